What follows belongs to an exercise in optimizing a design on an open flow for small area; a production flow would make more cautious choices.
Where RTL was checked, it was by simulation tests only, not by an equivalence proof against the original.
Runs are listed by start time; runs that overlapped did not see each other's results, and the first one shown may already differ from the original design.
Some runs may be left out. An edit can pass the tests and still lose a function that they never use.
The RTL of runs 6, 7 and 10 was laid out without a check of its function.
Power is estimated from default activity; no workload was simulated.

<file path="design/flow/config.mk">
export PLATFORM = sky130hd
export DESIGN_NAME = PharmacyMem
export DESIGN_NICKNAME = PharmacyMem
export VERILOG_FILES = /design/flow/design.v
export SDC_FILE = /design/flow/constraint.sdc
export NUM_CORES = 4
export LEC_CHECK = 0
export CAP_MARGIN = 20
export CORE_MARGIN = 2
export CORE_UTILIZATION = 40
export SETUP_SLACK_MARGIN = 0.2
export SLEW_MARGIN = 20
</file>
<file path="design/flow/constraint.sdc">
create_clock -name core_clock -period 11.0 [get_ports {clk}]
set_input_delay 2.2000 -clock core_clock [delete_from_list [all_inputs] [get_ports {clk}]]
set_output_delay 2.2000 -clock core_clock [all_outputs]
set_load 0.01 [all_outputs]
</file>
<file path="design/flow/design.v">
`timescale 1ns / 1ps
module PharmacyMem(
    input [4:0] studentID ,
    input clk,
    input [1:0] mode ,  
    input [7:0] checkInTime,
    output reg [4:0] listOutput,
    output reg listBusy ,
    output reg ready,
    input rst  
	);
reg[3:0] last;
reg[3:0] i;
reg[4:0]stdid[10:1];
reg[7:0]chkin[10:1];
reg[7:0] tempt;
reg[4:0] tempid;
always@(posedge clk)
begin
	if(rst)begin
		i=0;
		last = 0;
		listBusy = 0;
		ready = 0;
		listOutput = 0;
		stdid[1] = 0;stdid[2] = 0;stdid[3] = 0;stdid[4] = 0;stdid[5] = 0;stdid[6] = 0;stdid[7] = 0;stdid[8] = 0;stdid[9] = 0;stdid[10] = 0;
		chkin[1] = 0;chkin[2] = 0;chkin[3] = 0;chkin[4] = 0;chkin[5] = 0;chkin[6] = 0;chkin[7] = 0;chkin[8] = 0;chkin[9] = 0;chkin[10] = 0;
	end
	else if(mode == 2  && last!=10)begin
		listBusy = 0;
		last = last+1;
		stdid[last] = studentID;
		chkin[last] = checkInTime;
		if((stdid[10] != 0) && chkin[10] < chkin[5])begin
			tempt = chkin[5];
			chkin[5] = chkin[10];
			chkin[10] = tempt;
			tempid = stdid[5];
			stdid[5] = stdid[10];
			stdid[10] = tempid;
		end
		if((stdid[9] != 0) && chkin[9] < chkin[4])begin
			tempt = chkin[4];
			chkin[4] = chkin[9];
			chkin[9] = tempt;
			tempid = stdid[4];
			stdid[4] = stdid[9];
			stdid[9] = tempid;
		end
		if((stdid[8] != 0) && chkin[8] < chkin[4])begin
			tempt = chkin[4];
			chkin[4] = chkin[8];
			chkin[8] = tempt;
			tempid = stdid[4];
			stdid[4] = stdid[8];
			stdid[8] = tempid;
		end
		if((stdid[7] != 0) && chkin[7] < chkin[3])begin
			tempt = chkin[3];
			chkin[3] = chkin[7];
			chkin[7] = tempt;
			tempid = stdid[3];
			stdid[3] = stdid[7];
			stdid[7] = tempid;
		end
		if((stdid[6] != 0) && chkin[6] < chkin[3])begin
			tempt = chkin[3];
			chkin[3] = chkin[6];
			chkin[6] = tempt;
			tempid = stdid[3];
			stdid[3] = stdid[6];
			stdid[6] = tempid;
		end
		if((stdid[5] != 0) && chkin[5] < chkin[2])begin
			tempt = chkin[2];
			chkin[2] = chkin[5];
			chkin[5] = tempt;
			tempid = stdid[2];
			stdid[2] = stdid[5];
			stdid[5] = tempid;
		end
		if((stdid[4] != 0) && chkin[4] < chkin[2])begin
			tempt = chkin[2];
			chkin[2] = chkin[4];
			chkin[4] = tempt;
			tempid = stdid[2];
			stdid[2] = stdid[4];
			stdid[4] = tempid;
		end
		if((stdid[3] != 0) && chkin[3] < chkin[1])begin
			tempt = chkin[1];
			chkin[1] = chkin[3];
			chkin[3] = tempt;
			tempid = stdid[1];
			stdid[1] = stdid[3];
			stdid[3] = tempid;
		end
		if((stdid[2] != 0) && chkin[2] < chkin[1])begin
			tempt = chkin[1];
			chkin[1] = chkin[2];
			chkin[2] = tempt;
			tempid = stdid[1];
			stdid[1] = stdid[2];
			stdid[2] = tempid;
		end
		i=0;
	end
	else if(mode==3 && last!=0)begin
		listBusy = 0;
		stdid[1] = stdid[last];
		chkin[1] = chkin[last];
		stdid[last] = 0;
		chkin[last] = 0;
		last = last-1;
		if(((chkin[1] > chkin[2]) && (chkin[3] > chkin[2]) && (stdid[2] != 0)))begin
			tempt = chkin[1];
			chkin[1] = chkin[2];
			chkin[2] = tempt;
			tempid = stdid[1];
			stdid[1] = stdid[2];
			stdid[2] = tempid;
		end
		else if(((chkin[1] > chkin[2]) && (stdid[3]==0) && (stdid[2] != 0)))begin
			tempt = chkin[1];
			chkin[1] = chkin[2];
			chkin[2] = tempt;
			tempid = stdid[1];
			stdid[1] = stdid[2];
			stdid[2] = tempid;
		end
		else if((chkin[1] > chkin[3]) && (chkin[2] > chkin[3]) && (stdid[3] != 0))begin
			tempt = chkin[1];
			chkin[1] = chkin[3];
			chkin[3] = tempt;
			tempid = stdid[1];
			stdid[1] = stdid[3];
			stdid[3] = tempid;
		end
		if((chkin[2] > chkin[4]) && (chkin[5] > chkin[4]) && (stdid[4] != 0))begin
			tempt = chkin[2];
			chkin[2] = chkin[4];
			chkin[4] = tempt;
			tempid = stdid[2];
			stdid[2] = stdid[4];
			stdid[4] = tempid;
		end
		else if(((chkin[2] > chkin[4]) && (stdid[5]==0) && (stdid[4] != 0)))begin
			tempt = chkin[2];
			chkin[2] = chkin[4];
			chkin[4] = tempt;
			tempid = stdid[2];
			stdid[2] = stdid[4];
			stdid[4] = tempid;
		end
		else if((chkin[2] > chkin[5]) && (chkin[4] > chkin[5]) && (stdid[5] != 0))begin
			tempt = chkin[2];
			chkin[2] = chkin[5];
			chkin[5] = tempt;
			tempid = stdid[2];
			stdid[2] = stdid[5];
			stdid[5] = tempid;
		end
		if((chkin[3] > chkin[6]) && (chkin[7] > chkin[6]) && (stdid[6] != 0))begin
			tempt = chkin[3];
			chkin[3] = chkin[6];
			chkin[6] = tempt;
			tempid = stdid[3];
			stdid[3] = stdid[6];
			stdid[6] = tempid;
		end
		else if(((chkin[3] > chkin[6]) && (stdid[7]==0) && (stdid[6] != 0)))begin
			tempt = chkin[3];
			chkin[3] = chkin[6];
			chkin[6] = tempt;
			tempid = stdid[3];
			stdid[3] = stdid[6];
			stdid[6] = tempid;
		end
		else if((chkin[3] > chkin[7]) && (chkin[6] > chkin[7]) && (stdid[7] != 0))begin
			tempt = chkin[3];
			chkin[3] = chkin[7];
			chkin[7] = tempt;
			tempid = stdid[3];
			stdid[3] = stdid[7];
			stdid[7] = tempid;
		end
		if((chkin[4] > chkin[8]) && (chkin[9] > chkin[8]) && (stdid[8] != 0))begin
			tempt = chkin[4];
			chkin[4] = chkin[8];
			chkin[8] = tempt;
			tempid = stdid[4];
			stdid[4] = stdid[8];
			stdid[8] = tempid;
		end
		else if(((chkin[4] > chkin[8]) && (stdid[9]==0) && (stdid[8] != 0)))begin
			tempt = chkin[4];
			chkin[4] = chkin[8];
			chkin[8] = tempt;
			tempid = stdid[4];
			stdid[4] = stdid[8];
			stdid[8] = tempid;
		end
		else if((chkin[4] > chkin[9]) && (chkin[8] > chkin[9]) && (stdid[9] != 0))begin
			tempt = chkin[4];
			chkin[4] = chkin[9];
			chkin[9] = tempt;
			tempid = stdid[4];
			stdid[4] = stdid[9];
			stdid[9] = tempid;
		end
		i=0;
	end
	else if(mode == 0)begin
		if(i==0)begin
			ready=1;
			listBusy = 0;
			i=i+1;
		end
		if(i>0 && i<=last)begin
			listBusy=1;
			ready=0;
			listOutput = stdid[i];
			i=i+1;
		end
		else if(i>last)begin
			ready = 1;
			listBusy = 0;
			i = 1;
		end
	end
end
endmodule
</file>
<file path="design/flow/run.sh">
#!/bin/bash
# synth_recipe.tcl (not shown) runs the flow's synth.tcl, then flattens the netlist and writes it again
# the make line also repeats each setting of config.mk as NAME=value (left out here)
make -C /OpenROAD-flow-scripts/flow DESIGN_CONFIG=/design/flow/config.mk WORK_HOME=/design/flow/orfs CLKGATE_MAP_FILE= SYNTH_SCRIPT=/design/flow/synth_recipe.tcl finish
</file>
==> results of run 1 <==
metrics by stage:
stage / setup TNS, ns / setup slack [ns]
5_1_grt: 0 / 0.177
3_5_place_dp: -3.98 / -0.264
2_1_floorplan: 0 / 0.317
6_report: 0 / 0.552
4_1_cts: 0 / 0.261
3_3_place_gp: -2.48 / -0.197
cell usage after synthesis, drive strengths merged, types with 7 or more instances:
cell	n
nand2	297
nor2	239
mux2i	206
a21oi	176
ha	164
o21ai	159
dfxtp	145
clkbuf	141
inv	132
a221oi	81
a211oi	71
a22oi	55
nand3	53
buf	51
nor3	49
and2	45
a21o	43
mux2	36
nand4	32
o211ai	30
nor2b	29
o221ai	28
nand2b	24
a2111oi	21
o21a	19
or3	17
a311oi	14
a31oi	13
edfxtp	13
a222oi	12
o22ai	12
o31ai	12
nor4	10
xnor2	10
a211o	9
and3	8
or2	7
worst paths after layout:
kind	cells past startpoint	startpoint	endpoint
setup / recovery	35	checkInTime[2]	chkin[2][0]
setup reg to reg	44	last[1]	chkin[2][0]
hold reg to reg	2	ready	ready
hold / removal	2	ready	ready
worst max-delay path, delay by kind of cell:
family	cells	cell delay, ns
simple gates	8	2.01
buf+inv	6	1.44
mux	4	0.94
fa+ha+maj	4	1.20
compound gates	13	3.01
placed cells by master, fill, tap and decap left out, types with 30 or more instances in the layout:
| master | Yosys | final |
|---|---|---|
| nor2_1 | 237 | 237 |
| nor3_1 | 48 | 46 |
| a21oi_1 | 176 | 170 |
| buf_4 | 6 | 139 |
| o21ai_0 | 152 | 149 |
| a211oi_1 | 70 | 70 |
| mux2_2 | 33 | 33 |
| mux2i_1 | 206 | 197 |
| nand3_1 | 53 | 50 |
| ha_1 | 164 | 163 |
| nand4_1 | 32 | 32 |
| a221oi_1 | 81 | 81 |
| dfxtp_1 | 145 | 145 |
| a22oi_1 | 55 | 55 |
| inv_1 | 132 | 132 |
| o211ai_1 | 30 | 30 |
| nand2_1 | 297 | 297 |
| and2_1 | 45 | 45 |
| a21o_1 | 43 | 41 |
layout make-up:
type	instances	area [µm²]	area share
tap	607	759	0.0365
inverter	133	499	0.0240
timing repair buffer	163	1310	0.0631
sequential	158	3290	0.158
antenna	1	2.50	0.000120
multi-input combinational	2066	14400	0.690
clock buffer	19	453	0.0218
clock inverter	13	140	0.00673
logic make-up after synthesis:
group | Yosys count | share of synthesized area
AO/OA/AOI/OAI | 812 | 0.302
AND/OR/NAND/NOR | 834 | 0.205
XOR/XNOR | 10 | 0.00468
flip-flops | 158 | 0.176
buffers and inverters | 325 | 0.0688
multiplexers | 242 | 0.132
adder cells (fa/ha/maj) | 166 | 0.111
state kept, by name, summed over array words and instances, names as in the netlist:
register,cells
listBusy,1
i,4
last,4
listOutput,5
stdid,55
ready,1
chkin,88
routing by layer:
layer,up-vias,part of all wire
met5,-,0
met1,10100,0.41
met3,225,0.097
met2,1151,0.44
met4,0,0.047
li1,9493,-
what timing repair did:
item	CTS	global route
setup buffers	0	5
endpoints found under the setup margin	0	26
gates resized for setup	0	33
hold buffers	0	0
endpoints found under the hold margin	0	0
==> flow_summary.toml, run 1 <==
[status]
outcome = "no timing/DRC/antenna violations"

[yosys]
synth_top_area_frac = 0.155
ys_types = 89
yosysSeqAreaShare = 0.176
dominantRegCellSynth = "dfxtp_1"
syn_nets = 2728
ys_ff_latch = 158
synth_top_area_cell = "dfxtp_1"
synth.area.top_cells = "dfxtp_1 (16%), mux2i_1 (11%), ha_1 (11%), nand2_1 (6.0%), nor2_1 (4.8%)"
synth-warning-count = 3
synthArstFlopShare = 0
avgSynthCellArea_um2 = 7.34
synth-edff-count = 13
synthCells = 2547
syn-cell-area_um2 = 18700

[floorplanning]
fp.dieH_um = 220
die_area_um2 = 48500
io-pin-count = 24
fp.coreArea_um2 = 46400
rows = 79
initial_utilization = 0.403
die_w_um = 220

[min_path]
min_path_type = "reg2reg"

[placement]
dp_cells = 3120
portBuffers = 23
post-dp-hpwl_mm = 66.5
place_congestion = 1.02
placed_area_um2 = 20000

[timing]
skew_ns = 0.0191
worst_pin_slew_ns = 1.16
finalCriticalPeriod_ns = 10.45
fmax_ghz = 0.0957
slew_headroom = 0.206
timing.hold.ws_ns = 0.459
post-route-period-util = 0.950
slew_violations = 0
rsz0062_at_grt = "false"
setup_viol = 0
hold_viol = 0

[global_route]
busiest_layer = "met2"
grt_pass1_vias = 19700
overflow = 0
grt_first_pass_wirelength_mm = 127
grtUsageMet3 = 0.0685
grtUsageMet1 = 0.464
grtUsageTotal = 0.352
antenna_found_initial = 1
grt_max_degree = 65
grtUsageMet2 = 0.553

[clocking]
cts_buffers = 17
h-tree-depth = 4
cts_root_buffer = "clkbuf_16"
clkTransAtPathRegs_ns = 0.07
tritoncts = "done"
clock_latency_ns = 0.52
clk_path_buf_depth = 2
cts_sinks = 158

[critical_path]
crit_slowest_cell = "clkdlybuf4s50_1"
max_stage_delay_ns = 0.61
critPathArrivalTime_ns = 10.85
crit_fanout = 22
critical_path_class = "in2reg"
required_ns = 11.40
crit_top_cell = "ha_1"
rrSetupSlack_ns = 0.73
cp-end-kind = "flop"
startpoint_type = "input port"

[final_layout]
layout.nets = 2720
drive_gt1_frac = 0.109
area_growth_pct = 11.3
stdcell_count = 3160
post-route-util = 0.449
finalInstanceArea_um2 = 20800
fillCellCount = 4738

[drt]
drt_iter0_markers = 2875
vias_per_cell = 6.63
vias = 20900
dr.pass1.iters = 7
ant_nets = 0
routed_wirelength_mm = 86.1
wl_per_cell_um = 27.3
drc = 0

[flow_run]
cap_violations = 0
Power of run 1 is not shown: default switching activity piles up to over one toggle a cycle in this logic, so the estimate is an artifact.
==> run 2, diff against run 1 <==
==> design/flow/design.v (replaced) <==
`timescale 1ns / 1ps
module PharmacyMem(
    input [4:0] studentID ,
    input clk,
    input [1:0] mode ,  
    input [7:0] checkInTime,
    output reg [4:0] listOutput,
    output reg listBusy ,
    output reg ready,
    input rst  
	);
reg [3:0] last;           
reg [3:0] ptr;            
reg [12:0] slot [1:10];   
wire ins = (mode == 2'd2) && (last != 4'd10);
wire del = (mode == 2'd3) && (last != 4'd0);
function lt8(input [7:0] a, input [7:0] b);
	integer j;
	begin
		lt8 = 1'b0;
		for (j = 0; j < 8; j = j + 1)
			lt8 = (~a[j] & b[j]) | ((~a[j] | b[j]) & lt8);
	end
endfunction
wire [3:0] sel = mode[1] ? last : ptr;
reg  [12:0] rdata;
integer r;
always @* begin
	rdata = slot[1];
	for (r = 2; r <= 10; r = r + 1)
		if (sel == r) rdata = slot[r];
end
wire [12:0] newe = {studentID, checkInTime};
reg [12:0] a [1:10];
reg nza [1:10];
reg sw;
reg [12:0] tq;
integer c, q;
always @* begin
	for (q = 1; q <= 10; q = q + 1) begin
		a[q] = (q == last + 1) ? newe : slot[q];
		nza[q] = ins && (q <= last + 1) && (|a[q][12:8]);
	end
	for (c = 10; c >= 2; c = c - 1) begin
		sw = nza[c] && lt8(a[c][7:0], a[c/2][7:0]);
		tq = a[c/2];
		if (sw) begin a[c/2] = a[c]; a[c] = tq; nza[c/2] = 1'b1; end
	end
end
reg [7:0] st [1:10];
reg nzd [1:10];
reg sl [1:4];
reg sr [1:4];
reg [7:0] tp;
integer p, k;
always @* begin
	for (k = 1; k <= 10; k = k + 1) begin
		st[k] = slot[k][7:0];
		nzd[k] = del && (k < last) && (|slot[k][12:8]);
	end
	st[1] = rdata[7:0];
	for (p = 1; p <= 4; p = p + 1) begin
		sl[p] = nzd[2*p] && lt8(st[2*p], st[p]) &&
		        (lt8(st[2*p], st[2*p+1]) || !nzd[2*p+1]);
		sr[p] = nzd[2*p+1] && lt8(st[2*p+1], st[p]) &&
		        lt8(st[2*p+1], st[2*p]);
		tp = st[p];
		if (sl[p]) begin st[p] = st[2*p]; st[2*p] = tp; end
		if (sr[p]) begin st[p] = st[2*p+1]; st[2*p+1] = tp; end
	end
end
reg [12:0] d [1:10];
reg [12:0] tz;
integer m;
always @* begin
	for (m = 1; m <= 10; m = m + 1) d[m] = a[m];
	if (mode == 2'd3) d[1] = rdata;
	for (m = 1; m <= 4; m = m + 1) begin
		tz = d[m];
		if (sl[m]) begin d[m] = d[2*m]; d[2*m] = tz; end
		if (sr[m]) begin d[m] = d[2*m+1]; d[2*m+1] = tz; end
	end
end
integer w;
always @(posedge clk) begin
	for (w = 1; w <= 10; w = w + 1) slot[w] <= d[w];
	if (rst) begin
		last <= 4'd0;
		ptr <= 4'd1;
		listBusy <= 1'b0;
		ready <= 1'b0;
		listOutput <= 5'd0;
	end else if (ins) begin
		last <= last + 4'd1;
		ptr <= 4'd1;
		listBusy <= 1'b0;
	end else if (del) begin
		last <= last - 4'd1;
		ptr <= 4'd1;
		listBusy <= 1'b0;
	end else if (mode == 2'd0) begin
		if (ptr <= last) begin
			listBusy <= 1'b1;
			ready <= 1'b0;
			listOutput <= rdata[12:8];
			ptr <= ptr + 4'd1;
		end else begin
			listBusy <= 1'b0;
			ready <= 1'b1;
			ptr <= 4'd1;
		end
	end
end
endmodule
==> design/flow/flow/run.sh (new file) <==
#!/bin/bash
# Standard ORFS layout (standard.sh), with one change: Yosys's ABC step maps
# the logic with the area-oriented script in flow/abc_area.script.
set -euo pipefail
work=$(pwd)
rm -rf "$work/scripts_abc"
cp -r "$FLOW_HOME/scripts" "$work/scripts_abc"
cp "$work/flow/abc_area.script" "$work/scripts_abc/abc_area.script"
cp "$work/flow/abc_area.script" "$work/scripts_abc/abc_speed.script"
sed "s#^make -C #make SCRIPTS_DIR=$work/scripts_abc -C #" standard.sh > standard_abc.sh
grep -q "SCRIPTS_DIR=" standard_abc.sh
bash standard_abc.sh > "$work/flow_make.log" 2>&1
==> design/flow/flow/abc_area.script (new file) <==
strash
dch
amap -m
topo
==> design/flow/standard.sh (new file) <==
#!/bin/bash
# synth_recipe.tcl (not shown) runs the flow's synth.tcl, then flattens the netlist and writes it again
# the make line also repeats each setting of config.mk as NAME=value (left out here)
make -C /OpenROAD-flow-scripts/flow DESIGN_CONFIG=/design/flow/config.mk WORK_HOME=/design/flow/orfs CLKGATE_MAP_FILE= SYNTH_SCRIPT=/design/flow/synth_recipe.tcl "${@:-finish}"
--- a/design/flow/config.mk
+++ b/design/flow/config.mk
@@ -5,6 +5,7 @@
 export SDC_FILE = /design/flow/constraint.sdc
 export NUM_CORES = 4
 export LEC_CHECK = 0
+export ABC_AREA = 1
 export CAP_MARGIN = 20
 export CORE_MARGIN = 2
 export CORE_UTILIZATION = 40
removed: design/flow/run.sh
==> run 2 against run 1 <==
Still clean. Worst hold slack got worse by 0.0075 ns. Clock skew decreased by 0.0030 ns. Via count decreased by 15%. Non-clock buffer count increased by 307. Synthesized cell count decreased by 28%. Sequential cell count decreased by 13. Register-to-register slack got worse by 0.27 ns. Sequential share of layout area about the same. Setup slack got worse by 0.18 ns. Critical path depth increased by 19. Critical endpoint is now slot[3][10].
==> flow_summary.toml, run 2 <==
[yosys]
syn_nets = 1855
synthArstFlopShare = 0
synth.area.top_cells = "o22ai_1 (25%), dfxtp_1 (24%), nor2_1 (8.6%), clkinv_1 (8.4%), a21oi_1 (6.8%)"
synth.most_common_cell = "o22ai_1"
syn-cell-area_um2 = 11900
synth_top_area_frac = 0.250
ys_types = 44
synthCells = 1824
synth-warning-count = 9
dominantRegCellSynth = "dfxtp_1"
avgSynthCellArea_um2 = 6.54
ys_ff_latch = 145
synth_top_area_cell = "o22ai_1"
synth-edff-count = 0
synthTopCellsByCount = "o22ai_1 (477), nor2_1 (273), clkinv_1 (266), a21oi_1 (161), dfxtp_1 (145)"
yosysSeqAreaShare = 0.243

[final_layout]
layout.nets = 2348
area_growth_pct = 54.1
layout_commonest_cell = "buf_4"
drive_gt1_frac = 0.300
diodes = 0
largest_register_ffs = 130
final_cell_mix = "buf_4 (396), o22ai_1 (383), nor2_1 (257)"
regArea_um2 = 2900
fillCellCount = 2718
multi_input_area_um2 = 9350

[global_route]
grt_max_degree = 34
overflow = 0
grt_first_pass_wirelength_mm = 96.5
grtUsageMet3 = 0.0689
grtUsageTotal = 0.411
grt_pass1_vias = 16300
grtUsageMet1 = 0.530
grtUsageMet2 = 0.633
antenna_found_initial = 0
busiest_layer = "met2"

[clocking]
cts_root_buffer = "clkbuf_16"
clk_path_buf_depth = 2
cts_sinks = 145
clkTransAtPathRegs_ns = 0.07
h-tree-depth = 4
clock_latency_ns = 0.47
tritoncts = "done"
cts_hold_buffers = 0
cts_buffers = 17

[min_path]
worstHoldStart = "listOutput[1]"
min_path_type = "reg2reg"
worstHoldPathCells = 2
hold-path-endpoint = "listOutput[1]"

[critical_path]
critPathArrivalTime_ns = 10.98
crit_slowest_cell = "a221oi_1"
rrSetupSlack_ns = 0.46
critical_path_class = "in2reg"
cp-end-kind = "flop"
crit_fanout = 6
max_stage_delay_ns = 0.34
reg2reg_depth = 67
r2r_start = "last[0]"
startpoint_type = "input port"
required_ns = 11.35
timing.rr.end = "slot[3][10]"

[placement]
place_congestion = 1.06
post-dp-hpwl_mm = 51.6
portBuffers = 23

[drt]
dr.pass1.iters = 6
routed_wirelength_mm = 67.1
ant_nets = 0
wl_per_cell_um = 24.7
drt_iter0_markers = 2132
vias_per_cell = 6.57
vias = 17900
drc = 0

[floorplanning]
die_w_um = 177
fp.coreArea_um2 = 29500
rows = 63
io-pin-count = 24
fp.dieH_um = 177
die_area_um2 = 31200
initial_utilization = 0.405

[timing]
fin_tns_setup_ns = 0
finalCriticalPeriod_ns = 10.63
fmax_ghz = 0.0941
post-route-period-util = 0.966
slew_violations = 0
hold_viol = 0
setup_viol = 0
worst_pin_slew_ns = 0.986
slew_headroom = 0.339
skew_ns = 0.0161
rsz0062_at_grt = "true"

[flow_run]
cap_violations = 0

[status]
outcome = "no timing/DRC/antenna violations"
==> run 2: routing by layer <==
layer	wire length, µm	part of all wire	up-vias
met5	0	0	-
met4	4930	0.073	0
met3	6530	0.097	247
met2	29200	0.44	1129
met1	26400	0.39	8374
li1	-	-	8127
==> run 2: logic make-up after synthesis <==
kind of cell    synth area share
compound gates             0.501
flops                      0.243
fa+ha+maj                 0.0153
buf+inv                   0.0837
simple gates               0.157
==> run 2: layout make-up <==
| type | count | share of cell area |
|---|---|---|
| multi-input cells | 1413 | 0.508 |
| repair buffers | 470 | 0.212 |
| flip-flops and latches | 145 | 0.158 |
| inverters | 266 | 0.0601 |
| well taps | 390 | 0.0265 |
| clock buffers | 19 | 0.0246 |
| clock inverters | 12 | 0.00850 |
| repair inverters | 4 | 0.00218 |
==> run 2: how the worst max path moves through the flow <==
| stage | startpoint | endpoint | cells after the start |
|---|---|---|---|
| after floorplan | mode[1] | slot[4][0] | 56 |
| after global placement | checkInTime[1] | slot[4][12] | 61 |
| after detailed placement | checkInTime[1] | slot[4][12] | 61 |
| after CTS | checkInTime[1] | slot[4][10] | 63 |
| after global routing | last[0] | slot[4][10] | 67 |
| final | checkInTime[0] | slot[3][10] | 54 |
==> run 2: timing repair <==
action | 4_1_cts | 5_1_grt
hold endpoints to repair | 0 | 0
buffers inserted | 16 | 17
cloned | 5 | 3
pin swaps | 23 | 78
resized for setup | 59 | 216
setup endpoints to repair | 93 | 93
==> run 2: stage by stage <==
stage               worst slack (ns)  instance area [µm²]  std cells  hold slack (ns)  utilization
floorplan                     -0.233                12400       1824            0.484            -
global placement               -1.10                16200       2647            0.434        0.551
detailed placement             -1.05                16200       2647            0.442        0.551
CTS                            0.215                17300       2699            0.457        0.586
global route                  -0.238                18400       2719            0.496        0.624
finish                         0.373                18400       2719            0.451        0.624
==> run 2: worst max-delay path: cells and delay by family <==
kind / cells / cell delay (ns)
compound gates: 37 / 6.57
buf+inv: 11 / 1.59
simple gates: 6 / 0.63
Power of run 2 is not shown: the default activity estimate is doubtful for this run.
==> run 3, diff against run 2 <==
--- a/design/flow/config.mk
+++ b/design/flow/config.mk
@@ -9,5 +9,6 @@
 export CAP_MARGIN = 20
 export CORE_MARGIN = 2
 export CORE_UTILIZATION = 40
-export SETUP_SLACK_MARGIN = 0.2
+export GPL_TIMING_DRIVEN = 0
+export SETUP_SLACK_MARGIN = 0
 export SLEW_MARGIN = 20
==> run 3 against run 2 <==
Now fails the layout checks on setup timing. Setup slack worse by 0.66 ns. Clock-buffer cell count is 1 lower. Routed wire length is 8.8% lower. Die area stayed put. Critical path depth is 7 higher. Via count is 5.7% lower. Sequential cell count stayed put. First-iteration DRC count is 20% higher. Cell area is 10% lower. Synthesized area stayed put. Synthesized cell count stayed put. Worst hold slack worse by 0.0013 ns.
==> flow_summary.toml, run 3 <==
[global_route]
overflow = 0
grt_pass1_vias = 14700
grt_max_degree = 49
antenna_found_initial = 0
grtUsageTotal = 0.373
grt_first_pass_wirelength_mm = 88.4

[placement]
placed_area_um2 = 13200
portBuffers = 23
dp_cells = 2243
post-dp-hpwl_mm = 41.0
pre_cts_ws_ns = -4.43
place_congestion = 0.998

[critical_path]
crit_fanout = 12
cp-end-kind = "flop"
required_ns = 11.34
startpoint_type = "input port"
crit_slowest_cell = "a222oi_1"
crit_top_cell = "o21ai_1"
critPathArrivalTime_ns = 11.62
critical_path_class = "in2reg"
max_stage_delay_ns = 0.44

[yosys]
yosysSeqAreaShare = 0.243
ys_ff_latch = 145
dominantRegCellSynth = "dfxtp_1"
synth-edff-count = 0
avgSynthCellArea_um2 = 6.54
synthArstFlopShare = 0
synthTopCellsByCount = "o22ai_1 (477), nor2_1 (273), clkinv_1 (266), a21oi_1 (161), dfxtp_1 (145)"
synthCells = 1824
syn_nets = 1855
ys_types = 44
synth.most_common_cell = "o22ai_1"
syn-cell-area_um2 = 11900
synth.area.top_cells = "o22ai_1 (25%), dfxtp_1 (24%), nor2_1 (8.6%), clkinv_1 (8.4%), a21oi_1 (6.8%)"
synth-warning-count = 9
synth_top_area_cell = "o22ai_1"
synth_top_area_frac = 0.250

[clocking]
cts_buffers = 17
cts_sinks = 145
h-tree-depth = 4
cts_hold_buffers = 0
clk_path_buf_depth = 2
cts_root_buffer = "clkbuf_16"
tritoncts = "done"
clkTransAtPathRegs_ns = 0.06
clock_latency_ns = 0.47

[drt]
routed_wirelength_mm = 61.2
vias_per_cell = 6.97
dr.pass1.iters = 6
drt_iter0_markers = 2564
drc = 0
vias = 16900
ant_nets = 0
wl_per_cell_um = 25.3

[floorplanning]
die_w_um = 177
fp.dieH_um = 177
die_area_um2 = 31200
rows = 63
io-pin-count = 24
fp.coreArea_um2 = 29500
initial_utilization = 0.405

[timing]
slew_violations = 0
hold_viol = 0
slew_headroom = 0.142
setup_viol = 59
worst_pin_slew_ns = 1.29
setup_slack_ns = -0.286
rsz0062_at_grt = "true"
post-route-period-util = 1.03
fmax_ghz = 0.0886
skew_ns = 0.0147
finalCriticalPeriod_ns = 11.29

[final_layout]
multi_input_area_um2 = 9810
drive_gt1_frac = 0.220
layout.nets = 2045
area_growth_pct = 38.4
final_cell_mix = "o22ai_1 (389), nor2_1 (254), clkinv_1 (211)"
regArea_um2 = 2910
diodes = 0
fillCellCount = 2835
stdcell_count = 2417
largest_register_ffs = 130
layout_commonest_cell = "o22ai_1"
finalInstanceArea_um2 = 16500

[status]
outcome = "finished with violations"
violatedChecks = "setup timing"

[min_path]
min_path_type = "reg2reg"

[flow_run]
cap_violations = 0
-- run 3: cell count changes in the layout (fill, tap and decap cells not counted), sizes merged, moves of 3 or more --
cell / delta
o221ai: +3
clkinv: -5
clkdlybuf4s50: -4
clkbuf: -3
inv: +11
buf: -315
dlygate4sd2: +4
-- run 3: repair_timing --
item,in CTS,in global routing
setup buffers,57,63
pin swaps,30,72
setup endpoints to repair,117,113
resized for setup,186,207
cloned,18,4
-- run 3: per-stage QoR --
stage	hold WS [ns]	setup TNS [ns]	util
CTS	0.455	0	0.507
global route	0.471	-37.97	0.560
detailed placement	0.441	-408.23	0.447
floorplan	0.484	-3.16	-
global placement	0.433	-513.79	0.444
finish	0.450	-7.20	0.560
-- run 3: area by class of cell --
cell class / count / share of cell area
multi-input combinational: 1425 / 0.594
sequential: 145 / 0.176
timing repair buffer: 150 / 0.0841
inverter: 266 / 0.0766
tap: 390 / 0.0295
clock buffer: 18 / 0.0266
clock inverter: 14 / 0.00833
timing repair inverter: 9 / 0.00454
-- run 3: per-layer routing --
layer,vias up,share of wire,GRT usage
met2,1155,0.42,0.549
li1,7545,-,-
met4,0,0.069,0.221
met1,7882,0.41,0.506
met3,268,0.11,0.0672
met5,-,0,0
-- run 3: cells by family (layout without fill, tap and decap cells) --
kind of cell / count (synthesis) / count (layout) / share of synthesized area
adders and majority gates: 14 / 14 / 0.0153
AOI/OAI and AO/OA: 937 / 945 / 0.501
DFF: 145 / 145 / 0.243
and+or+nand+nor: 462 / 466 / 0.157
buffers and inverters: 266 / 457 / 0.0837
-- run 3: worst paths after layout --
kind	from	to	slack [ns]	cells after the start
max	checkInTime[0]	slot[4][5]	-0.29	61
min	listOutput[3]	listOutput[3]	0.45	2
max reg2reg	last[0]	slot[4][9]	-0.22	57
min reg2reg	listOutput[3]	listOutput[3]	0.45	2
-- run 3: worst max-delay path: cells and delay by family --
kind,cells,cell delay (ns)
AO/OA/AOI/OAI,44,7.09
AND/OR/NAND/NOR,5,0.50
buffers and inverters,12,1.79
Power of run 3 is not shown: the default activity estimate is doubtful for this run.
==> run 4, diff against run 3 <==
==> design/flow/run.sh (new file) <==
#!/bin/bash
# synth_recipe.tcl (not shown) runs the flow's synth.tcl, then flattens the netlist and writes it again
# the make line also repeats each setting of config.mk as NAME=value (left out here)
make -C /OpenROAD-flow-scripts/flow DESIGN_CONFIG=/design/flow/config.mk WORK_HOME=/design/flow/orfs CLKGATE_MAP_FILE= SYNTH_SCRIPT=/design/flow/synth_recipe.tcl finish
removed: design/flow/flow/run.sh
removed: design/flow/flow/abc_area.script
removed: design/flow/standard.sh
==> run 4 against run 3 <==
The run now finishes clean. Critical path depth fell by 18. Non-clock buffer count shrank 9. Register-to-register slack gained 3.0 ns. Critical endpoint is now slot[8][0].
==> flow_summary.toml, run 4 <==
[status]
outcome = "no timing/DRC/antenna violations"

[global_route]
grt_max_degree = 17
grt_pass1_vias = 18200
overflow = 0
antenna_found_initial = 1
grtUsageTotal = 0.397
grt_first_pass_wirelength_mm = 117

[timing]
post-route-period-util = 0.871
timing.hold.ws_ns = 0.487
setup_viol = 0
rsz0062_at_grt = "false"
worst_pin_slew_ns = 1.14
finalCriticalPeriod_ns = 9.58
slew_violations = 0
fmax_ghz = 0.104
hold_viol = 0
skew_ns = 0.0127
slew_headroom = 0.229
fin_tns_setup_ns = 0

[floorplanning]
rows = 72
die_w_um = 202
io-pin-count = 24
initial_utilization = 0.405
die_area_um2 = 40700
fp.dieH_um = 202
fp.coreArea_um2 = 38600

[power]
comb_power_share = 0.687
total_power_mw = 5.88
p_seq_frac = 0.199
leakage_nw = 9.06
p_switching_mw = 3.51
power_density_nw_per_um2 = 342
p_clk_frac = 0.113
p_int_mw = 2.36
p_sw_frac = 0.598
ir_drop_v = 0.000148

[clocking]
cts_sinks = 145
cts_root_buffer = "clkbuf_16"
cts_hold_buffers = 0
clock_latency_ns = 0.47
post-cts-setup-buffers = 0
tritoncts = "done"
clk_path_buf_depth = 2
cts_buffers = 17
clkTransAtPathRegs_ns = 0.06
h-tree-depth = 4
ctsResizeCount = 0

[yosys]
ys_ff_latch = 145
avgSynthCellArea_um2 = 5.48
synth_top_area_frac = 0.239
synth-edff-count = 0
synth.most_common_cell = "nand2_1"
synth.area.top_cells = "nand2_1 (24%), dfxtp_1 (19%), o21ai_0 (13%), inv_1 (9.1%), nand3_1 (6.7%)"
dominantRegCellSynth = "dfxtp_1"
synth_top_area_cell = "nand2_1"
synthArstFlopShare = 0
syn-cell-area_um2 = 15600
syn_nets = 2886
yosysSeqAreaShare = 0.186
synthCells = 2855
synth-warning-count = 9
synthTopCellsByCount = "nand2_1 (995), o21ai_0 (392), inv_1 (380), nand3_1 (209), dfxtp_1 (145)"
ys_types = 59

[final_layout]
layout.nets = 2928
layout_commonest_cell = "nand2_1"
stdcell_count = 3427
area_growth_pct = 9.70
drive_gt1_frac = 0.0791
final_cell_mix = "nand2_1 (995), o21ai_0 (392), inv_1 (380)"
largest_register_ffs = 130
post-route-util = 0.444

[drt]
drc = 0
routed_wirelength_mm = 82.0
vias = 19700
dr.pass1.iters = 8
ant_nets = 0
vias_per_cell = 5.74
drt_iter0_markers = 2132
wl_per_cell_um = 23.9

[critical_path]
crit_top_cell = "nand2_1"
crit_slowest_cell = "o21ai_0"
critical_path_class = "in2reg"
required_ns = 11.32
max_stage_delay_ns = 0.72
critPathArrivalTime_ns = 9.90
startpoint_type = "input port"
cp-end-kind = "flop"
crit_fanout = 10

[placement]
portBuffers = 23
dp_cells = 3396
post-dp-hpwl_mm = 67.5
place_congestion = 1.04

[min_path]
min_path_type = "reg2reg"

[flow_run]
cap_violations = 0
-- run 4: cell types whose count changed after synthesis, sizes merged, moves of 65 or more --
cell,change
a21oi,-83
clkbuf,+65
clkinv,-261
inv,+405
nand2,+923
nand3,+216
nor2,-165
o21ai,+417
o22ai,-434
-- run 4: kinds of logic after synthesis --
logic type | after synthesis | synth area share
adder cells (fa/ha/maj) | 14 | 0.0117
AND/OR/NAND/NOR | 1415 | 0.387
XOR/XNOR | 2 | 0.00112
flip-flops | 145 | 0.186
AO/OA/AOI/OAI | 737 | 0.266
multiplexers | 14 | 0.00896
buffers and inverters | 528 | 0.140
-- run 4: area by class of cell --
cell class | count | area (µm²)
fillers | 4314 | 21500
multi-input cells | 2182 | 10600
flip-flops and latches | 145 | 2900
inverters | 410 | 1540
plain buffers | 118 | 648
well taps | 518 | 648
clock buffers | 22 | 484
repair buffers | 23 | 230
clock inverters | 8 | 153
diodes | 1 | 2.50
-- run 4: final timing paths --
path / from / end / slack, ns / cells after the start
worst max-delay path: mode[1] / slot[8][0] / 1.42 / 43
worst min-delay path: listBusy / listBusy / 0.49 / 2
worst max register to register: last[0] / slot[9][2] / 2.75 / 56
worst min register to register: listBusy / listBusy / 0.49 / 2
-- run 4: routing by layer --
layer | vias to the layer above | part of all wire | global-route usage
met4 | 2 | 0.075 | 0.258
met5 | - | 0.00017 | 0
met1 | 9041 | 0.40 | 0.489
li1 | 9380 | - | -
met2 | 989 | 0.44 | 0.638
met3 | 244 | 0.086 | 0.0724
-- run 4: stage by stage --
step           area, µm²  setup WS, ns
2_1_floorplan      15600          4.25
3_3_place_gp       16500          1.25
3_5_place_dp       16500          1.24
4_1_cts            17200          1.69
5_1_grt            17200         0.811
6_report           17200          1.42
-- run 4: critical path, delay by kind of cell --
family | cells | cell delay, ns
buffers and inverters | 9 | 2.12
and+or+nand+nor | 20 | 2.59
AOI/OAI and AO/OA | 14 | 2.94
-- run 4: power by group through the flow --
stage / Sequential [mW] / Combinational (mW) / Clock [mW]
CTS: 1.14 / 3.93 / 0.665
global placement: 1.15 / 3.89 / 0
floorplan: 0.952 / 2.68 / 0
global route: 1.17 / 4.44 / 0.683
finish: 1.17 / 4.04 / 0.666
detailed placement: 1.15 / 3.90 / 0
==> run 5, diff against run 4 <==
==> design/flow/flow/run.sh (new file) <==
#!/bin/bash
# Standard ORFS layout (standard.sh), with one change: Yosys's ABC step maps
# the logic with the area-oriented script in flow/abc_area.script.
set -euo pipefail
work=$(pwd)
rm -rf "$work/scripts_abc"
cp -r "$FLOW_HOME/scripts" "$work/scripts_abc"
cp "$work/flow/abc_area.script" "$work/scripts_abc/abc_area.script"
cp "$work/flow/abc_area.script" "$work/scripts_abc/abc_speed.script"
sed "s#^make -C #make SCRIPTS_DIR=$work/scripts_abc -C #" standard.sh > standard_abc.sh
grep -q "SCRIPTS_DIR=" standard_abc.sh
bash standard_abc.sh > "$work/flow_make.log" 2>&1
==> design/flow/flow/abc_area.script (new file) <==
strash
dch
amap -m
topo
stime -c
buffer -c
upsize -c
dnsize -c
==> design/flow/standard.sh (new file) <==
#!/bin/bash
# synth_recipe.tcl (not shown) runs the flow's synth.tcl, then flattens the netlist and writes it again
# the make line also repeats each setting of config.mk as NAME=value (left out here)
make -C /OpenROAD-flow-scripts/flow DESIGN_CONFIG=/design/flow/config.mk WORK_HOME=/design/flow/orfs CLKGATE_MAP_FILE= SYNTH_SCRIPT=/design/flow/synth_recipe.tcl "${@:-finish}"
removed: design/flow/run.sh
==> run 5 against run 4 <==
Cell area down 8.4%. Final cell count fell by 28%. Fmax is 11% lower. Die area fell by 19%. Critical path type unchanged. Global-route usage up 0.73 points. Non-clock buffer count is 59 higher. Synthesized area down 20%. Critical endpoint is now slot[4][12]. Register-to-register slack got worse by 2.4 ns. Worst hold slack worse by 0.035 ns. Clock-buffer cell count fell by 3. First-iteration DRC count grew 45%. Via count is 12% lower.
==> flow_summary.toml, run 5 <==
[status]
outcome = "no timing/DRC/antenna violations"

[floorplanning]
initial_utilization = 0.409
io-pin-count = 24
rows = 64
fp.dieH_um = 181
fp.coreArea_um2 = 30700
die_area_um2 = 32900
die_w_um = 181

[yosys]
ys_types = 68
synthArstFlopShare = 0
synth.mux.area_fraction = 0
syn-cell-area_um2 = 12600
synthAdderAreaFrac = 0.0145
synthCells = 1948
synthTopCellsByCount = "o22ai_1 (469), nor2_1 (270), inv_1 (241), a21oi_1 (159), dfxtp_1 (145)"
synth_top_area_frac = 0.233
synth-simple-area-share = 0.151
dominantRegCellSynth = "dfxtp_1"
synth_top_area_cell = "o22ai_1"
avgSynthCellArea_um2 = 6.46
synth-edff-count = 0
synth-compound-area-share = 0.485
synth_top_family_by_area = "compound AO/OA/AOI/OAI gates"
yosysSeqAreaShare = 0.231
syn_nets = 1979
synth-warning-count = 9
ys_ff_latch = 145
synth.area.top_cells = "o22ai_1 (23%), dfxtp_1 (23%), nor2_1 (8.1%), inv_1 (7.2%), a21oi_1 (6.3%)"
synth.most_common_cell = "o22ai_1"
yosys.area_share.xor_xnor = 0

[critical_path]
crit_fanout = 10
critical_path_class = "in2reg"
max_stage_delay_ns = 0.79
crit_slowest_cell = "clkbuf_1"
critPathArrivalTime_ns = 11.14
cp-end-kind = "flop"
required_ns = 11.35
critPathLaunch = "checkInTime[5]"
startpoint_type = "input port"
r2r_start = "last[0]"

[placement]
placed_area_um2 = 13200
portBuffers = 15
dp_cells = 2360
place_congestion = 1.10
post-dp-hpwl_mm = 54.6

[min_path]
worstHoldStart = "listOutput[3]"
min_path_type = "reg2reg"

[timing]
fmax_ghz = 0.0927
worst_pin_slew_ns = 1.10
setup_viol = 0
slew_violations = 0
slew_headroom = 0.270
fin_tns_setup_ns = 0
hold_viol = 0
post-route-period-util = 0.981
skew_ns = 0.0171
timing.hold.ws_ns = 0.451
finalCriticalPeriod_ns = 10.79

[drt]
dr.pass1.iters = 8
ant_nets = 0
vias_per_cell = 7.03
routed_wirelength_mm = 70.5
drc = 0
wl_per_cell_um = 28.7
drt_iter0_markers = 3089
vias = 17300

[global_route]
overflow = 0
antenna_found_initial = 3
grt_first_pass_wirelength_mm = 98.1
grtUsageTotal = 0.405
grt_max_degree = 17
grt_pass1_vias = 14700

[final_layout]
stdcell_count = 2453
drive_gt1_frac = 0.163
finalInstanceArea_um2 = 15700
largest_register_ffs = 130
layout.nets = 2075
diodes = 0
layout_commonest_cell = "o22ai_1"
area_growth_pct = 25.0
final_cell_mix = "o22ai_1 (382), nor2_1 (258), inv_1 (227)"

[flow_run]
cap_violations = 0

[clocking]
clkTransAtPathRegs_ns = 0.07
cts_buffers = 17
cts_root_buffer = "clkbuf_16"
tritoncts = "done"
cts_hold_buffers = 0
h-tree-depth = 4
cts_sinks = 145
clk_path_buf_depth = 2
clock_latency_ns = 0.47
-- run 5: cell count changes in the layout (fill, tap and decap cells not counted), sizes merged, moves of 30 or more --
cell    change
buf        +35
nor3       +31
nor2      +165
o22ai     +434
clkbuf     +32
o21ai     -417
nand2     -922
a21oi      +83
a221oi     +30
o22a       +42
inv       -143
o211ai     -43
nand3     -216
-- run 5: through the flow --
stage	util	setup WS (ns)
after CTS	0.471	0.00127
final	0.511	0.209
after global placement	0.430	-2.81
after floorplan	-	0.994
after global routing	0.511	-0.0835
after detailed placement	0.431	-2.82
-- run 5: final cells by class --
type                    instances  area (µm²)
multi-input cells            1414        9370
clock buffers                  19         453
inverters                     266        1030
flip-flops and latches        145        2910
plain buffers                 122         594
repair buffers                 78         667
clock inverters                13         199
well taps                     396         495
fillers                      3209       15000
-- run 5: path summary, 6_finish.rpt --
kind                                 endpoint  slack [ns]  cells past startpoint
worst max-delay path              slot[4][12]        0.21                     46
worst min-delay path            listOutput[3]        0.45                      2
worst max register to register    slot[4][12]        0.32                     55
worst min register to register  listOutput[3]        0.45                      2
-- run 5: cell families (layout without fill, tap and decap cells) --
| group | count (synthesis) | after routing |
|---|---|---|
| AOI/OAI and AO/OA | 937 | 937 |
| and+or+nand+nor | 462 | 463 |
| buffers and inverters | 390 | 498 |
| DFF | 145 | 145 |
| adders and majority gates | 14 | 14 |
-- run 5: repair_timing --
item,in CTS,in global routing
gates cloned,0,3
setup endpoints to repair,117,117
setup buffers,14,46
pin swaps,9,43
gates resized for setup,118,186
-- run 5: critical path: cells and delay by family --
family                 cells  cell delay (ns)
AOI/OAI and AO/OA         34             6.44
buffers and inverters      9             2.06
and+or+nand+nor            3             0.39
-- run 5: routing by layer --
metal  GRT usage  wire (µm)
met1       0.552      27900
met2       0.564      27800
met3       0.127      10200
met4       0.215       4580
met5           0         13
Power of run 5 is not shown: the default activity estimate is doubtful for this run.
==> run 6, diff against run 5 <==
--- a/design/flow/design.v
+++ b/design/flow/design.v
@@ -23,13 +23,18 @@
 	end
 endfunction
 wire [3:0] sel = mode[1] ? last : ptr;
-reg  [12:0] rdata;
+reg  [7:0] rtime;
+reg  [4:0] rid;
 integer r;
 always @* begin
-	rdata = slot[1];
-	for (r = 2; r <= 10; r = r + 1)
-		if (sel == r) rdata = slot[r];
+	rtime = 8'd0;
+	rid = 5'd0;
+	for (r = 1; r <= 10; r = r + 1) begin
+		rtime = rtime | ({8{last == r}} & slot[r][7:0]);
+		rid = rid | ({5{sel == r}} & slot[r][12:8]);
+	end
 end
+wire [12:0] rdata = {rid, rtime};
 wire [12:0] newe = {studentID, checkInTime};
 reg [12:0] a [1:10];
 reg nza [1:10];
@@ -38,8 +43,8 @@
 integer c, q;
 always @* begin
 	for (q = 1; q <= 10; q = q + 1) begin
-		a[q] = (q == last + 1) ? newe : slot[q];
-		nza[q] = ins && (q <= last + 1) && (|a[q][12:8]);
+		a[q] = (last == q - 1) ? newe : slot[q];
+		nza[q] = ins && (last >= q - 1) && (|a[q][12:8]);
 	end
 	for (c = 10; c >= 2; c = c - 1) begin
 		sw = nza[c] && lt8(a[c][7:0], a[c/2][7:0]);
==> run 6 against run 5 <==
Still clean on timing, DRC and antenna. Non-clock buffer count is 24 lower. Core utilization decreased by 2.7 points. Global-route usage shrank 3.2 points. Critical path type unchanged.
==> flow_summary.toml, run 6 <==
[drt]
wl_per_cell_um = 26.1
drt_iter0_markers = 2354
drc = 0
vias = 16000
ant_nets = 0
dr.pass1.iters = 9
routed_wirelength_mm = 61.2
vias_per_cell = 6.84

[final_layout]
largest_register_ffs = 130
diodes = 0
drive_gt1_frac = 0.124
final_cell_mix = "o22ai_1 (399), inv_1 (251), nor2_1 (249)"
layout.nets = 1966
fillCellCount = 3111
post-route-util = 0.484
layout_commonest_cell = "o22ai_1"
area_growth_pct = 18.5

[yosys]
synth-edff-count = 0
ys_types = 61
dominantRegCellSynth = "dfxtp_1"
synth.most_common_cell = "o22ai_1"
yosysSeqAreaShare = 0.239
synthArstFlopShare = 0
syn_nets = 1888
synthTopCellsByCount = "o22ai_1 (439), inv_1 (257), nor2_1 (254), dfxtp_1 (145), a21oi_1 (133)"
synth_top_area_cell = "dfxtp_1"
synth-warning-count = 9
ys_ff_latch = 145
avgSynthCellArea_um2 = 6.55
syn-cell-area_um2 = 12200
synthCells = 1859
synth_top_area_frac = 0.239
synth.area.top_cells = "dfxtp_1 (24%), o22ai_1 (23%), inv_1 (7.9%), nor2_1 (7.8%), a21oi_1 (5.5%)"

[power]
p_seq_frac = 0.229
p_clk_frac = 0.124
p_switching_mw = 2.60
comb_power_share = 0.647
total_power_mw = 4.86
power_density_nw_per_um2 = 337
p_int_mw = 2.26
p_sw_frac = 0.535
leakage_nw = 5.77
ir_drop_v = 0.000149

[clocking]
clkTransAtPathRegs_ns = 0.06
cts_buffers = 17
tritoncts = "done"
cts_hold_buffers = 0
cts_root_buffer = "clkbuf_16"
cts_sinks = 145
h-tree-depth = 4
clk_path_buf_depth = 2
clock_latency_ns = 0.48

[timing]
finalCriticalPeriod_ns = 10.73
fmax_ghz = 0.0932
skew_ns = 0.0171
slew_headroom = 0.232
hold_viol = 0
setup_viol = 0
worst_pin_slew_ns = 1.15
post-route-period-util = 0.975
slew_violations = 0

[floorplanning]
initial_utilization = 0.408
rows = 63
fp.coreArea_um2 = 29800
fp.dieH_um = 178
die_w_um = 178
die_area_um2 = 31800
io-pin-count = 24

[global_route]
grt_pass1_vias = 14400
grtUsageTotal = 0.373
grt_max_degree = 17
overflow = 0
grt_first_pass_wirelength_mm = 87.5
antenna_found_initial = 1

[placement]
place_congestion = 1.03
post-dp-hpwl_mm = 47.9
portBuffers = 16

[critical_path]
cp-end-kind = "flop"
crit_fanout = 10
critical_path_class = "in2reg"
crit_slowest_cell = "clkdlybuf4s50_1"
critPathArrivalTime_ns = 11.10
required_ns = 11.37
max_stage_delay_ns = 0.65
crit_top_cell = "o22ai_1"
startpoint_type = "input port"

[status]
outcome = "no timing/DRC/antenna violations"

[flow_run]
cap_violations = 0

[min_path]
min_path_type = "reg2reg"
run 6: cell count changes after synthesis, sizes merged, moves of 7 or more:
cell    change
a211oi      +7
a21oi      -27
a221oi      +8
a222oi     +16
buf        +12
clkbuf     -17
inv        +19
nand2      -16
nor2       -17
nor3        +9
o21ai      -31
o22a       -14
o22ai      -36
or3         +8
run 6: final timing paths:
kind / from / cells past startpoint / slack (ns) / end
max: studentID[4] / 44 / 0.27 / slot[2][0]
min: listBusy / 2 / 0.51 / listBusy
max reg2reg: last[0] / 56 / 0.50 / slot[2][0]
min reg2reg: listBusy / 2 / 0.51 / listBusy
run 6: cell families after synthesis:
| family | count (synthesis) | synth area share |
|---|---|---|
| AO/OA/AOI/OAI | 853 | 0.469 |
| AND/OR/NAND/NOR | 446 | 0.153 |
| buffers and inverters | 403 | 0.127 |
| flip-flops | 145 | 0.239 |
| adder cells (fa/ha/maj) | 12 | 0.0123 |
run 6: final cells by class:
type,count,area (µm²),area share
Multi-Input combinational cell,1313,8360,0.579
Sequential cell,145,2900,0.201
Inverter,284,1100,0.0762
Buffer,118,524,0.0363
Tap cell,390,488,0.0338
Timing Repair Buffer,58,478,0.0331
Clock buffer,18,439,0.0304
Clock inverter,13,138,0.00954
run 6: timing repair:
item                       4_1_cts  5_1_grt
pin swaps                        2       45
resized for setup               44      119
setup buffers                    9       32
gates cloned                     0        2
setup endpoints to repair       95       94
run 6: worst max-delay path, delay by kind of cell:
family | cells | cell delay, ns
AND/OR/NAND/NOR | 7 | 1.02
buffers and inverters | 10 | 2.66
AO/OA/AOI/OAI | 27 | 5.18
run 6: metal layers:
layer,up-vias,global-route usage,share of wire
li1,7163,-,-
met1,7582,0.480,0.40
met2,1045,0.597,0.44
met3,198,0.0797,0.11
met4,2,0.168,0.046
met5,-,0,0.00015
run 6: stage by stage:
stage	worst slack [ns]	TNS [ns]	cells	hold slack [ns]	area, µm²
6_report	0.272	0	2339	0.506	14400
5_1_grt	-0.0608	-0.137	2339	0.531	14400
4_1_cts	0.00697	0	2306	0.508	13600
3_5_place_dp	-1.70	-125.49	2266	0.497	12800
3_3_place_gp	-1.63	-118.45	2265	0.482	12800
2_1_floorplan	1.15	0	1859	0.475	12200
run 6: power groups by stage:
stage | Combinational [mW] | Sequential, mW | Clock [mW]
CTS | 2.83 | 1.08 | 0.602
floorplan | 2.06 | 0.952 | 0
global route | 3.38 | 1.12 | 0.625
global placement | 2.75 | 1.09 | 0
detailed placement | 2.76 | 1.08 | 0
finish | 3.15 | 1.11 | 0.604
==> run 7, diff against run 6 <==
--- a/design/flow/design.v
+++ b/design/flow/design.v
@@ -38,7 +38,7 @@
 wire [12:0] newe = {studentID, checkInTime};
 reg [12:0] a [1:10];
 reg nza [1:10];
-reg sw;
+reg sw1, sw2;
 reg [12:0] tq;
 integer c, q;
 always @* begin
@@ -46,33 +46,55 @@
 		a[q] = (last == q - 1) ? newe : slot[q];
 		nza[q] = ins && (last >= q - 1) && (|a[q][12:8]);
 	end
-	for (c = 10; c >= 2; c = c - 1) begin
-		sw = nza[c] && lt8(a[c][7:0], a[c/2][7:0]);
-		tq = a[c/2];
-		if (sw) begin a[c/2] = a[c]; a[c] = tq; nza[c/2] = 1'b1; end
+	sw1 = nza[10] && lt8(a[10][7:0], a[5][7:0]);
+	tq = a[5];
+	if (sw1) begin a[5] = a[10]; a[10] = tq; nza[5] = 1'b1; end
+	for (c = 4; c >= 1; c = c - 1) begin
+		sw1 = nza[2*c+1] && lt8(a[2*c+1][7:0], a[c][7:0]);
+		sw2 = nza[2*c] && (sw1 ? lt8(a[2*c][7:0], a[2*c+1][7:0])
+		                       : lt8(a[2*c][7:0], a[c][7:0]));
+		tq = a[c];
+		if (sw1) begin a[c] = a[2*c+1]; a[2*c+1] = tq; end
+		tq = a[c];
+		if (sw2) begin a[c] = a[2*c]; a[2*c] = tq; end
+		if (sw1 || sw2) nza[c] = 1'b1;
 	end
 end
-reg [7:0] st [1:10];
+wire [7:0] x = rtime;
+reg [7:0] tt [1:10];
 reg nzd [1:10];
+integer k;
+always @* begin
+	for (k = 1; k <= 10; k = k + 1) begin
+		tt[k] = slot[k][7:0];
+		nzd[k] = del && (k < last) && (|slot[k][12:8]);
+	end
+end
+wire c23 = lt8(tt[2], tt[3]), c32 = lt8(tt[3], tt[2]);
+wire c45 = lt8(tt[4], tt[5]), c54 = lt8(tt[5], tt[4]);
+wire c67 = lt8(tt[6], tt[7]), c76 = lt8(tt[7], tt[6]);
+wire c89 = lt8(tt[8], tt[9]), c98 = lt8(tt[9], tt[8]);
+wire s1l = nzd[2] && lt8(tt[2], x) && (c23 || !nzd[3]);
+wire s1r = nzd[3] && lt8(tt[3], x) && c32;
+wire l4p = s1l ? lt8(tt[4], x) : lt8(tt[4], tt[2]);
+wire l5p = s1l ? lt8(tt[5], x) : lt8(tt[5], tt[2]);
+wire s2l = nzd[4] && l4p && (c45 || !nzd[5]);
+wire s2r = nzd[5] && l5p && c54;
+wire l6p = s1r ? lt8(tt[6], x) : lt8(tt[6], tt[3]);
+wire l7p = s1r ? lt8(tt[7], x) : lt8(tt[7], tt[3]);
+wire s3l = nzd[6] && l6p && (c67 || !nzd[7]);
+wire s3r = nzd[7] && l7p && c76;
+wire l8p = s2l ? (s1l ? lt8(tt[8], x) : lt8(tt[8], tt[2])) : lt8(tt[8], tt[4]);
+wire l9p = s2l ? (s1l ? lt8(tt[9], x) : lt8(tt[9], tt[2])) : lt8(tt[9], tt[4]);
+wire s4l = nzd[8] && l8p && (c89 || !nzd[9]);
+wire s4r = nzd[9] && l9p && c98;
 reg sl [1:4];
 reg sr [1:4];
-reg [7:0] tp;
-integer p, k;
 always @* begin
-	for (k = 1; k <= 10; k = k + 1) begin
-		st[k] = slot[k][7:0];
-		nzd[k] = del && (k < last) && (|slot[k][12:8]);
-	end
-	st[1] = rdata[7:0];
-	for (p = 1; p <= 4; p = p + 1) begin
-		sl[p] = nzd[2*p] && lt8(st[2*p], st[p]) &&
-		        (lt8(st[2*p], st[2*p+1]) || !nzd[2*p+1]);
-		sr[p] = nzd[2*p+1] && lt8(st[2*p+1], st[p]) &&
-		        lt8(st[2*p+1], st[2*p]);
-		tp = st[p];
-		if (sl[p]) begin st[p] = st[2*p]; st[2*p] = tp; end
-		if (sr[p]) begin st[p] = st[2*p+1]; st[2*p+1] = tp; end
-	end
+	sl[1] = s1l; sr[1] = s1r;
+	sl[2] = s2l; sr[2] = s2r;
+	sl[3] = s3l; sr[3] = s3r;
+	sl[4] = s4l; sr[4] = s4r;
 end
 reg [12:0] d [1:10];
 reg [12:0] tz;
==> run 7 against run 6 <==
Sequential share of layout area decreased by 0.23 points. Worst hold slack worse by 0.045 ns. Largest power group unchanged. Highest routed layer unchanged. Core utilization down 3.2 points. First-iteration DRC count grew 63%. Cell area is 1.2% higher. Critical endpoint is now slot[4][11]. Critical path type unchanged. Sequential power about the same. Clock skew is 0.0065 ns lower. Final cell count grew 7.2%. Global-route usage increased by 1.9 points. Die area is 7.0% higher. Combinational power up 13%.
==> flow_summary.toml, run 7 <==
[final_layout]
layout.nets = 2080
area_growth_pct = 11.9
drive_gt1_frac = 0.0683
stdcell_count = 2508
layout_commonest_cell = "o22ai_1"
final_cell_mix = "o22ai_1 (408), nor2_1 (292), inv_1 (234)"
finalInstanceArea_um2 = 14600
fillCellCount = 3471
post-route-util = 0.452
largest_register_ffs = 130

[power]
p_seq_frac = 0.205
ir_drop_v = 0.000136
leakage_nw = 5.70
p_clk_frac = 0.119
power_density_nw_per_um2 = 361
p_sw_frac = 0.553
comb_power_share = 0.677
total_power_mw = 5.27
p_switching_mw = 2.92
p_int_mw = 2.36

[critical_path]
crit_fanout = 10
cp.buffers_inverters = 13
startpoint_type = "input port"
required_ns = 11.30
crit_slowest_cell = "o22ai_2"
critPathArrivalTime_ns = 10.91
reg2reg_depth = 47
critPathTopFamily = "compound AO/OA/AOI/OAI gates"
cp-end-kind = "flop"
crit_cells = 47
critical_path_class = "in2reg"
max_stage_delay_ns = 0.42

[timing]
post-route-period-util = 0.964
setup_viol = 0
slew_headroom = 0.234
worst_pin_slew_ns = 1.12
fmax_ghz = 0.0943
slew_violations = 0
hold_viol = 0
finalCriticalPeriod_ns = 10.61
skew_ns = 0.0106
fin_tns_setup_ns = 0

[drt]
routed_wirelength_mm = 68.4
drt_iter0_markers = 3845
vias_per_cell = 7.01
drc = 0
dr.pass1.iters = 11
ant_nets = 0
wl_per_cell_um = 27.3
vias = 17600

[yosys]
synthCells = 2010
synth_top_area_frac = 0.223
syn-cell-area_um2 = 13000
synth.most_common_cell = "o22ai_1"
synth.area.top_cells = "dfxtp_1 (22%), o22ai_1 (20%), nor2_1 (8.4%), inv_1 (6.8%), a21oi_1 (5.5%)"
synth-simple-area-share = 0.166
syn_nets = 2038
synth.mux.area_fraction = 0
yosysSeqAreaShare = 0.223
dominantRegCellSynth = "dfxtp_1"
synth_top_area_cell = "dfxtp_1"
synth-compound-area-share = 0.479
avgSynthCellArea_um2 = 6.49
synth_top_family_by_area = "compound AO/OA/AOI/OAI gates"
synthAdderAreaFrac = 0.0106
synthTopCellsByCount = "o22ai_1 (421), nor2_1 (292), inv_1 (235), dfxtp_1 (145), a21oi_1 (143)"
synth-warning-count = 9
synth-edff-count = 0
ys_types = 64
yosys.area_share.xor_xnor = 0
synthArstFlopShare = 0
ys_ff_latch = 145

[floorplanning]
fp.coreArea_um2 = 32300
io-pin-count = 24
rows = 66
die_w_um = 185
fp.dieH_um = 185
initial_utilization = 0.404
die_area_um2 = 34100

[global_route]
grt_max_degree = 17
antenna_found_initial = 3
grtUsageTotal = 0.392
grt_first_pass_wirelength_mm = 98.5
overflow = 0
grt_pass1_vias = 15400

[placement]
place_congestion = 1.02
portBuffers = 16
placed_area_um2 = 13800
dp_cells = 2469
post-dp-hpwl_mm = 54.5

[clocking]
cts_root_buffer = "clkbuf_16"
tritoncts = "done"
h-tree-depth = 4
clk_path_buf_depth = 2
clock_latency_ns = 0.46
clkTransAtPathRegs_ns = 0.06
cts_buffers = 17
cts_sinks = 145
cts_hold_buffers = 0

[min_path]
worstHoldPathCells = 2
min_path_type = "reg2reg"

[status]
outcome = "no timing/DRC/antenna violations"

[flow_run]
cap_violations = 0
[run 7: metal layers]
layer	wire length (µm)	vias to the layer above	global-route usage
li1	-	7707	-
met1	28200	8199	0.550
met2	28200	1473	0.575
met3	8790	191	0.0869
met4	3220	4	0.165
met5	24	-	0
[run 7: kinds of logic after synthesis]
family          Yosys count
compound gates          926
simple gates            520
buf+inv                 408
flops                   145
fa+ha+maj                11
[run 7: power by group through the flow]
stage          registers, mW  logic (mW)  clock network [mW]
6_report                1.08        3.57               0.625
2_1_floorplan          0.944        2.43                   0
3_5_place_dp            1.08        3.34                   0
3_3_place_gp            1.07        3.34                   0
5_1_grt                 1.10        3.81               0.648
4_1_cts                 1.07        3.38               0.625
[run 7: cell type report]
type	count	area, µm²	share of cell area
multi-input cells	1457	8740	0.599
flip-flops and latches	145	2900	0.199
inverters	271	1020	0.0700
plain buffers	137	567	0.0388
well taps	442	553	0.0379
clock buffers	20	447	0.0306
repair buffers	23	205	0.0141
clock inverters	12	158	0.0108
diodes	1	2.50	0.000171
[run 7: path summary, 6_finish.rpt]
path / slack (ns) / end / start
hold reg to reg: 0.46 / listOutput[0] / listOutput[0]
setup / recovery: 0.39 / slot[4][11] / checkInTime[1]
hold / removal: 0.46 / listOutput[0] / listOutput[0]
setup reg to reg: 0.50 / slot[4][11] / last[0]
[run 7: what timing repair did]
action / in CTS / in global routing
endpoints found under the setup margin: 33 / 109
pin swaps: 0 / 1
buffers inserted: 0 / 6
resized for setup: 12 / 21
[run 7: per-stage QoR]
| step | setup slack, ns | hold WS (ns) |
|---|---|---|
| floorplan | 2.29 | 0.475 |
| global placement | -0.752 | 0.444 |
| detailed placement | -0.728 | 0.445 |
| CTS | 0.0875 | 0.463 |
| global route | -0.0236 | 0.489 |
| finish | 0.391 | 0.461 |
[run 7: tightest hold or removal path, stage by stage, from the launching register on]
cell     delay [ns]
dfxtp_1        0.33
nand2_1        0.04
o21ai_0        0.06
==> run 8, diff against run 7 <==
--- a/design/flow/design.v
+++ b/design/flow/design.v
@@ -60,41 +60,27 @@
 		if (sw1 || sw2) nza[c] = 1'b1;
 	end
 end
-wire [7:0] x = rtime;
-reg [7:0] tt [1:10];
+reg [7:0] st [1:10];
 reg nzd [1:10];
-integer k;
+reg sl [1:4];
+reg sr [1:4];
+reg [7:0] tp;
+integer p, k;
 always @* begin
 	for (k = 1; k <= 10; k = k + 1) begin
-		tt[k] = slot[k][7:0];
+		st[k] = slot[k][7:0];
 		nzd[k] = del && (k < last) && (|slot[k][12:8]);
 	end
-end
-wire c23 = lt8(tt[2], tt[3]), c32 = lt8(tt[3], tt[2]);
-wire c45 = lt8(tt[4], tt[5]), c54 = lt8(tt[5], tt[4]);
-wire c67 = lt8(tt[6], tt[7]), c76 = lt8(tt[7], tt[6]);
-wire c89 = lt8(tt[8], tt[9]), c98 = lt8(tt[9], tt[8]);
-wire s1l = nzd[2] && lt8(tt[2], x) && (c23 || !nzd[3]);
-wire s1r = nzd[3] && lt8(tt[3], x) && c32;
-wire l4p = s1l ? lt8(tt[4], x) : lt8(tt[4], tt[2]);
-wire l5p = s1l ? lt8(tt[5], x) : lt8(tt[5], tt[2]);
-wire s2l = nzd[4] && l4p && (c45 || !nzd[5]);
-wire s2r = nzd[5] && l5p && c54;
-wire l6p = s1r ? lt8(tt[6], x) : lt8(tt[6], tt[3]);
-wire l7p = s1r ? lt8(tt[7], x) : lt8(tt[7], tt[3]);
-wire s3l = nzd[6] && l6p && (c67 || !nzd[7]);
-wire s3r = nzd[7] && l7p && c76;
-wire l8p = s2l ? (s1l ? lt8(tt[8], x) : lt8(tt[8], tt[2])) : lt8(tt[8], tt[4]);
-wire l9p = s2l ? (s1l ? lt8(tt[9], x) : lt8(tt[9], tt[2])) : lt8(tt[9], tt[4]);
-wire s4l = nzd[8] && l8p && (c89 || !nzd[9]);
-wire s4r = nzd[9] && l9p && c98;
-reg sl [1:4];
-reg sr [1:4];
-always @* begin
-	sl[1] = s1l; sr[1] = s1r;
-	sl[2] = s2l; sr[2] = s2r;
-	sl[3] = s3l; sr[3] = s3r;
-	sl[4] = s4l; sr[4] = s4r;
+	st[1] = rdata[7:0];
+	for (p = 1; p <= 4; p = p + 1) begin
+		sl[p] = nzd[2*p] && lt8(st[2*p], st[p]) &&
+		        (lt8(st[2*p], st[2*p+1]) || !nzd[2*p+1]);
+		sr[p] = nzd[2*p+1] && lt8(st[2*p+1], st[p]) &&
+		        lt8(st[2*p+1], st[2*p]);
+		tp = st[p];
+		if (sl[p]) begin st[p] = st[2*p]; st[2*p] = tp; end
+		if (sr[p]) begin st[p] = st[2*p+1]; st[2*p+1] = tp; end
+	end
 end
 reg [12:0] d [1:10];
 reg [12:0] tz;
==> run 8 against run 7 <==
Clock power grew 2%. Via count shrank 5.3%. Cell area shrank 4.4%. Critical path type unchanged. Non-clock buffer count shrank 12. Clock skew grew 0.0057 ns. Fmax shrank 0.83%. Critical path depth shrank 9. Sequential cell count is the same. Core utilization grew 0.40 points. Sequential share of layout area grew 0.92 points. Synthesized cell count shrank 7.6%.
==> flow_summary.toml, run 8 <==
[critical_path]
startpoint_type = "input port"
max_stage_delay_ns = 0.59
critPathTopFamily = "compound AO/OA/AOI/OAI gates"
critical_path_class = "in2reg"
crit_slowest_cell = "nor4_1"
critPathArrivalTime_ns = 11.07
required_ns = 11.37
cp-end-kind = "flop"
cp.buffers_inverters = 7
crit_fanout = 10
crit_top_cell = "o22ai_1"

[clocking]
clock_latency_ns = 0.47
cts_root_buffer = "clkbuf_16"
cts_buffers = 17
cts_sinks = 145
h-tree-depth = 4
clk_path_buf_depth = 2
cts_hold_buffers = 0
tritoncts = "done"
clkTransAtPathRegs_ns = 0.06

[power]
p_switching_mw = 2.62
leakage_nw = 5.42
p_seq_frac = 0.224
p_clk_frac = 0.130
p_sw_frac = 0.536
ir_drop_v = 0.000157
comb_power_share = 0.645
power_density_nw_per_um2 = 350
p_int_mw = 2.26

[yosys]
synth-edff-count = 0
synthTopCellsByCount = "o22ai_1 (460), inv_1 (233), nor2_1 (228), dfxtp_1 (145), a21oi_1 (120)"
avgSynthCellArea_um2 = 6.68
synth.most_common_cell = "o22ai_1"
syn_nets = 1885
dominantRegCellSynth = "dfxtp_1"
synth_top_area_cell = "dfxtp_1"
ys_types = 65
synthCells = 1857
synth_top_area_frac = 0.234
ys_ff_latch = 145
synth.area.top_cells = "dfxtp_1 (23%), o22ai_1 (23%), inv_1 (7.1%), nor2_1 (6.9%), a21oi_1 (4.8%)"
yosysSeqAreaShare = 0.234
syn-cell-area_um2 = 12400
synth-warning-count = 9
synthArstFlopShare = 0

[min_path]
min_path_type = "reg2reg"

[final_layout]
largest_register_ffs = 130
final_cell_mix = "o22ai_1 (452), inv_1 (231), nor2_1 (227)"
post-route-util = 0.456
layout_commonest_cell = "o22ai_1"
fillCellCount = 3272
drive_gt1_frac = 0.0761
area_growth_pct = 12.5
finalInstanceArea_um2 = 13900
layout.nets = 1934

[status]
outcome = "no timing/DRC/antenna violations"

[timing]
slew_violations = 0
finalCriticalPeriod_ns = 10.70
setup_viol = 0
skew_ns = 0.0163
worst_pin_slew_ns = 1.19
post-route-period-util = 0.972
fmax_ghz = 0.0935
slew_headroom = 0.201
hold_viol = 0

[placement]
portBuffers = 15
placed_area_um2 = 13100
post-dp-hpwl_mm = 52.1
place_congestion = 1.07

[global_route]
grtUsageTotal = 0.385
grt_first_pass_wirelength_mm = 94.6
grt_pass1_vias = 15200
overflow = 0
grt_max_degree = 17
antenna_found_initial = 4

[drt]
vias_per_cell = 7.18
vias = 16600
dr.pass1.iters = 7
top_layer_used = "met5"
wl_per_cell_um = 28.3
dr_wl_met3_mm = 7.66
drc = 0
routed_wirelength_mm = 65.5
wl_met1_mm = 25.2
wl_met2_mm = 29.6
drt_iter0_markers = 2846
ant_nets = 0

[floorplanning]
die_area_um2 = 32400
rows = 64
io-pin-count = 24
initial_utilization = 0.405
fp.dieH_um = 180
fp.coreArea_um2 = 30600
die_w_um = 180

[flow_run]
cap_violations = 0
-- run 8: cell types whose count changed in the layout (fill, tap and decap cells not counted), moves of 8 or more --
| cell | delta |
|---|---|
| o22ai_2 | -10 |
| o21ai_0 | -14 |
| buf_2 | +8 |
| clkbuf_1 | -22 |
| o221ai_1 | -13 |
| a21oi_1 | -25 |
| nand2_1 | -40 |
| a222oi_1 | -17 |
| o21ai_1 | -11 |
| clkinv_1 | -9 |
| a221oi_1 | +12 |
| o22ai_1 | +44 |
| nor2_1 | -65 |
-- run 8: kinds of logic (layout without fill, tap and decap cells) --
logic type,after synthesis,count (layout),share of synthesized area
buffers and inverters,382,444,0.119
AND/OR/NAND/NOR,426,426,0.147
adder cells (fa/ha/maj),11,11,0.0111
flip-flops,145,145,0.234
other,0,1,0
AO/OA/AOI/OAI,893,893,0.489
-- run 8: power groups by stage --
stage	Clock (mW)	Sequential, mW	Combinational (mW)
after global routing	0.656	1.11	3.37
after CTS	0.636	1.07	2.99
final	0.637	1.10	3.15
after floorplan	0	0.948	2.18
after detailed placement	0	1.07	2.97
after global placement	0	1.07	2.95
-- run 8: layer usage --
metal  GRT usage  up-vias
li1            -     7231
met1       0.484     7895
met2       0.625     1275
met3      0.0901      231
met4       0.179        2
met5           0        -
-- run 8: stage by stage --
step	power [mW]	setup slack (ns)	TNS [ns]	hold WS, ns	instances
after global placement	4.03	-1.91	-116.17	0.440	2268
after global routing	5.14	-0.0103	-0.0103	0.488	2316
after detailed placement	4.04	-1.81	-106.50	0.446	2269
after CTS	4.69	0.0113	0	0.461	2301
final	4.88	0.303	0	0.456	2316
after floorplan	3.13	1.68	0	0.475	1857
-- run 8: worst reg2reg max path, delay by kind of cell, from the launching register on --
| family | cells | cell delay, ns |
|---|---|---|
| flops | 1 | 0.48 |
| buf+inv | 9 | 2.63 |
| simple gates | 7 | 1.99 |
| compound gates | 25 | 5.38 |
-- run 8: timing repair --
action                     4_1_cts  5_1_grt
cloned                           0        1
setup endpoints to repair       92       55
pin swaps                        0        7
resized for setup               18       27
buffers inserted                 0       11
-- run 8: worst paths after layout --
path	startpoint	end	slack (ns)	depth (start not counted)
worst min register to register	listOutput[3]	listOutput[3]	0.46	2
worst min-delay path	listOutput[3]	listOutput[3]	0.46	2
worst max-delay path	studentID[1]	slot[4][9]	0.30	38
worst max register to register	last[3]	slot[4][9]	0.44	41
-- run 8: final cells by class --
type	instances	area, µm²	share of cell area
Multi-Input combinational cell	1330	8170	0.586
Antenna cell	1	2.50	0.000179
Timing Repair Buffer	29	250	0.0179
Inverter	263	1010	0.0726
Tap cell	396	495	0.0355
Clock buffer	24	492	0.0353
Sequential cell	145	2900	0.208
Buffer	119	495	0.0355
Clock inverter	8	125	0.00897
Timing Repair inverter	1	5.00	0.000359
==> run 9, diff against run 8 <==
==> design/flow/design.v (replaced) <==
`timescale 1ns / 1ps
module PharmacyMem(
    input [4:0] studentID ,
    input clk,
    input [1:0] mode ,  
    input [7:0] checkInTime,
    output reg [4:0] listOutput,
    output reg listBusy ,
    output reg ready,
    input rst  
	);
reg [3:0] last;           
reg [3:0] ptr;            
reg [12:0] slot [1:10];   
wire ins = (mode == 2'd2) && (last != 4'd10);
wire del = (mode == 2'd3) && (last != 4'd0);
wire mdel = (mode == 2'd3);
function lt8(input [7:0] a, input [7:0] b);
	integer j;
	begin
		lt8 = 1'b0;
		for (j = 0; j < 8; j = j + 1)
			lt8 = (~a[j] & b[j]) | ((~a[j] | b[j]) & lt8);
	end
endfunction
function [7:0] tm(input [12:0] e); tm = e[7:0]; endfunction
function nz(input [12:0] e); nz = |e[12:8]; endfunction
wire [3:0] sel = mode[1] ? last : ptr;
reg  [7:0] rtime;
reg  [4:0] rid;
integer r;
always @* begin
	rtime = 8'd0;
	rid = 5'd0;
	for (r = 1; r <= 10; r = r + 1) begin
		rtime = rtime | ({8{last == r}} & slot[r][7:0]);
		rid = rid | ({5{sel == r}} & slot[r][12:8]);
	end
end
wire [12:0] x = {rid, rtime};
wire [12:0] newe = {studentID, checkInTime};
reg [12:0] a [1:10];
reg za [1:10];
integer q;
always @* begin
	for (q = 1; q <= 10; q = q + 1) begin
		a[q] = (last == q - 1) ? newe : slot[q];
		za[q] = ins && (last >= q - 1) && nz(a[q]);
	end
end
wire c89 = lt8(tm(a[8]), tm(a[9]));
wire c67 = lt8(tm(a[6]), tm(a[7]));
wire i5 = za[10] && lt8(checkInTime, tm(slot[5]));
wire [12:0] b5  = (i5 || last == 4'd4) ? newe : slot[5];
wire [12:0] b10 = i5 ? slot[5] : a[10];
wire zb5 = za[5] || i5;
wire i4r = za[9] && lt8(tm(a[9]), tm(a[4]));
wire i4l = za[8] && (i4r ? c89 : lt8(tm(a[8]), tm(a[4])));
wire [12:0] t4 = i4r ? a[9] : a[4];
wire [12:0] b9 = i4r ? a[4] : a[9];
wire [12:0] b4 = i4l ? a[8] : t4;
wire [12:0] b8 = i4l ? t4 : a[8];
wire zb4 = za[4] || i4r || i4l;
wire i3r = za[7] && lt8(tm(a[7]), tm(a[3]));
wire i3l = za[6] && (i3r ? c67 : lt8(tm(a[6]), tm(a[3])));
wire [12:0] t3 = i3r ? a[7] : a[3];
wire [12:0] b7 = i3r ? a[3] : a[7];
wire [12:0] b3 = i3l ? a[6] : t3;
wire [12:0] b6 = i3l ? t3 : a[6];
wire zb3 = za[3] || i3r || i3l;
wire i2r = zb5 && lt8(tm(b5), tm(a[2]));
wire i2l = zb4 && (i2r ? lt8(tm(b4), tm(b5)) : lt8(tm(b4), tm(a[2])));
wire [12:0] t2 = i2r ? b5 : a[2];
wire [12:0] c5 = i2r ? a[2] : b5;
wire [12:0] c2 = i2l ? b4 : t2;
wire [12:0] c4 = i2l ? t2 : b4;
wire zc2 = za[2] || i2r || i2l;
wire i1r = zb3 && lt8(tm(b3), tm(a[1]));
wire i1l = zc2 && (i1r ? lt8(tm(c2), tm(b3)) : lt8(tm(c2), tm(a[1])));
wire [7:0] u2 = tm(slot[2]), u3 = tm(slot[3]), u4 = tm(slot[4]), u5 = tm(slot[5]);
wire [7:0] u6 = tm(slot[6]), u7 = tm(slot[7]), u8 = tm(slot[8]), u9 = tm(slot[9]);
reg zd [1:10];
integer k;
always @* for (k = 1; k <= 10; k = k + 1) zd[k] = del && (k < last) && nz(slot[k]);
wire c23 = lt8(u2, u3), c32 = lt8(u3, u2);
wire c45 = lt8(u4, u5), c54 = lt8(u5, u4);
wire c76 = lt8(u7, u6);
wire c98 = lt8(u9, u8);
wire kl1 = zd[2] && (c23 || !zd[3]), kr1 = zd[3] && c32;
wire kl2 = zd[4] && (c45 || !zd[5]), kr2 = zd[5] && c54;
wire kl3 = zd[6] && (c67 || !zd[7]), kr3 = zd[7] && c76;
wire kl4 = zd[8] && (c89 || !zd[9]), kr4 = zd[9] && c98;
wire [7:0] m1 = kr1 ? u3 : u2;
wire [7:0] m2 = kr2 ? u5 : u4;
wire [7:0] m3 = kr3 ? u7 : u6;
wire [7:0] m4 = kr4 ? u9 : u8;
wire g1 = lt8(m1, rtime);
wire s1l = kl1 && g1, s1r = kr1 && g1;
wire [7:0] q2 = s1l ? rtime : u2;
wire [7:0] q3 = s1r ? rtime : u3;
wire g2 = lt8(m2, q2);
wire s2l = kl2 && g2, s2r = kr2 && g2;
wire g3 = lt8(m3, q3);
wire s3l = kl3 && g3, s3r = kr3 && g3;
wire [7:0] q4 = s2l ? q2 : u4;
wire g4 = lt8(m4, q4);
wire s4l = kl4 && g4, s4r = kr4 && g4;
reg sl [1:4];
reg sr [1:4];
always @* begin
	sl[1] = s1l; sr[1] = s1r;
	sl[2] = s2l; sr[2] = s2r;
	sl[3] = s3l; sr[3] = s3r;
	sl[4] = s4l; sr[4] = s4r;
end
wire [12:0] p1 = mdel ? x : a[1];
wire to_l = i1l || sl[1];                
wire to_r = (i1r && !i1l) || sr[1];      
wire l_r  = i1l && i1r;                  
wire l_p  = (i1l && !i1r) || sl[1];      
wire r_p  = i1r || sr[1];                
wire [12:0] d1 = to_l ? c2 : (to_r ? b3 : p1);
wire [12:0] d2 = l_r ? b3 : (l_p ? p1 : c2);
wire [12:0] d3 = r_p ? p1 : b3;
wire [12:0] e2 = sl[2] ? c4 : (sr[2] ? c5 : d2);
wire [12:0] e4 = sl[2] ? d2 : c4;
wire [12:0] e5 = sr[2] ? d2 : c5;
wire [12:0] e3 = sl[3] ? b6 : (sr[3] ? b7 : d3);
wire [12:0] e6 = sl[3] ? d3 : b6;
wire [12:0] e7 = sr[3] ? d3 : b7;
wire [12:0] f4 = sl[4] ? b8 : (sr[4] ? b9 : e4);
wire [12:0] f8 = sl[4] ? e4 : b8;
wire [12:0] f9 = sr[4] ? e4 : b9;
always @(posedge clk) begin
	slot[1] <= d1;  slot[2] <= e2;  slot[3] <= e3;  slot[4] <= f4;
	slot[5] <= e5;  slot[6] <= e6;  slot[7] <= e7;  slot[8] <= f8;
	slot[9] <= f9;  slot[10] <= b10;
	if (rst) begin
		last <= 4'd0;
		ptr <= 4'd1;
		listBusy <= 1'b0;
		ready <= 1'b0;
		listOutput <= 5'd0;
	end else if (ins) begin
		last <= last + 4'd1;
		ptr <= 4'd1;
		listBusy <= 1'b0;
	end else if (del) begin
		last <= last - 4'd1;
		ptr <= 4'd1;
		listBusy <= 1'b0;
	end else if (mode == 2'd0) begin
		if (ptr <= last) begin
			listBusy <= 1'b1;
			ready <= 1'b0;
			listOutput <= rid;
			ptr <= ptr + 4'd1;
		end else begin
			listBusy <= 1'b0;
			ready <= 1'b1;
			ptr <= 4'd1;
		end
	end
end
endmodule
==> design/flow/flow/run.sh (replaced) <==
#!/bin/bash
# Standard ORFS layout (standard.sh), with two changes: Yosys's ABC step maps
# the logic with the area-oriented script in flow/abc_area.script, and the
# port buffers are buf_2 cells.
set -euo pipefail
work=$(pwd)
rm -rf "$work/scripts_abc"
cp -r "$FLOW_HOME/scripts" "$work/scripts_abc"
cp "$work/flow/abc_area.script" "$work/scripts_abc/abc_area.script"
cp "$work/flow/abc_area.script" "$work/scripts_abc/abc_speed.script"
sed "s#^make -C #make SCRIPTS_DIR=$work/scripts_abc BUFFER_PORTS_ARGS=\"-buffer_cell sky130_fd_sc_hd__buf_2\" -C #" standard.sh > standard_abc.sh
grep -q "SCRIPTS_DIR=" standard_abc.sh
bash standard_abc.sh > "$work/flow_make.log" 2>&1
==> design/flow/flow/abc_area.script (replaced) <==
strash
dch
amap -m -F 3 -A 8 -C 1000
strash
dch
amap -m -F 3 -A 8 -C 1000
strash
dch
amap -m -F 3 -A 8 -C 1000
strash
dch
amap -m -F 3 -A 8 -C 1000
strash
dch
amap -m -F 3 -A 8 -C 1000
strash
dch
amap -m -F 3 -A 8 -C 1000
strash
dch
amap -m -F 3 -A 8 -C 1000
topo
stime -c
buffer -c
upsize -c
dnsize -c
--- a/design/flow/config.mk
+++ b/design/flow/config.mk
@@ -9,6 +9,7 @@
 export CAP_MARGIN = 20
 export CORE_MARGIN = 2
 export CORE_UTILIZATION = 40
+export CTS_BUF_LIST = sky130_fd_sc_hd__clkbuf_8
 export GPL_TIMING_DRIVEN = 0
 export SETUP_SLACK_MARGIN = 0
 export SLEW_MARGIN = 20
==> run 9 against run 8 <==
Still clean on timing, DRC and antenna. Core utilization is 0.98 points higher. First-iteration DRC count increased by 3.7%. Final cell count down 8.5%. Power down 11%. Sequential power barely moved. Register-to-register slack about the same. Cell area shrank 4.9%. Die area shrank 7.3%. Synthesized area fell by 7.5%. Non-clock buffer count grew 9. Synthesized cell count shrank 11%.
==> flow_summary.toml, run 9 <==
[global_route]
grtUsageTotal = 0.381
grt_first_pass_wirelength_mm = 87.0
antenna_found_initial = 0
grt_pass1_vias = 13800
grt_max_degree = 17
overflow = 0

[clocking]
cts_hold_buffers = 0
cts_buffers = 17
h-tree-depth = 4
cts_root_buffer = "clkbuf_8"
clock_latency_ns = 0.52
clk_path_buf_depth = 2
cts_sinks = 145
tritoncts = "done"
clkTransAtPathRegs_ns = 0.09

[yosys]
dominantRegCellSynth = "dfxtp_1"
syn_nets = 1676
yosysSeqAreaShare = 0.260
avgSynthCellArea_um2 = 6.96
synth.most_common_cell = "o22ai_1"
syn-cell-area_um2 = 11500
synth-warning-count = 7
ys_ff_latch = 145
synthTopCellsByCount = "o22ai_1 (453), inv_1 (207), dfxtp_1 (137), nor2_1 (136), nand2_1 (92)"
synth-edff-count = 8
synth_top_area_frac = 0.247
synthCells = 1650
synth.area.top_cells = "o22ai_1 (25%), dfxtp_1 (24%), inv_1 (6.8%), nor2_1 (4.4%), o21ai_0 (3.9%)"
synth_top_area_cell = "o22ai_1"
ys_types = 66
synthArstFlopShare = 0

[timing]
post-route-period-util = 0.977
timing.hold.ws_ns = 0.478
worst_pin_slew_ns = 1.03
fin_tns_setup_ns = 0
hold_viol = 0
slew_violations = 0
fmax_ghz = 0.0931
finalCriticalPeriod_ns = 10.75
setup_viol = 0
skew_ns = 0.0282
slew_headroom = 0.307

[final_layout]
fillCellCount = 3016
diodes = 0
regArea_um2 = 2980
drive_gt1_frac = 0.117
final_cell_mix = "o22ai_1 (425), inv_1 (206), dfxtp_1 (137)"
layout_commonest_cell = "o22ai_1"
layout.nets = 1747
multi_input_area_um2 = 7610
area_growth_pct = 15.5
largest_register_ffs = 130

[floorplanning]
fp.dieH_um = 173
initial_utilization = 0.403
io-pin-count = 24
rows = 62
die_w_um = 173
fp.coreArea_um2 = 28500
die_area_um2 = 30100

[critical_path]
required_ns = 11.43
critPathLaunch = "checkInTime[1]"
r2r_start = "last[0]"
crit_slowest_cell = "a222oi_1"
cp.buffers_inverters = 15
crit_fanout = 10
max_stage_delay_ns = 0.36
critPathTopFamily = "compound AO/OA/AOI/OAI gates"
startpoint_type = "input port"
critical_path_class = "in2reg"
critPathArrivalTime_ns = 11.17
cp-end-kind = "flop"
crit_top_cell = "o221ai_1"

[drt]
ant_nets = 0
drt_iter0_markers = 2952
vias_per_cell = 7.28
wl_per_cell_um = 28.4
vias = 15400
drc = 0
routed_wirelength_mm = 60.1
dr.pass1.iters = 7

[min_path]
min_path_type = "reg2reg"
worstHoldStart = "listBusy"

[placement]
portBuffers = 17
post-dp-hpwl_mm = 46.8
place_congestion = 1.07

[power]
leakage_nw = 5.06
power_density_nw_per_um2 = 329
ir_drop_v = 0.000138

[status]
outcome = "no timing/DRC/antenna violations"

[flow_run]
cap_violations = 0
## run 9: final cells by class
cell class / instances / area share
Multi-Input combinational cell: 1171 / 0.574
Sequential cell: 145 / 0.225
Inverter: 229 / 0.0667
Buffer: 105 / 0.0372
Tap cell: 384 / 0.0362
Timing Repair Buffer: 52 / 0.0295
Clock buffer: 17 / 0.0176
Clock inverter: 15 / 0.0139
## run 9: path summary, 6_finish.rpt
check / to / slack (ns) / cells after the start
setup / recovery: slot[4][9] / 0.25 / 59
hold / removal: listBusy / 0.48 / 2
setup reg to reg: slot[4][9] / 0.44 / 60
hold reg to reg: listBusy / 0.48 / 2
## run 9: power breakdown
| group | total [mW] | switching [mW] | leakage [nW] | internal [mW] |
|---|---|---|---|---|
| combinational | 2.77 | 1.73 | 3.62 | 1.04 |
| sequential | 1.11 | 0.337 | 1.23 | 0.776 |
| clock | 0.486 | 0.259 | 0.209 | 0.227 |
## run 9: cells by family (layout without fill, tap and decap cells)
kind of cell | Yosys count | after routing | share of synthesized area
compound gates | 874 | 874 | 0.512
fa+ha+maj | 9 | 9 | 0.00981
buf+inv | 334 | 418 | 0.111
flops | 145 | 145 | 0.260
simple gates | 288 | 288 | 0.107
## run 9: through the flow
stage | std cells | setup slack (ns) | area (µm²) | utilization | power [mW]
2_1_floorplan | 1650 | 1.39 | 11500 | - | 2.80
3_3_place_gp | 2051 | -3.04 | 12000 | 0.423 | 3.59
3_5_place_dp | 2052 | -2.93 | 12100 | 0.424 | 3.58
4_1_cts | 2097 | 0.0223 | 12800 | 0.449 | 4.12
5_1_grt | 2118 | -0.0963 | 13300 | 0.466 | 4.58
6_report | 2118 | 0.255 | 13300 | 0.466 | 4.37
## run 9: routing by layer
metal | part of all wire | wire [µm] | GRT usage
met1 | 0.40 | 24000 | 0.525
met2 | 0.42 | 25100 | 0.571
met3 | 0.12 | 7060 | 0.0605
met4 | 0.064 | 3840 | 0.204
met5 | 0 | 0 | 0
## run 9: repair_timing
action | CTS | global route
cloned | 0 | 1
resized for setup | 52 | 78
setup endpoints to repair | 78 | 40
setup buffers | 13 | 20
pin swaps | 9 | 21
## run 9: worst reg2reg max path, delay by kind of cell, from the launching register on
kind	cells	cell delay [ns]
buffers and inverters	13	2.20
AND/OR/NAND/NOR	10	1.40
flip-flops	1	0.48
AO/OA/AOI/OAI	36	6.22
adder cells (fa/ha/maj)	1	0.22
==> run 10, diff against run 9 <==
--- a/design/flow/design.v
+++ b/design/flow/design.v
@@ -31,13 +31,14 @@
 integer r;
 always @* begin
 	rtime = 8'd0;
-	rid = 5'd0;
+	rid = {5{sel == 4'd0}} & studentID;
 	for (r = 1; r <= 10; r = r + 1) begin
 		rtime = rtime | ({8{last == r}} & slot[r][7:0]);
 		rid = rid | ({5{sel == r}} & slot[r][12:8]);
 	end
 end
 wire [12:0] x = {rid, rtime};
+wire [12:0] xw = {rid, rtime | ({8{last == 4'd0}} & checkInTime)};
 wire [12:0] newe = {studentID, checkInTime};
 reg [12:0] a [1:10];
 reg za [1:10];
@@ -54,36 +55,37 @@
 wire [12:0] b5  = (i5 || last == 4'd4) ? newe : slot[5];
 wire [12:0] b10 = i5 ? slot[5] : a[10];
 wire zb5 = za[5] || i5;
-wire i4r = za[9] && lt8(tm(a[9]), tm(a[4]));
-wire i4l = za[8] && (i4r ? c89 : lt8(tm(a[8]), tm(a[4])));
+wire i4r = za[9] && lt8(tm(a[9]), tm(slot[4]));
+wire i4l = za[8] && (i4r ? c89 : lt8(tm(a[8]), tm(slot[4])));
 wire [12:0] t4 = i4r ? a[9] : a[4];
 wire [12:0] b9 = i4r ? a[4] : a[9];
 wire [12:0] b4 = i4l ? a[8] : t4;
 wire [12:0] b8 = i4l ? t4 : a[8];
 wire zb4 = za[4] || i4r || i4l;
-wire i3r = za[7] && lt8(tm(a[7]), tm(a[3]));
-wire i3l = za[6] && (i3r ? c67 : lt8(tm(a[6]), tm(a[3])));
+wire i3r = za[7] && lt8(tm(a[7]), tm(slot[3]));
 wire [12:0] t3 = i3r ? a[7] : a[3];
+wire i3l = za[6] && lt8(tm(a[6]), tm(t3));
 wire [12:0] b7 = i3r ? a[3] : a[7];
 wire [12:0] b3 = i3l ? a[6] : t3;
 wire [12:0] b6 = i3l ? t3 : a[6];
 wire zb3 = za[3] || i3r || i3l;
-wire i2r = zb5 && lt8(tm(b5), tm(a[2]));
-wire i2l = zb4 && (i2r ? lt8(tm(b4), tm(b5)) : lt8(tm(b4), tm(a[2])));
+wire i2r = zb5 && lt8(tm(b5), tm(slot[2]));
+wire c45 = lt8(tm(b4), tm(b5));
+wire i2l = zb4 && (i2r ? c45 : lt8(tm(b4), tm(slot[2])));
 wire [12:0] t2 = i2r ? b5 : a[2];
 wire [12:0] c5 = i2r ? a[2] : b5;
 wire [12:0] c2 = i2l ? b4 : t2;
 wire [12:0] c4 = i2l ? t2 : b4;
 wire zc2 = za[2] || i2r || i2l;
-wire i1r = zb3 && lt8(tm(b3), tm(a[1]));
-wire i1l = zc2 && (i1r ? lt8(tm(c2), tm(b3)) : lt8(tm(c2), tm(a[1])));
+wire i1r = zb3 && lt8(tm(b3), tm(slot[1]));
+wire i1l = zc2 && (i1r ? lt8(tm(c2), tm(b3)) : lt8(tm(c2), tm(slot[1])));
 wire [7:0] u2 = tm(slot[2]), u3 = tm(slot[3]), u4 = tm(slot[4]), u5 = tm(slot[5]);
 wire [7:0] u6 = tm(slot[6]), u7 = tm(slot[7]), u8 = tm(slot[8]), u9 = tm(slot[9]);
 reg zd [1:10];
 integer k;
 always @* for (k = 1; k <= 10; k = k + 1) zd[k] = del && (k < last) && nz(slot[k]);
 wire c23 = lt8(u2, u3), c32 = lt8(u3, u2);
-wire c45 = lt8(u4, u5), c54 = lt8(u5, u4);
+wire c54 = lt8(u5, u4);
 wire c76 = lt8(u7, u6);
 wire c98 = lt8(u9, u8);
 wire kl1 = zd[2] && (c23 || !zd[3]), kr1 = zd[3] && c32;
@@ -113,7 +115,7 @@
 	sl[3] = s3l; sr[3] = s3r;
 	sl[4] = s4l; sr[4] = s4r;
 end
-wire [12:0] p1 = mdel ? x : a[1];
+wire [12:0] p1 = (mdel || last == 4'd0) ? xw : slot[1];
 wire to_l = i1l || sl[1];                
 wire to_r = (i1r && !i1l) || sr[1];      
 wire l_r  = i1l && i1r;                  
==> run 10 against run 9 <==
Sequential cell count stayed put. Critical endpoint is now slot[4][12]. Setup slack improved by 0.12 ns. First-iteration DRC count decreased by 0.95%. Still clean on timing, DRC and antenna. Critical path type unchanged.
==> flow_summary.toml, run 10 <==
[status]
outcome = "no timing/DRC/antenna violations"

[drt]
vias_per_cell = 7.21
dr.pass1.iters = 9
vias = 14900
drc = 0
routed_wirelength_mm = 57.9
wl_per_cell_um = 28.0
ant_nets = 0
drt_iter0_markers = 2924

[yosys]
synthTopCellsByCount = "o22ai_1 (427), inv_1 (177), nor2_1 (139), dfxtp_1 (137), nand2_1 (96)"
syn-cell-area_um2 = 11300
synth-warning-count = 7
dominantRegCellSynth = "dfxtp_1"
ys_types = 62
synth_top_area_cell = "dfxtp_1"
synth_top_area_frac = 0.243
syn_nets = 1618
synthCells = 1592
synth.area.top_cells = "dfxtp_1 (24%), o22ai_1 (24%), a222oi_1 (6.2%), inv_1 (5.9%), nor2_1 (4.6%)"
synthArstFlopShare = 0
synth.most_common_cell = "o22ai_1"
avgSynthCellArea_um2 = 7.09
ys_ff_latch = 145
synth-edff-count = 8
yosysSeqAreaShare = 0.264

[final_layout]
stdcell_count = 2069
layout_commonest_cell = "o22ai_1"
layout.nets = 1704
area_growth_pct = 16.7
final_cell_mix = "o22ai_1 (400), inv_1 (174), dfxtp_1 (137)"
drive_gt1_frac = 0.128
largest_register_ffs = 130
diodes = 0

[placement]
portBuffers = 17
dp_cells = 1987
post-dp-hpwl_mm = 45.5
place_congestion = 1.00

[critical_path]
critPathArrivalTime_ns = 11.06
crit_fanout = 10
startpoint_type = "input port"
crit_slowest_cell = "a222oi_1"
required_ns = 11.43
max_stage_delay_ns = 0.41
cp-end-kind = "flop"
critical_path_class = "in2reg"

[timing]
worst_pin_slew_ns = 1.13
post-route-period-util = 0.966
fin_tns_setup_ns = 0
slew_violations = 0
finalCriticalPeriod_ns = 10.63
timing.hold.ws_ns = 0.455
hold_viol = 0
skew_ns = 0.0230
setup_viol = 0
slew_headroom = 0.248
fmax_ghz = 0.0941

[global_route]
antenna_found_initial = 0
grt_first_pass_wirelength_mm = 83.0
grt_pass1_vias = 13100
grtUsageTotal = 0.379
grt_max_degree = 17
overflow = 0

[clocking]
cts_root_buffer = "clkbuf_8"
cts_hold_buffers = 0
cts_buffers = 17
clock_latency_ns = 0.51
h-tree-depth = 4
clk_path_buf_depth = 2
clkTransAtPathRegs_ns = 0.09
tritoncts = "done"
cts_sinks = 145

[floorplanning]
fp.dieH_um = 172
rows = 61
die_area_um2 = 29600
die_w_um = 172
io-pin-count = 24
fp.coreArea_um2 = 27800
initial_utilization = 0.406

[power]
leakage_nw = 4.99
ir_drop_v = 0.000128
power_density_nw_per_um2 = 322

[flow_run]
cap_violations = 0

[min_path]
min_path_type = "reg2reg"
[run 10: routing by layer]
layer | vias up | GRT usage | part of all wire
met5 | - | 0 | 0
met4 | 0 | 0.177 | 0.058
met3 | 217 | 0.0666 | 0.11
met2 | 1183 | 0.572 | 0.42
met1 | 7011 | 0.525 | 0.41
li1 | 6513 | - | -
[run 10: logic make-up after synthesis]
kind of cell / synth area share
AO/OA/AOI/OAI: 0.510
adder cells (fa/ha/maj): 0.00998
buffers and inverters: 0.105
flip-flops: 0.264
AND/OR/NAND/NOR: 0.111
[run 10: worst paths after layout]
kind,slack (ns),to,cells past startpoint,start
worst max-delay path,0.37,slot[4][12],56,checkInTime[2]
worst min register to register,0.46,listOutput[4],2,listOutput[4]
worst max register to register,0.69,slot[4][12],62,last[1]
worst min-delay path,0.46,listOutput[4],2,listOutput[4]
[run 10: layout make-up]
cell class | instances | area, µm²
repair buffers | 65 | 465
well taps | 378 | 473
multi-input cells | 1141 | 7540
inverters | 202 | 787
plain buffers | 106 | 463
clock buffers | 18 | 248
clock inverters | 14 | 213
fillers | 2979 | 14600
flip-flops and latches | 145 | 2980
[run 10: where the power goes]
group          total [mW]  switching, mW  internal (mW)  leakage, nW
clock network       0.522          0.247          0.275        0.232
registers            1.12          0.353          0.770         1.23
logic                2.60           1.59           1.01         3.53
[run 10: critical path, delay by kind of cell]
kind,cells,cell delay (ns)
AO/OA/AOI/OAI,34,5.73
buffers and inverters,9,1.50
AND/OR/NAND/NOR,13,1.57
[run 10: through the flow]
stage               instance area (µm²)  total power [mW]   util  worst slack [ns]
detailed placement                11800              3.40  0.426             -2.14
finish                            13200              4.24  0.474             0.372
global route                      13200              4.45  0.474           -0.0816
CTS                               12600              3.98  0.452            0.0178
global placement                  11800              3.41  0.426             -2.28
floorplan                         11300              2.68      -              1.32
[run 10: timing repair]
| action | in CTS | in global routing |
|---|---|---|
| pin swaps | 6 | 24 |
| gates resized for setup | 32 | 80 |
| endpoints found under the setup margin | 39 | 39 |
| hold endpoints to repair | 0 | 0 |
| gates cloned | 0 | 2 |
| buffers inserted | 14 | 34 |
==> run 11, diff against run 10 <==
--- a/design/flow/design.v
+++ b/design/flow/design.v
@@ -63,22 +63,13 @@
 wire [12:0] b8 = i4l ? t4 : a[8];
 wire zb4 = za[4] || i4r || i4l;
 wire i3r = za[7] && lt8(tm(a[7]), tm(slot[3]));
-wire [12:0] t3 = i3r ? a[7] : a[3];
-wire i3l = za[6] && lt8(tm(a[6]), tm(t3));
-wire [12:0] b7 = i3r ? a[3] : a[7];
-wire [12:0] b3 = i3l ? a[6] : t3;
-wire [12:0] b6 = i3l ? t3 : a[6];
+wire [7:0] t3 = i3r ? tm(a[7]) : tm(a[3]);
+wire i3l = za[6] && lt8(tm(a[6]), t3);
 wire zb3 = za[3] || i3r || i3l;
 wire i2r = zb5 && lt8(tm(b5), tm(slot[2]));
 wire c45 = lt8(tm(b4), tm(b5));
 wire i2l = zb4 && (i2r ? c45 : lt8(tm(b4), tm(slot[2])));
-wire [12:0] t2 = i2r ? b5 : a[2];
-wire [12:0] c5 = i2r ? a[2] : b5;
-wire [12:0] c2 = i2l ? b4 : t2;
-wire [12:0] c4 = i2l ? t2 : b4;
 wire zc2 = za[2] || i2r || i2l;
-wire i1r = zb3 && lt8(tm(b3), tm(slot[1]));
-wire i1l = zc2 && (i1r ? lt8(tm(c2), tm(b3)) : lt8(tm(c2), tm(slot[1])));
 wire [7:0] u2 = tm(slot[2]), u3 = tm(slot[3]), u4 = tm(slot[4]), u5 = tm(slot[5]);
 wire [7:0] u6 = tm(slot[6]), u7 = tm(slot[7]), u8 = tm(slot[8]), u9 = tm(slot[9]);
 reg zd [1:10];
@@ -116,26 +107,31 @@
 	sl[4] = s4l; sr[4] = s4r;
 end
 wire [12:0] p1 = (mdel || last == 4'd0) ? xw : slot[1];
-wire to_l = i1l || sl[1];                
-wire to_r = (i1r && !i1l) || sr[1];      
-wire l_r  = i1l && i1r;                  
-wire l_p  = (i1l && !i1r) || sl[1];      
-wire r_p  = i1r || sr[1];                
-wire [12:0] d1 = to_l ? c2 : (to_r ? b3 : p1);
-wire [12:0] d2 = l_r ? b3 : (l_p ? p1 : c2);
-wire [12:0] d3 = r_p ? p1 : b3;
-wire [12:0] e2 = sl[2] ? c4 : (sr[2] ? c5 : d2);
-wire [12:0] e4 = sl[2] ? d2 : c4;
-wire [12:0] e5 = sr[2] ? d2 : c5;
-wire [12:0] e3 = sl[3] ? b6 : (sr[3] ? b7 : d3);
-wire [12:0] e6 = sl[3] ? d3 : b6;
-wire [12:0] e7 = sr[3] ? d3 : b7;
-wire [12:0] f4 = sl[4] ? b8 : (sr[4] ? b9 : e4);
-wire [12:0] f8 = sl[4] ? e4 : b8;
-wire [12:0] f9 = sr[4] ? e4 : b9;
+wire [12:0] d1 = sl[1] ? a[2] : (sr[1] ? a[3] : p1);
+wire [12:0] d2 = sl[1] ? p1 : a[2];
+wire [12:0] d3 = sr[1] ? p1 : a[3];
+wire to_l2 = i2l || sl[2], to_r2 = (i2r && !i2l) || sr[2];
+wire l_r2 = i2l && i2r, l_p2 = (i2l && !i2r) || sl[2], r_p2 = i2r || sr[2];
+wire [12:0] n2 = to_l2 ? b4 : (to_r2 ? b5 : d2);
+wire [12:0] n4 = l_r2 ? b5 : (l_p2 ? d2 : b4);
+wire [12:0] n5 = r_p2 ? d2 : b5;
+wire to_l3 = i3l || sl[3], to_r3 = (i3r && !i3l) || sr[3];
+wire l_r3 = i3l && i3r, l_p3 = (i3l && !i3r) || sl[3], r_p3 = i3r || sr[3];
+wire [12:0] n3 = to_l3 ? a[6] : (to_r3 ? a[7] : d3);
+wire [12:0] n6 = l_r3 ? a[7] : (l_p3 ? d3 : a[6]);
+wire [12:0] n7 = r_p3 ? d3 : a[7];
+wire i1r = zb3 && lt8(tm(n3), tm(slot[1]));
+wire i1l = zc2 && (i1r ? lt8(tm(n2), tm(n3)) : lt8(tm(n2), tm(slot[1])));
+wire [12:0] t1 = i1r ? n3 : d1;
+wire [12:0] h3 = i1r ? d1 : n3;
+wire [12:0] h1 = i1l ? n2 : t1;
+wire [12:0] h2 = i1l ? t1 : n2;
+wire [12:0] f4 = sl[4] ? b8 : (sr[4] ? b9 : n4);
+wire [12:0] f8 = sl[4] ? n4 : b8;
+wire [12:0] f9 = sr[4] ? n4 : b9;
 always @(posedge clk) begin
-	slot[1] <= d1;  slot[2] <= e2;  slot[3] <= e3;  slot[4] <= f4;
-	slot[5] <= e5;  slot[6] <= e6;  slot[7] <= e7;  slot[8] <= f8;
+	slot[1] <= h1;  slot[2] <= h2;  slot[3] <= h3;  slot[4] <= f4;
+	slot[5] <= n5;  slot[6] <= n6;  slot[7] <= n7;  slot[8] <= f8;
 	slot[9] <= f9;  slot[10] <= b10;
 	if (rst) begin
 		last <= 4'd0;
==> design/flow/flow/run.sh (replaced) <==
#!/bin/bash
# Own layout flow: the standard ORFS layout (standard.sh, run whole), with
# these changes passed as make variables:
#  - Yosys's ABC step maps the logic with the area-oriented script in
#    flow/abc_area.script (a copy of ORFS's scripts folder holds it);
#  - the port buffers are buf_2 cells;
#  - clock tree synthesis uses clkbuf_8 buffers, clusters of up to 20 sinks
#    and no dummy loads.
# make's output goes to flow_make.log; ORFS writes each step's log under orfs/logs.
set -euo pipefail
work=$(pwd)
rm -rf "$work/scripts_abc"
cp -r "$FLOW_HOME/scripts" "$work/scripts_abc"
cp "$work/flow/abc_area.script" "$work/scripts_abc/abc_area.script"
cp "$work/flow/abc_area.script" "$work/scripts_abc/abc_speed.script"
extra="SCRIPTS_DIR=$work/scripts_abc"
extra+=' BUFFER_PORTS_ARGS="-buffer_cell sky130_fd_sc_hd__buf_2"'
extra+=' CTS_ARGS="-sink_clustering_enable -repair_clock_nets -buf_list sky130_fd_sc_hd__clkbuf_8 -sink_clustering_size 20 -dont_use_dummy_load"'
while IFS= read -r line; do
  if [[ $line == "make -C "* ]]; then
    printf 'make %s %s\n' "$extra" "${line#make }"
  else
    printf '%s\n' "$line"
  fi
done < standard.sh > standard_own.sh
grep -q "^make SCRIPTS_DIR=" standard_own.sh
bash standard_own.sh > "$work/flow_make.log" 2>&1
--- a/design/flow/config.mk
+++ b/design/flow/config.mk
@@ -8,8 +8,7 @@
 export ABC_AREA = 1
 export CAP_MARGIN = 20
 export CORE_MARGIN = 2
-export CORE_UTILIZATION = 40
-export CTS_BUF_LIST = sky130_fd_sc_hd__clkbuf_8
+export CORE_UTILIZATION = 60
 export GPL_TIMING_DRIVEN = 0
 export SETUP_SLACK_MARGIN = 0
 export SLEW_MARGIN = 20
==> run 11 against run 10 <==
Cell area down 11%. Clock power decreased by 35%. Largest power group unchanged. Sequential power fell by 4%. Largest cell class unchanged. First-iteration DRC count increased by 32%. Via count decreased by 2.2%. Register-to-register slack improved by 0.39 ns.
==> flow_summary.toml, run 11 <==
[yosys]
synthCells = 1551
synth-edff-count = 8
synth-simple-area-share = 0.104
avgSynthCellArea_um2 = 7.14
yosysSeqAreaShare = 0.269
synth.area.top_cells = "dfxtp_1 (25%), o22ai_1 (23%), inv_1 (6.5%), nor2_1 (4.3%), a222oi_1 (4.2%)"
syn-cell-area_um2 = 11100
synth.most_common_cell = "o22ai_1"
synth-warning-count = 7
synthTopCellsByCount = "o22ai_1 (409), inv_1 (193), dfxtp_1 (137), nor2_1 (127), o21ai_0 (77)"
ys_ff_latch = 145
syn_nets = 1577
yosys.area_share.xor_xnor = 0
dominantRegCellSynth = "dfxtp_1"
synthAdderAreaFrac = 0.0102
synth_top_family_by_area = "compound AO/OA/AOI/OAI gates"
ys_types = 65
synthArstFlopShare = 0
synth_top_area_cell = "dfxtp_1"
synth_top_area_frac = 0.248
synth.mux.area_fraction = 0
synth-compound-area-share = 0.506

[floorplanning]
die_area_um2 = 19600
rows = 49
io-pin-count = 24
fp.coreArea_um2 = 18000
die_w_um = 140
fp.dieH_um = 140
initial_utilization = 0.615

[timing]
rsz0062_at_grt = "false"
skew_ns = 0.0306
worst_pin_slew_ns = 1.22
slew_headroom = 0.179
slew_violations = 0
finalCriticalPeriod_ns = 10.63
post-route-period-util = 0.966
fin_tns_setup_ns = 0
hold_viol = 0
setup_viol = 0
fmax_ghz = 0.0941

[final_layout]
regArea_um2 = 2980
fillCellCount = 1709
multi_input_area_um2 = 6880
layout.nets = 1608
largest_register_ffs = 130
diodes = 0
stdcell_count = 1809
final_cell_mix = "o22ai_1 (409), inv_1 (193), dfxtp_1 (137)"
area_growth_pct = 5.38
drive_gt1_frac = 0.0684
layout_commonest_cell = "o22ai_1"

[min_path]
hold-path-endpoint = "listOutput[0]"
min_path_type = "reg2reg"
worstHoldPathCells = 2
worstHoldStart = "listOutput[0]"

[clocking]
cts_buffers = 17
h-tree-depth = 4
ctsResizeCount = 0
tritoncts = "done"
clock_latency_ns = 0.50
post-cts-setup-buffers = 0
clk_path_buf_depth = 2
cts_root_buffer = "clkbuf_8"
cts_hold_buffers = 0
clkTransAtPathRegs_ns = 0.07
cts_sinks = 145

[power]
ir_drop_v = 0.000199
power_density_nw_per_um2 = 312
leakage_nw = 4.44

[drt]
routed_wirelength_mm = 50.3
vias_per_cell = 8.07
ant_nets = 0
vias = 14600
dr.pass1.iters = 13
drt_iter0_markers = 3846
drc = 0
wl_per_cell_um = 27.8

[critical_path]
required_ns = 11.34
critical_path_class = "in2reg"
crit_fanout = 10
critPathTopFamily = "compound AO/OA/AOI/OAI gates"
critPathArrivalTime_ns = 10.97
startpoint_type = "input port"
timing.rr.end = "slot[4][12]"
reg2reg_depth = 44
cp.buffers_inverters = 8
cp-end-kind = "flop"
r2r_start = "last[0]"
crit_slowest_cell = "clkbuf_1"
critPathLaunch = "mode[1]"
max_stage_delay_ns = 0.53
rrSetupSlack_ns = 1.08

[global_route]
grt_pass1_vias = 13100
grtUsageTotal = 0.498
grt_first_pass_wirelength_mm = 75.9
grt_max_degree = 17
overflow = 0
antenna_found_initial = 0

[placement]
place_congestion = 1.14
portBuffers = 12
post-dp-hpwl_mm = 39.1
dp_cells = 1792

[status]
outcome = "no timing/DRC/antenna violations"

[flow_run]
cap_violations = 0
==> run 11: cell count changes after synthesis, sizes merged, moves of 9 or more <==
cell	change
a221oi	+9
a222oi	-24
clkbuf	-11
inv	+22
nand2	-37
nand3	+10
o221ai	+18
o22ai	-20
==> run 11: cells by family after synthesis <==
kind of cell | after synthesis
buffers and inverters | 319
adder cells (fa/ha/maj) | 9
AO/OA/AOI/OAI | 823
AND/OR/NAND/NOR | 255
flip-flops | 145
==> run 11: worst max path at each step <==
stage | endpoint | slack [ns] | cells past startpoint
floorplan | slot[1][6] | 2.84 | 44
detailed placement | slot[3][8] | 0.54 | 43
CTS | slot[3][8] | 0.99 | 43
finish | slot[3][8] | 0.37 | 43
global placement | slot[3][8] | 0.70 | 43
global route | slot[4][9] | 0.07 | 43
==> run 11: power breakdown <==
part	internal (mW)	switching, mW
sequential	0.764	0.313
combinational	0.827	1.40
clock	0.136	0.202
==> run 11: metal layers <==
layer,global-route usage,share of wire,vias up
li1,-,-,6188
met1,0.653,0.35,6471
met2,0.735,0.41,1605
met3,0.150,0.16,333
met4,0.268,0.072,0
met5,0,0,-
==> run 11: layout make-up <==
class / instances / share of cell area
buffer: 95 / 0.0335
inverter: 224 / 0.0720
sequential: 145 / 0.256
multi-input combinational: 1087 / 0.589
timing repair buffer: 12 / 0.00514
tap: 229 / 0.0245
clock buffer: 17 / 0.0200
==> run 11: worst min-delay path: stages (launching register included) <==
cell	delay, ns
dfxtp_1	0.32
nand2_1	0.04
o21ai_0	0.05
==> run 11: through the flow <==
step | util | area (µm²) | total power [mW] | worst slack, ns | hold WS [ns]
6_report | 0.648 | 11700 | 3.64 | 0.373 | 0.451
3_3_place_gp | 0.634 | 11400 | 3.13 | 0.700 | 0.430
2_1_floorplan | - | 11100 | 2.54 | 2.84 | 0.461
3_5_place_dp | 0.635 | 11400 | 3.15 | 0.543 | 0.437
5_1_grt | 0.648 | 11700 | 3.80 | 0.0651 | 0.474
4_1_cts | 0.648 | 11700 | 3.48 | 0.990 | 0.454
==> run 12, diff against run 11 <==
--- a/design/flow/config.mk
+++ b/design/flow/config.mk
@@ -8,7 +8,7 @@
 export ABC_AREA = 1
 export CAP_MARGIN = 20
 export CORE_MARGIN = 2
-export CORE_UTILIZATION = 60
+export CORE_UTILIZATION = 40
 export GPL_TIMING_DRIVEN = 0
-export SETUP_SLACK_MARGIN = 0
+export SETUP_SLACK_MARGIN = 0.2
 export SLEW_MARGIN = 20
==> run 12 against run 11 <==
Still clean on timing, DRC and antenna. Sequential cell count unchanged. Combinational power hardly changed. Cell area is 1.9% higher. First-iteration DRC count down 35%. Synthesized area is the same. Setup slack better by 0.041 ns. Via count is 2.0% lower. Sequential share of layout area down 0.48 points. Routed wire length up 11%.
==> flow_summary.toml, run 12 <==
[clocking]
clk_path_buf_depth = 2
cts_sinks = 145
tritoncts = "done"
clkTransAtPathRegs_ns = 0.09
clock_latency_ns = 0.50
cts_buffers = 17
h-tree-depth = 4
cts_root_buffer = "clkbuf_8"

[global_route]
antenna_found_initial = 0
grt_max_degree = 17
overflow = 0
grt_pass1_vias = 13100
grt_first_pass_wirelength_mm = 81.9
grtUsageTotal = 0.378

[timing]
timing.hold.ws_ns = 0.455
setup_viol = 0
finalCriticalPeriod_ns = 10.59
hold_viol = 0
slew_headroom = 0.118
fmax_ghz = 0.0945
skew_ns = 0.0462
rsz0062_at_grt = "false"
slew_violations = 0
fin_tns_setup_ns = 0
setup_slack_ns = 0.415
worst_pin_slew_ns = 1.32
post-route-period-util = 0.962

[drt]
drt_iter0_markers = 2510
vias = 14300
drc = 0
vias_per_cell = 7.32
wl_per_cell_um = 28.7
routed_wirelength_mm = 56.0
ant_nets = 0
dr.pass1.iters = 7

[yosys]
yosys.area_share.xor_xnor = 0
synth_top_area_frac = 0.248
synthCells = 1551
synth.most_common_cell = "o22ai_1"
syn-cell-area_um2 = 11100
synth-simple-area-share = 0.104
synthTopCellsByCount = "o22ai_1 (409), inv_1 (193), dfxtp_1 (137), nor2_1 (127), o21ai_0 (77)"
synth.mux.area_fraction = 0
synth-compound-area-share = 0.506
dominantRegCellSynth = "dfxtp_1"
synth_top_family_by_area = "compound AO/OA/AOI/OAI gates"
synth-warning-count = 7
syn_nets = 1577
synth-edff-count = 8
synth_top_area_cell = "dfxtp_1"
synthAdderAreaFrac = 0.0102
synthArstFlopShare = 0
ys_ff_latch = 145
avgSynthCellArea_um2 = 7.14
yosysSeqAreaShare = 0.269
ys_types = 65
synth.area.top_cells = "dfxtp_1 (25%), o22ai_1 (23%), inv_1 (6.5%), nor2_1 (4.3%), a222oi_1 (4.2%)"

[placement]
placed_area_um2 = 11600
place_congestion = 1.03
portBuffers = 12
dp_cells = 1935
post-dp-hpwl_mm = 44.4
pre_cts_ws_ns = 0.198

[floorplanning]
io-pin-count = 24
fp.coreArea_um2 = 27100
die_area_um2 = 29000
fp.dieH_um = 170
die_w_um = 170
rows = 60
initial_utilization = 0.409

[critical_path]
r2r_start = "last[3]"
timing.rr.end = "slot[1][12]"
critPathTopFamily = "compound AO/OA/AOI/OAI gates"
required_ns = 11.34
crit_top_cell = "a21oi_1"
startpoint_type = "input port"
critical_path_class = "in2reg"
cp-end-kind = "flop"
reg2reg_depth = 42
crit_fanout = 10
max_stage_delay_ns = 0.46
crit_slowest_cell = "a22oi_1"
critPathArrivalTime_ns = 10.93
rrSetupSlack_ns = 1.16
cp.buffers_inverters = 7

[final_layout]
area_growth_pct = 7.38
diodes = 0
stdcell_count = 1954
multi_input_area_um2 = 6900
layout.nets = 1610
layout_commonest_cell = "o22ai_1"
finalInstanceArea_um2 = 11900
drive_gt1_frac = 0.0752
final_cell_mix = "o22ai_1 (407), inv_1 (193), dfxtp_1 (137)"
largest_register_ffs = 130
regArea_um2 = 2980
post-route-util = 0.439
fillCellCount = 2859

[power]
total_power_mw = 3.70
p_sw_frac = 0.532
power_density_nw_per_um2 = 311
p_int_mw = 1.73
comb_power_share = 0.609
leakage_nw = 4.47
p_seq_frac = 0.297
p_clk_frac = 0.094
p_switching_mw = 1.97
ir_drop_v = 0.000122

[min_path]
hold-path-endpoint = "listOutput[3]"
worstHoldPathCells = 2
min_path_type = "reg2reg"
worstHoldStart = "listOutput[3]"

[status]
outcome = "no timing/DRC/antenna violations"

[flow_run]
cap_violations = 0
[run 12: changes by cell type in the layout (fill, tap and decap cells not counted), sizes merged]
cell / before / now
buf: 35 / 36
clkbuf: 89 / 90
[run 12: worst register-to-register path, delay by kind of cell (launching register included)]
family / cells / cell delay (ns)
AOI/OAI and AO/OA: 25 / 4.97
and+or+nand+nor: 8 / 2.47
buffers and inverters: 9 / 1.94
DFF: 1 / 0.30
[run 12: worst max path at each step]
stage | end | start | cells after the start | slack [ns]
6_report | slot[1][12] | mode[1] | 42 | 0.41
5_1_grt | slot[1][5] | mode[1] | 46 | 0.26
4_1_cts | slot[3][10] | mode[1] | 43 | 0.68
3_5_place_dp | slot[3][10] | mode[1] | 43 | 0.20
3_3_place_gp | slot[3][10] | mode[1] | 43 | 0.19
2_1_floorplan | slot[1][6] | checkInTime[1] | 44 | 2.84
[run 12: what timing repair did]
| action | 4_1_cts | 5_1_grt |
|---|---|---|
| setup endpoints to repair | 0 | 48 |
| hold buffers | 0 | 0 |
| resized for setup | 0 | 13 |
| setup buffers | 0 | 2 |
[run 12: layer usage]
layer / GRT usage / vias to the layer above / share of wire
li1: - / 6185 / -
met1: 0.492 / 6747 / 0.40
met3: 0.0819 / 233 / 0.11
met4: 0.217 / 0 / 0.069
met5: 0 / - / 0
met2: 0.577 / 1139 / 0.42
[run 12: cells by family after synthesis]
group | Yosys count
compound gates | 823
buf+inv | 319
simple gates | 255
flops | 145
fa+ha+maj | 9
[run 12: final cells by class]
class	instances	area share
inverter	224	0.0707
clock buffer	17	0.0197
timing repair buffer	14	0.00631
buffer	95	0.0334
multi-input combinational	1087	0.580
sequential	145	0.251
tap	372	0.0391
[run 12: power groups by stage]
stage / clock, mW / combinational [mW] / sequential [mW]
final: 0.348 / 2.25 / 1.10
after global routing: 0.366 / 2.40 / 1.10
after CTS: 0.349 / 2.15 / 1.07
after detailed placement: 0 / 2.14 / 1.09
after global placement: 0 / 2.15 / 1.09
after floorplan: 0 / 1.61 / 0.929
==> run 13, diff against run 12 <==
--- a/design/flow/flow/run.sh
+++ b/design/flow/flow/run.sh
@@ -4,7 +4,7 @@
 #  - Yosys's ABC step maps the logic with the area-oriented script in
 #    flow/abc_area.script (a copy of ORFS's scripts folder holds it);
 #  - the port buffers are buf_2 cells;
-#  - clock tree synthesis uses clkbuf_8 buffers, clusters of up to 20 sinks
+#  - clock tree synthesis uses clkbuf_8 buffers, clusters of up to 40 sinks
 #    and no dummy loads.
 # make's output goes to flow_make.log; ORFS writes each step's log under orfs/logs.
 set -euo pipefail
@@ -15,7 +15,7 @@
 cp "$work/flow/abc_area.script" "$work/scripts_abc/abc_speed.script"
 extra="SCRIPTS_DIR=$work/scripts_abc"
 extra+=' BUFFER_PORTS_ARGS="-buffer_cell sky130_fd_sc_hd__buf_2"'
-extra+=' CTS_ARGS="-sink_clustering_enable -repair_clock_nets -buf_list sky130_fd_sc_hd__clkbuf_8 -sink_clustering_size 20 -dont_use_dummy_load"'
+extra+=' CTS_ARGS="-sink_clustering_enable -repair_clock_nets -buf_list sky130_fd_sc_hd__clkbuf_8 -sink_clustering_size 40 -dont_use_dummy_load"'
 while IFS= read -r line; do
   if [[ $line == "make -C "* ]]; then
     printf 'make %s %s\n' "$extra" "${line#make }"
--- a/design/flow/flow/abc_area.script
+++ b/design/flow/flow/abc_area.script
@@ -1,3 +1,18 @@
+strash
+dch
+amap -m -F 3 -A 8 -C 1000
+strash
+dch
+amap -m -F 3 -A 8 -C 1000
+strash
+dch
+amap -m -F 3 -A 8 -C 1000
+strash
+dch
+amap -m -F 3 -A 8 -C 1000
+strash
+dch
+amap -m -F 3 -A 8 -C 1000
 strash
 dch
 amap -m -F 3 -A 8 -C 1000
==> run 13 against run 12 <==
First-iteration DRC count up 3.7%. Synthesized cell count up 0.19%. Sequential share of layout area grew 0.21 points. Core utilization shrank 0.12 points. Die area down 0.84%. Register-to-register slack better by 0.02 ns. Routed wire length grew 2.7%. Clock skew fell by 0.0097 ns. Critical path type unchanged. Largest cell class unchanged. Still clean.
==> flow_summary.toml, run 13 <==
[status]
outcome = "no timing/DRC/antenna violations"

[floorplanning]
rows = 60
die_area_um2 = 28800
initial_utilization = 0.408
io-pin-count = 24
fp.coreArea_um2 = 27000
fp.dieH_um = 170
die_w_um = 170

[final_layout]
drive_gt1_frac = 0.0738
layout_commonest_cell = "o22ai_1"
finalInstanceArea_um2 = 11800
layout.nets = 1614
final_cell_mix = "o22ai_1 (378), inv_1 (186), dfxtp_1 (137)"
diodes = 0
area_growth_pct = 7.40
largest_register_ffs = 130

[drt]
routed_wirelength_mm = 57.5
dr.pass1.iters = 9
vias_per_cell = 7.39
ant_nets = 0
vias = 14200
drc = 0
wl_per_cell_um = 29.8
drt_iter0_markers = 2604

[yosys]
synthArstFlopShare = 0
syn_nets = 1580
dominantRegCellSynth = "dfxtp_1"
synth-edff-count = 8
synth-warning-count = 7
synthCells = 1554
syn-cell-area_um2 = 11000
synth_top_area_cell = "dfxtp_1"
yosysSeqAreaShare = 0.272
ys_types = 64
avgSynthCellArea_um2 = 7.07
ys_ff_latch = 145
synthTopCellsByCount = "o22ai_1 (383), inv_1 (186), dfxtp_1 (137), nor2_1 (128), o21ai_0 (94)"
synth.area.top_cells = "dfxtp_1 (25%), o22ai_1 (22%), inv_1 (6.4%), a222oi_1 (4.7%), o221ai_1 (4.4%)"
synth.most_common_cell = "o22ai_1"
synth_top_area_frac = 0.250

[global_route]
grtUsageTotal = 0.393
grt_max_degree = 17
overflow = 0
grt_first_pass_wirelength_mm = 84.2
grt_pass1_vias = 12900
antenna_found_initial = 1

[timing]
fmax_ghz = 0.0947
post-route-period-util = 0.960
finalCriticalPeriod_ns = 10.56
rsz0062_at_grt = "false"
skew_ns = 0.0365
setup_viol = 0
hold_viol = 0
worst_pin_slew_ns = 1.30
slew_violations = 0
setup_slack_ns = 0.444
slew_headroom = 0.134
fin_tns_setup_ns = 0

[critical_path]
startpoint_type = "input port"
reg2reg_depth = 51
rrSetupSlack_ns = 1.18
critPathArrivalTime_ns = 10.93
critical_path_class = "in2reg"
cp-end-kind = "flop"
required_ns = 11.38
max_stage_delay_ns = 0.61
crit_slowest_cell = "o21ai_1"
crit_top_cell = "o221ai_1"
crit_fanout = 10

[clocking]
post-cts-setup-buffers = 0
h-tree-depth = 4
cts_root_buffer = "clkbuf_8"
clkTransAtPathRegs_ns = 0.06
cts_sinks = 145
clock_latency_ns = 0.49
cts_buffers = 17
clk_path_buf_depth = 2
tritoncts = "done"

[power]
p_seq_frac = 0.303
ir_drop_v = 0.000106
p_int_mw = 1.71
comb_power_share = 0.605
p_clk_frac = 0.092
power_density_nw_per_um2 = 314
total_power_mw = 3.71
p_switching_mw = 2.00
p_sw_frac = 0.538
leakage_nw = 4.50

[placement]
portBuffers = 14
placed_area_um2 = 11500
place_congestion = 1.01
pre_cts_ws_ns = -0.0718
post-dp-hpwl_mm = 46.6

[min_path]
min_path_type = "reg2reg"
worstHoldPathCells = 2

[flow_run]
cap_violations = 0
-- run 13: final timing paths --
kind                                     start             to
worst min register to register   listOutput[4]  listOutput[4]
worst max-delay path            checkInTime[0]    slot[2][10]
worst max register to register         last[0]    slot[2][10]
worst min-delay path             listOutput[4]  listOutput[4]
-- run 13: metrics by stage --
| stage | instances | hold slack [ns] | utilization |
|---|---|---|---|
| 6_report | 1927 | 0.448 | 0.438 |
| 5_1_grt | 1927 | 0.486 | 0.438 |
| 4_1_cts | 1927 | 0.453 | 0.436 |
| 3_5_place_dp | 1910 | 0.439 | 0.427 |
| 3_3_place_gp | 1909 | 0.429 | 0.426 |
| 2_1_floorplan | 1554 | 0.462 | - |
-- run 13: what timing repair did --
action / 4_1_cts / 5_1_grt
endpoints found under the setup margin: 0 / 70
hold endpoints to repair: 0 / 0
gates resized for setup: 0 / 24
hold buffers: 0 / 0
-- run 13: final cells by class --
type	instances	area, µm²
clock buffers	17	234
repair buffers	15	77.6
inverters	211	792
multi-input cells	1101	6880
fillers	2961	15200
well taps	341	427
plain buffers	97	408
flip-flops and latches	145	2980
-- run 13: power by group through the flow --
stage | clock (mW) | sequential [mW] | combinational (mW)
finish | 0.341 | 1.12 | 2.24
global route | 0.363 | 1.12 | 2.41
CTS | 0.342 | 1.09 | 2.14
detailed placement | 0 | 1.10 | 2.13
global placement | 0 | 1.11 | 2.13
floorplan | 0 | 0.933 | 1.57
-- run 13: critical path, delay by kind of cell --
family	cells	cell delay, ns
buffers and inverters	11	2.10
AND/OR/NAND/NOR	6	0.59
AO/OA/AOI/OAI	30	6.02
-- run 13: kinds of logic (layout without fill, tap and decap cells) --
| kind of cell | after synthesis | in the layout | share of synthesized area |
|---|---|---|---|
| AOI/OAI and AO/OA | 820 | 820 | 0.502 |
| buffers and inverters | 308 | 340 | 0.108 |
| and+or+nand+nor | 272 | 272 | 0.108 |
| DFF | 145 | 145 | 0.272 |
| adders and majority gates | 9 | 9 | 0.0103 |
-- run 13: per-layer routing --
metal | track usage | up-vias | part of all wire
li1 | - | 6195 | -
met1 | 0.531 | 6709 | 0.41
met2 | 0.596 | 1129 | 0.42
met3 | 0.0865 | 210 | 0.12
met4 | 0.184 | 0 | 0.058
met5 | 0 | - | 0
==> run 14, diff against run 13 <==
--- a/design/flow/flow/run.sh
+++ b/design/flow/flow/run.sh
@@ -4,7 +4,7 @@
 #  - Yosys's ABC step maps the logic with the area-oriented script in
 #    flow/abc_area.script (a copy of ORFS's scripts folder holds it);
 #  - the port buffers are buf_2 cells;
-#  - clock tree synthesis uses clkbuf_8 buffers, clusters of up to 40 sinks
+#  - clock tree synthesis uses clkbuf_8 buffers, clusters of up to 20 sinks
 #    and no dummy loads.
 # make's output goes to flow_make.log; ORFS writes each step's log under orfs/logs.
 set -euo pipefail
@@ -15,7 +15,7 @@
 cp "$work/flow/abc_area.script" "$work/scripts_abc/abc_speed.script"
 extra="SCRIPTS_DIR=$work/scripts_abc"
 extra+=' BUFFER_PORTS_ARGS="-buffer_cell sky130_fd_sc_hd__buf_2"'
-extra+=' CTS_ARGS="-sink_clustering_enable -repair_clock_nets -buf_list sky130_fd_sc_hd__clkbuf_8 -sink_clustering_size 40 -dont_use_dummy_load"'
+extra+=' CTS_ARGS="-sink_clustering_enable -repair_clock_nets -buf_list sky130_fd_sc_hd__clkbuf_8 -sink_clustering_size 20 -dont_use_dummy_load"'
 while IFS= read -r line; do
   if [[ $line == "make -C "* ]]; then
     printf 'make %s %s\n' "$extra" "${line#make }"
--- a/design/flow/flow/abc_area.script
+++ b/design/flow/flow/abc_area.script
@@ -36,6 +36,5 @@
 amap -m -F 3 -A 8 -C 1000
 topo
 stime -c
-buffer -c
 upsize -c
 dnsize -c
==> run 14 against run 13 <==
Still clean. Fmax is 0.90% higher. Sequential power hardly changed. Die area down 1.3%. Via count shrank 3.8%. Clock skew decreased by 0.0031 ns. Sequential share of layout area shrank 0.42 points. First-iteration DRC count fell by 25%. Core utilization is 0.98 points higher. Setup slack improved by 0.094 ns. Combinational power is 2% lower. Critical path type unchanged. Critical endpoint is now slot[1][8].
==> flow_summary.toml, run 14 <==
[critical_path]
critPathTopFamily = "compound AO/OA/AOI/OAI gates"
critPathArrivalTime_ns = 10.81
max_stage_delay_ns = 0.45
cp-end-kind = "flop"
startpoint_type = "input port"
critical_path_class = "in2reg"
required_ns = 11.35
cp.buffers_inverters = 8
crit_fanout = 33
crit_slowest_cell = "a222oi_1"

[global_route]
grt_max_degree = 39
antenna_found_initial = 0
grt_first_pass_wirelength_mm = 73.7
grtUsageTotal = 0.334
overflow = 0
grt_pass1_vias = 12500

[yosys]
avgSynthCellArea_um2 = 7.44
synth-edff-count = 8
syn-cell-area_um2 = 10800
ys_ff_latch = 145
ys_types = 68
dominantRegCellSynth = "dfxtp_1"
synth-warning-count = 7
synth.area.top_cells = "dfxtp_1 (25%), o22ai_1 (22%), clkinv_1 (5.2%), a222oi_1 (4.8%), o221ai_1 (4.4%)"
synthArstFlopShare = 0
yosysSeqAreaShare = 0.275
synth.most_common_cell = "o22ai_1"
synthTopCellsByCount = "o22ai_1 (383), clkinv_1 (149), dfxtp_1 (137), nor2_1 (122), o21ai_0 (94)"
syn_nets = 1483
synth_top_area_frac = 0.253
synth_top_area_cell = "dfxtp_1"
synthCells = 1457

[placement]
dp_cells = 1825
post-dp-hpwl_mm = 36.5
portBuffers = 23
placed_area_um2 = 11500
place_congestion = 1.03

[timing]
hold_viol = 0
setup_viol = 0
finalCriticalPeriod_ns = 10.46
timing.hold.ws_ns = 0.447
slew_headroom = 0.207
post-route-period-util = 0.951
skew_ns = 0.0334
slew_violations = 0
rsz0062_at_grt = "false"
worst_pin_slew_ns = 1.18
fmax_ghz = 0.0956

[floorplanning]
initial_utilization = 0.404
rows = 60
fp.dieH_um = 169
io-pin-count = 24
die_w_um = 169
die_area_um2 = 28400
fp.coreArea_um2 = 26800

[clocking]
clkTransAtPathRegs_ns = 0.06
cts_sinks = 145
cts_buffers = 17
clk_path_buf_depth = 2
clock_latency_ns = 0.47
cts_root_buffer = "clkbuf_8"
h-tree-depth = 4
tritoncts = "done"

[status]
outcome = "no timing/DRC/antenna violations"

[min_path]
min_path_type = "reg2reg"

[final_layout]
stdcell_count = 1866
diodes = 0
final_cell_mix = "o22ai_1 (380), clkinv_1 (147), dfxtp_1 (137)"
drive_gt1_frac = 0.102
post-route-util = 0.448
layout_commonest_cell = "o22ai_1"
layout.nets = 1553
area_growth_pct = 10.7
largest_register_ffs = 130
finalInstanceArea_um2 = 12000

[drt]
wl_per_cell_um = 26.6
drc = 0
routed_wirelength_mm = 49.7
dr.pass1.iters = 9
ant_nets = 0
vias = 13700
vias_per_cell = 7.34
drt_iter0_markers = 1952

[power]
ir_drop_v = 0.000139
leakage_nw = 3.97
total_power_mw = 3.64
power_density_nw_per_um2 = 303

[flow_run]
cap_violations = 0
-- run 14: layout make-up --
cell class / count / area, µm²
flip-flops and latches: 145 / 2980
well taps: 341 / 427
clock buffers: 17 / 234
multi-input cells: 1109 / 7190
repair buffers: 43 / 298
inverters: 211 / 865
fillers: 2761 / 14800
-- run 14: where the power goes --
| part | switching (mW) | leakage [nW] | internal (mW) |
|---|---|---|---|
| sequential | 0.347 | 1.23 | 0.767 |
| clock | 0.193 | 0.122 | 0.136 |
| combinational | 1.37 | 2.62 | 0.826 |
| total | 1.91 | 3.97 | 1.73 |
-- run 14: metrics by stage --
step	setup TNS (ns)	worst slack (ns)
6_report	0	0.539
2_1_floorplan	0	2.07
3_5_place_dp	-18.21	-0.782
3_3_place_gp	-20.64	-0.806
4_1_cts	0	0.253
5_1_grt	0	0.204
-- run 14: logic make-up (layout without fill, tap and decap cells) --
kind of cell    count (synthesis)  in the layout  synth area share
fa+ha+maj                       9              9            0.0104
flops                         145            145             0.275
buf+inv                       211            271            0.0788
simple gates                  272            274             0.118
compound gates                820            826             0.517
-- run 14: metal layers --
| metal | GRT usage | up-vias | routed length [µm] |
|---|---|---|---|
| li1 | - | 6134 | - |
| met1 | 0.430 | 6376 | 19800 |
| met2 | 0.526 | 1000 | 21400 |
| met3 | 0.0426 | 189 | 4870 |
| met4 | 0.219 | 0 | 3640 |
| met5 | 0 | - | 0 |
-- run 14: worst paths after layout --
path                  from  slack (ns)  cells after the start            end
max                mode[1]        0.54                     49     slot[1][8]
min          listOutput[2]        0.45                      2  listOutput[2]
max reg2reg        last[0]        0.81                     47    slot[1][12]
min reg2reg  listOutput[2]        0.45                      2  listOutput[2]
-- run 14: repair_timing --
action	CTS	global route
hold buffers	0	0
gates resized for setup	3	16
gates cloned	2	6
buffers inserted	0	16
endpoints found under the setup margin	26	34
pin swaps	1	9
-- run 14: worst register-to-register path, delay by kind of cell (launching register included) --
family	cells	cell delay, ns
adders and majority gates	1	0.25
DFF	1	0.40
buffers and inverters	10	1.87
and+or+nand+nor	7	1.35
AOI/OAI and AO/OA	29	6.25
==> run 15, diff against run 14 <==
--- a/design/flow/flow/abc_area.script
+++ b/design/flow/flow/abc_area.script
@@ -35,6 +35,3 @@
 dch
 amap -m -F 3 -A 8 -C 1000
 topo
-stime -c
-upsize -c
-dnsize -c
==> run 15 against run 14 <==
Still clean on timing, DRC and antenna. Fmax fell by 1.4%. Die area decreased by 3.2%. Sequential share of layout area is essentially flat. Power increased by 0.32%. Clock skew up 0.0074 ns. Setup slack lost 0.15 ns. Sequential cell count is the same. Via count rose by 2.4%. Critical path depth decreased by 3. First-iteration DRC count grew 5.2%. Synthesized cell count stayed put. Non-clock buffer count is 13 higher. Critical path type unchanged. Critical endpoint is now slot[1][12]. Largest cell class unchanged. Highest routed layer unchanged.
==> flow_summary.toml, run 15 <==
[floorplanning]
rows = 59
die_area_um2 = 27500
fp.dieH_um = 166
initial_utilization = 0.404
fp.coreArea_um2 = 25900
die_w_um = 166
io-pin-count = 24

[final_layout]
layout_commonest_cell = "o22ai_1"
final_cell_mix = "o22ai_1 (381), clkinv_1 (191), dfxtp_1 (137)"
drive_gt1_frac = 0.0980
area_growth_pct = 14.7
diodes = 0
stdcell_count = 1876
largest_register_ffs = 130
layout.nets = 1569

[clocking]
cts_hold_buffers = 0
tritoncts = "done"
cts_sinks = 145
cts_buffers = 17
clkTransAtPathRegs_ns = 0.07
clock_latency_ns = 0.47
cts_root_buffer = "clkbuf_8"
clk_path_buf_depth = 2
h-tree-depth = 4

[yosys]
synth_top_area_frac = 0.262
ys_ff_latch = 145
synthTopCellsByCount = "o22ai_1 (385), clkinv_1 (211), dfxtp_1 (137), nor2_1 (133), o21ai_0 (117)"
yosysSeqAreaShare = 0.285
synth.most_common_cell = "o22ai_1"
synth-warning-count = 7
synthCells = 1457
synth_top_area_cell = "dfxtp_1"
synth.area.top_cells = "dfxtp_1 (26%), o22ai_1 (23%), clkinv_1 (7.6%), o21ai_0 (5.6%), a222oi_1 (5.0%)"
syn-cell-area_um2 = 10500
synth-edff-count = 8
synthArstFlopShare = 0
dominantRegCellSynth = "dfxtp_1"
avgSynthCellArea_um2 = 7.19
syn_nets = 1483
ys_types = 45

[global_route]
grtUsageMet1 = 0.453
antenna_found_initial = 0
grtUsageTotal = 0.353
grtUsageMet2 = 0.541
grt_first_pass_wirelength_mm = 76.4
grt_max_degree = 34
grt_pass1_vias = 12900
busiest_layer = "met2"
grtUsageMet3 = 0.0694
overflow = 0

[placement]
place_congestion = 0.994
portBuffers = 23
dp_cells = 1824
post-dp-hpwl_mm = 36.9

[timing]
post-route-period-util = 0.965
setup_viol = 0
timing.hold.ws_ns = 0.454
fmax_ghz = 0.0942
slew_violations = 0
skew_ns = 0.0408
slew_headroom = 0.218
rsz0062_at_grt = "false"
fin_tns_setup_ns = 0
worst_pin_slew_ns = 1.17
hold_viol = 0
finalCriticalPeriod_ns = 10.61

[drt]
vias_per_cell = 7.48
dr.pass1.iters = 7
routed_wirelength_mm = 51.1
drc = 0
ant_nets = 0
drt_iter0_markers = 2053
wl_per_cell_um = 27.3
vias = 14000

[power]
leakage_nw = 3.86
total_power_mw = 3.65
power_density_nw_per_um2 = 304
ir_drop_v = 0.000141

[flow_run]
cap_violations = 0

[status]
outcome = "no timing/DRC/antenna violations"

[critical_path]
crit_fanout = 26
required_ns = 11.36
crit_slowest_cell = "nor3_4"
critPathArrivalTime_ns = 10.97
cp-end-kind = "flop"
crit_top_cell = "o221ai_1"
max_stage_delay_ns = 0.53
critical_path_class = "in2reg"
startpoint_type = "input port"

[min_path]
min_path_type = "reg2reg"
[run 15: cell count changes after synthesis, sizes merged]
cell,change
clkinv,+62
inv,-61
bufinv,-1
[run 15: critical path, delay by kind of cell]
kind / cells / cell delay (ns)
AO/OA/AOI/OAI: 27 / 4.93
AND/OR/NAND/NOR: 9 / 1.65
buffers and inverters: 10 / 2.08
[run 15: repair_timing]
item / in CTS / in global routing
cloned: 8 / 3
gates resized for setup: 36 / 31
setup endpoints to repair: 88 / 76
buffers inserted: 13 / 10
pin swaps: 11 / 6
[run 15: path summary, 6_finish.rpt]
kind                                    start       endpoint  slack [ns]  cells after the start
worst min-delay path            listOutput[3]  listOutput[3]        0.45                      2
worst max register to register        last[3]    slot[1][12]        0.62                     50
worst max-delay path                  mode[1]    slot[1][12]        0.39                     46
worst min register to register  listOutput[3]  listOutput[3]        0.45                      2
[run 15: routing by layer]
| metal | vias up | wire, µm |
|---|---|---|
| met3 | 219 | 5650 |
| met2 | 1126 | 21700 |
| met4 | 0 | 4050 |
| met1 | 6534 | 19700 |
| li1 | 6150 | - |
| met5 | - | 0 |
[run 15: cell type report]
class,count,area [µm²]
clock buffer,17,234
tap,335,419
timing repair inverter,1,7.51
inverter,211,852
timing repair buffer,56,417
multi-input combinational,1111,7100
sequential,145,2980
fill,2702,13900
[run 15: cell families (layout without fill, tap and decap cells)]
family          after synthesis  in the layout  synth area share
compound gates              820            826             0.521
simple gates                272            276             0.108
buf+inv                     211            285            0.0756
flops                       145            145             0.285
fa+ha+maj                     9              9            0.0107
[run 15: stage by stage]
stage / cell area [µm²] / setup WS, ns / util
2_1_floorplan: 10600 / 0.206 / -
3_3_place_gp: 11100 / -4.76 / 0.428
3_5_place_dp: 11300 / -3.48 / 0.434
4_1_cts: 11800 / 0.270 / 0.455
5_1_grt: 12000 / 0.212 / 0.464
6_report: 12000 / 0.390 / 0.464
[run 15: where the power goes]
part / internal, mW / switching (mW) / leakage [nW]
Combinational: 0.820 / 1.38 / 2.51
Clock: 0.136 / 0.190 / 0.122
Sequential: 0.767 / 0.354 / 1.23
Total: 1.72 / 1.92 / 3.86
==> run 16, diff against run 15 <==
--- a/design/flow/design.v
+++ b/design/flow/design.v
@@ -15,6 +15,20 @@
 wire ins = (mode == 2'd2) && (last != 4'd10);
 wire del = (mode == 2'd3) && (last != 4'd0);
 wire mdel = (mode == 2'd3);
+function [3:0] inc4(input [3:0] v);
+	inc4 = {v[3] ^ (v[2] & v[1] & v[0]), v[2] ^ (v[1] & v[0]), v[1] ^ v[0], ~v[0]};
+endfunction
+function [3:0] dec4(input [3:0] v);
+	dec4 = {v[3] ^ ~(v[2] | v[1] | v[0]), v[2] ^ ~(v[1] | v[0]), v[1] ^ ~v[0], ~v[0]};
+endfunction
+function le4(input [3:0] a, input [3:0] b);
+	integer j;
+	begin
+		le4 = 1'b1;
+		for (j = 0; j < 4; j = j + 1)
+			le4 = (~a[j] & b[j]) | ((~a[j] | b[j]) & le4);
+	end
+endfunction
 function lt8(input [7:0] a, input [7:0] b);
 	integer j;
 	begin
@@ -140,19 +154,19 @@
 		ready <= 1'b0;
 		listOutput <= 5'd0;
 	end else if (ins) begin
-		last <= last + 4'd1;
+		last <= inc4(last);
 		ptr <= 4'd1;
 		listBusy <= 1'b0;
 	end else if (del) begin
-		last <= last - 4'd1;
+		last <= dec4(last);
 		ptr <= 4'd1;
 		listBusy <= 1'b0;
 	end else if (mode == 2'd0) begin
-		if (ptr <= last) begin
+		if (le4(ptr, last)) begin
 			listBusy <= 1'b1;
 			ready <= 1'b0;
 			listOutput <= rid;
-			ptr <= ptr + 4'd1;
+			ptr <= inc4(ptr);
 		end else begin
 			listBusy <= 1'b0;
 			ready <= 1'b1;
--- a/design/flow/flow/abc_area.script
+++ b/design/flow/flow/abc_area.script
@@ -35,3 +35,7 @@
 dch
 amap -m -F 3 -A 8 -C 1000
 topo
+stime -c
+buffer -c
+upsize -c
+dnsize -c
==> run 16 against run 15 <==
Sequential cell count did not move. Die area rose by 3.5%. Sequential share of layout area rose by 0.46 points. Via count fell by 0.16%. Global-route usage rose by 2.6 points. Final cell count rose by 1.4%. Sequential power barely moved. Fmax rose by 0.81%.
==> flow_summary.toml, run 16 <==
[final_layout]
diodes = 0
area_growth_pct = 8.74
stdcell_count = 1902
post-route-util = 0.440
layout_commonest_cell = "o22ai_1"
multi_input_area_um2 = 6810
fillCellCount = 2862
layout.nets = 1581
largest_register_ffs = 130
final_cell_mix = "o22ai_1 (380), inv_1 (172), dfxtp_1 (137)"
regArea_um2 = 2980
drive_gt1_frac = 0.0916

[critical_path]
critPathArrivalTime_ns = 10.85
critical_path_class = "in2reg"
cp-end-kind = "flop"
r2r_start = "last[3]"
rrSetupSlack_ns = 1.27
crit_top_cell = "a211oi_1"
timing.rr.end = "slot[1][10]"
max_stage_delay_ns = 0.45
reg2reg_depth = 41
crit_fanout = 10
startpoint_type = "input port"
crit_slowest_cell = "or4_4"
required_ns = 11.33

[power]
power_density_nw_per_um2 = 310
total_power_mw = 3.65
leakage_nw = 4.42
ir_drop_v = 0.000139

[timing]
finalCriticalPeriod_ns = 10.52
setup_slack_ns = 0.476
hold_viol = 0
fmax_ghz = 0.0950
skew_ns = 0.0412
slew_violations = 0
setup_viol = 0
rsz0062_at_grt = "true"
worst_pin_slew_ns = 1.05
slew_headroom = 0.293
post-route-period-util = 0.957
timing.hold.ws_ns = 0.453

[yosys]
synth-warning-count = 7
synth_top_area_frac = 0.253
synth-compound-area-share = 0.511
syn-cell-area_um2 = 10800
synth.most_common_cell = "o22ai_1"
avgSynthCellArea_um2 = 7.15
synth-edff-count = 8
ys_types = 65
synth-simple-area-share = 0.107
synthArstFlopShare = 0
ys_ff_latch = 145
synthAdderAreaFrac = 0.00115
syn_nets = 1535
synth_top_family_by_area = "compound AO/OA/AOI/OAI gates"
yosys.area_share.xor_xnor = 0
synthCells = 1517
synthTopCellsByCount = "o22ai_1 (385), inv_1 (172), dfxtp_1 (137), nor2_1 (122), o21ai_0 (82)"
dominantRegCellSynth = "dfxtp_1"
synth.area.top_cells = "dfxtp_1 (25%), o22ai_1 (22%), inv_1 (6.0%), a222oi_1 (5.4%), o221ai_1 (4.9%)"
yosysSeqAreaShare = 0.275
synth_top_area_cell = "dfxtp_1"
synth.mux.area_fraction = 0

[clocking]
clkTransAtPathRegs_ns = 0.08
h-tree-depth = 4
tritoncts = "done"
clock_latency_ns = 0.48
cts_sinks = 145
cts_hold_buffers = 0
cts_root_buffer = "clkbuf_8"
cts_buffers = 17
clk_path_buf_depth = 2

[min_path]
min_path_type = "reg2reg"
hold-path-endpoint = "listOutput[1]"
worstHoldStart = "listOutput[1]"
worstHoldPathCells = 2

[drt]
vias = 14000
wl_per_cell_um = 29.1
vias_per_cell = 7.36
wl_met2_mm = 23.5
drt_iter0_markers = 2737
dr.pass1.iters = 10
top_layer_used = "met4"
drc = 0
dr_wl_met3_mm = 6.32
routed_wirelength_mm = 55.4
ant_nets = 0
wl_met1_mm = 22.5

[placement]
pre_cts_ws_ns = -0.408
post-dp-hpwl_mm = 44.4
place_congestion = 0.962
dp_cells = 1872
portBuffers = 14

[global_route]
overflow = 0
grt_max_degree = 17
grt_first_pass_wirelength_mm = 81.3
grtUsageTotal = 0.378
antenna_found_initial = 0
grt_pass1_vias = 12700

[floorplanning]
fp.coreArea_um2 = 26800
fp.dieH_um = 169
rows = 60
die_area_um2 = 28500
io-pin-count = 24
die_w_um = 169
initial_utilization = 0.405

[status]
outcome = "no timing/DRC/antenna violations"

[flow_run]
cap_violations = 0
run 16: cell types whose count changed in the layout (fill, tap and decap cells not counted), sizes merged, moves of 8 or more:
cell,delta
inv,+197
clkinv,-198
ha,-8
o21ai,-25
a21oi,-14
clkbuf,+72
a221oi,-13
a22o,+8
run 16: metrics by stage:
step	TNS (ns)	area, µm²
global placement	-12.10	11300
detailed placement	-18.59	11400
CTS	0	11600
floorplan	0	10800
global route	0	11800
finish	0	11800
run 16: per-layer routing:
| metal | track usage | vias up |
|---|---|---|
| met5 | 0 | - |
| met1 | 0.516 | 6598 |
| met4 | 0.177 | 0 |
| li1 | - | 6108 |
| met2 | 0.582 | 1122 |
| met3 | 0.0638 | 178 |
run 16: kinds of logic (layout without fill, tap and decap cells):
logic type	count (synthesis)	in the layout
AO/OA/AOI/OAI	807	807
flip-flops	145	145
adder cells (fa/ha/maj)	1	1
AND/OR/NAND/NOR	262	262
buffers and inverters	302	346
run 16: cell type report:
| cell class | instances | area share |
|---|---|---|
| Clock buffer | 17 | 0.0198 |
| Inverter | 208 | 0.0669 |
| Sequential cell | 145 | 0.253 |
| Tap cell | 341 | 0.0362 |
| Buffer | 93 | 0.0322 |
| Multi-Input combinational cell | 1070 | 0.577 |
| Timing Repair Buffer | 28 | 0.0148 |
run 16: how the worst max path moves through the flow:
stage	startpoint	end	slack [ns]	cells past startpoint
after floorplan	mode[1]	slot[1][5]	2.26	46
after global placement	mode[1]	slot[2][2]	-0.36	40
after detailed placement	mode[1]	slot[2][2]	-0.41	41
after CTS	mode[1]	slot[3][10]	0.20	45
after global routing	mode[1]	slot[1][11]	0.12	46
final	mode[1]	slot[1][10]	0.48	43
run 16: repair_timing:
item                       4_1_cts  5_1_grt
setup endpoints to repair       23       78
pin swaps                        0        5
setup buffers                    0       13
gates resized for setup          2       32
run 16: critical path: cells and delay by family:
| kind | cells | cell delay (ns) |
|---|---|---|
| simple gates | 10 | 2.09 |
| compound gates | 24 | 4.61 |
| buf+inv | 9 | 1.91 |
run 16: power breakdown:
group / internal, mW / total (mW) / leakage, nW / switching, mW
registers: 0.752 / 1.09 / 1.20 / 0.334
clock network: 0.137 / 0.345 / 0.122 / 0.208
logic: 0.813 / 2.22 / 3.09 / 1.41
total: 1.70 / 3.65 / 4.42 / 1.95

-- re-timing with driven ports --
No port has a modelled driver above. Below, the same layouts with a new extraction and two added sets of constraints.
Step 1 (the two cells are an assumption about what drives the block):
set clk [get_ports {clk}]
set_driving_cell -lib_cell sky130_fd_sc_hd__clkbuf_16 $clk
set_driving_cell -lib_cell sky130_fd_sc_hd__buf_2 [delete_from_list [all_inputs] $clk]
Step 2 also shifts input and output timing later by t, the mid clock arrival at the registers, as if the neighbouring blocks saw the same clock.
Three values: ideal ports, drivers, drivers and shift; two values: the first two.
| run | t (ns) | setup slack, ns | worst setup path at the end |
|---|---|---|---|
| run 1 | 0.573 | 0.552 / 0.576 / 0.003 | input to register |
| run 2 | 0.511 | 0.373 / 0.389 / -0.122 | input to register |
| run 3 | 0.512 | -0.286 / -0.255 / -0.767 | input to register |
| run 4 | 0.522 | 1.423 / 1.436 / 0.914 | input to register |
| run 5 | 0.518 | 0.209 / 0.215 / -0.302 | input to register |
| run 6 | 0.522 | 0.272 / 0.293 / -0.229 | input to register |
| run 7 | 0.512 | 0.391 / 0.420 / -0.092 | input to register |
| run 8 | 0.516 | 0.303 / 0.299 / -0.218 | input to register |
| run 9 | 0.548 | 0.255 / 0.262 / -0.286 | input to register |
| run 10 | 0.550 | 0.372 / 0.381 / -0.170 | input to register |
| run 11 | 0.534 | 0.373 / 0.397 / -0.138 | input to register |
| run 12 | 0.523 | 0.415 / 0.435 / -0.088 | input to register |
| run 13 | 0.512 | 0.444 / 0.453 / -0.060 | input to register |
| run 14 | 0.502 | 0.539 / 0.565 / 0.063 | input to register |
| run 15 | 0.496 | 0.390 / 0.412 / -0.084 | input to register |
| run 16 | 0.504 | 0.476 / 0.497 / -0.008 | input to register |
Met with ideal ports but missed after step 2: setup timing in 12 of these runs. The setup slack of run 1, which loses most, moves by +0.024 ns with the drivers and by -0.549 ns with both steps.
